Context: an optimization exercise on an open-source flow, tuned for small area and a short achievable clock period. The choices shown serve that exercise and are no tape-out recipe. At most, simulation tests tie the RTL to the original design; equivalence was not proved. Order is by start time. A run may have started before the one above it ended, and the first run may already hold edits. Not every run is shown, and edits may drop behaviour that the tests do not exercise. Function not checked in runs 2 to 11, 14, 16 to 21 and 24: the RTL went through the layout flow alone. Power figures rest on the tool's default switching activity, not on a simulated workload.

==> design.v <==
module iitb_proc (clk, reset, i_mem_addr, i_mem_data, reg1, reg2, reg3, reg4, reg5, reg6, reg7);
input clk, reset;
output [15:0] i_mem_addr;
input [15:0] i_mem_data;
output [15:0] reg1, reg2, reg3, reg4, reg5, reg6, reg7;
reg         first;               
reg  [15:0] irf, pc_f;           
reg  [4:0]  d_op;                
reg  [2:0]  d_ra, d_rc;
reg  [8:0]  d_imm;               
reg         d_cimm;
reg  [15:0] pc_d;
reg  [4:0]  e_op;                
reg  [2:0]  e_rc;
reg         e_alu, e_compl;
reg  [15:0] out_d1, out_d2, brj;
reg         sig1_q, sig2_q;
reg  [15:0] frm_q;
reg  [15:0] alu_q;               
reg  [6:0]  m_addr;
reg         m_rd, m_wr, m_wb, m_alu;
reg  [2:0]  m_rc;
reg         fc, fz;
reg  [1:0]  wbdis;
reg  [15:0] rd_data;             
reg         w_wb, w_alu;
reg  [2:0]  w_rc;
reg  [15:0] R0;
reg  [15:0] R1, R2, R3, R4, R5, R6, R7;
assign i_mem_addr = R0;
assign reg1 = R1; assign reg2 = R2; assign reg3 = R3; assign reg4 = R4;
assign reg5 = R5; assign reg6 = R6; assign reg7 = R7;
always @(posedge clk or posedge reset)
	if (reset) begin
		first <= 1'b1;
		irf <= 16'd0;
		pc_f <= 16'd0;
	end else begin
		first <= 1'b0;
		irf <= first ? 16'd0 : i_mem_data;
		pc_f <= R0;
	end
wire [3:0] opc = irf[15:12];
wire [2:0] fn = irf[2:0];
wire d_hold = (opc == 4'b0010) && (fn[1:0] == 2'b11);
reg  [4:0] dn_op;
reg  [2:0] dn_ra, dn_rc;
reg        dn_cimm;
always @(*) begin
	dn_op = 5'd0;
	dn_ra = irf[11:9];
	dn_rc = irf[11:9];
	dn_cimm = 1'b0;
	case (opc)
	4'b0000: begin dn_op = 5'd0; dn_rc = irf[8:6]; dn_cimm = 1'b1; end
	4'b0001: begin
		dn_rc = irf[5:3];
		case (fn)
		3'b000: dn_op = 5'd1;
		3'b010: dn_op = 5'd2;
		3'b001: dn_op = 5'd3;
		3'b011: dn_op = 5'd4;
		3'b100: dn_op = 5'd5;
		3'b110: dn_op = 5'd6;
		3'b101: dn_op = 5'd7;
		default: dn_op = 5'd8;
		endcase
	end
	4'b0010: begin
		dn_rc = irf[5:3];
		case (fn)
		3'b000: dn_op = 5'd9;
		3'b010: dn_op = 5'd10;
		3'b001: dn_op = 5'd11;
		3'b100: dn_op = 5'd12;
		3'b110: dn_op = 5'd13;
		default: dn_op = 5'd14;
		endcase
	end
	4'b0011: begin dn_op = 5'd15; dn_ra = irf[8:6]; dn_cimm = 1'b1; end
	4'b0100: begin dn_op = 5'd16; dn_ra = irf[8:6]; dn_cimm = 1'b1; end
	4'b0101: begin dn_op = 5'd17; dn_cimm = 1'b1; end   
	4'b1000: dn_op = 5'd20;
	4'b1001: dn_op = 5'd21;
	4'b1010: dn_op = 5'd22;
	4'b1100: begin dn_op = 5'd23; dn_cimm = 1'b1; end
	4'b1101: dn_op = 5'd24;
	4'b1111: begin dn_op = 5'd25; dn_cimm = 1'b1; end
	default: dn_rc = irf[5:3];
	endcase
end
always @(posedge clk or posedge reset)
	if (reset) begin
		d_op <= 5'd0;
		d_ra <= 3'd0;
		d_rc <= 3'd0;
		d_imm <= 9'd0;
		d_cimm <= 1'b0;
		pc_d <= 16'd0;
	end else begin
		if (!d_hold) begin
			d_op <= dn_op;
			d_ra <= dn_ra;
			d_rc <= dn_rc;
			d_imm <= irf[8:0];
			d_cimm <= dn_cimm;
		end
		pc_d <= pc_f;
	end
wire [4:0]  f = d_op;
wire [2:0]  ra = d_ra, rb = d_imm[8:6];
wire        f_alu = (f != 5'd0) && (f < 5'd15);
wire        f_jump = (f == 5'd23) || (f == 5'd24) || (f == 5'd25);
wire        f_sw = (f == 5'd17);
wire        f_lli = (f == 5'd15);
wire        f_compl = (f == 5'd5) || (f == 5'd6) || (f == 5'd7) || (f == 5'd8) ||
                      (f == 5'd12) || (f == 5'd13) || (f == 5'd14);
wire [15:0] sext6 = {{10{d_imm[5]}}, d_imm[5:0]};
wire [15:0] zext9 = {7'd0, d_imm};
reg [15:0] rA, rB;
always @(*) begin
	case (ra)
	3'd0: rA = R0; 3'd1: rA = R1; 3'd2: rA = R2; 3'd3: rA = R3;
	3'd4: rA = R4; 3'd5: rA = R5; 3'd6: rA = R6; default: rA = R7;
	endcase
	case (rb)
	3'd0: rB = R0; 3'd1: rB = R1; 3'd2: rB = R2; 3'd3: rB = R3;
	3'd4: rB = R4; 3'd5: rB = R5; 3'd6: rB = R6; default: rB = R7;
	endcase
end
wire [15:0] alu_fwd;
wire        f_upd = f_alu && (e_alu || m_alu || w_alu);
wire [2:0]  fw_rc = w_alu ? w_rc : m_alu ? m_rc : e_rc;
wire [15:0] fw_val = w_alu ? rd_data : m_alu ? alu_q : alu_fwd;
wire        sig1 = f_upd ? (fw_rc == ra) : sig1_q;
wire        sig2 = f_upd ? (fw_rc == rb) : sig2_q;
wire [15:0] frm = f_upd ? fw_val : frm_q;
wire [15:0] d1n = sig1 ? frm : f_jump ? pc_d + 16'd2 : rA;
wire [15:0] d2n = sig2 ? frm : f_sw ? rB + sext6 : d_cimm ? (f_lli ? zext9 : sext6) : rB;
wire        bj;
wire [15:0] r0n = first ? 16'd0 :
                  bj ? brj :
                  (f == 5'd23) ? pc_d + {zext9[14:0], 1'b0} :
                  (f == 5'd24) ? rB :
                  (f == 5'd25) ? rA + {zext9[14:0], 1'b0} :
                  R0 + 16'd2;
always @(posedge clk or posedge reset)
	if (reset) begin
		e_op <= 5'd0;
		e_rc <= 3'd0;
		e_alu <= 1'b0;
		e_compl <= 1'b0;
		out_d1 <= 16'd0;
		out_d2 <= 16'd0;
		brj <= 16'd0;
		sig1_q <= 1'b0;
		sig2_q <= 1'b0;
		frm_q <= 16'd0;
		R0 <= 16'd0;
	end else begin
		e_op <= f;
		e_rc <= d_rc;
		e_alu <= f_alu;
		e_compl <= f_compl;
		out_d1 <= d1n;
		out_d2 <= d2n;
		brj <= pc_d + {sext6[14:0], 1'b0};
		sig1_q <= sig1;
		sig2_q <= sig2;
		frm_q <= frm;
		R0 <= r0n;
	end
wire [15:0] wd = rd_data;
always @(posedge clk) begin
	if (reset) R1 <= 16'd1; else if (w_wb && w_rc == 3'd1) R1 <= wd;
	if (reset) R2 <= 16'd2; else if (w_wb && w_rc == 3'd2) R2 <= wd;
	if (reset) R3 <= 16'd3; else if (w_wb && w_rc == 3'd3) R3 <= wd;
	if (reset) R4 <= 16'd4; else if (w_wb && w_rc == 3'd4) R4 <= wd;
	if (reset) R5 <= 16'd5; else if (w_wb && w_rc == 3'd5) R5 <= wd;
	if (reset) R6 <= 16'h8000; else if (w_wb && w_rc == 3'd6) R6 <= wd;
	if (reset) R7 <= 16'h8000; else if (w_wb && w_rc == 3'd7) R7 <= wd;
end
wire [4:0]  x = e_op;
wire [15:0] op1 = out_d1, op2 = out_d2;
wire        x_add = (x < 5'd9);
wire        x_nand = (x > 5'd8) && (x < 5'd15);
wire        x_jump = (x == 5'd23) || (x == 5'd24) || (x == 5'd25);
wire        x_cc = (x == 5'd2) || (x == 5'd6) || (x == 5'd10) || (x == 5'd13);
wire        x_cz = (x == 5'd3) || (x == 5'd7) || (x == 5'd11) || (x == 5'd14);
wire        x_unc = (x == 5'd0) || (x == 5'd1) || (x == 5'd4) || (x == 5'd5) || (x == 5'd8) ||
                    (x == 5'd9) || (x == 5'd12) || (x == 5'd15) || (x == 5'd16) ||
                    (x == 5'd23) || (x == 5'd24);
wire        cin = ((x == 5'd4) || (x == 5'd8)) && fc;
wire [15:0] opb = op2 ^ {16{e_compl}};
wire [16:0] sum = {1'b0, op1} + {1'b0, opb} + {16'd0, e_compl} + {16'd0, cin};
wire [15:0] opr2 = e_compl ? (~op2 + 16'd1) : op2;
wire [15:0] nand_out = ~(op1 & opr2);
assign alu_fwd = x_add ? sum[15:0] : nand_out;
wire [15:0] alu_n = x_add ? sum[15:0] : x_nand ? nand_out :
                    ((x == 5'd15) || (x == 5'd16)) ? op2 : op1;
wire        eq = (op1 == op2);
wire        lt = (op1 < op2);
assign bj = ((x == 5'd20) && eq) || ((x == 5'd21) && lt) || ((x == 5'd22) && (lt || eq));
wire        wb_n = (wbdis == 2'd0) && ((x_cc && fc) || (x_cz && fz) || x_unc);
wire        fc_n = (wbdis == 2'd0) ? (!e_compl && sum[16]) : fc;
wire        fz_n = (wbdis != 2'd0) ? fz :
                   x_add ? (sum[15:0] == 16'd0) :
                   x_nand ? (nand_out == 16'd0) : fz;
always @(posedge clk or posedge reset)
	if (reset) begin
		alu_q <= 16'd0;
		m_addr <= 7'd0;
		m_rd <= 1'b0;
		m_wr <= 1'b0;
		m_wb <= 1'b0;
		m_alu <= 1'b0;
		m_rc <= 3'd0;
		fc <= 1'b0;
		fz <= 1'b0;
		wbdis <= 2'd0;
	end else begin
		alu_q <= alu_n;
		m_addr <= (x == 5'd16) ? sum[6:0] : op2[6:0];
		m_rd <= (x == 5'd16);
		m_wr <= (x == 5'd17);
		m_wb <= wb_n;
		m_alu <= e_alu;
		m_rc <= e_rc;
		fc <= fc_n;
		fz <= fz_n;
		wbdis <= bj ? 2'd3 : x_jump ? 2'd2 : (wbdis != 2'd0) ? wbdis - 2'd1 : 2'd0;
	end
wire [5:0] oi = m_addr[6:1];
wire [5:0] ei = m_addr[6:1] + {5'd0, m_addr[0]};
wire [7:0] wd_e = m_addr[0] ? alu_q[15:8] : alu_q[7:0];
wire [7:0] wd_o = m_addr[0] ? alu_q[7:0] : alu_q[15:8];
localparam [47:0] INIT_E = 48'h33_84_03_02_01_06;    
localparam [47:0] INIT_O = 48'h99_40_20_80_40_00;    
reg [511:0] ebank, obank;
genvar j;
generate for (j = 0; j < 64; j = j + 1) begin : bank
	always @(posedge clk) begin
		if (reset || (m_wr && ei == j))
			ebank[8*j +: 8] <= reset ? ((j < 6) ? INIT_E[8*j +: 8] : 8'd0) : wd_e;
		if (reset || (m_wr && oi == j))
			obank[8*j +: 8] <= reset ? ((j < 6) ? INIT_O[8*j +: 8] : 8'd0) : wd_o;
	end
end endgenerate
wire [7:0] rd_e = ebank[8*ei +: 8];
wire [7:0] rd_o = obank[8*oi +: 8];
wire [15:0] rd_n = m_addr[0] ? {rd_e, rd_o} : {rd_o, rd_e};
always @(posedge clk or posedge reset)
	if (reset) begin
		rd_data <= 16'd0;
		w_wb <= 1'b0;
		w_alu <= 1'b0;
		w_rc <= 3'd0;
	end else begin
		rd_data <= m_rd ? rd_n : alu_q;
		w_wb <= m_wb;
		w_alu <= m_alu;
		w_rc <= m_rc;
	end
endmodule
==> run.sh <==
#!/bin/bash
# synth_recipe.tcl (not shown) runs the flow's synth.tcl, then flattens the netlist and writes it again
# the make line also repeats each setting of config.mk as NAME=value (left out here)
make -C /OpenROAD-flow-scripts/flow DESIGN_CONFIG=/design/flow/config.mk WORK_HOME=/design/flow/orfs CLKGATE_MAP_FILE= SYNTH_SCRIPT=/design/flow/synth_recipe.tcl finish
==> config.mk <==
export PLATFORM = sky130hd
export DESIGN_NAME = iitb_proc
export DESIGN_NICKNAME = iitb_proc
export VERILOG_FILES = /design/flow/design.v
export SDC_FILE = /design/flow/constraint.sdc
export NUM_CORES = 4
export LEC_CHECK = 0
export CAP_MARGIN = 20
export CORE_MARGIN = 2
export CORE_UTILIZATION = 30
export PLACE_DENSITY = 0.4
export SLEW_MARGIN = 20
==> constraint.sdc <==
create_clock -name core_clock -period 10.0 [get_ports {clk}]
set_input_delay 2.0000 -clock core_clock [delete_from_list [all_inputs] [get_ports {clk}]]
set_output_delay 2.0000 -clock core_clock [all_outputs]
set_load 0.01 [all_outputs]
==> flow_summary.yaml, run 1 <==
layout:
  fin_util_pct: 35.2
  multi_input_area_um2: 21200
  syn_to_final_growth_pct: 16.8
  nets: 4490
  final_cells: 7183
  n_fill_cell: 19500
  ff_latch_area_um2: 38400
  final_layout_size_suffix_gt1_share_pct: 18.5
  reg.largest.list: "ebank (512), obank (512)"
cts:
  cts_buffers: 159
  cts.sinks: 1353
  htree_levels: 4
  path_clk_slew_ps: 60
  worstSkewPairLatency_ps: 810
  clk_path_buf_depth: 3
  cts_tree: "yes"
  cts-root-buf: "clkbuf_16"
  ctsHoldBuffers: 0
  cts-resized-gates: 0
  post-cts-setup-buffer-count: 0
flow_run:
  maxCapViolCount: 0
global_routing:
  globalRouteTotalUtil_pct: 19.3
  overflow: 0
  grt_pass1_vias: 37500
  grt_pass1_wl_mm: 287
  antenna_found_initial: 11
  grt_max_degree: 158
die:
  floorplan.die_area_um2: 206000
  boundaryPins: 146
  core_area_um2: 202000
  die_w_um: 454
  start_util_pct: 30.1
  die_y_um: 454
  num_rows: 165
detailed_routing:
  wl_met2_mm: 95.7
  route.top_layer_used: "met4"
  dr.pass1.iters: 5
  vias: 37500
  wl_met1_mm: 91.5
  drtIter0Drc: 3753
  vias_per_cell: 5.22
  wl_met3_mm: 8.73
  antenna_left: 0
  drcViolationCount: 0
  totalWireLength_mm: 201
  wl_per_cell_um: 27.9
synth:
  ys.flop_type: "edfxtp_1"
  synth_top_area_share_pct: 50.6
  synth_fp_nets: 4341
  synth_cells: 4224
  synth_area_leaders: "edfxtp_1, mux4_2, dfrtp_1, dfxtp_1, nand2_1"
  syn_area_um2: 60800
  synth_edf_count: 1024
  synth_cell_types: 87
  avgSynthCellArea_um2: 14.4
  yosys.area.top_type: "edfxtp_1"
  ys_warn_count: 1
  ys_ff_latch: 1353
  ys_top_cells_by_count: "edfxtp_1, nand2_1, mux4_2"
  async_reset_ff_share_pct: 16.0
  ys_seq_area_share_pct: 63.2
  yosysMostFrequentCell: "edfxtp_1"
setup_path:
  path_class: "reg2reg"
  crit_path_max_incr_delay_ps: 790
  slowest_stage: "nand3_1"
  crit_chain: "buf_4, nand3_1, o22ai_1, inv_1, ha_1, nor3_1, a221oi_1, a2111oi_0, o31ai_1, a31oi_1, xnor2_1, a21oi_1, mux2_2"
  worstPathRequired_ps: 10680
  critical_path.endpoint_type: "register"
  cp_top_family: "compound AO/OA/AOI/OAI gates"
  worstPathArrival_ps: 5760
  cp-start-kind: "register"
  path_buf_inv: 2
  critPathMaxFanout: 57
timing:
  fin_crit_sh_pct: 50.8
  slew_violations: 0
  max_slew_margin_pct: 25.0
  tightest_slew_ps: 1120
  hold_viol_final: 0
  fin_crit_ps: 5080
  rsz0062_at_grt: "no"
  fmax_mhz: 197
  skew_ps: 41.8
  setup_tns_ps: 0
  finalSetupViolCount: 0
  timing.hold.ws_ps: 322
pwr:
  finalPower_w: 0.0223
  p_leak_nw: 25.4
  p_per_area_nw_per_um2: 314
  ir_drop_mv: 0.218
place:
  hpwl_mm: 135
  placed_cells: 6881
  port_buffers: 145
  place_congestion: 0.901
min_path:
  hold_class: "reg2reg"
status:
  status: "complete, no violations"
## layout make-up
| class | instances | share of cell area, % |
|---|---|---|
| diodes | 2 | 0.00704 |
| clock buffers | 207 | 6.11 |
| clock inverters | 90 | 1.42 |
| inverters | 73 | 0.396 |
| multi-input cells | 2518 | 29.8 |
| flip-flops and latches | 1353 | 54.1 |
| well taps | 2672 | 4.71 |
| repair buffers | 268 | 3.44 |
## metrics by stage
stage / worst slack (ps) / instance area, um2
after CTS: 4770 / 71000
after global routing: 4650 / 71000
after global placement: 4780 / 65600
final: 4920 / 71000
after floorplan: 2960 / 60800
after detailed placement: 4800 / 65600
## metal layers
layer / vias up / track usage, %
li1: 16500 / -
met1: 19700 / 27.4
met2: 985 / 31.1
met3: 236 / 2.50
met4: 0 / 5.12
met5: - / 0
## kinds of logic (layout without fill, tap and decap cells)
group / after synthesis / after routing / share of synthesized area (%)
other cells: 1 / 3 / 0.00617
fa+ha+maj: 100 / 100 / 2.10
compound gates: 718 / 718 / 7.56
buf+inv: 353 / 638 / 2.38
mux: 481 / 481 / 15.1
xor+xnor: 121 / 121 / 1.74
flops: 1353 / 1353 / 63.2
simple gates: 1097 / 1097 / 7.89
## cell usage in the layout, fill, tap and decap left out, types with 13 or more instances in the layout
| master | netlist | routed |
|---|---|---|
| nand3_1 | 74 | 74 |
| a221oi_1 | 23 | 23 |
| clkbuf_16 | 0 | 160 |
| clkinv_2 | 0 | 34 |
| nor3_1 | 41 | 40 |
| and2_1 | 13 | 13 |
| o21ai_0 | 138 | 135 |
| nor2_4 | 0 | 16 |
| buf_4 | 3 | 119 |
| inv_1 | 73 | 72 |
| xor2_1 | 43 | 41 |
| mux2i_1 | 98 | 98 |
| o31ai_1 | 25 | 20 |
| a21oi_1 | 248 | 248 |
| a21o_1 | 29 | 29 |
| o21a_1 | 15 | 15 |
| or2_2 | 18 | 18 |
| nand2_1 | 561 | 561 |
| o22ai_1 | 31 | 31 |
| mux4_2 | 347 | 347 |
| or3_1 | 15 | 15 |
| clkdlybuf4s50_1 | 0 | 144 |
| nand2b_1 | 20 | 20 |
| nor2b_1 | 42 | 42 |
| edfxtp_1 | 1024 | 1024 |
| clkinv_1 | 0 | 22 |
| dfxtp_1 | 112 | 112 |
| mux2_2 | 36 | 36 |
| clkbuf_1 | 187 | 28 |
| nand4_1 | 13 | 13 |
| o211ai_1 | 19 | 19 |
| ha_1 | 95 | 93 |
| a31oi_1 | 21 | 21 |
| and3_1 | 21 | 21 |
| clkbuf_8 | 0 | 16 |
| dfrtp_1 | 216 | 206 |
| nor2_1 | 236 | 218 |
| xnor2_1 | 78 | 77 |
| a211oi_1 | 47 | 47 |
## final timing paths
kind                                         to  slack [ps]  depth (start not counted)                 start
max in group asynchronous       first$_DFF_PP1_        6170                          5                 reset
hold reg to reg               pc_d[1]$_DFF_PP0_         320                          0     pc_f[1]$_DFF_PP0_
setup reg to reg           out_d2[15]$_DFF_PP0_        4920                         13  d_imm[7]$_DFFE_PP0N_
hold / removal                pc_d[1]$_DFF_PP0_         320                          0     pc_f[1]$_DFF_PP0_
setup / recovery           out_d2[15]$_DFF_PP0_        4920                         13  d_imm[7]$_DFFE_PP0N_
min in group asynchronous  rd_data[3]$_DFF_PP0_        1730                          2                 reset
## report_power, final
| group | internal, W | switching [W] |
|---|---|---|
| Combinational | 0.00338 | 0.00438 |
| Sequential | 0.00771 | 0.000952 |
| Clock | 0.00342 | 0.00247 |
| Total | 0.0145 | 0.00780 |
==> inputs of run 2 (changes only) <==
--- a/design.v
+++ b/design.v
@@ -172,13 +172,13 @@
 	end
 wire [15:0] wd = rd_data;
 always @(posedge clk) begin
-	if (reset) R1 <= 16'd1; else if (w_wb && w_rc == 3'd1) R1 <= wd;
-	if (reset) R2 <= 16'd2; else if (w_wb && w_rc == 3'd2) R2 <= wd;
-	if (reset) R3 <= 16'd3; else if (w_wb && w_rc == 3'd3) R3 <= wd;
-	if (reset) R4 <= 16'd4; else if (w_wb && w_rc == 3'd4) R4 <= wd;
-	if (reset) R5 <= 16'd5; else if (w_wb && w_rc == 3'd5) R5 <= wd;
-	if (reset) R6 <= 16'h8000; else if (w_wb && w_rc == 3'd6) R6 <= wd;
-	if (reset) R7 <= 16'h8000; else if (w_wb && w_rc == 3'd7) R7 <= wd;
+	if (reset || (w_wb && w_rc == 3'd1)) R1 <= reset ? 16'd1 : wd;
+	if (reset || (w_wb && w_rc == 3'd2)) R2 <= reset ? 16'd2 : wd;
+	if (reset || (w_wb && w_rc == 3'd3)) R3 <= reset ? 16'd3 : wd;
+	if (reset || (w_wb && w_rc == 3'd4)) R4 <= reset ? 16'd4 : wd;
+	if (reset || (w_wb && w_rc == 3'd5)) R5 <= reset ? 16'd5 : wd;
+	if (reset || (w_wb && w_rc == 3'd6)) R6 <= reset ? 16'h8000 : wd;
+	if (reset || (w_wb && w_rc == 3'd7)) R7 <= reset ? 16'h8000 : wd;
 end
 wire [4:0]  x = e_op;
 wire [15:0] op1 = out_d1, op2 = out_d2;
@@ -237,17 +237,27 @@
 localparam [47:0] INIT_E = 48'h33_84_03_02_01_06;    
 localparam [47:0] INIT_O = 48'h99_40_20_80_40_00;    
 reg [511:0] ebank, obank;
-genvar j;
+wire [63:0] dec_e = 64'd1 << ei;
+wire [63:0] dec_o = 64'd1 << oi;
+genvar j, b;
 generate for (j = 0; j < 64; j = j + 1) begin : bank
 	always @(posedge clk) begin
-		if (reset || (m_wr && ei == j))
+		if (reset || (m_wr && dec_e[j]))
 			ebank[8*j +: 8] <= reset ? ((j < 6) ? INIT_E[8*j +: 8] : 8'd0) : wd_e;
-		if (reset || (m_wr && oi == j))
+		if (reset || (m_wr && dec_o[j]))
 			obank[8*j +: 8] <= reset ? ((j < 6) ? INIT_O[8*j +: 8] : 8'd0) : wd_o;
 	end
 end endgenerate
-wire [7:0] rd_e = ebank[8*ei +: 8];
-wire [7:0] rd_o = obank[8*oi +: 8];
+wire [7:0] rd_e, rd_o;
+generate for (b = 0; b < 8; b = b + 1) begin : rdbit
+	wire [63:0] ecol, ocol;
+	for (j = 0; j < 64; j = j + 1) begin : col
+		assign ecol[j] = ebank[8*j + b];
+		assign ocol[j] = obank[8*j + b];
+	end
+	assign rd_e[b] = |(ecol & dec_e);
+	assign rd_o[b] = |(ocol & dec_o);
+end endgenerate
 wire [15:0] rd_n = m_addr[0] ? {rd_e, rd_o} : {rd_o, rd_e};
 always @(posedge clk or posedge reset)
 	if (reset) begin
--- a/config.mk
+++ b/config.mk
@@ -7,6 +7,6 @@
 export LEC_CHECK = 0
 export CAP_MARGIN = 20
 export CORE_MARGIN = 2
-export CORE_UTILIZATION = 30
-export PLACE_DENSITY = 0.4
+export CORE_UTILIZATION = 45
+export PLACE_DENSITY = 0.55
 export SLEW_MARGIN = 20
==> run 2 against run 1 <==
  * Still clean
  * Via count up 17%
  * Synthesized area down 1.4%
  * Register-to-register slack worse by 290 ps
  * Setup slack worse by 290 ps
  * Critical path type unchanged
  * Critical endpoint is now rd_data[14]$_DFF_PP0_
==> flow_summary.yaml, run 2 <==
status:
  status: "complete, no violations"
cts:
  htree_levels: 4
  cts-root-buf: "clkbuf_16"
  ctsHoldBuffers: 0
  cts_buffers: 145
  path_clk_slew_ps: 60
  cts.sinks: 1353
  clk_path_buf_depth: 3
  cts-resized-gates: 0
  cts_tree: "yes"
  post-cts-setup-buffer-count: 0
  worstSkewPairLatency_ps: 810
die:
  die_w_um: 369
  boundaryPins: 146
  num_rows: 133
  floorplan.die_area_um2: 136000
  die_y_um: 369
  core_area_um2: 132000
  start_util_pct: 45.5
timing:
  hold_viol_final: 0
  setup_tns_ps: 0
  max_slew_margin_pct: 20.6
  fin_crit_ps: 5370
  finalSetupViolCount: 0
  timing.final.ws_setup_ps: 4630
  fmax_mhz: 186
  fin_crit_sh_pct: 53.7
  skew_ps: 28.4
  slew_violations: 0
  rsz0062_at_grt: "no"
  tightest_slew_ps: 1160
synth:
  synth_cell_types: 103
  synth_edf_count: 1136
  ys_seq_area_share_pct: 66.0
  ys.flop_type: "edfxtp_1"
  ys_warn_count: 1
  syn_area_um2: 60000
  synth_cells: 4587
  synth_fp_nets: 4704
  ys_ff_latch: 1353
  synth_top_area_share_pct: 56.9
  yosys.area.top_type: "edfxtp_1"
  ys_top_cells_by_count: "edfxtp_1, nand2_1, a22oi_1"
  async_reset_ff_share_pct: 16.0
  avgSynthCellArea_um2: 13.1
  yosysMostFrequentCell: "edfxtp_1"
  synth_area_leaders: "edfxtp_1, dfrtp_1, a22oi_1, nand2_1, ha_1"
detailed_routing:
  totalWireLength_mm: 229
  dr.pass1.iters: 6
  vias_per_cell: 6.57
  wl_per_cell_um: 34.2
  drtIter0Drc: 6651
  antenna_left: 0
  vias: 43900
  drcViolationCount: 0
place:
  dpl_worst_slack_ps: 4930
  hpwl_mm: 156
  port_buffers: 145
  place_congestion: 0.950
pwr:
  intPower_w: 0.0130
  pwr-share-clk_pct: 26.8
  p_per_area_nw_per_um2: 299
  ir_drop_mv: 0.189
  p_sw_w: 0.00765
  pwr-share-seq_pct: 43.2
  p_leak_nw: 25.5
  combPwrFrac_pct: 30.0
  switching_share_pct: 37.0
layout:
  final_cell_mix: "edfxtp_1, nand2_1, a22oi_1, nor2_1, dfrtp_1"
  reg.largest.list: "ebank (512), obank (512)"
  n_fill_cell: 11200
  final_layout_size_suffix_gt1_share_pct: 11.2
  syn_to_final_growth_pct: 15.2
  final_common_cell: "edfxtp_1"
  nets: 4926
  fin_util_pct: 52.4
setup_path:
  critPathMaxFanout: 18
  worstPathRequired_ps: 10630
  worstPathArrival_ps: 6000
  path_class: "reg2reg"
  cp-start-kind: "register"
  critical_path.endpoint_type: "register"
global_routing:
  antenna_found_initial: 4
  overflow: 0
  grt_max_degree: 86
  globalRouteTotalUtil_pct: 33.1
  grt_pass1_vias: 41200
  grt_pass1_wl_mm: 318
min_path:
  hold_class: "reg2reg"
flow_run:
  maxCapViolCount: 0
-- run 2: path summary, 6_finish.rpt --
check / start / end / slack (ps) / depth (start not counted)
max: m_addr[1]$_DFF_PP0_ / rd_data[14]$_DFF_PP0_ / 4630 / 11
max in group asynchronous: reset / brj[2]$_DFF_PP0_ / 7150 / 3
min in group asynchronous: reset / alu_q[7]$_DFF_PP0_ / 1500 / 2
min reg2reg: pc_f[2]$_DFF_PP0_ / pc_d[2]$_DFF_PP0_ / 340 / 0
max reg2reg: m_addr[1]$_DFF_PP0_ / rd_data[14]$_DFF_PP0_ / 4630 / 11
min: pc_f[2]$_DFF_PP0_ / pc_d[2]$_DFF_PP0_ / 340 / 0
-- run 2: cell families after synthesis --
family	count (synthesis)	share of synthesized area (%)
and+or+nand+nor	1372	10.9
DFF	1353	66.0
AOI/OAI and AO/OA	1184	14.4
buffers and inverters	334	2.27
muxes	124	2.55
xor gates and xnor gates	119	1.76
adders and majority gates	100	2.13
other	1	0.00625
-- run 2: stage by stage --
step                instance area [um2]  power (W)  cells  hold slack, ps
global placement                  64200     0.0149   6417             331
CTS                               69100     0.0205   6684             347
floorplan                         60000     0.0120   4587             331
detailed placement                64200     0.0150   6417             336
global route                      69100     0.0213   6684             348
finish                            69100     0.0207   6686             340
-- run 2: critical path, cell delays in order, from the launching register on --
cell and delay [ps]:
dfrtp_1 510, ha_1 350, ha_1 830, nor2b_1 320
nand2_1 340, a211oi_1 110, buf_4 230, a2111oi_0 1020
nand3_1 130, or4_1 590, nor3_1 590, o22ai_1 170
-- run 2: routing by layer --
| layer | share of wire [%] | GRT usage, % | vias up |
|---|---|---|---|
| met5 | 0.044 | 0 | - |
| met4 | 5.1 | 15.2 | 4 |
| li1 | - | - | 18400 |
| met2 | 44 | 50.0 | 2933 |
| met3 | 11 | 6.82 | 504 |
| met1 | 40 | 46.1 | 22100 |
-- run 2: cell type report --
class / instances / area [um2] / area share (%)
inverters: 94 / 360 / 0.522
flip-flops and latches: 1353 / 39600 / 57.2
multi-input cells: 2900 / 19400 / 28.0
repair buffers: 315 / 2730 / 3.94
clock buffers: 186 / 3900 / 5.64
well taps: 1755 / 2200 / 3.18
clock inverters: 81 / 1000 / 1.45
diodes: 2 / 5.00 / 0.00724
-- run 2: power groups by stage --
stage	registers, W	logic (W)	clock network, W
2_1_floorplan	0.00855	0.00348	0
3_3_place_gp	0.00898	0.00596	0
3_5_place_dp	0.00900	0.00600	0
4_1_cts	0.00890	0.00602	0.00559
5_1_grt	0.00902	0.00649	0.00580
6_report	0.00893	0.00619	0.00555
==> inputs of run 3 (changes only) <==
--- a/config.mk
+++ b/config.mk
@@ -5,8 +5,10 @@
 export SDC_FILE = /design/flow/constraint.sdc
 export NUM_CORES = 4
 export LEC_CHECK = 0
+export ABC_CLOCK_PERIOD_IN_PS = 3500
 export CAP_MARGIN = 20
 export CORE_MARGIN = 2
 export CORE_UTILIZATION = 45
 export PLACE_DENSITY = 0.55
+export SETUP_SLACK_MARGIN = 5
 export SLEW_MARGIN = 20
==> run 3 against run 2 <==
  * Largest power group unchanged
  * Total power down 0.21%
  * Largest cell class unchanged
  * Critical path type unchanged
  * Sequential cell count unchanged
  * Still clean on timing, DRC and antenna
  * Clock-buffer cell count decreased by 1
  * First-iteration DRC count is 3.9% higher
  * Synthesized area did not move
==> flow_summary.yaml, run 3 <==
setup_path:
  worstPathArrival_ps: 5520
  crit_chain: "ha_1, ha_2, and3_1, a2111o_2, and2_1, nor3_1, o2bb2ai_1, or4_1, or4_1, a221o_1"
  crit_path_max_incr_delay_ps: 730
  reg2reg_to: "rd_data[0]$_DFF_PP0_"
  path_class: "reg2reg"
  slowest_stage: "or4_1"
  r2r_setup_slack_ps: 5160
  crit_path_start: "m_addr[1]$_DFF_PP0_"
  critical_path.endpoint_type: "register"
  cp_common_cell: "or4_1"
  reg2reg_depth: 10
  worstPathRequired_ps: 10680
  cp-start-kind: "register"
  critPathMaxFanout: 17
  r2r-start: "m_addr[1]$_DFF_PP0_"
layout:
  final_layout_size_suffix_gt1_share_pct: 11.2
  ff_latch_area_um2: 39600
  syn_to_final_growth_pct: 15.2
  final_cell_mix: "edfxtp_1, nand2_1, a22oi_1, nor2_1, dfrtp_1"
  final_common_cell: "edfxtp_1"
  final_cells: 6691
  nets: 4935
  n_fill_cell: 11300
  reg.largest.list: "ebank (512), obank (512)"
  multi_input_area_um2: 19400
cts:
  path_clk_slew_ps: 60
  cts.sinks: 1353
  ctsHoldBuffers: 0
  cts_tree: "yes"
  worstSkewPairLatency_ps: 810
  clk_path_buf_depth: 3
  htree_levels: 4
  cts_buffers: 146
  cts-root-buf: "clkbuf_16"
synth:
  yosys.area.top_type: "edfxtp_1"
  ys_ff_latch: 1353
  syn_area_um2: 60000
  synth_cell_types: 103
  ys_warn_count: 1
  avgSynthCellArea_um2: 13.1
  ys_top_cells_by_count: "edfxtp_1, nand2_1, a22oi_1"
  ys_seq_area_share_pct: 66.0
  synth_edf_count: 1136
  synth_cells: 4587
  async_reset_ff_share_pct: 16.0
  ys.flop_type: "edfxtp_1"
  synth_top_area_share_pct: 56.9
  synth_area_leaders: "edfxtp_1, dfrtp_1, a22oi_1, nand2_1, ha_1"
  synth_fp_nets: 4704
  yosysMostFrequentCell: "edfxtp_1"
min_path:
  hp-start: "pc_f[3]$_DFF_PP0_"
  hold_path_depth: 0
  hold_class: "reg2reg"
  whs_endpoint: "pc_d[3]$_DFF_PP0_"
detailed_routing:
  dr.pass1.iters: 7
  vias_per_cell: 6.58
  wl_per_cell_um: 34.5
  totalWireLength_mm: 231
  antenna_left: 0
  vias: 44000
  drcViolationCount: 0
  drtIter0Drc: 6910
die:
  boundaryPins: 146
  num_rows: 133
  die_w_um: 369
  floorplan.die_area_um2: 136000
  start_util_pct: 45.5
  core_area_um2: 132000
  die_y_um: 369
flow_run:
  maxCapViolCount: 0
global_routing:
  overflow: 0
  antenna_found_initial: 8
  globalRouteTotalUtil_pct: 33.5
  grt_max_degree: 119
  grt_pass1_vias: 41100
  grt_pass1_wl_mm: 321
timing:
  slew_violations: 0
  rsz0062_at_grt: "yes"
  fmax_mhz: 206
  fin_crit_sh_pct: 48.4
  setup_tns_ps: 0
  fin_crit_ps: 4840
  max_slew_margin_pct: 19.4
  hold_viol_final: 0
  tightest_slew_ps: 1200
  skew_ps: 33.4
  finalSetupViolCount: 0
pwr:
  p_per_area_nw_per_um2: 299
  p_leak_nw: 25.5
  ir_drop_mv: 0.185
place:
  place_congestion: 0.971
  placed_cells: 6419
  hpwl_mm: 159
  port_buffers: 145
status:
  status: "complete, no violations"
[run 3: cell types whose count changed in the layout (fill, tap and decap cells not counted), moves of 3 or more]
cell       delta
bufinv_16     -6
buf_6         +5
nor2_1        +3
nor2_2        -3
a211oi_1      -4
a211oi_2      +4
clkinv_1      +5
[run 3: cell families (layout without fill, tap and decap cells)]
kind of cell    after synthesis  after routing  share of synthesized area (%)
xor+xnor                    119            119                           1.76
buf+inv                     334            682                           2.27
compound gates             1184           1184                           14.4
fa+ha+maj                   100            100                           2.13
simple gates               1372           1372                           10.9
flops                      1353           1353                           66.0
mux                         124            124                           2.55
other cells                   1              2                        0.00625
[run 3: final cells by class]
type                            count  area share [%]
Sequential cell                  1353            57.3
Multi-Input combinational cell   2900            28.1
Clock buffer                      185            5.64
Timing Repair Buffer              323            4.09
Tap cell                         1755            3.18
Clock inverter                     80            1.22
Inverter                           94           0.522
Antenna cell                        1         0.00362
[run 3: routing by layer]
metal / routed length [um] / share of wire, % / GRT usage, % / vias to the layer above
li1: - / - / - / 18400
met1: 92600 / 40 / 46.6 / 22300
met2: 104000 / 45 / 51.5 / 2797
met3: 23600 / 10 / 6.62 / 522
met4: 10600 / 4.6 / 13.8 / 8
met5: 53 / 0.023 / 0 / -
[run 3: timing repair]
action                                  4_1_cts  5_1_grt
hold endpoints to repair                      0        0
pin swaps                                     0        2
endpoints found under the setup margin        5       13
resized for setup                             3       11
buffers inserted                              0        4
[run 3: through the flow]
step	setup WS (ps)	area, um2	power (W)	hold WS, ps	util [%]
CTS	5070	69000	0.0205	346	52.3
finish	5160	69100	0.0206	339	52.4
global route	4920	69100	0.0213	354	52.4
detailed placement	4930	64200	0.0151	336	48.7
floorplan	5420	60000	0.0120	331	-
global placement	4990	64200	0.0151	332	48.7
[run 3: how the worst max path moves through the flow]
stage / end / slack (ps)
2_1_floorplan: R0[15]$_DFF_PP0_ / 5420
3_3_place_gp: out_d2[14]$_DFF_PP0_ / 4990
3_5_place_dp: rd_data[15]$_DFF_PP0_ / 4930
4_1_cts: rd_data[14]$_DFF_PP0_ / 5070
5_1_grt: out_d2[14]$_DFF_PP0_ / 4920
6_report: rd_data[0]$_DFF_PP0_ / 5160
[run 3: worst max-delay path: cells and delay by family, from the launching register on]
family / cells / cell delay, ps
DFF: 1 / 550
adders and majority gates: 2 / 760
and+or+nand+nor: 5 / 2370
AOI/OAI and AO/OA: 3 / 1040
[run 3: where the power goes]
group | internal, W | leakage [nW] | total, W | switching [W]
clock | 0.00305 | 2.29 | 0.00539 | 0.00235
combinational | 0.00187 | 8.86 | 0.00627 | 0.00441
sequential | 0.00799 | 14.3 | 0.00896 | 0.000967
==> inputs of run 4 (changes only) <==
--- a/design.v
+++ b/design.v
@@ -17,7 +17,8 @@
 reg         sig1_q, sig2_q;
 reg  [15:0] frm_q;
 reg  [15:0] alu_q;               
-reg  [6:0]  m_addr;
+reg  [5:0]  m_ei, m_oi;
+reg         m_a0;
 reg         m_rd, m_wr, m_wb, m_alu;
 reg  [2:0]  m_rc;
 reg         fc, fz;
@@ -34,12 +35,12 @@
 	if (reset) begin
 		first <= 1'b1;
 		irf <= 16'd0;
-		pc_f <= 16'd0;
 	end else begin
 		first <= 1'b0;
 		irf <= first ? 16'd0 : i_mem_data;
-		pc_f <= R0;
-	end
+	end
+always @(posedge clk)
+	pc_f <= R0;
 wire [3:0] opc = irf[15:12];
 wire [2:0] fn = irf[2:0];
 wire d_hold = (opc == 4'b0010) && (fn[1:0] == 2'b11);
@@ -92,21 +93,19 @@
 always @(posedge clk or posedge reset)
 	if (reset) begin
 		d_op <= 5'd0;
-		d_ra <= 3'd0;
 		d_rc <= 3'd0;
-		d_imm <= 9'd0;
-		d_cimm <= 1'b0;
-		pc_d <= 16'd0;
-	end else begin
-		if (!d_hold) begin
-			d_op <= dn_op;
-			d_ra <= dn_ra;
-			d_rc <= dn_rc;
-			d_imm <= irf[8:0];
-			d_cimm <= dn_cimm;
-		end
-		pc_d <= pc_f;
-	end
+	end else if (!d_hold) begin
+		d_op <= dn_op;
+		d_rc <= dn_rc;
+	end
+always @(posedge clk) begin
+	if (!d_hold) begin
+		d_ra <= dn_ra;
+		d_imm <= irf[8:0];
+		d_cimm <= dn_cimm;
+	end
+	pc_d <= pc_f;
+end
 wire [4:0]  f = d_op;
 wire [2:0]  ra = d_ra, rb = d_imm[8:6];
 wire        f_alu = (f != 5'd0) && (f < 5'd15);
@@ -138,9 +137,10 @@
 wire [15:0] d1n = sig1 ? frm : f_jump ? pc_d + 16'd2 : rA;
 wire [15:0] d2n = sig2 ? frm : f_sw ? rB + sext6 : d_cimm ? (f_lli ? zext9 : sext6) : rB;
 wire        bj;
+wire [15:0] pc_off = pc_d + {(f == 5'd23) ? zext9[14:0] : sext6[14:0], 1'b0};
 wire [15:0] r0n = first ? 16'd0 :
                   bj ? brj :
-                  (f == 5'd23) ? pc_d + {zext9[14:0], 1'b0} :
+                  (f == 5'd23) ? pc_off :
                   (f == 5'd24) ? rB :
                   (f == 5'd25) ? rA + {zext9[14:0], 1'b0} :
                   R0 + 16'd2;
@@ -150,26 +150,24 @@
 		e_rc <= 3'd0;
 		e_alu <= 1'b0;
 		e_compl <= 1'b0;
-		out_d1 <= 16'd0;
-		out_d2 <= 16'd0;
-		brj <= 16'd0;
 		sig1_q <= 1'b0;
 		sig2_q <= 1'b0;
-		frm_q <= 16'd0;
 		R0 <= 16'd0;
 	end else begin
 		e_op <= f;
 		e_rc <= d_rc;
 		e_alu <= f_alu;
 		e_compl <= f_compl;
-		out_d1 <= d1n;
-		out_d2 <= d2n;
-		brj <= pc_d + {sext6[14:0], 1'b0};
 		sig1_q <= sig1;
 		sig2_q <= sig2;
-		frm_q <= frm;
 		R0 <= r0n;
 	end
+always @(posedge clk) begin
+	out_d1 <= d1n;
+	out_d2 <= d2n;
+	brj <= pc_off;
+	frm_q <= frm;
+end
 wire [15:0] wd = rd_data;
 always @(posedge clk) begin
 	if (reset || (w_wb && w_rc == 3'd1)) R1 <= reset ? 16'd1 : wd;
@@ -206,34 +204,34 @@
 wire        fz_n = (wbdis != 2'd0) ? fz :
                    x_add ? (sum[15:0] == 16'd0) :
                    x_nand ? (nand_out == 16'd0) : fz;
-always @(posedge clk or posedge reset)
-	if (reset) begin
-		alu_q <= 16'd0;
-		m_addr <= 7'd0;
+wire [6:0]  maddr = (x == 5'd16) ? sum[6:0] : op2[6:0];
+always @(posedge clk or posedge reset)
+	if (reset) begin
 		m_rd <= 1'b0;
 		m_wr <= 1'b0;
 		m_wb <= 1'b0;
 		m_alu <= 1'b0;
-		m_rc <= 3'd0;
-		fc <= 1'b0;
-		fz <= 1'b0;
 		wbdis <= 2'd0;
 	end else begin
-		alu_q <= alu_n;
-		m_addr <= (x == 5'd16) ? sum[6:0] : op2[6:0];
 		m_rd <= (x == 5'd16);
 		m_wr <= (x == 5'd17);
 		m_wb <= wb_n;
 		m_alu <= e_alu;
-		m_rc <= e_rc;
-		fc <= fc_n;
-		fz <= fz_n;
 		wbdis <= bj ? 2'd3 : x_jump ? 2'd2 : (wbdis != 2'd0) ? wbdis - 2'd1 : 2'd0;
 	end
-wire [5:0] oi = m_addr[6:1];
-wire [5:0] ei = m_addr[6:1] + {5'd0, m_addr[0]};
-wire [7:0] wd_e = m_addr[0] ? alu_q[15:8] : alu_q[7:0];
-wire [7:0] wd_o = m_addr[0] ? alu_q[7:0] : alu_q[15:8];
+always @(posedge clk) begin
+	alu_q <= alu_n;
+	m_a0 <= maddr[0];
+	m_oi <= maddr[6:1];
+	m_ei <= maddr[6:1] + {5'd0, maddr[0]};
+	m_rc <= e_rc;
+	fc <= fc_n;
+	fz <= fz_n;
+end
+wire [5:0] oi = m_oi;
+wire [5:0] ei = m_ei;
+wire [7:0] wd_e = m_a0 ? alu_q[15:8] : alu_q[7:0];
+wire [7:0] wd_o = m_a0 ? alu_q[7:0] : alu_q[15:8];
 localparam [47:0] INIT_E = 48'h33_84_03_02_01_06;    
 localparam [47:0] INIT_O = 48'h99_40_20_80_40_00;    
 reg [511:0] ebank, obank;
@@ -258,17 +256,17 @@
 	assign rd_e[b] = |(ecol & dec_e);
 	assign rd_o[b] = |(ocol & dec_o);
 end endgenerate
-wire [15:0] rd_n = m_addr[0] ? {rd_e, rd_o} : {rd_o, rd_e};
-always @(posedge clk or posedge reset)
-	if (reset) begin
-		rd_data <= 16'd0;
+wire [15:0] rd_n = m_a0 ? {rd_e, rd_o} : {rd_o, rd_e};
+always @(posedge clk or posedge reset)
+	if (reset) begin
 		w_wb <= 1'b0;
 		w_alu <= 1'b0;
-		w_rc <= 3'd0;
-	end else begin
-		rd_data <= m_rd ? rd_n : alu_q;
+	end else begin
 		w_wb <= m_wb;
 		w_alu <= m_alu;
-		w_rc <= m_rc;
-	end
+	end
+always @(posedge clk) begin
+	rd_data <= m_rd ? rd_n : alu_q;
+	w_rc <= m_rc;
+end
 endmodule
==> flow/run.sh (new file) <==
#!/bin/bash
# Layout flow: the standard ORFS flow (standard synthesis unchanged), with
# timing repair aimed below the 10 ns period so that the achieved period is short.
set -euo pipefail
cd "$(dirname "$0")/.."
bash standard.sh SETUP_SLACK_MARGIN=6.5 finish > flow_orfs.log 2>&1
==> standard.sh (new file) <==
#!/bin/bash
# synth_recipe.tcl (not shown) runs the flow's synth.tcl, then flattens the netlist and writes it again
# the make line also repeats each setting of config.mk as NAME=value (left out here)
make -C /OpenROAD-flow-scripts/flow DESIGN_CONFIG=/design/flow/config.mk WORK_HOME=/design/flow/orfs CLKGATE_MAP_FILE= SYNTH_SCRIPT=/design/flow/synth_recipe.tcl "${@:-finish}"
--- a/config.mk
+++ b/config.mk
@@ -8,7 +8,6 @@
 export ABC_CLOCK_PERIOD_IN_PS = 3500
 export CAP_MARGIN = 20
 export CORE_MARGIN = 2
-export CORE_UTILIZATION = 45
-export PLACE_DENSITY = 0.55
-export SETUP_SLACK_MARGIN = 5
+export CORE_UTILIZATION = 30
+export PLACE_DENSITY = 0.4
 export SLEW_MARGIN = 20
removed: run.sh
==> run 4 against run 3 <==
  * Setup slack better by 1200 ps
  * Critical path type unchanged
  * Die area is 45% higher
  * Clock skew increased by 20 ps
==> flow_summary.yaml, run 4 <==
place:
  place_area_um2: 63300
  dpl_worst_slack_ps: 4980
  place_congestion: 0.948
  port_buffers: 145
  hpwl_mm: 178
synth:
  synth_top_family_by_area: "compound AO/OA/AOI/OAI gates"
  synthSimpleGateAreaFrac_pct: 11.3
  ys.flop_type: "edfxtp_1"
  synth_area_leaders: "edfxtp_1, a22oi_1, dfxtp_1, nand2_1, dfrtp_1"
  ys_ff_latch: 1359
  synth_edf_count: 1151
  ys_top_cells_by_count: "edfxtp_1, nand2_1, a22oi_1"
  synth_cells: 4432
  ys_warn_count: 1
  synth_fp_nets: 4546
  yosys.area.top_type: "edfxtp_1"
  synth-xor-area-share_pct: 1.64
  synth_cell_types: 98
  yosysMostFrequentCell: "edfxtp_1"
  async_reset_ff_share_pct: 4.49
  synth_mux_area_share_pct: 2.81
  synth_fa_ha_area_share_pct: 2.12
  synth_compound_area_share_pct: 13.0
  syn_area_um2: 58200
  ys_seq_area_share_pct: 67.1
  synth_top_area_share_pct: 59.4
  avgSynthCellArea_um2: 13.1
timing:
  skew_ps: 53.0
  fin_crit_ps: 3650
  timing.hold.ws_ps: 303
  setup_tns_ps: 0
  max_slew_margin_pct: 20.9
  slew_violations: 0
  rsz0062_at_grt: "yes"
  hold_viol_final: 0
  timing.final.ws_setup_ps: 6350
  tightest_slew_ps: 1180
  fmax_mhz: 274
  fin_crit_sh_pct: 36.5
  finalSetupViolCount: 0
cts:
  cts.sinks: 1359
  worstSkewPairLatency_ps: 840
  ctsHoldBuffers: 0
  cts-root-buf: "clkbuf_16"
  clk_path_buf_depth: 3
  htree_levels: 4
  path_clk_slew_ps: 60
  cts_buffers: 156
  cts_tree: "yes"
setup_path:
  worstPathRequired_ps: 10710
  worstPathArrival_ps: 4370
  path_class: "reg2reg"
  critPathMaxFanout: 16
  cp-start-kind: "register"
  critical_path.endpoint_type: "register"
die:
  core_area_um2: 193000
  floorplan.die_area_um2: 197000
  boundaryPins: 146
  num_rows: 161
  die_w_um: 444
  start_util_pct: 30.2
  die_y_um: 444
flow_run:
  maxCapViolCount: 0
global_routing:
  grt_pass1_vias: 40700
  overflow: 0
  grt_pass1_wl_mm: 349
  antenna_found_initial: 6
  grt_max_degree: 87
  globalRouteTotalUtil_pct: 25.5
detailed_routing:
  drcViolationCount: 0
  antenna_left: 0
  totalWireLength_mm: 258
  drtIter0Drc: 5181
  wl_per_cell_um: 34.2
  dr.pass1.iters: 6
  vias: 42400
  vias_per_cell: 5.62
layout:
  final_area_um2: 70900
  final_cell_mix: "edfxtp_1, nand2_1, a22oi_1, buf_4, nor2_1"
  nets: 5014
  fin_util_pct: 36.8
  final_layout_size_suffix_gt1_share_pct: 21.1
  reg.largest.list: "ebank (512), obank (512)"
  syn_to_final_growth_pct: 22.0
  final_common_cell: "edfxtp_1"
pwr:
  p_per_area_nw_per_um2: 301
  ir_drop_mv: 0.162
  p_leak_nw: 26.3
min_path:
  hold_class: "reg2reg"
status:
  status: "complete, no violations"
==> run 4: final cells by class <==
cell class | instances | area (um2)
clock buffers | 214 | 4250
fillers | 18700 | 122000
diodes | 3 | 7.51
repair buffers | 505 | 4170
well taps | 2526 | 3160
inverters | 84 | 353
multi-input cells | 2794 | 19200
clock inverters | 72 | 751
flip-flops and latches | 1359 | 39100
==> run 4: worst max-delay path: stages (launching register included) <==
cell and delay, ps:
dfxtp_1 570, or2_4 380, nor2_1 120, buf_4 210, a22oi_1 460, nand3_1 330
nor3_2 420, nand4_1 370, mux2_2 380, mux2_2 260
==> run 4: kinds of logic (layout without fill, tap and decap cells) <==
group,Yosys count,count (layout)
other,1,4
AO/OA/AOI/OAI,1040,1040
flip-flops,1359,1359
AND/OR/NAND/NOR,1410,1410
buffers and inverters,279,875
adder cells (fa/ha/maj),96,96
multiplexers,138,138
XOR/XNOR,109,109
==> run 4: what timing repair did <==
action / 4_1_cts / 5_1_grt
pin swaps: 32 / 41
hold endpoints to repair: 0 / 0
gates cloned: 8 / 2
setup buffers: 148 / 56
resized for setup: 727 / 110
endpoints found under the setup margin: 970 / 329
==> run 4: final timing paths <==
| kind | from | endpoint | slack [ps] | depth (start not counted) |
|---|---|---|---|---|
| hold reg to reg | pc_f[6]$_DFF_P_ | pc_d[6]$_DFF_P_ | 300 | 0 |
| max in group asynchronous | reset | e_compl$_DFF_PP0_ | 7820 | 3 |
| min in group asynchronous | reset | irf[0]$_DFF_PP0_ | 1270 | 2 |
| setup / recovery | m_ei[3]$_DFF_P_ | rd_data[9]$_DFF_P_ | 6350 | 9 |
| hold / removal | pc_f[6]$_DFF_P_ | pc_d[6]$_DFF_P_ | 300 | 0 |
| setup reg to reg | m_ei[3]$_DFF_P_ | rd_data[9]$_DFF_P_ | 6350 | 9 |
==> run 4: per-layer routing <==
| layer | track usage (%) | part of all wire [%] | vias up |
|---|---|---|---|
| met5 | 0 | 0.0050 | - |
| met4 | 8.07 | 3.3 | 2 |
| met3 | 4.10 | 7.4 | 346 |
| met2 | 38.8 | 45 | 1871 |
| met1 | 37.1 | 45 | 22100 |
| li1 | - | - | 18200 |
==> run 4: per-stage QoR <==
step | cells | power (W)
after CTS | 7496 | 0.0211
after global routing | 7556 | 0.0222
after floorplan | 4432 | 0.0119
after detailed placement | 7054 | 0.0150
final | 7557 | 0.0214
after global placement | 7054 | 0.0151
==> run 4: power breakdown <==
part           internal (W)  switching (W)
Clock               0.00319        0.00247
Sequential          0.00812        0.00121
Combinational       0.00214        0.00421
==> inputs of run 5 (changes only) <==
--- a/design.v
+++ b/design.v
@@ -170,13 +170,13 @@
 end
 wire [15:0] wd = rd_data;
 always @(posedge clk) begin
-	if (reset || (w_wb && w_rc == 3'd1)) R1 <= reset ? 16'd1 : wd;
-	if (reset || (w_wb && w_rc == 3'd2)) R2 <= reset ? 16'd2 : wd;
-	if (reset || (w_wb && w_rc == 3'd3)) R3 <= reset ? 16'd3 : wd;
-	if (reset || (w_wb && w_rc == 3'd4)) R4 <= reset ? 16'd4 : wd;
-	if (reset || (w_wb && w_rc == 3'd5)) R5 <= reset ? 16'd5 : wd;
-	if (reset || (w_wb && w_rc == 3'd6)) R6 <= reset ? 16'h8000 : wd;
-	if (reset || (w_wb && w_rc == 3'd7)) R7 <= reset ? 16'h8000 : wd;
+	if (reset) R1 <= 16'd1; else if (w_wb && w_rc == 3'd1) R1 <= wd;
+	if (reset) R2 <= 16'd2; else if (w_wb && w_rc == 3'd2) R2 <= wd;
+	if (reset) R3 <= 16'd3; else if (w_wb && w_rc == 3'd3) R3 <= wd;
+	if (reset) R4 <= 16'd4; else if (w_wb && w_rc == 3'd4) R4 <= wd;
+	if (reset) R5 <= 16'd5; else if (w_wb && w_rc == 3'd5) R5 <= wd;
+	if (reset) R6 <= 16'h8000; else if (w_wb && w_rc == 3'd6) R6 <= wd;
+	if (reset) R7 <= 16'h8000; else if (w_wb && w_rc == 3'd7) R7 <= wd;
 end
 wire [4:0]  x = e_op;
 wire [15:0] op1 = out_d1, op2 = out_d2;
==> run 5 against run 4 <==
  * Sequential share of layout area shrank 0.99 points
  * Critical path depth grew 4
  * Critical endpoint is now out_d2[15]$_DFF_P_
  * Largest cell class unchanged
  * Still clean on timing, DRC and antenna
  * First-iteration DRC count shrank 2.3%
  * Register-to-register slack lost 80 ps
  * Final area shrank 0.12%
  * Total power shrank 7.4%
==> flow_summary.yaml, run 5 <==
global_routing:
  overflow: 0
  grt_max_degree: 91
  antenna_found_initial: 6
  grt_pass1_wl_mm: 349
  grt_pass1_vias: 41000
  globalRouteTotalUtil_pct: 25.4
detailed_routing:
  vias: 43100
  drtIter0Drc: 5062
  wl_per_cell_um: 33.0
  antenna_left: 0
  totalWireLength_mm: 255
  dr.pass1.iters: 6
  drcViolationCount: 0
  vias_per_cell: 5.58
synth:
  synth_fp_nets: 4818
  ys_seq_area_share_pct: 65.7
  syn_area_um2: 57700
  ys_top_cells_by_count: "edfxtp_1, nand2_1, a22oi_1"
  ys_warn_count: 1
  synth_area_leaders: "edfxtp_1, dfxtp_1, a22oi_1, nand2_1, dfrtp_1"
  ys.flop_type: "edfxtp_1"
  synth_top_area_share_pct: 54.1
  synth_cells: 4704
  yosys.area.top_type: "edfxtp_1"
  async_reset_ff_share_pct: 4.49
  synth_cell_types: 83
  ys_ff_latch: 1359
  avgSynthCellArea_um2: 12.3
  synth_edf_count: 1039
  yosysMostFrequentCell: "edfxtp_1"
timing:
  fin_crit_ps: 3730
  fmax_mhz: 268
  tightest_slew_ps: 1180
  max_slew_margin_pct: 21.0
  fin_crit_sh_pct: 37.3
  rsz0062_at_grt: "yes"
  hold_viol_final: 0
  setup_tns_ps: 0
  slew_violations: 0
  skew_ps: 46.3
  finalSetupViolCount: 0
place:
  hpwl_mm: 173
  place_congestion: 0.933
  port_buffers: 145
layout:
  final_cell_mix: "edfxtp_1, nand2_1, a22oi_1, nor2_1, buf_4"
  syn_to_final_growth_pct: 22.8
  nets: 5202
  final_common_cell: "edfxtp_1"
  n_fill_cell: 18600
  reg.largest.list: "ebank (512), obank (512)"
  final_layout_size_suffix_gt1_share_pct: 21.0
  fin_util_pct: 37.2
die:
  floorplan.die_area_um2: 196000
  die_y_um: 442
  die_w_um: 442
  start_util_pct: 30.3
  num_rows: 160
  core_area_um2: 191000
  boundaryPins: 146
cts:
  worstSkewPairLatency_ps: 830
  htree_levels: 4
  cts-root-buf: "clkbuf_16"
  ctsHoldBuffers: 0
  cts.sinks: 1359
  path_clk_slew_ps: 60
  cts_tree: "yes"
  clk_path_buf_depth: 3
  cts_buffers: 157
setup_path:
  critical_path.endpoint_type: "register"
  critPathMaxFanout: 6
  path_class: "reg2reg"
  worstPathRequired_ps: 10670
  cp-start-kind: "register"
  reg2reg_depth: 13
  worstPathArrival_ps: 4400
min_path:
  hold_class: "reg2reg"
  hold_path_depth: 0
pwr:
  p_leak_nw: 26.0
  ir_drop_mv: 0.164
  p_per_area_nw_per_um2: 279
status:
  status: "complete, no violations"
flow_run:
  maxCapViolCount: 0
run 5: report_power, final:
part	leakage, nW	internal (W)	switching [W]
combinational	9.92	0.00164	0.00354
clock	2.47	0.00323	0.00249
sequential	13.6	0.00783	0.00103
total	26.0	0.0127	0.00706
run 5: cells by family after synthesis:
logic type | synth area share, %
fa+ha+maj | 2.13
flops | 65.7
other cells | 0.00650
mux | 2.85
simple gates | 11.8
xor+xnor | 1.79
buf+inv | 2.01
compound gates | 13.7
run 5: routing by layer:
metal	global-route usage, %	part of all wire [%]	up-vias
met5	0	0	-
met4	7.24	3.0	0
met3	3.66	6.6	318
met1	36.3	45	22200
met2	39.8	46	1957
li1	-	-	18600
run 5: area by class of cell:
class / count / area, um2 / area share [%]
sequential: 1359 / 38300 / 54.1
multi-input combinational: 3046 / 19900 / 28.1
clock buffer: 208 / 4290 / 6.06
timing repair buffer: 458 / 4090 / 5.78
tap: 2511 / 3140 / 4.43
clock inverter: 84 / 790 / 1.11
inverter: 66 / 264 / 0.373
antenna: 1 / 2.50 / 0.00353
run 5: critical path, cell delays in order (launching register included):
cell and delay (ps):
dfrtp_2 450, buf_12 170, xor2_2 180, ha_4 290, ha_4 210, a2111oi_4 310
o21ai_2 130, a221o_1 390, a31o_4 280, o41ai_4 260, mux2i_2 310, o31ai_1 110
a22o_1 220, mux2_4 260
run 5: path summary, 6_finish.rpt:
kind | to | startpoint | slack [ps]
max in group asynchronous | sig2_q$_DFF_PP0_ | reset | 7460
worst min register to register | pc_d[15]$_DFF_P_ | pc_f[15]$_DFF_P_ | 320
worst max-delay path | out_d2[15]$_DFF_P_ | e_compl$_DFF_PP0_ | 6270
worst min-delay path | pc_d[15]$_DFF_P_ | pc_f[15]$_DFF_P_ | 320
worst max register to register | out_d2[15]$_DFF_P_ | e_compl$_DFF_PP0_ | 6270
min in group asynchronous | m_rd$_DFF_PP0_ | reset | 1550
run 5: stage by stage:
stage                     area [um2]  std cells  hold WS (ps)  setup slack, ps  power (W)
after floorplan                58000       4704           310             6270     0.0110
after global placement         62800       7273           310             5360     0.0136
after detailed placement       62800       7275           312             5310     0.0136
after CTS                      70000       7690           317             6200     0.0195
after global routing           70800       7733           317             6110     0.0205
final                          70800       7733           318             6270     0.0198
run 5: repair_timing:
action                     CTS  global route
setup endpoints to repair  598           170
resized for setup          826           110
pin swaps                   44            48
buffers inserted           113            40
cloned                      10             1
==> inputs of run 6 (changes only) <==
--- a/design.v
+++ b/design.v
@@ -170,13 +170,13 @@
 end
 wire [15:0] wd = rd_data;
 always @(posedge clk) begin
-	if (reset) R1 <= 16'd1; else if (w_wb && w_rc == 3'd1) R1 <= wd;
-	if (reset) R2 <= 16'd2; else if (w_wb && w_rc == 3'd2) R2 <= wd;
-	if (reset) R3 <= 16'd3; else if (w_wb && w_rc == 3'd3) R3 <= wd;
-	if (reset) R4 <= 16'd4; else if (w_wb && w_rc == 3'd4) R4 <= wd;
-	if (reset) R5 <= 16'd5; else if (w_wb && w_rc == 3'd5) R5 <= wd;
-	if (reset) R6 <= 16'h8000; else if (w_wb && w_rc == 3'd6) R6 <= wd;
-	if (reset) R7 <= 16'h8000; else if (w_wb && w_rc == 3'd7) R7 <= wd;
+	if (reset || (w_wb && w_rc == 3'd1)) R1 <= reset ? 16'd1 : wd;
+	if (reset || (w_wb && w_rc == 3'd2)) R2 <= reset ? 16'd2 : wd;
+	if (reset || (w_wb && w_rc == 3'd3)) R3 <= reset ? 16'd3 : wd;
+	if (reset || (w_wb && w_rc == 3'd4)) R4 <= reset ? 16'd4 : wd;
+	if (reset || (w_wb && w_rc == 3'd5)) R5 <= reset ? 16'd5 : wd;
+	if (reset || (w_wb && w_rc == 3'd6)) R6 <= reset ? 16'h8000 : wd;
+	if (reset || (w_wb && w_rc == 3'd7)) R7 <= reset ? 16'h8000 : wd;
 end
 wire [4:0]  x = e_op;
 wire [15:0] op1 = out_d1, op2 = out_d2;
--- a/config.mk
+++ b/config.mk
@@ -9,5 +9,7 @@
 export CAP_MARGIN = 20
 export CORE_MARGIN = 2
 export CORE_UTILIZATION = 30
+export CTS_CLUSTER_DIAMETER = 100
+export CTS_CLUSTER_SIZE = 30
 export PLACE_DENSITY = 0.4
 export SLEW_MARGIN = 20
==> run 6 against run 5 <==
  * Total power down 3.1%
  * Sequential share of layout area up 3.0 points
  * Final cell count down 4.6%
  * Global-route usage down 0.12 points
  * Clock skew up 24 ps
  * Core utilization down 1.6 points
  * Via count down 3.4%
  * Largest power group unchanged
==> flow_summary.yaml, run 6 <==
status:
  status: "complete, no violations"
min_path:
  hold_class: "reg2reg"
synth:
  avgSynthCellArea_um2: 13.1
  synth_top_area_share_pct: 59.4
  synth_area_leaders: "edfxtp_1, a22oi_1, dfxtp_1, nand2_1, dfrtp_1"
  yosys.area.top_type: "edfxtp_1"
  ys.flop_type: "edfxtp_1"
  async_reset_ff_share_pct: 4.49
  synth_cell_types: 98
  syn_area_um2: 58200
  synth_fp_nets: 4546
  ys_seq_area_share_pct: 67.1
  ys_warn_count: 1
  ys_ff_latch: 1359
  synth_edf_count: 1151
  ys_top_cells_by_count: "edfxtp_1, nand2_1, a22oi_1"
  yosysMostFrequentCell: "edfxtp_1"
  synth_cells: 4432
detailed_routing:
  vias_per_cell: 5.65
  antenna_left: 0
  dr.pass1.iters: 6
  totalWireLength_mm: 256
  wl_per_cell_um: 34.8
  drtIter0Drc: 5525
  vias: 41700
  drcViolationCount: 0
layout:
  n_fill_cell: 18900
  reg.largest.list: "ebank (512), obank (512)"
  ff_latch_area_um2: 39100
  final_layout_size_suffix_gt1_share_pct: 19.2
  fin_util_pct: 35.6
  syn_to_final_growth_pct: 17.7
  final_cells: 7377
  final_cell_mix: "edfxtp_1, nand2_1, a22oi_1, buf_4, nor2_1"
  multi_input_area_um2: 19400
  nets: 4917
  final_common_cell: "edfxtp_1"
die:
  num_rows: 161
  boundaryPins: 146
  floorplan.die_area_um2: 197000
  die_w_um: 444
  core_area_um2: 193000
  start_util_pct: 30.2
  die_y_um: 444
timing:
  fmax_mhz: 271
  hold_viol_final: 0
  fin_crit_sh_pct: 36.9
  rsz0062_at_grt: "yes"
  finalSetupViolCount: 0
  setup_tns_ps: 0
  skew_ps: 70.2
  slew_violations: 0
  tightest_slew_ps: 1180
  timing.hold.ws_ps: 335
  max_slew_margin_pct: 21.3
  fin_crit_ps: 3690
  timing.final.ws_setup_ps: 6310
cts:
  path_clk_slew_ps: 120
  cts_buffers: 66
  htree_levels: 3
  cts_tree: "yes"
  worstSkewPairLatency_ps: 770
  cts.sinks: 1359
  cts-root-buf: "clkbuf_16"
  clk_path_buf_depth: 3
global_routing:
  globalRouteTotalUtil_pct: 25.2
  overflow: 0
  grt_pass1_vias: 39700
  grt_pass1_wl_mm: 346
  grt_max_degree: 87
  busiest_layer: "met2"
  met3_usage_pct: 2.85
  met1_usage_pct: 37.4
  met2_usage_pct: 38.6
  antenna_found_initial: 4
setup_path:
  path_class: "reg2reg"
  crit_path_start: "e_compl$_DFF_PP0_"
  worstPathRequired_ps: 10560
  path_buf_inv: 1
  r2r-start: "e_compl$_DFF_PP0_"
  cp.depth: 12
  crit_path_end: "fz$_DFFE_PP_"
  reg2reg_depth: 12
  cp-start-kind: "register"
  r2r_setup_slack_ps: 6310
  critical_path.endpoint_type: "register"
  slowest_stage: "dfrtp_2"
  cp_top_family: "compound AO/OA/AOI/OAI gates"
  crit_chain: "buf_12, xor2_1, ha_1, ha_4, a211o_1, a21o_4, a2111oi_4, o21ai_2, a222oi_1, nand4_1, nor4_2, a21o_1"
  worstPathArrival_ps: 4250
  critPathMaxFanout: 20
  reg2reg_to: "fz$_DFFE_PP_"
  crit_path_max_incr_delay_ps: 440
flow_run:
  maxCapViolCount: 0
place:
  dpl_worst_slack_ps: 4980
  placed_cells: 7054
  port_buffers: 145
  hpwl_mm: 178
  place_congestion: 0.948
pwr:
  ir_drop_mv: 0.156
  p_per_area_nw_per_um2: 280
  p_leak_nw: 25.0
==> run 6: cell count changes after synthesis, sizes merged, moves of 47 or more <==
cell    before   now
nor3        71   118
dfxtp      259   147
edfxtp    1039  1151
clkbuf     186   103
a21oi      239    93
nand2      811   605
==> run 6: logic make-up (layout without fill, tap and decap cells) <==
kind of cell / after synthesis / count (layout) / synth area share (%)
multiplexers: 138 / 138 / 2.81
XOR/XNOR: 109 / 109 / 1.64
other: 1 / 6 / 0.00645
adder cells (fa/ha/maj): 96 / 96 / 2.12
AO/OA/AOI/OAI: 1040 / 1040 / 13.0
buffers and inverters: 279 / 693 / 2.00
AND/OR/NAND/NOR: 1410 / 1410 / 11.3
flip-flops: 1359 / 1359 / 67.1
==> run 6: worst reg2reg max path, delay by kind of cell, from the launching register on <==
kind	cells	cell delay, ps
compound gates	6	1640
fa+ha+maj	2	590
buf+inv	1	170
xor+xnor	1	190
simple gates	2	470
flops	1	440
==> run 6: timing repair <==
action / in CTS / in global routing
gates resized for setup: 569 / 151
setup endpoints to repair: 974 / 339
pin swaps: 30 / 63
cloned: 8 / 3
hold buffers: 0 / 0
setup buffers: 144 / 52
==> run 6: how the worst min path moves through the flow <==
stage                     slack (ps)                to        startpoint  depth (start not counted)
after floorplan                  310   pc_d[0]$_DFF_P_   pc_f[0]$_DFF_P_                          0
after CTS                        340  pc_d[13]$_DFF_P_  pc_f[13]$_DFF_P_                          0
after detailed placement         310   pc_d[4]$_DFF_P_   pc_f[4]$_DFF_P_                          0
after global placement           310   pc_d[0]$_DFF_P_   pc_f[0]$_DFF_P_                          0
after global routing             340  pc_d[12]$_DFF_P_  pc_f[12]$_DFF_P_                          0
final                            340   pc_d[7]$_DFF_P_   pc_f[7]$_DFF_P_                          0
==> run 6: metal layers <==
layer	vias up	wire [um]
li1	17800	-
met1	21800	117000
met2	1736	115000
met3	283	16000
met4	0	8450
met5	-	0
==> run 6: layout make-up <==
| type | instances | share of cell area, % |
|---|---|---|
| Clock buffer | 77 | 2.53 |
| Antenna cell | 5 | 0.0183 |
| Inverter | 84 | 0.512 |
| Multi-Input combinational cell | 2794 | 28.4 |
| Clock inverter | 34 | 0.724 |
| Tap cell | 2526 | 4.62 |
| Timing Repair Buffer | 497 | 6.15 |
| Sequential cell | 1359 | 57.1 |
| Timing Repair inverter | 1 | 0.0164 |
==> run 6: power breakdown <==
group	internal, W	leakage (nW)	switching, W
Combinational	0.00216	10.2	0.00426
Clock	0.00136	1.07	0.00208
Sequential	0.00810	13.7	0.00121
Total	0.0116	25.0	0.00754
==> run 6: per-stage QoR <==
step | instance area [um2] | total power [W]
after floorplan | 58400 | 0.0119
after global placement | 63300 | 0.0151
after detailed placement | 63300 | 0.0150
after CTS | 67300 | 0.0188
after global routing | 68500 | 0.0199
final | 68500 | 0.0192
==> inputs of run 7 (changes only) <==
--- a/design.v
+++ b/design.v
@@ -19,7 +19,8 @@
 reg  [15:0] alu_q;               
 reg  [5:0]  m_ei, m_oi;
 reg         m_a0;
-reg         m_rd, m_wr, m_wb, m_alu;
+reg         m_wr, m_wb, m_alu;
+reg         m_selo, m_sele, m_sela;    
 reg  [2:0]  m_rc;
 reg         fc, fz;
 reg  [1:0]  wbdis;
@@ -130,12 +131,15 @@
 wire [15:0] alu_fwd;
 wire        f_upd = f_alu && (e_alu || m_alu || w_alu);
 wire [2:0]  fw_rc = w_alu ? w_rc : m_alu ? m_rc : e_rc;
-wire [15:0] fw_val = w_alu ? rd_data : m_alu ? alu_q : alu_fwd;
 wire        sig1 = f_upd ? (fw_rc == ra) : sig1_q;
 wire        sig2 = f_upd ? (fw_rc == rb) : sig2_q;
-wire [15:0] frm = f_upd ? fw_val : frm_q;
-wire [15:0] d1n = sig1 ? frm : f_jump ? pc_d + 16'd2 : rA;
-wire [15:0] d2n = sig2 ? frm : f_sw ? rB + sext6 : d_cimm ? (f_lli ? zext9 : sext6) : rB;
+wire        fw_e = f_upd && !w_alu && !m_alu;
+wire [15:0] frm_early = !f_upd ? frm_q : w_alu ? rd_data : alu_q;
+wire [15:0] frm = fw_e ? alu_fwd : frm_early;
+wire [15:0] d1_early = sig1 ? frm_early : f_jump ? pc_d + 16'd2 : rA;
+wire [15:0] d2_early = sig2 ? frm_early : f_sw ? rB + sext6 : d_cimm ? (f_lli ? zext9 : sext6) : rB;
+wire [15:0] d1n = (fw_e && sig1) ? alu_fwd : d1_early;
+wire [15:0] d2n = (fw_e && sig2) ? alu_fwd : d2_early;
 wire        bj;
 wire [15:0] pc_off = pc_d + {(f == 5'd23) ? zext9[14:0] : sext6[14:0], 1'b0};
 wire [15:0] r0n = first ? 16'd0 :
@@ -170,13 +174,13 @@
 end
 wire [15:0] wd = rd_data;
 always @(posedge clk) begin
-	if (reset || (w_wb && w_rc == 3'd1)) R1 <= reset ? 16'd1 : wd;
-	if (reset || (w_wb && w_rc == 3'd2)) R2 <= reset ? 16'd2 : wd;
-	if (reset || (w_wb && w_rc == 3'd3)) R3 <= reset ? 16'd3 : wd;
-	if (reset || (w_wb && w_rc == 3'd4)) R4 <= reset ? 16'd4 : wd;
-	if (reset || (w_wb && w_rc == 3'd5)) R5 <= reset ? 16'd5 : wd;
-	if (reset || (w_wb && w_rc == 3'd6)) R6 <= reset ? 16'h8000 : wd;
-	if (reset || (w_wb && w_rc == 3'd7)) R7 <= reset ? 16'h8000 : wd;
+	if (reset) R1 <= 16'd1; else if (w_wb && w_rc == 3'd1) R1 <= wd;
+	if (reset) R2 <= 16'd2; else if (w_wb && w_rc == 3'd2) R2 <= wd;
+	if (reset) R3 <= 16'd3; else if (w_wb && w_rc == 3'd3) R3 <= wd;
+	if (reset) R4 <= 16'd4; else if (w_wb && w_rc == 3'd4) R4 <= wd;
+	if (reset) R5 <= 16'd5; else if (w_wb && w_rc == 3'd5) R5 <= wd;
+	if (reset) R6 <= 16'h8000; else if (w_wb && w_rc == 3'd6) R6 <= wd;
+	if (reset) R7 <= 16'h8000; else if (w_wb && w_rc == 3'd7) R7 <= wd;
 end
 wire [4:0]  x = e_op;
 wire [15:0] op1 = out_d1, op2 = out_d2;
@@ -190,7 +194,7 @@
                     (x == 5'd23) || (x == 5'd24);
 wire        cin = ((x == 5'd4) || (x == 5'd8)) && fc;
 wire [15:0] opb = op2 ^ {16{e_compl}};
-wire [16:0] sum = {1'b0, op1} + {1'b0, opb} + {16'd0, e_compl} + {16'd0, cin};
+wire [16:0] sum = {1'b0, op1} + {1'b0, opb} + {15'd0, e_compl & cin, e_compl ^ cin};
 wire [15:0] opr2 = e_compl ? (~op2 + 16'd1) : op2;
 wire [15:0] nand_out = ~(op1 & opr2);
 assign alu_fwd = x_add ? sum[15:0] : nand_out;
@@ -207,13 +211,11 @@
 wire [6:0]  maddr = (x == 5'd16) ? sum[6:0] : op2[6:0];
 always @(posedge clk or posedge reset)
 	if (reset) begin
-		m_rd <= 1'b0;
 		m_wr <= 1'b0;
 		m_wb <= 1'b0;
 		m_alu <= 1'b0;
 		wbdis <= 2'd0;
 	end else begin
-		m_rd <= (x == 5'd16);
 		m_wr <= (x == 5'd17);
 		m_wb <= wb_n;
 		m_alu <= e_alu;
@@ -221,6 +223,9 @@
 	end
 always @(posedge clk) begin
 	alu_q <= alu_n;
+	m_sele <= (x == 5'd16) && !maddr[0];
+	m_selo <= (x == 5'd16) && maddr[0];
+	m_sela <= (x != 5'd16);
 	m_a0 <= maddr[0];
 	m_oi <= maddr[6:1];
 	m_ei <= maddr[6:1] + {5'd0, maddr[0]};
@@ -256,7 +261,8 @@
 	assign rd_e[b] = |(ecol & dec_e);
 	assign rd_o[b] = |(ocol & dec_o);
 end endgenerate
-wire [15:0] rd_n = m_a0 ? {rd_e, rd_o} : {rd_o, rd_e};
+wire [15:0] rd_n = ({rd_o, rd_e} & {16{m_sele}}) | ({rd_e, rd_o} & {16{m_selo}}) |
+                   (alu_q & {16{m_sela}});
 always @(posedge clk or posedge reset)
 	if (reset) begin
 		w_wb <= 1'b0;
@@ -266,7 +272,7 @@
 		w_alu <= m_alu;
 	end
 always @(posedge clk) begin
-	rd_data <= m_rd ? rd_n : alu_q;
+	rd_data <= rd_n;
 	w_rc <= m_rc;
 end
 endmodule
--- a/config.mk
+++ b/config.mk
@@ -9,7 +9,5 @@
 export CAP_MARGIN = 20
 export CORE_MARGIN = 2
 export CORE_UTILIZATION = 30
-export CTS_CLUSTER_DIAMETER = 100
-export CTS_CLUSTER_SIZE = 30
 export PLACE_DENSITY = 0.4
 export SLEW_MARGIN = 20
==> run 7 against run 6 <==
  * Synthesized area decreased by 0.36%
  * Clock-buffer cell count grew 136
  * Critical path depth grew 6
  * Core utilization increased by 1.3 points
  * Clock power increased by 65%
  * Synthesized cell count is 7.2% higher
  * Final area rose by 3.5%
  * Critical endpoint is now R0[15]$_DFF_PP0_
  * Largest cell class unchanged
  * Largest power group unchanged
==> flow_summary.yaml, run 7 <==
status:
  status: "complete, no violations"
synth:
  synth_fp_nets: 4867
  synth_top_area_share_pct: 53.8
  ys_warn_count: 1
  ys_ff_latch: 1361
  ys_seq_area_share_pct: 65.5
  syn_area_um2: 58000
  avgSynthCellArea_um2: 12.2
  ys.flop_type: "edfxtp_1"
  synth_cells: 4753
  ys_top_cells_by_count: "edfxtp_1, nand2_1, a22oi_1"
  yosys.area.top_type: "edfxtp_1"
  synth_cell_types: 90
  synth_edf_count: 1039
  async_reset_ff_share_pct: 4.41
  yosysMostFrequentCell: "edfxtp_1"
  synth_area_leaders: "edfxtp_1, dfxtp_1, a22oi_1, nand2_1, dfrtp_1"
cts:
  cts-root-buf: "clkbuf_16"
  cts_tree: "yes"
  worstSkewPairLatency_ps: 800
  cts_buffers: 157
  path_clk_slew_ps: 60
  cts.sinks: 1361
  htree_levels: 4
  clk_path_buf_depth: 3
pwr:
  p_per_area_nw_per_um2: 282
  p_leak_nw: 25.6
  finalPower_w: 0.0200
  ir_drop_mv: 0.187
global_routing:
  globalRouteTotalUtil_pct: 25.7
  grt_max_degree: 100
  overflow: 0
  antenna_found_initial: 2
  grt_pass1_vias: 41900
  grt_pass1_wl_mm: 355
timing:
  timing.final.ws_setup_ps: 6070
  fmax_mhz: 255
  finalSetupViolCount: 0
  max_slew_margin_pct: 22.7
  hold_viol_final: 0
  tightest_slew_ps: 1150
  setup_tns_ps: 0
  rsz0062_at_grt: "yes"
  fin_crit_ps: 3930
  fin_crit_sh_pct: 39.3
  skew_ps: 38.6
  slew_violations: 0
setup_path:
  crit_chain: "buf_12, nor2b_4, a22oi_2, nor2_1, a311o_1, o21ai_1, a21oi_2, ha_2, inv_2, fa_2, nand2b_4, a21oi_4, o31a_1, o21ai_2, nor4b_2, xor2_1, a211o_1, a311oi_1"
  critPathMaxFanout: 6
  slowest_stage: "edfxtp_1"
  worstPathArrival_ps: 4610
  critical_path.endpoint_type: "register"
  crit_path_max_incr_delay_ps: 440
  cp-start-kind: "register"
  path_class: "reg2reg"
  worstPathRequired_ps: 10690
detailed_routing:
  wl_per_cell_um: 33.6
  totalWireLength_mm: 260
  dr.pass1.iters: 8
  vias_per_cell: 5.67
  drtIter0Drc: 5444
  vias: 43900
  antenna_left: 0
  drcViolationCount: 0
layout:
  final_common_cell: "edfxtp_1"
  reg.largest.list: "ebank (512), obank (512)"
  fin_util_pct: 36.9
  n_fill_cell: 18800
  syn_to_final_growth_pct: 22.3
  final_cell_mix: "edfxtp_1, nand2_1, a22oi_1, nor2_1, buf_4"
  nets: 5206
  final_layout_size_suffix_gt1_share_pct: 19.2
die:
  start_util_pct: 30.2
  die_y_um: 444
  die_w_um: 444
  floorplan.die_area_um2: 197000
  core_area_um2: 192000
  num_rows: 161
  boundaryPins: 146
place:
  dpl_worst_slack_ps: 5400
  place_congestion: 0.924
  hpwl_mm: 178
  port_buffers: 145
flow_run:
  maxCapViolCount: 0
min_path:
  hold_class: "reg2reg"
-- run 7: changes by cell type after synthesis, sizes merged, moves of 29 or more --
cell and delta:
a21oi +108, buf -37, clkbuf +79, dfxtp +115
edfxtp -112, nand2 +259, nor2b -33, nor3 -54
o211ai +29, o21ai +42
-- run 7: final timing paths --
check / startpoint / end / slack [ps] / depth (start not counted)
max in group asynchronous: reset / R0[13]$_DFF_PP0_ / 7610 / 3
hold / removal: pc_f[3]$_DFF_P_ / pc_d[3]$_DFF_P_ / 320 / 0
hold reg to reg: pc_f[3]$_DFF_P_ / pc_d[3]$_DFF_P_ / 320 / 0
min in group asynchronous: reset / m_wr$_DFF_PP0_ / 1380 / 2
setup reg to reg: d_ra[1]$_DFFE_PN_ / R0[15]$_DFF_PP0_ / 6070 / 18
setup / recovery: d_ra[1]$_DFFE_PN_ / R0[15]$_DFF_PP0_ / 6070 / 18
-- run 7: layout make-up --
type / instances / area (um2) / area share, %
flip-flops and latches: 1361 / 38200 / 53.9
multi-input cells: 3087 / 20400 / 28.8
clock buffers: 213 / 4180 / 5.90
repair buffers: 417 / 3850 / 5.43
well taps: 2526 / 3160 / 4.46
clock inverters: 74 / 792 / 1.12
inverters: 68 / 268 / 0.378
diodes: 5 / 12.5 / 0.0177
-- run 7: where the power goes --
part           switching, W  internal (W)  leakage, nW
Sequential          0.00103       0.00783         13.6
Clock               0.00246       0.00319         2.38
Combinational       0.00372       0.00177         9.65
Total               0.00721        0.0128         25.6
-- run 7: repair_timing --
item / 4_1_cts / 5_1_grt
endpoints found under the setup margin: 429 / 87
cloned: 7 / 1
buffers inserted: 70 / 30
pin swaps: 79 / 59
hold endpoints to repair: 0 / 0
resized for setup: 704 / 156
hold buffers: 0 / 0
-- run 7: cell families after synthesis --
family	synth area share [%]
compound gates	14.4
xor+xnor	1.74
fa+ha+maj	2.15
buf+inv	2.10
flops	65.5
mux	2.12
other cells	0.00647
simple gates	12.0
-- run 7: routing by layer --
layer	up-vias	global-route usage [%]	part of all wire [%]
met5	-	0	0
met4	0	8.82	3.8
met3	381	3.49	6.5
met2	2114	41.9	47
met1	22600	35.1	43
li1	18800	-	-
-- run 7: worst max-delay path, delay by kind of cell (launching register included) --
kind                       cells  cell delay, ps
AOI/OAI and AO/OA              9            1680
adders and majority gates      2             610
buffers and inverters          2             220
xor gates and xnor gates       1             110
and+or+nand+nor                4             750
DFF                            1             440
-- run 7: metrics by stage --
stage               cell area (um2)  hold slack (ps)  cells
floorplan                     58200              310   4753
global placement              63200              311   7351
finish                        70900              324   7751
detailed placement            63200              312   7351
CTS                           69900              325   7715
global route                  70900              327   7746
==> inputs of run 8 (changes only) <==
==> design.v: back to that of run 5 <==
--- a/config.mk
+++ b/config.mk
@@ -9,5 +9,7 @@
 export CAP_MARGIN = 20
 export CORE_MARGIN = 2
 export CORE_UTILIZATION = 30
+export CTS_CLUSTER_DIAMETER = 80
+export CTS_CLUSTER_SIZE = 20
 export PLACE_DENSITY = 0.4
 export SLEW_MARGIN = 20
==> run 8 against run 7 <==
  * Still clean on timing, DRC and antenna
  * Sequential cell count is 2 lower
  * Non-clock buffer count grew 18
  * Core utilization decreased by 0.78 points
  * Hold slack got worse by 11 ps
  * Total power fell by 9.1%
  * Via count shrank 3.1%
  * Setup slack improved by 200 ps
  * First-iteration DRC count fell by 1.8%
  * Final cell count fell by 2.1%
  * Largest power group unchanged
==> flow_summary.yaml, run 8 <==
setup_path:
  slowest_stage: "dfrtp_2"
  worstPathRequired_ps: 10680
  crit_path_max_incr_delay_ps: 470
  critPathMaxFanout: 6
  cp_common_cell: "ha_4"
  cp_top_family: "compound AO/OA/AOI/OAI gates"
  crit_chain: "buf_12, xor2_2, ha_4, ha_4, a2111oi_4, o21ai_2, a221o_1, a31o_4, o41ai_4, mux2i_2, o31ai_1, a22o_1, mux2_4"
  critical_path.endpoint_type: "register"
  worstPathArrival_ps: 4410
  path_class: "reg2reg"
  path_buf_inv: 1
  cp-start-kind: "register"
layout:
  final_layout_size_suffix_gt1_share_pct: 19.2
  final_common_cell: "edfxtp_1"
  syn_to_final_growth_pct: 19.3
  fin_util_pct: 36.1
  final_area_um2: 68800
  final_cell_mix: "edfxtp_1, nand2_1, a22oi_1, nor2_1, buf_4"
  nets: 5120
  reg.largest.list: "ebank (512), obank (512)"
synth:
  ys_top_cells_by_count: "edfxtp_1, nand2_1, a22oi_1"
  synth_edf_count: 1039
  synth_cells: 4704
  synth_fp_nets: 4818
  synth_area_leaders: "edfxtp_1, dfxtp_1, a22oi_1, nand2_1, dfrtp_1"
  synth_top_area_share_pct: 54.1
  ys_warn_count: 1
  yosys.area.top_type: "edfxtp_1"
  yosysMostFrequentCell: "edfxtp_1"
  ys_ff_latch: 1359
  syn_area_um2: 57700
  ys_seq_area_share_pct: 65.7
  async_reset_ff_share_pct: 4.49
  ys.flop_type: "edfxtp_1"
  synth_cell_types: 83
  avgSynthCellArea_um2: 12.3
timing:
  skew_ps: 43.3
  slew_violations: 0
  finalSetupViolCount: 0
  tightest_slew_ps: 1190
  fin_crit_ps: 3720
  hold_viol_final: 0
  setup_tns_ps: 0
  max_slew_margin_pct: 20.2
  timing.final.ws_setup_ps: 6280
  fmax_mhz: 268
  fin_crit_sh_pct: 37.2
  rsz0062_at_grt: "yes"
cts:
  path_clk_slew_ps: 70
  clk_path_buf_depth: 3
  cts_buffers: 98
  cts-root-buf: "clkbuf_16"
  cts_tree: "yes"
  ctsHoldBuffers: 0
  htree_levels: 3
  worstSkewPairLatency_ps: 800
  cts.sinks: 1359
status:
  status: "complete, no violations"
global_routing:
  globalRouteTotalUtil_pct: 25.2
  grt_pass1_vias: 40400
  overflow: 0
  grt_pass1_wl_mm: 347
  antenna_found_initial: 5
  grt_max_degree: 91
die:
  floorplan.die_area_um2: 196000
  boundaryPins: 146
  core_area_um2: 191000
  num_rows: 160
  die_y_um: 442
  start_util_pct: 30.3
  die_w_um: 442
pwr:
  ir_drop_mv: 0.166
  switching_share_pct: 37.5
  p_sw_w: 0.00682
  pwr-share-clk_pct: 23.4
  combPwrFrac_pct: 27.9
  intPower_w: 0.0114
  pwr-share-seq_pct: 48.7
  p_leak_nw: 25.0
  p_per_area_nw_per_um2: 264
place:
  port_buffers: 145
  dpl_worst_slack_ps: 5310
  hpwl_mm: 173
  place_area_um2: 62800
  place_congestion: 0.933
detailed_routing:
  vias: 42600
  wl_per_cell_um: 33.4
  antenna_left: 0
  drtIter0Drc: 5347
  dr.pass1.iters: 5
  drcViolationCount: 0
  vias_per_cell: 5.61
  totalWireLength_mm: 253
min_path:
  hold_class: "reg2reg"
flow_run:
  maxCapViolCount: 0
run 8: cell types whose count changed after synthesis, moves of 12 or more:
cell      change
a211oi_1     +18
a21oi_1      +39
buf_2        -16
mux2_2       +14
mux2i_1      +12
nand2_1      -53
nand4_1      +15
nor2_1       +41
o211ai_1     -33
o21ai_0      -38
o221ai_1     -21
run 8: repair_timing:
| action | 4_1_cts | 5_1_grt |
|---|---|---|
| setup endpoints to repair | 597 | 160 |
| gates resized for setup | 766 | 105 |
| buffers inserted | 106 | 26 |
| gates cloned | 9 | 1 |
| pin swaps | 44 | 51 |
run 8: cells by family (layout without fill, tap and decap cells):
kind of cell / Yosys count / after routing / share of synthesized area (%)
flip-flops: 1359 / 1359 / 65.7
buffers and inverters: 299 / 671 / 2.01
AO/OA/AOI/OAI: 1151 / 1151 / 13.7
XOR/XNOR: 118 / 118 / 1.79
AND/OR/NAND/NOR: 1546 / 1546 / 11.8
multiplexers: 134 / 134 / 2.85
adder cells (fa/ha/maj): 96 / 96 / 2.13
other: 1 / 4 / 0.00650
run 8: metrics by stage:
step | hold WS [ps] | instances | total power [W]
after detailed placement | 312 | 7275 | 0.0136
after global placement | 310 | 7273 | 0.0136
after floorplan | 310 | 4704 | 0.0110
after global routing | 318 | 7587 | 0.0189
after CTS | 312 | 7560 | 0.0180
final | 314 | 7590 | 0.0182
run 8: per-layer routing:
layer	track usage (%)	share of wire (%)
met1	36.4	45
met2	39.4	46
met3	3.21	6.5
met4	7.33	3.2
met5	0	0
run 8: area by class of cell:
type,count,area [um2]
fill,18700,122000
sequential,1359,38300
multi-input combinational,3046,19900
timing repair buffer,435,3930
tap,2511,3140
clock buffer,113,2550
clock inverter,57,688
inverter,66,264
antenna,3,7.51
run 8: path summary, 6_finish.rpt:
path                              startpoint                  end  slack (ps)  cells past startpoint
setup / recovery           e_compl$_DFF_PP0_   out_d2[15]$_DFF_P_        6280                     13
hold / removal              pc_f[13]$_DFF_P_     pc_d[13]$_DFF_P_         310                      0
setup reg to reg           e_compl$_DFF_PP0_   out_d2[15]$_DFF_P_        6280                     13
hold reg to reg             pc_f[13]$_DFF_P_     pc_d[13]$_DFF_P_         310                      0
max in group asynchronous              reset  d_op[4]$_DFFE_PP0N_        7400                      3
min in group asynchronous              reset       m_rd$_DFF_PP0_        1540                      2
run 8: power groups by stage:
| stage | combinational, W | sequential (W) | clock [W] |
|---|---|---|---|
| 5_1_grt | 0.00540 | 0.00894 | 0.00453 |
| 3_3_place_gp | 0.00464 | 0.00899 | 0 |
| 2_1_floorplan | 0.00273 | 0.00824 | 0 |
| 3_5_place_dp | 0.00460 | 0.00895 | 0 |
| 4_1_cts | 0.00488 | 0.00882 | 0.00435 |
| 6_report | 0.00508 | 0.00885 | 0.00426 |
==> inputs of run 9 (changes only) <==
--- a/design.v
+++ b/design.v
@@ -19,7 +19,8 @@
 reg  [15:0] alu_q;               
 reg  [5:0]  m_ei, m_oi;
 reg         m_a0;
-reg         m_rd, m_wr, m_wb, m_alu;
+reg         m_wr, m_wb, m_alu;
+reg         m_selo, m_sele, m_sela;    
 reg  [2:0]  m_rc;
 reg         fc, fz;
 reg  [1:0]  wbdis;
@@ -130,12 +131,15 @@
 wire [15:0] alu_fwd;
 wire        f_upd = f_alu && (e_alu || m_alu || w_alu);
 wire [2:0]  fw_rc = w_alu ? w_rc : m_alu ? m_rc : e_rc;
-wire [15:0] fw_val = w_alu ? rd_data : m_alu ? alu_q : alu_fwd;
 wire        sig1 = f_upd ? (fw_rc == ra) : sig1_q;
 wire        sig2 = f_upd ? (fw_rc == rb) : sig2_q;
-wire [15:0] frm = f_upd ? fw_val : frm_q;
-wire [15:0] d1n = sig1 ? frm : f_jump ? pc_d + 16'd2 : rA;
-wire [15:0] d2n = sig2 ? frm : f_sw ? rB + sext6 : d_cimm ? (f_lli ? zext9 : sext6) : rB;
+wire        fw_e = f_upd && !w_alu && !m_alu;
+wire [15:0] frm_early = !f_upd ? frm_q : w_alu ? rd_data : alu_q;
+wire [15:0] frm = fw_e ? alu_fwd : frm_early;
+wire [15:0] d1_early = sig1 ? frm_early : f_jump ? pc_d + 16'd2 : rA;
+wire [15:0] d2_early = sig2 ? frm_early : f_sw ? rB + sext6 : d_cimm ? (f_lli ? zext9 : sext6) : rB;
+wire [15:0] d1n = (fw_e && sig1) ? alu_fwd : d1_early;
+wire [15:0] d2n = (fw_e && sig2) ? alu_fwd : d2_early;
 wire        bj;
 wire [15:0] pc_off = pc_d + {(f == 5'd23) ? zext9[14:0] : sext6[14:0], 1'b0};
 wire [15:0] r0n = first ? 16'd0 :
@@ -190,7 +194,12 @@
                     (x == 5'd23) || (x == 5'd24);
 wire        cin = ((x == 5'd4) || (x == 5'd8)) && fc;
 wire [15:0] opb = op2 ^ {16{e_compl}};
-wire [16:0] sum = {1'b0, op1} + {1'b0, opb} + {16'd0, e_compl} + {16'd0, cin};
+wire [15:0] cs_r = {14'd0, e_compl & cin, e_compl ^ cin};
+wire [15:0] cs_s = op1 ^ opb ^ cs_r;
+wire [16:0] cs_c = {(op1 & opb) | (op1 & cs_r) | (opb & cs_r), 1'b0};
+wire [16:0] sum = {1'b0, cs_s} + cs_c;
+wire [15:0] cs_p = cs_s ^ cs_c[15:0];
+wire        sum_zero = (cs_p == {cs_s[14:0] | cs_c[14:0], 1'b0});
 wire [15:0] opr2 = e_compl ? (~op2 + 16'd1) : op2;
 wire [15:0] nand_out = ~(op1 & opr2);
 assign alu_fwd = x_add ? sum[15:0] : nand_out;
@@ -201,19 +210,18 @@
 assign bj = ((x == 5'd20) && eq) || ((x == 5'd21) && lt) || ((x == 5'd22) && (lt || eq));
 wire        wb_n = (wbdis == 2'd0) && ((x_cc && fc) || (x_cz && fz) || x_unc);
 wire        fc_n = (wbdis == 2'd0) ? (!e_compl && sum[16]) : fc;
+wire        nand_zero = (op1 == 16'hffff) && (e_compl ? (op2 == 16'd1) : (op2 == 16'hffff));
 wire        fz_n = (wbdis != 2'd0) ? fz :
-                   x_add ? (sum[15:0] == 16'd0) :
-                   x_nand ? (nand_out == 16'd0) : fz;
+                   x_add ? sum_zero :
+                   x_nand ? nand_zero : fz;
 wire [6:0]  maddr = (x == 5'd16) ? sum[6:0] : op2[6:0];
 always @(posedge clk or posedge reset)
 	if (reset) begin
-		m_rd <= 1'b0;
 		m_wr <= 1'b0;
 		m_wb <= 1'b0;
 		m_alu <= 1'b0;
 		wbdis <= 2'd0;
 	end else begin
-		m_rd <= (x == 5'd16);
 		m_wr <= (x == 5'd17);
 		m_wb <= wb_n;
 		m_alu <= e_alu;
@@ -221,6 +229,9 @@
 	end
 always @(posedge clk) begin
 	alu_q <= alu_n;
+	m_sele <= (x == 5'd16) && !maddr[0];
+	m_selo <= (x == 5'd16) && maddr[0];
+	m_sela <= (x != 5'd16);
 	m_a0 <= maddr[0];
 	m_oi <= maddr[6:1];
 	m_ei <= maddr[6:1] + {5'd0, maddr[0]};
@@ -256,7 +267,8 @@
 	assign rd_e[b] = |(ecol & dec_e);
 	assign rd_o[b] = |(ocol & dec_o);
 end endgenerate
-wire [15:0] rd_n = m_a0 ? {rd_e, rd_o} : {rd_o, rd_e};
+wire [15:0] rd_n = ({rd_o, rd_e} & {16{m_sele}}) | ({rd_e, rd_o} & {16{m_selo}}) |
+                   (alu_q & {16{m_sela}});
 always @(posedge clk or posedge reset)
 	if (reset) begin
 		w_wb <= 1'b0;
@@ -266,7 +278,7 @@
 		w_alu <= m_alu;
 	end
 always @(posedge clk) begin
-	rd_data <= m_rd ? rd_n : alu_q;
+	rd_data <= rd_n;
 	w_rc <= m_rc;
 end
 endmodule
==> run 9 against run 8 <==
  * Still clean
  * Critical path type unchanged
  * Total power up 3.1%
  * Sequential share of layout area decreased by 0.80 points
  * Largest power group unchanged
  * Critical endpoint is now out_d1[15]$_DFF_P_
  * Non-clock buffer count is 22 higher
==> flow_summary.yaml, run 9 <==
status:
  status: "complete, no violations"
die:
  start_util_pct: 30.1
  die_y_um: 443
  die_w_um: 443
  core_area_um2: 192000
  boundaryPins: 146
  num_rows: 161
  floorplan.die_area_um2: 197000
setup_path:
  path_class: "reg2reg"
  path_buf_inv: 0
  crit_path_max_incr_delay_ps: 420
  r2r-start: "e_op[4]$_DFF_PP0_"
  cp_top_family: "compound AO/OA/AOI/OAI gates"
  worstPathRequired_ps: 10610
  critical_path.endpoint_type: "register"
  cp-start-kind: "register"
  reg2reg_to: "out_d1[15]$_DFF_P_"
  worstPathArrival_ps: 4450
  r2r_setup_slack_ps: 6160
  crit_chain: "nand2b_4, nor4_4, ha_4, fa_2, ha_4, fa_2, a211oi_2, nor2_2, o41ai_2, o21ai_2, a21o_1, a21oi_2, xor2_2, o2bb2ai_4, o221ai_2"
  slowest_stage: "dfrtp_2"
  critPathMaxFanout: 3
  reg2reg_depth: 15
detailed_routing:
  vias: 43100
  drcViolationCount: 0
  wl_per_cell_um: 35.0
  dr.pass1.iters: 6
  vias_per_cell: 5.72
  totalWireLength_mm: 264
  antenna_left: 0
  drtIter0Drc: 5367
layout:
  nets: 5065
  n_fill_cell: 18700
  final_common_cell: "edfxtp_1"
  fin_util_pct: 36.3
  multi_input_area_um2: 20300
  final_layout_size_suffix_gt1_share_pct: 19.2
  syn_to_final_growth_pct: 20.5
  ff_latch_area_um2: 38300
  reg.largest.list: "ebank (512), obank (512)"
  final_cell_mix: "edfxtp_1, nand2_1, buf_4, nor2_1, a22oi_1"
  final_area_um2: 69800
synth:
  synth_cells: 4615
  ys_warn_count: 1
  ys_seq_area_share_pct: 65.5
  synth_edf_count: 1039
  ys_ff_latch: 1361
  synth_cell_types: 82
  avgSynthCellArea_um2: 12.5
  synth_fp_nets: 4744
  yosysMostFrequentCell: "edfxtp_1"
  ys_top_cells_by_count: "edfxtp_1, nand2_1, dfxtp_1"
  yosys.area.top_type: "edfxtp_1"
  synth_top_area_share_pct: 53.9
  async_reset_ff_share_pct: 4.41
  synth_area_leaders: "edfxtp_1, dfxtp_1, nand2_1, a22o_1, a22oi_1"
  syn_area_um2: 57900
  ys.flop_type: "edfxtp_1"
pwr:
  pwr-share-clk_pct: 23.8
  intPower_w: 0.0116
  ir_drop_mv: 0.145
  switching_share_pct: 37.9
  p_sw_w: 0.00711
  p_leak_nw: 25.0
  p_per_area_nw_per_um2: 269
  pwr-share-seq_pct: 47.8
  combPwrFrac_pct: 28.4
timing:
  fmax_mhz: 261
  hold_viol_final: 0
  fin_crit_sh_pct: 38.4
  skew_ps: 53.2
  tightest_slew_ps: 1180
  timing.final.ws_setup_ps: 6160
  rsz0062_at_grt: "yes"
  setup_tns_ps: 0
  fin_crit_ps: 3840
  max_slew_margin_pct: 20.9
  slew_violations: 0
  finalSetupViolCount: 0
min_path:
  whs_endpoint: "pc_d[11]$_DFF_P_"
  hp-start: "pc_f[11]$_DFF_P_"
  hold_class: "reg2reg"
  hold_path_depth: 0
place:
  place_area_um2: 63100
  dpl_worst_slack_ps: 5150
  port_buffers: 145
  place_congestion: 0.985
  hpwl_mm: 182
flow_run:
  maxCapViolCount: 0
cts:
  cts_buffers: 99
  ctsHoldBuffers: 0
  cts_tree: "yes"
  worstSkewPairLatency_ps: 790
  cts.sinks: 1361
  path_clk_slew_ps: 90
  cts-root-buf: "clkbuf_16"
  clk_path_buf_depth: 3
  htree_levels: 3
global_routing:
  antenna_found_initial: 12
  overflow: 0
  grt_pass1_vias: 40800
  grt_pass1_wl_mm: 356
  globalRouteTotalUtil_pct: 25.9
  grt_max_degree: 85
==> run 9: cell types whose count changed after synthesis, moves of 23 or more <==
cell and change:
a21oi_1 -29, nand3_1 +23, nor2_1 -69, nand2_1 -96, a221oi_1 +158, clkbuf_1 -25
a22oi_1 -315, a22o_1 +162
==> run 9: kinds of logic (layout without fill, tap and decap cells) <==
group,count (synthesis),in the layout,share of synthesized area (%)
adders and majority gates,113,113,2.51
AOI/OAI and AO/OA,1152,1152,14.4
other,1,3,0.00648
muxes,111,111,2.31
DFF,1361,1361,65.5
xor gates and xnor gates,135,135,2.04
and+or+nand+nor,1427,1427,11.0
buffers and inverters,315,714,2.21
==> run 9: final cells by class <==
cell class              count  area share [%]
flip-flops and latches   1361            54.9
clock inverters            58            1.17
repair buffers            457            6.04
well taps                2526            4.53
clock buffers             121            3.76
diodes                      2         0.00717
inverters                  78           0.441
multi-input cells        2939            29.2
==> run 9: worst max-delay path by stage <==
stage,start,end,slack [ps],depth (start not counted)
6_report,e_op[4]$_DFF_PP0_,out_d1[15]$_DFF_P_,6160,15
5_1_grt,d_imm[6]$_DFFE_PN_,out_d2[15]$_DFF_P_,6000,17
4_1_cts,e_op[4]$_DFF_PP0_,out_d1[15]$_DFF_P_,6170,15
3_5_place_dp,d_imm[7]$_DFFE_PN_,out_d2[15]$_DFF_P_,5150,13
3_3_place_gp,d_imm[7]$_DFFE_PN_,out_d2[15]$_DFF_P_,5240,13
2_1_floorplan,e_op[2]$_DFF_PP0_,out_d1[15]$_DFF_P_,6310,16
==> run 9: power by group through the flow <==
stage	clock network, W	registers (W)	logic [W]
3_5_place_dp	0	0.00903	0.00464
5_1_grt	0.00472	0.00903	0.00562
6_report	0.00446	0.00896	0.00532
4_1_cts	0.00453	0.00892	0.00490
3_3_place_gp	0	0.00907	0.00466
2_1_floorplan	0	0.00823	0.00272
==> run 9: through the flow <==
| stage | hold WS [ps] | cells | total power (W) |
|---|---|---|---|
| 4_1_cts | 329 | 7466 | 0.0183 |
| 6_report | 322 | 7542 | 0.0187 |
| 3_3_place_gp | 311 | 7221 | 0.0137 |
| 2_1_floorplan | 310 | 4615 | 0.0110 |
| 3_5_place_dp | 312 | 7221 | 0.0137 |
| 5_1_grt | 335 | 7542 | 0.0194 |
==> run 9: per-layer routing <==
layer / global-route usage, % / share of wire, %
met2: 40.8 / 45
met4: 8.71 / 3.9
met3: 4.20 / 7.2
met1: 36.2 / 44
met5: 0 / 0.019
==> run 9: timing repair <==
action / CTS / global route
endpoints found under the hold margin: 0 / 0
pin swaps: 53 / 97
setup buffers: 59 / 71
resized for setup: 626 / 182
cloned: 7 / 3
setup endpoints to repair: 729 / 74
==> run 9: worst reg2reg max path: stages, from the launching register on <==
cell,delay [ps]
dfrtp_2,420
nand2b_4,150
nor4_4,260
ha_4,250
fa_2,390
ha_4,190
fa_2,410
a211oi_2,240
nor2_2,80
o41ai_2,290
o21ai_2,100
a21o_1,180
a21oi_2,160
xor2_2,280
o2bb2ai_4,180
o221ai_2,110
==> inputs of run 10 (changes only) <==
==> flow/run.sh (replaced) <==
#!/bin/bash
# Layout flow: the standard ORFS flow (standard synthesis unchanged), with
# timing repair aimed below the 10 ns period so that the achieved period is short,
# and clock tree synthesis without dummy loads.
set -euo pipefail
cd "$(dirname "$0")/.."
bash standard.sh SETUP_SLACK_MARGIN=6.5 \
  "CTS_ARGS=-sink_clustering_enable -repair_clock_nets -sink_clustering_size 20 -sink_clustering_max_diameter 80 -dont_use_dummy_load" \
  finish > flow_orfs.log 2>&1
==> run 10 against run 9 <==
  * Still clean on timing, DRC and antenna
  * Core utilization down 0.80 points
  * Non-clock buffer count fell by 29
  * Clock-buffer cell count is 22 lower
  * Sequential power is essentially flat
  * Maximum frequency decreased by 0.62%
  * Sequential share of layout area up 1.2 points
  * Critical endpoint is now out_d2[15]$_DFF_P_
  * Highest routed layer unchanged
==> flow_summary.yaml, run 10 <==
synth:
  ys_warn_count: 1
  ys_ff_latch: 1361
  synth_cell_types: 82
  synth_area_leaders: "edfxtp_1, dfxtp_1, nand2_1, a22o_1, a22oi_1"
  avgSynthCellArea_um2: 12.5
  yosys.area.top_type: "edfxtp_1"
  synth_top_area_share_pct: 53.9
  synth_edf_count: 1039
  async_reset_ff_share_pct: 4.41
  yosysMostFrequentCell: "edfxtp_1"
  ys_top_cells_by_count: "edfxtp_1, nand2_1, dfxtp_1"
  ys.flop_type: "edfxtp_1"
  syn_area_um2: 57900
  ys_seq_area_share_pct: 65.5
  synth_cells: 4615
  synth_fp_nets: 4744
place:
  port_buffers: 145
  placed_cells: 7221
  place_congestion: 0.985
  dpl_worst_slack_ps: 5150
  hpwl_mm: 182
layout:
  multi_input_area_um2: 20200
  final_cells: 7436
  final_layout_size_suffix_gt1_share_pct: 16.5
  n_fill_cell: 18800
  final_cell_mix: "edfxtp_1, nand2_1, buf_4, nor2_1, a22oi_1"
  fin_util_pct: 35.5
  nets: 5036
  syn_to_final_growth_pct: 17.8
  final_common_cell: "edfxtp_1"
  ff_latch_area_um2: 38200
  reg.largest.list: "ebank (512), obank (512)"
setup_path:
  crit_chain: "buf_12, buf_6, buf_4, mux2i_2, nor3_2, o22a_2, ha_4, a211o_1, a2111oi_4, o31ai_2, o211ai_1, o21ai_2, a2111oi_4, a41oi_2, o211ai_1, o2bb2ai_1"
  worstPathRequired_ps: 10650
  slowest_stage: "edfxtp_1"
  cp_top_family: "compound AO/OA/AOI/OAI gates"
  worstPathArrival_ps: 4520
  cp-start-kind: "register"
  path_buf_inv: 3
  reg2reg_to: "out_d2[15]$_DFF_P_"
  reg2reg_depth: 16
  crit_path_max_incr_delay_ps: 450
  critical_path.endpoint_type: "register"
  r2r_setup_slack_ps: 6140
  path_class: "reg2reg"
  r2r-start: "d_imm[6]$_DFFE_PN_"
  critPathMaxFanout: 7
die:
  die_w_um: 443
  die_y_um: 443
  floorplan.die_area_um2: 197000
  core_area_um2: 192000
  num_rows: 161
  start_util_pct: 30.1
  boundaryPins: 146
cts:
  path_clk_slew_ps: 80
  htree_levels: 3
  cts.sinks: 1361
  clk_path_buf_depth: 3
  worstSkewPairLatency_ps: 780
  cts_buffers: 99
  cts-root-buf: "clkbuf_16"
  cts_tree: "yes"
global_routing:
  grt_max_degree: 85
  met2_usage_pct: 40.8
  globalRouteTotalUtil_pct: 25.9
  grt_pass1_wl_mm: 355
  grt_pass1_vias: 40500
  met1_usage_pct: 36.4
  busiest_layer: "met2"
  met3_usage_pct: 3.92
  overflow: 0
  antenna_found_initial: 19
pwr:
  p_leak_nw: 24.6
  finalPower_w: 0.0180
  p_per_area_nw_per_um2: 263
  ir_drop_mv: 0.145
detailed_routing:
  wl_per_cell_um: 35.4
  vias_per_cell: 5.74
  totalWireLength_mm: 263
  drtIter0Drc: 5341
  antenna_left: 0
  drcViolationCount: 0
  vias: 42700
  dr.pass1.iters: 6
timing:
  tightest_slew_ps: 1170
  timing.final.ws_setup_ps: 6140
  max_slew_margin_pct: 21.6
  setup_tns_ps: 0
  slew_violations: 0
  hold_viol_final: 0
  fmax_mhz: 259
  fin_crit_sh_pct: 38.6
  fin_crit_ps: 3860
  finalSetupViolCount: 0
  rsz0062_at_grt: "yes"
  skew_ps: 93.4
min_path:
  hold_path_depth: 0
  whs_endpoint: "pc_d[11]$_DFF_P_"
  hp-start: "pc_f[11]$_DFF_P_"
  hold_class: "reg2reg"
flow_run:
  maxCapViolCount: 0
status:
  status: "complete, no violations"
run 10: cell count changes in the layout (fill, tap and decap cells not counted), moves of 8 or more:
cell	before	now
buf_4	271	246
clkbuf_1	17	0
clkdlybuf4s15_1	66	16
clkdlybuf4s15_2	28	3
clkinv_4	8	0
dfxtp_1	143	152
dfxtp_2	52	61
dfxtp_4	67	49
dlygate4sd2_1	27	106
run 10: final cells by class:
type,instances,share of cell area [%]
diodes,5,0.0183
repair buffers,428,5.62
flip-flops and latches,1361,56.0
well taps,2526,4.63
inverters,78,0.451
multi-input cells,2939,29.6
clock buffers,99,3.63
run 10: how the worst max path moves through the flow:
| stage | depth (start not counted) | start | endpoint | slack (ps) |
|---|---|---|---|---|
| after floorplan | 16 | e_op[2]$_DFF_PP0_ | out_d1[15]$_DFF_P_ | 6310 |
| after global placement | 13 | d_imm[7]$_DFFE_PN_ | out_d2[15]$_DFF_P_ | 5240 |
| after detailed placement | 13 | d_imm[7]$_DFFE_PN_ | out_d2[15]$_DFF_P_ | 5150 |
| after CTS | 15 | d_imm[6]$_DFFE_PN_ | out_d2[15]$_DFF_P_ | 6170 |
| after global routing | 16 | d_imm[6]$_DFFE_PN_ | out_d2[15]$_DFF_P_ | 5980 |
| final | 16 | d_imm[6]$_DFFE_PN_ | out_d2[15]$_DFF_P_ | 6140 |
run 10: what timing repair did:
item	in CTS	in global routing
gates resized for setup	475	164
pin swaps	31	73
hold buffers	0	0
cloned	8	2
endpoints found under the setup margin	730	72
setup buffers	54	47
run 10: through the flow:
stage          area, um2  hold slack [ps]
2_1_floorplan      58200              310
3_3_place_gp       63100              311
3_5_place_dp       63100              312
4_1_cts            67000              322
5_1_grt            68200              333
6_report           68200              316
run 10: kinds of logic after synthesis:
| kind of cell | after synthesis | synth area share [%] |
|---|---|---|
| adders and majority gates | 113 | 2.51 |
| and+or+nand+nor | 1427 | 11.0 |
| xor gates and xnor gates | 135 | 2.04 |
| DFF | 1361 | 65.5 |
| other | 1 | 0.00648 |
| buffers and inverters | 315 | 2.21 |
| muxes | 111 | 2.31 |
| AOI/OAI and AO/OA | 1152 | 14.4 |
run 10: where the power goes:
| part | internal, W | leakage (nW) | switching, W |
|---|---|---|---|
| clock network | 0.00174 | 1.22 | 0.00197 |
| registers | 0.00780 | 13.6 | 0.00117 |
| logic | 0.00168 | 9.83 | 0.00362 |
run 10: per-layer routing:
metal  wire [um]  vias to the layer above
met5          17                        -
met2      119000                     1977
met3       18900                      346
met1      115000                    22100
li1            -                    18200
met4        9520                        4
==> inputs of run 11 (changes only) <==
--- a/design.v
+++ b/design.v
@@ -13,7 +13,8 @@
 reg  [4:0]  e_op;                
 reg  [2:0]  e_rc;
 reg         e_alu, e_compl;
-reg  [15:0] out_d1, out_d2, brj;
+reg  [15:0] out_d1, out_d2, brj;    
+reg         e_t0, e_t1;              
 reg         sig1_q, sig2_q;
 reg  [15:0] frm_q;
 reg  [15:0] alu_q;               
@@ -138,12 +139,13 @@
 wire [15:0] frm = fw_e ? alu_fwd : frm_early;
 wire [15:0] d1_early = sig1 ? frm_early : f_jump ? pc_d + 16'd2 : rA;
 wire [15:0] d2_early = sig2 ? frm_early : f_sw ? rB + sext6 : d_cimm ? (f_lli ? zext9 : sext6) : rB;
+wire [15:0] alu_fwd_x;                
 wire [15:0] d1n = (fw_e && sig1) ? alu_fwd : d1_early;
-wire [15:0] d2n = (fw_e && sig2) ? alu_fwd : d2_early;
+wire [15:0] d2n_x = (fw_e && sig2) ? alu_fwd_x : (d2_early ^ {16{f_compl}});
 wire        bj;
 wire [15:0] pc_off = pc_d + {(f == 5'd23) ? zext9[14:0] : sext6[14:0], 1'b0};
-wire [15:0] r0n = first ? 16'd0 :
-                  bj ? brj :
+wire [15:0] r0n = bj ? brj :          
+                  first ? 16'd0 :
                   (f == 5'd23) ? pc_off :
                   (f == 5'd24) ? rB :
                   (f == 5'd25) ? rA + {zext9[14:0], 1'b0} :
@@ -168,7 +170,9 @@
 	end
 always @(posedge clk) begin
 	out_d1 <= d1n;
-	out_d2 <= d2n;
+	out_d2 <= d2n_x;
+	e_t1 <= (f == 5'd8) && fc_n;
+	e_t0 <= f_compl ^ (((f == 5'd4) || (f == 5'd8)) && fc_n);
 	brj <= pc_off;
 	frm_q <= frm;
 end
@@ -183,7 +187,7 @@
 	if (reset) R7 <= 16'h8000; else if (w_wb && w_rc == 3'd7) R7 <= wd;
 end
 wire [4:0]  x = e_op;
-wire [15:0] op1 = out_d1, op2 = out_d2;
+wire [15:0] op1 = out_d1, opb = out_d2;
 wire        x_add = (x < 5'd9);
 wire        x_nand = (x > 5'd8) && (x < 5'd15);
 wire        x_jump = (x == 5'd23) || (x == 5'd24) || (x == 5'd25);
@@ -192,29 +196,29 @@
 wire        x_unc = (x == 5'd0) || (x == 5'd1) || (x == 5'd4) || (x == 5'd5) || (x == 5'd8) ||
                     (x == 5'd9) || (x == 5'd12) || (x == 5'd15) || (x == 5'd16) ||
                     (x == 5'd23) || (x == 5'd24);
-wire        cin = ((x == 5'd4) || (x == 5'd8)) && fc;
-wire [15:0] opb = op2 ^ {16{e_compl}};
-wire [15:0] cs_r = {14'd0, e_compl & cin, e_compl ^ cin};
+wire        fc_n;
+wire [15:0] cs_r = {14'd0, e_t1, e_t0};
 wire [15:0] cs_s = op1 ^ opb ^ cs_r;
 wire [16:0] cs_c = {(op1 & opb) | (op1 & cs_r) | (opb & cs_r), 1'b0};
 wire [16:0] sum = {1'b0, cs_s} + cs_c;
 wire [15:0] cs_p = cs_s ^ cs_c[15:0];
 wire        sum_zero = (cs_p == {cs_s[14:0] | cs_c[14:0], 1'b0});
-wire [15:0] opr2 = e_compl ? (~op2 + 16'd1) : op2;
+wire [15:0] opr2 = opb + {15'd0, e_compl};    
 wire [15:0] nand_out = ~(op1 & opr2);
 assign alu_fwd = x_add ? sum[15:0] : nand_out;
+assign alu_fwd_x = x_add ? (sum[15:0] ^ {16{f_compl}}) : (nand_out ^ {16{f_compl}});
 wire [15:0] alu_n = x_add ? sum[15:0] : x_nand ? nand_out :
-                    ((x == 5'd15) || (x == 5'd16)) ? op2 : op1;
-wire        eq = (op1 == op2);
-wire        lt = (op1 < op2);
+                    ((x == 5'd15) || (x == 5'd16)) ? opb : op1;
+wire        eq = (op1 == opb);
+wire        lt = (op1 < opb);
 assign bj = ((x == 5'd20) && eq) || ((x == 5'd21) && lt) || ((x == 5'd22) && (lt || eq));
 wire        wb_n = (wbdis == 2'd0) && ((x_cc && fc) || (x_cz && fz) || x_unc);
-wire        fc_n = (wbdis == 2'd0) ? (!e_compl && sum[16]) : fc;
-wire        nand_zero = (op1 == 16'hffff) && (e_compl ? (op2 == 16'd1) : (op2 == 16'hffff));
+assign      fc_n = (wbdis == 2'd0) ? (!e_compl && sum[16]) : fc;
+wire        nand_zero = (op1 == 16'hffff) && (e_compl ? (opb == 16'hfffe) : (opb == 16'hffff));
 wire        fz_n = (wbdis != 2'd0) ? fz :
                    x_add ? sum_zero :
                    x_nand ? nand_zero : fz;
-wire [6:0]  maddr = (x == 5'd16) ? sum[6:0] : op2[6:0];
+wire [6:0]  maddr = (x == 5'd16) ? sum[6:0] : opb[6:0];
 always @(posedge clk or posedge reset)
 	if (reset) begin
 		m_wr <= 1'b0;
==> flow/run.sh (replaced) <==
#!/bin/bash
# Layout flow: the standard ORFS flow (standard synthesis unchanged), with
# timing repair aimed below the 10 ns period so that the achieved period is short.
set -euo pipefail
cd "$(dirname "$0")/.."
bash standard.sh SETUP_SLACK_MARGIN=6.5 finish > flow_orfs.log 2>&1
==> run 11 against run 10 <==
  * Clock skew down 31 ps
  * First-iteration DRC count down 8.0%
  * Non-clock buffer count up 9
  * Hold slack better by 12 ps
  * Die area up 0.98%
  * Synthesized cell count up 0.26%
  * Routed wire length down 0.39%
  * Combinational power up 5.1%
  * Sequential share of layout area down 0.90 points
  * Critical path type unchanged
  * Critical endpoint is now out_d2[12]$_DFF_P_
  * Largest power group unchanged
==> flow_summary.yaml, run 11 <==
status:
  status: "complete, no violations"
pwr:
  finalPower_w: 0.0189
  ir_drop_mv: 0.213
  p_per_area_nw_per_um2: 271
  p_leak_nw: 24.9
setup_path:
  r2r-start: "d_imm[7]$_DFFE_PN_"
  crit_chain: "buf_4, buf_16, nor2_1, mux4_2, nor2_4, ha_4, inv_2, fa_2, nor2b_2, o2111ai_2, and4b_1, o31a_1, buf_4, o21bai_1, a21oi_1, xnor2_1, o211ai_1, xnor2_1"
  crit_path_start: "d_imm[7]$_DFFE_PN_"
  critPathMaxFanout: 13
  worstPathRequired_ps: 10630
  cp-start-kind: "register"
  slowest_stage: "mux4_2"
  path_class: "reg2reg"
  crit_path_max_incr_delay_ps: 530
  worstPathArrival_ps: 4550
  critical_path.endpoint_type: "register"
layout:
  n_fill_cell: 18800
  final_common_cell: "edfxtp_1"
  ff_latch_area_um2: 38400
  final_layout_size_suffix_gt1_share_pct: 20.2
  nets: 5074
  multi_input_area_um2: 20400
  final_cell_mix: "edfxtp_1, nand2_1, nor2_1, buf_4, a22oi_1"
  syn_to_final_growth_pct: 19.0
  final_area_um2: 69600
  reg.largest.list: "ebank (512), obank (512)"
  fin_util_pct: 35.8
die:
  floorplan.die_area_um2: 198000
  num_rows: 162
  core_area_um2: 194000
  die_y_um: 446
  boundaryPins: 146
  die_w_um: 446
  start_util_pct: 30.1
timing:
  max_slew_margin_pct: 16.6
  rsz0062_at_grt: "yes"
  fin_crit_sh_pct: 39.2
  fin_crit_ps: 3920
  timing.final.ws_setup_ps: 6080
  setup_tns_ps: 0
  fmax_mhz: 255
  hold_viol_final: 0
  slew_violations: 0
  finalSetupViolCount: 0
  skew_ps: 62.6
  tightest_slew_ps: 1250
synth:
  yosysMostFrequentCell: "edfxtp_1"
  synth_area_leaders: "edfxtp_1, dfxtp_1, nand2_1, a22oi_1, dfrtp_1"
  ys_warn_count: 1
  synth_cell_types: 108
  syn_area_um2: 58500
  ys.flop_type: "edfxtp_1"
  yosys.area.top_type: "edfxtp_1"
  synth_top_area_share_pct: 53.3
  synth_edf_count: 1038
  ys_top_cells_by_count: "edfxtp_1, nand2_1, nor2_1"
  avgSynthCellArea_um2: 12.6
  ys_seq_area_share_pct: 64.9
  synth_cells: 4627
  async_reset_ff_share_pct: 4.40
  ys_ff_latch: 1363
  synth_fp_nets: 4755
detailed_routing:
  wl_per_cell_um: 34.6
  drtIter0Drc: 4915
  drcViolationCount: 0
  totalWireLength_mm: 262
  dr.pass1.iters: 8
  vias_per_cell: 5.70
  vias: 43100
  antenna_left: 0
min_path:
  hold_class: "reg2reg"
  hp-start: "m_rc[2]$_DFF_P_"
global_routing:
  antenna_found_initial: 10
  grt_max_degree: 105
  globalRouteTotalUtil_pct: 25.7
  grt_pass1_wl_mm: 356
  grt_pass1_vias: 41300
  overflow: 0
cts:
  clk_path_buf_depth: 3
  cts_buffers: 95
  cts_tree: "yes"
  worstSkewPairLatency_ps: 800
  cts.sinks: 1363
  path_clk_slew_ps: 90
  htree_levels: 3
  cts-root-buf: "clkbuf_16"
place:
  place_congestion: 0.959
  port_buffers: 145
  hpwl_mm: 179
  dpl_worst_slack_ps: 5050
  place_area_um2: 63600
flow_run:
  maxCapViolCount: 0
==> run 11: cell types whose count changed in the layout (fill, tap and decap cells not counted), moves of 23 or more <==
cell,delta
clkbuf_1,+24
nand2_1,-59
buf_2,+29
clkdlybuf4s15_2,+54
dlygate4sd2_1,-95
dfxtp_4,+43
a22oi_1,+44
nor3_1,-27
dfxtp_2,-32
nor2_1,+23
==> run 11: power breakdown <==
part	internal, W	switching [W]	total [W]
Combinational	0.00171	0.00386	0.00557
Sequential	0.00793	0.00110	0.00903
Clock	0.00200	0.00226	0.00426
==> run 11: logic make-up after synthesis <==
| kind of cell | synth area share, % |
|---|---|
| xor gates and xnor gates | 1.90 |
| AOI/OAI and AO/OA | 14.2 |
| DFF | 64.9 |
| and+or+nand+nor | 11.4 |
| other | 0.00641 |
| muxes | 2.81 |
| buffers and inverters | 2.28 |
| adders and majority gates | 2.43 |
==> run 11: what timing repair did <==
action,CTS,global route
gates cloned,10,2
setup buffers,89,28
pin swaps,42,75
hold buffers,0,0
endpoints found under the setup margin,616,76
gates resized for setup,735,117
==> run 11: metrics by stage <==
| stage | hold slack, ps | std cells |
|---|---|---|
| after detailed placement | 312 | 7261 |
| after floorplan | 310 | 4627 |
| after global routing | 326 | 7567 |
| after global placement | 310 | 7260 |
| after CTS | 328 | 7534 |
| final | 328 | 7570 |
==> run 11: critical path: cells and delay by family, from the launching register on <==
| kind | cells | cell delay (ps) |
|---|---|---|
| AOI/OAI and AO/OA | 5 | 900 |
| buffers and inverters | 4 | 560 |
| DFF | 1 | 370 |
| and+or+nand+nor | 4 | 580 |
| xor gates and xnor gates | 2 | 240 |
| adders and majority gates | 2 | 530 |
| muxes | 1 | 530 |
==> run 11: layout make-up <==
cell class              count  area share [%]
multi-input cells        2955            29.3
clock buffers             124            3.69
inverters                  94           0.528
flip-flops and latches   1363            55.1
diodes                      5          0.0180
well taps                2542            4.57
clock inverters            50           0.937
repair buffers            437            5.77
==> run 11: final timing paths <==
check                                      to  slack [ps]  cells after the start
max in group asynchronous      m_wr$_DFF_PP0_        7060                      3
min                           w_rc[2]$_DFF_P_         330                      0
max reg2reg                out_d2[12]$_DFF_P_        6080                     18
min reg2reg                   w_rc[2]$_DFF_P_         330                      0
max                        out_d2[12]$_DFF_P_        6080                     18
min in group asynchronous      w_wb$_DFF_PP0_        2160                      3
==> run 11: layer usage <==
| layer | part of all wire (%) | vias to the layer above | global-route usage (%) |
|---|---|---|---|
| li1 | - | 18400 | - |
| met1 | 44 | 22400 | 36.1 |
| met2 | 45 | 1935 | 40.4 |
| met3 | 6.9 | 368 | 4.17 |
| met4 | 3.8 | 4 | 8.64 |
| met5 | 0.0080 | - | 0 |
==> inputs of run 12 (changes only) <==
--- a/design.v
+++ b/design.v
@@ -10,6 +10,8 @@
 reg  [8:0]  d_imm;               
 reg         d_cimm;
 reg  [15:0] pc_d;
+reg  [15:0] rA_q, rB_q;
+reg         ra_is0, rb_is0;
 reg  [4:0]  e_op;                
 reg  [2:0]  e_rc;
 reg         e_alu, e_compl;
@@ -100,7 +102,24 @@
 		d_op <= dn_op;
 		d_rc <= dn_rc;
 	end
-always @(posedge clk) begin
+wire [2:0] ra_n = d_hold ? d_ra : dn_ra;
+wire [2:0] rb_n = d_hold ? d_imm[8:6] : irf[8:6];
+reg  [15:0] rnA, rnB;
+always @(*) begin
+	case (ra_n)
+	3'd1: rnA = R1; 3'd2: rnA = R2; 3'd3: rnA = R3; 3'd4: rnA = R4;
+	3'd5: rnA = R5; 3'd6: rnA = R6; default: rnA = R7;
+	endcase
+	case (rb_n)
+	3'd1: rnB = R1; 3'd2: rnB = R2; 3'd3: rnB = R3; 3'd4: rnB = R4;
+	3'd5: rnB = R5; 3'd6: rnB = R6; default: rnB = R7;
+	endcase
+end
+always @(posedge clk) begin
+	rA_q <= (w_wb && w_rc == ra_n) ? rd_data : rnA;
+	rB_q <= (w_wb && w_rc == rb_n) ? rd_data : rnB;
+	ra_is0 <= (ra_n == 3'd0);
+	rb_is0 <= (rb_n == 3'd0);
 	if (!d_hold) begin
 		d_ra <= dn_ra;
 		d_imm <= irf[8:0];
@@ -118,17 +137,8 @@
                       (f == 5'd12) || (f == 5'd13) || (f == 5'd14);
 wire [15:0] sext6 = {{10{d_imm[5]}}, d_imm[5:0]};
 wire [15:0] zext9 = {7'd0, d_imm};
-reg [15:0] rA, rB;
-always @(*) begin
-	case (ra)
-	3'd0: rA = R0; 3'd1: rA = R1; 3'd2: rA = R2; 3'd3: rA = R3;
-	3'd4: rA = R4; 3'd5: rA = R5; 3'd6: rA = R6; default: rA = R7;
-	endcase
-	case (rb)
-	3'd0: rB = R0; 3'd1: rB = R1; 3'd2: rB = R2; 3'd3: rB = R3;
-	3'd4: rB = R4; 3'd5: rB = R5; 3'd6: rB = R6; default: rB = R7;
-	endcase
-end
+wire [15:0] rA = ra_is0 ? R0 : rA_q;
+wire [15:0] rB = rb_is0 ? R0 : rB_q;
 wire [15:0] alu_fwd;
 wire        f_upd = f_alu && (e_alu || m_alu || w_alu);
 wire [2:0]  fw_rc = w_alu ? w_rc : m_alu ? m_rc : e_rc;
==> flow/run.sh (replaced) <==
#!/bin/bash
# Layout flow: the standard ORFS flow (standard synthesis unchanged), with
# timing repair aimed below the 10 ns period so that the achieved period is short,
# and clock tree synthesis without dummy loads.
set -euo pipefail
cd "$(dirname "$0")/.."
bash standard.sh SETUP_SLACK_MARGIN=6.5 \
  "CTS_ARGS=-sink_clustering_enable -repair_clock_nets -sink_clustering_size 20 -sink_clustering_max_diameter 80 -dont_use_dummy_load" \
  finish > flow_orfs.log 2>&1
==> run 12 against run 11 <==
  * Still clean
  * Clock skew rose by 16 ps
  * Synthesized area increased by 1.3%
  * Synthesized cell count grew 5.5%
  * Maximum frequency grew 11%
  * Final area shrank 2.6%
  * Global-route usage hardly changed
  * Final cell count increased by 1.8%
  * Clock-buffer cell count shrank 23
  * Combinational power is about 10% lower
  * Critical endpoint is now rd_data[5]$_DFF_P_
  * Largest cell class unchanged
  * Largest power group unchanged
  * Highest routed layer unchanged
==> flow_summary.yaml, run 12 <==
setup_path:
  path_class: "reg2reg"
  critPathMaxFanout: 15
  crit_chain: "nand2_1, nor3_1, buf_4, a22o_1, a221oi_1, nand4_1, nor3_1, nand2_1, a22oi_1, nand2_1"
  reg2reg_depth: 10
  worstPathArrival_ps: 4150
  crit_path_start: "m_ei[2]$_DFF_P_"
  cp-start-kind: "register"
  crit_path_max_incr_delay_ps: 570
  critical_path.endpoint_type: "register"
  r2r_setup_slack_ps: 6470
  worstPathRequired_ps: 10620
  crit_path_end: "rd_data[5]$_DFF_P_"
  path_buf_inv: 1
  cp_common_cell: "nand2_1"
  cp.depth: 10
  reg2reg_to: "rd_data[5]$_DFF_P_"
  r2r-start: "m_ei[2]$_DFF_P_"
  slowest_stage: "a221oi_1"
  cp_top_family: "simple AND/OR/NAND/NOR gates"
die:
  die_w_um: 448
  die_y_um: 448
  boundaryPins: 146
  core_area_um2: 197000
  floorplan.die_area_um2: 201000
  start_util_pct: 30.1
  num_rows: 163
timing:
  fin_crit_sh_pct: 35.3
  finalSetupViolCount: 0
  setup_tns_ps: 0
  tightest_slew_ps: 1210
  timing.final.ws_setup_ps: 6470
  hold_viol_final: 0
  slew_violations: 0
  rsz0062_at_grt: "yes"
  fin_crit_ps: 3530
  fmax_mhz: 283
  skew_ps: 78.8
  max_slew_margin_pct: 18.8
pwr:
  p_leak_nw: 24.6
  ir_drop_mv: 0.217
  finalPower_w: 0.0181
  p_per_area_nw_per_um2: 266
cts:
  cts_tree: "yes"
  path_clk_slew_ps: 80
  cts-root-buf: "clkbuf_16"
  clk_path_buf_depth: 3
  ctsHoldBuffers: 0
  htree_levels: 3
  cts.sinks: 1397
  worstSkewPairLatency_ps: 810
  cts_buffers: 101
detailed_routing:
  drtIter0Drc: 5711
  totalWireLength_mm: 264
  vias: 43200
  dr.pass1.iters: 6
  drcViolationCount: 0
  vias_per_cell: 5.60
  antenna_left: 0
  wl_per_cell_um: 34.2
status:
  status: "complete, no violations"
place:
  port_buffers: 145
  place_congestion: 1.00
  hpwl_mm: 186
  placed_cells: 7574
  place_area_um2: 64400
  dpl_worst_slack_ps: 5260
layout:
  final_cells: 7710
  reg.largest.list: "ebank (512), obank (512)"
  final_layout_size_suffix_gt1_share_pct: 12.7
  final_cell_mix: "edfxtp_1, nand2_1, a22oi_1, a21oi_1, nor2_1"
  final_area_um2: 67800
  nets: 5193
  final_common_cell: "edfxtp_1"
  syn_to_final_growth_pct: 14.5
synth:
  async_reset_ff_share_pct: 4.29
  syn_area_um2: 59300
  yosysMostFrequentCell: "edfxtp_1"
  synth_cell_types: 93
  ys_seq_area_share_pct: 65.2
  synth_cells: 4880
  synth_top_area_share_pct: 52.5
  ys_ff_latch: 1397
  avgSynthCellArea_um2: 12.1
  synth_area_leaders: "edfxtp_1, dfxtp_1, nand2_1, a22oi_1, dfrtp_1"
  yosys.area.top_type: "edfxtp_1"
  ys_warn_count: 1
  synth_edf_count: 1035
  synth_fp_nets: 5003
  ys.flop_type: "edfxtp_1"
  ys_top_cells_by_count: "edfxtp_1, nand2_1, a22oi_1"
global_routing:
  overflow: 0
  grt_pass1_vias: 40900
  grt_pass1_wl_mm: 357
  globalRouteTotalUtil_pct: 25.7
  grt_max_degree: 96
  antenna_found_initial: 11
min_path:
  hold_class: "reg2reg"
flow_run:
  maxCapViolCount: 0
[run 12: area by class of cell]
type | count | area (um2)
Fill cell | 19300 | 129000
Sequential cell | 1397 | 38800
Multi-Input combinational cell | 3146 | 19900
Tap cell | 2640 | 3300
Timing Repair Buffer | 329 | 2810
Clock buffer | 101 | 2530
Inverter | 95 | 387
Antenna cell | 2 | 5.00
[run 12: metrics by stage]
stage / hold WS [ps] / utilization (%)
after global routing: 303 / 34.5
after global placement: 310 / 32.7
final: 300 / 34.5
after floorplan: 310 / -
after detailed placement: 312 / 32.7
after CTS: 298 / 34.3
[run 12: where the power goes]
group | leakage [nW] | total (W) | internal (W) | switching [W]
sequential | 13.8 | 0.00930 | 0.00804 | 0.00126
combinational | 9.52 | 0.00500 | 0.00140 | 0.00359
clock | 1.24 | 0.00377 | 0.00177 | 0.00199
[run 12: how the worst min path moves through the flow]
| stage | slack [ps] | to | depth (start not counted) | start |
|---|---|---|---|---|
| 6_report | 300 | pc_d[9]$_DFF_P_ | 0 | pc_f[9]$_DFF_P_ |
| 3_5_place_dp | 310 | pc_d[10]$_DFF_P_ | 0 | pc_f[10]$_DFF_P_ |
| 3_3_place_gp | 310 | pc_d[1]$_DFF_P_ | 0 | pc_f[1]$_DFF_P_ |
| 4_1_cts | 300 | pc_d[9]$_DFF_P_ | 0 | pc_f[9]$_DFF_P_ |
| 5_1_grt | 300 | pc_d[9]$_DFF_P_ | 0 | pc_f[9]$_DFF_P_ |
| 2_1_floorplan | 310 | pc_d[0]$_DFF_P_ | 0 | pc_f[0]$_DFF_P_ |
[run 12: cell families (layout without fill, tap and decap cells)]
group	Yosys count	count (layout)	synth area share, %
AOI/OAI and AO/OA	1196	1197	14.1
muxes	127	127	2.32
adders and majority gates	105	105	2.29
buffers and inverters	338	525	2.35
and+or+nand+nor	1570	1570	11.5
xor gates and xnor gates	146	146	2.16
other	1	3	0.00633
DFF	1397	1397	65.2
[run 12: worst reg2reg max path, delay by kind of cell, from the launching register on]
family / cells / cell delay (ps)
simple gates: 6 / 1530
compound gates: 3 / 1220
buf+inv: 1 / 220
flops: 1 / 450
[run 12: timing repair]
action	CTS	global route
setup endpoints to repair	551	75
pin swaps	8	12
setup buffers	26	5
gates resized for setup	391	54
gates cloned	1	0
[run 12: layer usage]
layer  track usage (%)  wire [um]  vias up
met5                 0         19        -
met4              8.30       9640        4
met3              3.86      18300      325
met2              40.9     122000     1979
met1              36.0     114000    22200
li1                  -          -    18700
==> inputs of run 13 (changes only) <==
==> flow/run.sh (replaced) <==
#!/bin/bash
# Layout flow: the standard ORFS flow (standard synthesis unchanged), with
# timing repair aimed below the 10 ns period so that the achieved period is short,
# clock tree synthesis without dummy loads, and plain buffers on the ports.
set -euo pipefail
cd "$(dirname "$0")/.."
bash standard.sh SETUP_SLACK_MARGIN=6.5 \
  "CTS_ARGS=-sink_clustering_enable -repair_clock_nets -sink_clustering_size 20 -sink_clustering_max_diameter 80 -dont_use_dummy_load" \
  "BUFFER_PORTS_ARGS=-buffer_cell sky130_fd_sc_hd__buf_2" \
  finish > flow_orfs.log 2>&1
==> run 13 against run 12 <==
  * First-iteration DRC count up 0.72%
  * Global-route usage up 0.10 points
  * Final area down 1.3%
  * Total power up 0.57%
  * Sequential power up 2%
  * Clock-buffer cell count down 2
  * Routed wire length up 0.59%
  * Die area unchanged
  * Largest power group unchanged
==> flow_summary.yaml, run 13 <==
die:
  boundaryPins: 146
  core_area_um2: 197000
  floorplan.die_area_um2: 201000
  start_util_pct: 30.1
  num_rows: 163
  die_w_um: 448
  die_y_um: 448
setup_path:
  crit_path_max_incr_delay_ps: 490
  cp.depth: 8
  critical_path.endpoint_type: "register"
  reg2reg_depth: 8
  slowest_stage: "dfxtp_1"
  critPathMaxFanout: 9
  worstPathRequired_ps: 10630
  cp-start-kind: "register"
  worstPathArrival_ps: 4210
  path_buf_inv: 0
  cp_top_family: "simple AND/OR/NAND/NOR gates"
  crit_chain: "nand3b_1, nor2_1, a22oi_1, nand4_1, nor3_1, nand4_1, a22oi_1, nand2_1"
  path_class: "reg2reg"
synth:
  synth_fp_nets: 5003
  yosys.area.top_type: "edfxtp_1"
  ys_top_cells_by_count: "edfxtp_1, nand2_1, a22oi_1"
  synth_cells: 4880
  ys_ff_latch: 1397
  synth_top_area_share_pct: 52.5
  synth_edf_count: 1035
  ys_warn_count: 1
  synth_cell_types: 93
  avgSynthCellArea_um2: 12.1
  async_reset_ff_share_pct: 4.29
  ys_seq_area_share_pct: 65.2
  syn_area_um2: 59300
  ys.flop_type: "edfxtp_1"
  yosysMostFrequentCell: "edfxtp_1"
  synth_area_leaders: "edfxtp_1, dfxtp_1, nand2_1, a22oi_1, dfrtp_1"
cts:
  cts-root-buf: "clkbuf_16"
  cts_buffers: 99
  cts.sinks: 1397
  path_clk_slew_ps: 80
  clk_path_buf_depth: 3
  htree_levels: 3
  ctsHoldBuffers: 0
  cts_tree: "yes"
  worstSkewPairLatency_ps: 790
timing:
  fmax_mhz: 280
  max_slew_margin_pct: 16.6
  rsz0062_at_grt: "yes"
  finalSetupViolCount: 0
  setup_tns_ps: 0
  fin_crit_sh_pct: 35.7
  skew_ps: 114
  hold_viol_final: 0
  tightest_slew_ps: 1250
  slew_violations: 0
  timing.final.ws_setup_ps: 6430
  fin_crit_ps: 3570
detailed_routing:
  wl_per_cell_um: 34.4
  dr.pass1.iters: 6
  vias_per_cell: 5.66
  totalWireLength_mm: 265
  drtIter0Drc: 5752
  vias: 43600
  antenna_left: 0
  drcViolationCount: 0
min_path:
  hold_path_depth: 0
  hold_class: "reg2reg"
global_routing:
  globalRouteTotalUtil_pct: 25.8
  grt_pass1_vias: 41000
  overflow: 0
  grt_max_degree: 109
  antenna_found_initial: 5
  grt_pass1_wl_mm: 359
place:
  place_congestion: 1.01
  hpwl_mm: 189
  dpl_worst_slack_ps: 5160
  port_buffers: 145
layout:
  n_fill_cell: 19500
  final_layout_size_suffix_gt1_share_pct: 13.4
  syn_to_final_growth_pct: 13.0
  reg.largest.list: "ebank (512), obank (512)"
  final_cell_mix: "edfxtp_1, nand2_1, a22oi_1, dfxtp_1, a21oi_1"
  nets: 5184
  final_common_cell: "edfxtp_1"
status:
  status: "complete, no violations"
pwr:
  p_leak_nw: 24.4
  ir_drop_mv: 0.182
  p_per_area_nw_per_um2: 271
  finalPower_w: 0.0182
flow_run:
  maxCapViolCount: 0
[run 13: metrics by stage]
stage | util (%) | area [um2] | cells | hold slack (ps)
final | 34.0 | 66900 | 7701 | 315
after global routing | 34.0 | 66900 | 7699 | 320
after CTS | 33.8 | 66600 | 7679 | 316
after detailed placement | 32.3 | 63600 | 7565 | 313
after global placement | 32.3 | 63600 | 7565 | 310
after floorplan | - | 59400 | 4880 | 310
[run 13: kinds of logic after synthesis]
kind of cell,after synthesis,synth area share (%)
mux,127,2.32
simple gates,1570,11.5
compound gates,1196,14.1
fa+ha+maj,105,2.29
buf+inv,338,2.35
flops,1397,65.2
other cells,1,0.00633
xor+xnor,146,2.16
[run 13: layout make-up]
cell class	count	area [um2]	share of cell area, %
Timing Repair Buffer	323	2170	3.24
Antenna cell	2	5.00	0.00748
Inverter	95	388	0.580
Sequential cell	1397	38700	57.8
Multi-Input combinational cell	3145	19900	29.7
Tap cell	2640	3300	4.94
Clock buffer	99	2480	3.70
[run 13: what timing repair did]
| action | CTS | global route |
|---|---|---|
| gates cloned | 0 | 0 |
| pin swaps | 7 | 14 |
| setup buffers | 15 | 18 |
| gates resized for setup | 103 | 51 |
| endpoints found under the hold margin | 0 | 0 |
| setup endpoints to repair | 415 | 73 |
[run 13: path summary, 6_finish.rpt]
path | startpoint | slack (ps) | endpoint
min in group asynchronous | reset | 2110 | w_wb$_DFF_PP0_
hold reg to reg | pc_f[8]$_DFF_P_ | 320 | pc_d[8]$_DFF_P_
hold / removal | pc_f[8]$_DFF_P_ | 320 | pc_d[8]$_DFF_P_
setup / recovery | m_oi[5]$_DFF_P_ | 6430 | rd_data[14]$_DFF_P_
setup reg to reg | m_oi[5]$_DFF_P_ | 6430 | rd_data[14]$_DFF_P_
max in group asynchronous | reset | 7190 | R0[12]$_DFF_PP0_
[run 13: metal layers]
layer / vias up / track usage (%) / routed length (um)
li1: 18700 / - / -
met1: 22500 / 36.2 / 115000
met2: 2019 / 40.2 / 120000
met3: 379 / 3.89 / 19300
met4: 2 / 9.84 / 10900
met5: - / 0 / 19
[run 13: where the power goes]
part / internal (W) / switching [W] / total [W] / leakage, nW
Clock: 0.00174 / 0.00200 / 0.00374 / 1.22
Combinational: 0.00142 / 0.00355 / 0.00497 / 9.31
Sequential: 0.00805 / 0.00140 / 0.00946 / 13.8
Total: 0.0112 / 0.00696 / 0.0182 / 24.4
==> inputs of run 14 (changes only) <==
--- a/design.v
+++ b/design.v
@@ -20,7 +20,7 @@
 reg         sig1_q, sig2_q;
 reg  [15:0] frm_q;
 reg  [15:0] alu_q;               
-reg  [5:0]  m_ei, m_oi;
+reg  [7:0]  m_ehi, m_elo, m_ohi, m_olo;    
 reg         m_a0;
 reg         m_wr, m_wb, m_alu;
 reg         m_selo, m_sele, m_sela;    
@@ -187,15 +187,24 @@
 	frm_q <= frm;
 end
 wire [15:0] wd = rd_data;
-always @(posedge clk) begin
-	if (reset) R1 <= 16'd1; else if (w_wb && w_rc == 3'd1) R1 <= wd;
-	if (reset) R2 <= 16'd2; else if (w_wb && w_rc == 3'd2) R2 <= wd;
-	if (reset) R3 <= 16'd3; else if (w_wb && w_rc == 3'd3) R3 <= wd;
-	if (reset) R4 <= 16'd4; else if (w_wb && w_rc == 3'd4) R4 <= wd;
-	if (reset) R5 <= 16'd5; else if (w_wb && w_rc == 3'd5) R5 <= wd;
-	if (reset) R6 <= 16'h8000; else if (w_wb && w_rc == 3'd6) R6 <= wd;
-	if (reset) R7 <= 16'h8000; else if (w_wb && w_rc == 3'd7) R7 <= wd;
-end
+always @(posedge clk or posedge reset)
+	if (reset) begin
+		R1 <= 16'd1;
+		R2 <= 16'd2;
+		R3 <= 16'd3;
+		R4 <= 16'd4;
+		R5 <= 16'd5;
+		R6 <= 16'h8000;
+		R7 <= 16'h8000;
+	end else if (w_wb) begin
+		if (w_rc == 3'd1) R1 <= wd;
+		if (w_rc == 3'd2) R2 <= wd;
+		if (w_rc == 3'd3) R3 <= wd;
+		if (w_rc == 3'd4) R4 <= wd;
+		if (w_rc == 3'd5) R5 <= wd;
+		if (w_rc == 3'd6) R6 <= wd;
+		if (w_rc == 3'd7) R7 <= wd;
+	end
 wire [4:0]  x = e_op;
 wire [15:0] op1 = out_d1, opb = out_d2;
 wire        x_add = (x < 5'd9);
@@ -247,39 +256,44 @@
 	m_selo <= (x == 5'd16) && maddr[0];
 	m_sela <= (x != 5'd16);
 	m_a0 <= maddr[0];
-	m_oi <= maddr[6:1];
-	m_ei <= maddr[6:1] + {5'd0, maddr[0]};
+	m_ohi <= 8'd1 << maddr[6:4];
+	m_olo <= 8'd1 << maddr[3:1];
+	m_ehi <= 8'd1 << (maddr[6:4] + {2'd0, maddr[0] && (maddr[3:1] == 3'd7)});
+	m_elo <= 8'd1 << (maddr[3:1] + {2'd0, maddr[0]});
 	m_rc <= e_rc;
 	fc <= fc_n;
 	fz <= fz_n;
 end
-wire [5:0] oi = m_oi;
-wire [5:0] ei = m_ei;
 wire [7:0] wd_e = m_a0 ? alu_q[15:8] : alu_q[7:0];
 wire [7:0] wd_o = m_a0 ? alu_q[7:0] : alu_q[15:8];
 localparam [47:0] INIT_E = 48'h33_84_03_02_01_06;    
 localparam [47:0] INIT_O = 48'h99_40_20_80_40_00;    
 reg [511:0] ebank, obank;
-wire [63:0] dec_e = 64'd1 << ei;
-wire [63:0] dec_o = 64'd1 << oi;
-genvar j, b;
+reg rst_q;
+always @(posedge clk) rst_q <= reset;
+genvar j, b, g;
 generate for (j = 0; j < 64; j = j + 1) begin : bank
 	always @(posedge clk) begin
-		if (reset || (m_wr && dec_e[j]))
-			ebank[8*j +: 8] <= reset ? ((j < 6) ? INIT_E[8*j +: 8] : 8'd0) : wd_e;
-		if (reset || (m_wr && dec_o[j]))
-			obank[8*j +: 8] <= reset ? ((j < 6) ? INIT_O[8*j +: 8] : 8'd0) : wd_o;
+		if (rst_q || (m_wr && m_ehi[j / 8] && m_elo[j % 8]))
+			ebank[8*j +: 8] <= rst_q ? ((j < 6) ? INIT_E[8*j +: 8] : 8'd0) : wd_e;
+		if (rst_q || (m_wr && m_ohi[j / 8] && m_olo[j % 8]))
+			obank[8*j +: 8] <= rst_q ? ((j < 6) ? INIT_O[8*j +: 8] : 8'd0) : wd_o;
 	end
 end endgenerate
 wire [7:0] rd_e, rd_o;
 generate for (b = 0; b < 8; b = b + 1) begin : rdbit
-	wire [63:0] ecol, ocol;
-	for (j = 0; j < 64; j = j + 1) begin : col
-		assign ecol[j] = ebank[8*j + b];
-		assign ocol[j] = obank[8*j + b];
+	wire [7:0] eg, og;
+	for (g = 0; g < 8; g = g + 1) begin : grp
+		wire [7:0] ecol, ocol;
+		for (j = 0; j < 8; j = j + 1) begin : col
+			assign ecol[j] = ebank[8*(8*g + j) + b];
+			assign ocol[j] = obank[8*(8*g + j) + b];
+		end
+		assign eg[g] = |(ecol & m_elo);
+		assign og[g] = |(ocol & m_olo);
 	end
-	assign rd_e[b] = |(ecol & dec_e);
-	assign rd_o[b] = |(ocol & dec_o);
+	assign rd_e[b] = |(eg & m_ehi);
+	assign rd_o[b] = |(og & m_ohi);
 end endgenerate
 wire [15:0] rd_n = ({rd_o, rd_e} & {16{m_sele}}) | ({rd_e, rd_o} & {16{m_selo}}) |
                    (alu_q & {16{m_sela}});
==> run 14 against run 13 <==
  * Still clean
  * Routed wire length is 23% lower
  * Maximum frequency is 2.6% higher
  * Global-route usage down 6.3 points
  * Synthesized area grew 1.5%
  * Synthesized cell count is 7.4% lower
  * Setup slack improved by 91 ps
  * Non-clock buffer count shrank 63
  * Critical endpoint is now reg3[1]
  * Largest cell class unchanged
  * Largest power group unchanged
  * Highest routed layer is now met4
==> flow_summary.yaml, run 14 <==
status:
  status: "complete, no violations"
detailed_routing:
  vias: 38900
  drtIter0Drc: 3455
  totalWireLength_mm: 205
  drcViolationCount: 0
  vias_per_cell: 5.39
  dr.pass1.iters: 6
  wl_per_cell_um: 28.4
  antenna_left: 0
timing:
  timing.final.ws_setup_ps: 6520
  skew_ps: 68.6
  setup_tns_ps: 0
  rsz0062_at_grt: "yes"
  finalSetupViolCount: 0
  tightest_slew_ps: 1080
  hold_viol_final: 0
  slew_violations: 0
  fin_crit_sh_pct: 34.8
  max_slew_margin_pct: 28.0
  fmax_mhz: 287
  fin_crit_ps: 3480
min_path:
  hold_path_depth: 0
  whs_endpoint: "pc_d[0]$_DFF_P_"
  hp-start: "pc_f[0]$_DFF_P_"
  hold_class: "reg2reg"
synth:
  synth_fp_nets: 4642
  async_reset_ff_share_pct: 12.1
  yosys.area.top_type: "edfxtp_1"
  synth_area_leaders: "edfxtp_1, a22oi_1, dfxtp_1, dfrtp_1, mux2_2"
  synth_edf_count: 1035
  synth_top_area_share_pct: 51.7
  synth_cell_types: 91
  synth_cells: 4517
  yosysMostFrequentCell: "edfxtp_1"
  syn_area_um2: 60200
  ys_seq_area_share_pct: 65.9
  ys.flop_type: "edfxtp_1"
  ys_ff_latch: 1418
  ys_top_cells_by_count: "edfxtp_1, a22oi_1, nand2_1"
  ys_warn_count: 1
  avgSynthCellArea_um2: 13.3
global_routing:
  antenna_found_initial: 7
  grt_pass1_vias: 38300
  overflow: 0
  grt_max_degree: 79
  grt_pass1_wl_mm: 293
  globalRouteTotalUtil_pct: 19.6
setup_path:
  reg2reg_depth: 11
  r2r_setup_slack_ps: 6560
  path_class: "reg2out"
  crit_chain: "buf_6"
  worstPathRequired_ps: 8000
  crit_path_max_incr_delay_ps: 620
  cp_top_family: "flip-flops"
  cp-start-kind: "register"
  critical_path.endpoint_type: "output port"
  reg2reg_to: "e_t1$_DFF_P_"
  critPathMaxFanout: 2
  slowest_stage: "dfstp_2"
  path_buf_inv: 1
  worstPathArrival_ps: 1480
  r2r-start: "out_d2[1]$_DFF_P_"
layout:
  reg.largest.list: "ebank (512), obank (512)"
  final_cell_mix: "edfxtp_1, a22oi_1, nand2_1, dfxtp_1, nor2_1"
  syn_to_final_growth_pct: 11.6
  ff_latch_area_um2: 39800
  final_layout_size_suffix_gt1_share_pct: 16.0
  final_common_cell: "edfxtp_1"
  n_fill_cell: 19700
  nets: 4677
  multi_input_area_um2: 19500
flow_run:
  maxCapViolCount: 0
pwr:
  intPower_w: 0.0123
  pwr-share-clk_pct: 18.8
  p_sw_w: 0.00757
  combPwrFrac_pct: 30.8
  p_per_area_nw_per_um2: 296
  pwr-share-seq_pct: 50.4
  ir_drop_mv: 0.149
  switching_share_pct: 38.0
  p_leak_nw: 24.4
die:
  core_area_um2: 199000
  die_y_um: 452
  num_rows: 164
  start_util_pct: 30.2
  die_w_um: 452
  floorplan.die_area_um2: 204000
  boundaryPins: 146
cts:
  clk_path_buf_depth: 3
  htree_levels: 3
  cts_buffers: 101
  worstSkewPairLatency_ps: 750
  cts.sinks: 1418
  path_clk_slew_ps: 80
  cts-root-buf: "clkbuf_16"
  cts_tree: "yes"
place:
  place_congestion: 0.851
  port_buffers: 145
  hpwl_mm: 130
  dpl_worst_slack_ps: 5740
## run 14: per-stage QoR
stage | instance area [um2] | cells | utilization, % | total power (W) | hold slack [ps]
after floorplan | 60200 | 4517 | - | 0.0129 | 310
after global routing | 67100 | 7207 | 33.6 | 0.0209 | 329
final | 67100 | 7212 | 33.7 | 0.0199 | 321
after CTS | 66900 | 7196 | 33.5 | 0.0200 | 323
after global placement | 63700 | 7057 | 31.9 | 0.0160 | 310
after detailed placement | 63700 | 7057 | 31.9 | 0.0160 | 312
## run 14: repair_timing
item,in CTS,in global routing
setup endpoints to repair,125,66
resized for setup,109,47
pin swaps,12,10
hold buffers,0,0
cloned,3,0
buffers inserted,35,10
## run 14: worst register-to-register path: stages, from the launching register on
cell	delay, ps
dfxtp_4	390
fa_2	460
ha_2	200
a211o_1	350
a2111oi_4	410
nor3_2	110
o41ai_2	230
buf_4	170
a21oi_2	80
xnor2_2	190
or4_4	460
a2111oi_4	290
## run 14: cell families (layout without fill, tap and decap cells)
kind of cell    count (synthesis)  count (layout)  share of synthesized area (%)
flops                        1418            1418                           65.9
compound gates               1313            1313                           15.4
simple gates                  882             884                           7.25
buf+inv                       415             445                           2.73
mux                           239             240                           4.36
xor+xnor                      141             141                           2.05
fa+ha+maj                     108             108                           2.32
other cells                     1               7                        0.00623
## run 14: metal layers
layer,up-vias,track usage (%),routed length (um)
met5,-,0,0
met4,0,4.82,4870
met3,205,2.62,9560
met2,980,30.7,93100
met1,20200,28.4,97000
li1,17500,-,-
## run 14: area by class of cell
class	count	area share, %
Antenna cell	6	0.0224
Clock buffer	101	3.77
Inverter	84	0.490
Multi-Input combinational cell	2687	29.0
Sequential cell	1418	59.3
Tap cell	2656	4.95
Timing Repair Buffer	260	2.51
## run 14: power groups by stage
| stage | Combinational (W) | Sequential, W | Clock, W |
|---|---|---|---|
| 2_1_floorplan | 0.00374 | 0.00911 | 0 |
| 3_3_place_gp | 0.00588 | 0.0101 | 0 |
| 3_5_place_dp | 0.00587 | 0.0101 | 0 |
| 4_1_cts | 0.00612 | 0.0100 | 0.00387 |
| 5_1_grt | 0.00667 | 0.0102 | 0.00405 |
| 6_report | 0.00613 | 0.0100 | 0.00375 |
## run 14: worst max-delay path by stage
stage / from / endpoint / slack [ps] / depth (start not counted)
2_1_floorplan: reset / R0[0]$_DFFE_PP0P_ / 5810 / 1
3_3_place_gp: irf[15]$_DFF_PP0_ / rA_q[10]$_DFF_P_ / 5680 / 11
3_5_place_dp: irf[15]$_DFF_PP0_ / rA_q[7]$_DFF_P_ / 5740 / 10
4_1_cts: R6[15]$_DFFE_PP1P_ / reg6[15] / 6460 / 1
5_1_grt: rb_is0$_DFF_P_ / out_d2[14]$_DFF_P_ / 6390 / 11
6_report: R3[1]$_DFFE_PP1P_ / reg3[1] / 6520 / 1
==> inputs of run 15 (changes only) <==
--- a/design.v
+++ b/design.v
@@ -187,24 +187,15 @@
 	frm_q <= frm;
 end
 wire [15:0] wd = rd_data;
-always @(posedge clk or posedge reset)
-	if (reset) begin
-		R1 <= 16'd1;
-		R2 <= 16'd2;
-		R3 <= 16'd3;
-		R4 <= 16'd4;
-		R5 <= 16'd5;
-		R6 <= 16'h8000;
-		R7 <= 16'h8000;
-	end else if (w_wb) begin
-		if (w_rc == 3'd1) R1 <= wd;
-		if (w_rc == 3'd2) R2 <= wd;
-		if (w_rc == 3'd3) R3 <= wd;
-		if (w_rc == 3'd4) R4 <= wd;
-		if (w_rc == 3'd5) R5 <= wd;
-		if (w_rc == 3'd6) R6 <= wd;
-		if (w_rc == 3'd7) R7 <= wd;
-	end
+always @(posedge clk) begin
+	if (reset) R1 <= 16'd1; else if (w_wb && w_rc == 3'd1) R1 <= wd;
+	if (reset) R2 <= 16'd2; else if (w_wb && w_rc == 3'd2) R2 <= wd;
+	if (reset) R3 <= 16'd3; else if (w_wb && w_rc == 3'd3) R3 <= wd;
+	if (reset) R4 <= 16'd4; else if (w_wb && w_rc == 3'd4) R4 <= wd;
+	if (reset) R5 <= 16'd5; else if (w_wb && w_rc == 3'd5) R5 <= wd;
+	if (reset) R6 <= 16'h8000; else if (w_wb && w_rc == 3'd6) R6 <= wd;
+	if (reset) R7 <= 16'h8000; else if (w_wb && w_rc == 3'd7) R7 <= wd;
+end
 wire [4:0]  x = e_op;
 wire [15:0] op1 = out_d1, opb = out_d2;
 wire        x_add = (x < 5'd9);
@@ -269,15 +260,13 @@
 localparam [47:0] INIT_E = 48'h33_84_03_02_01_06;    
 localparam [47:0] INIT_O = 48'h99_40_20_80_40_00;    
 reg [511:0] ebank, obank;
-reg rst_q;
-always @(posedge clk) rst_q <= reset;
 genvar j, b, g;
 generate for (j = 0; j < 64; j = j + 1) begin : bank
 	always @(posedge clk) begin
-		if (rst_q || (m_wr && m_ehi[j / 8] && m_elo[j % 8]))
-			ebank[8*j +: 8] <= rst_q ? ((j < 6) ? INIT_E[8*j +: 8] : 8'd0) : wd_e;
-		if (rst_q || (m_wr && m_ohi[j / 8] && m_olo[j % 8]))
-			obank[8*j +: 8] <= rst_q ? ((j < 6) ? INIT_O[8*j +: 8] : 8'd0) : wd_o;
+		if (reset || (m_wr && m_ehi[j / 8] && m_elo[j % 8]))
+			ebank[8*j +: 8] <= reset ? ((j < 6) ? INIT_E[8*j +: 8] : 8'd0) : wd_e;
+		if (reset || (m_wr && m_ohi[j / 8] && m_olo[j % 8]))
+			obank[8*j +: 8] <= reset ? ((j < 6) ? INIT_O[8*j +: 8] : 8'd0) : wd_o;
 	end
 end endgenerate
 wire [7:0] rd_e, rd_o;
==> run 15 against run 14 <==
  * Clock power is 2% lower
  * Synthesized area fell by 0.26%
  * Clock-buffer cell count decreased by 5
  * Largest cell class unchanged
  * Sequential power down 5%
  * Still clean on timing, DRC and antenna
  * Final area fell by 1.6%
  * Non-clock buffer count down 42
  * Total power shrank 7.6%
  * Global-route usage grew 0.82 points
==> flow_summary.yaml, run 15 <==
setup_path:
  crit_chain: "fa_1, ha_1, inv_1, fa_1, xnor2_1, mux2i_4, nor3_1, and2_1, ha_1, ha_1, xnor2_1, nor2_1"
  crit_path_max_incr_delay_ps: 540
  path_class: "reg2reg"
  worstPathRequired_ps: 10630
  critical_path.endpoint_type: "register"
  cp_common_cell: "ha_1"
  worstPathArrival_ps: 4070
  cp_top_family: "adder cells"
  slowest_stage: "fa_1"
  critPathMaxFanout: 9
  path_buf_inv: 1
  cp-start-kind: "register"
synth:
  synth_edf_count: 1035
  synth_fp_nets: 4996
  avgSynthCellArea_um2: 12.3
  synth_area_leaders: "edfxtp_1, dfxtp_1, a22oi_1, nand2_1, dfrtp_1"
  async_reset_ff_share_pct: 4.23
  synth_cells: 4871
  syn_area_um2: 60000
  ys_seq_area_share_pct: 65.1
  ys_ff_latch: 1417
  synth_top_area_share_pct: 51.8
  yosysMostFrequentCell: "edfxtp_1"
  ys.flop_type: "edfxtp_1"
  synth_cell_types: 102
  ys_warn_count: 1
  ys_top_cells_by_count: "edfxtp_1, nand2_1, a22oi_1"
  yosys.area.top_type: "edfxtp_1"
timing:
  max_slew_margin_pct: 21.6
  timing.final.ws_setup_ps: 6560
  setup_tns_ps: 0
  skew_ps: 115
  slew_violations: 0
  rsz0062_at_grt: "yes"
  finalSetupViolCount: 0
  fmax_mhz: 291
  tightest_slew_ps: 1170
  hold_viol_final: 0
  fin_crit_sh_pct: 34.4
  fin_crit_ps: 3440
detailed_routing:
  vias: 40300
  drcViolationCount: 0
  totalWireLength_mm: 213
  dr.pass1.iters: 5
  vias_per_cell: 5.37
  wl_per_cell_um: 28.4
  drtIter0Drc: 3843
  antenna_left: 0
place:
  dpl_worst_slack_ps: 5460
  port_buffers: 145
  placed_cells: 7383
  hpwl_mm: 139
  place_congestion: 0.864
  place_area_um2: 63300
cts:
  cts_tree: "yes"
  path_clk_slew_ps: 90
  cts-root-buf: "clkbuf_16"
  worstSkewPairLatency_ps: 780
  cts.sinks: 1417
  ctsHoldBuffers: 0
  cts_buffers: 96
  htree_levels: 3
  clk_path_buf_depth: 3
global_routing:
  grt_pass1_vias: 40000
  grt_max_degree: 109
  antenna_found_initial: 7
  overflow: 0
  globalRouteTotalUtil_pct: 20.4
  grt_pass1_wl_mm: 303
die:
  num_rows: 164
  boundaryPins: 146
  start_util_pct: 30.1
  floorplan.die_area_um2: 204000
  die_w_um: 451
  die_y_um: 451
  core_area_um2: 199000
layout:
  reg.largest.list: "ebank (512), obank (512)"
  final_cells: 7497
  final_common_cell: "edfxtp_1"
  n_fill_cell: 19800
  final_area_um2: 66100
  syn_to_final_growth_pct: 10.1
  final_cell_mix: "edfxtp_1, nand2_1, a22oi_1, dfxtp_1, a21oi_1"
  nets: 4962
  final_layout_size_suffix_gt1_share_pct: 10.8
pwr:
  p_leak_nw: 23.2
  p_per_area_nw_per_um2: 278
  ir_drop_mv: 0.141
status:
  status: "complete, no violations"
min_path:
  hold_class: "reg2reg"
flow_run:
  maxCapViolCount: 0
[run 15: final timing paths]
check | from | depth (start not counted) | to | slack, ps
worst max register to register | out_d1[1]$_DFF_P_ | 12 | m_ehi[6]$_SDFF_PN0_ | 6560
max in group asynchronous | reset | 3 | m_alu$_DFF_PP0_ | 7180
worst min register to register | pc_f[6]$_DFF_P_ | 0 | pc_d[6]$_DFF_P_ | 310
min in group asynchronous | reset | 3 | R0[4]$_DFF_PP0_ | 2330
worst max-delay path | out_d1[1]$_DFF_P_ | 12 | m_ehi[6]$_SDFF_PN0_ | 6560
worst min-delay path | pc_f[6]$_DFF_P_ | 0 | pc_d[6]$_DFF_P_ | 310
[run 15: cell type report]
class                           count  area [um2]  area share (%)
Antenna cell                        6        15.0          0.0227
Tap cell                         2656        3320            5.03
Multi-Input combinational cell   3026       19500            29.6
Timing Repair Buffer              218        1320            2.00
Sequential cell                  1417       39100            59.3
Clock buffer                       96        2400            3.64
Inverter                           78         313           0.474
[run 15: worst register-to-register path: stages (launching register included)]
cell     delay (ps)
dfxtp_1         370
fa_1            540
ha_1            210
inv_1            80
fa_1            460
xnor2_1         190
mux2i_4         320
nor3_1          100
and2_1          200
ha_1            190
ha_1            230
xnor2_1         370
nor2_1           90
[run 15: report_power, final]
part / switching [W] / total (W) / internal, W
combinational: 0.00369 / 0.00527 / 0.00158
sequential: 0.00128 / 0.00946 / 0.00818
clock: 0.00197 / 0.00366 / 0.00169
total: 0.00694 / 0.0184 / 0.0115
[run 15: metal layers]
| layer | vias up | routed length, um | track usage [%] | part of all wire (%) |
|---|---|---|---|---|
| met4 | 0 | 5960 | 5.89 | 2.8 |
| met3 | 208 | 10600 | 2.72 | 5.0 |
| li1 | 18300 | - | - | - |
| met5 | - | 0 | 0 | 0 |
| met1 | 20600 | 94700 | 27.9 | 44 |
| met2 | 1194 | 102000 | 33.5 | 48 |
[run 15: logic make-up (layout without fill, tap and decap cells)]
logic type / Yosys count / in the layout / share of synthesized area [%]
buffers and inverters: 428 / 392 / 2.88
adders and majority gates: 108 / 108 / 2.32
DFF: 1417 / 1417 / 65.1
xor gates and xnor gates: 137 / 137 / 2.01
muxes: 149 / 149 / 2.73
AOI/OAI and AO/OA: 1265 / 1265 / 14.6
and+or+nand+nor: 1366 / 1366 / 10.4
other: 1 / 7 / 0.00625
[run 15: what timing repair did]
action / CTS / global route
setup endpoints to repair: 422 / 60
pin swaps: 2 / 2
setup buffers: 4 / 8
gates resized for setup: 52 / 26
[run 15: through the flow]
step                      utilization (%)  hold WS, ps  total power (W)
final                                33.2          307           0.0184
after global routing                 33.1          306           0.0193
after CTS                            33.1          304           0.0186
after detailed placement             31.8          312           0.0149
after global placement               31.8          310           0.0149
after floorplan                         -          310           0.0120
==> inputs of run 16 (changes only) <==
--- a/design.v
+++ b/design.v
@@ -5,6 +5,7 @@
 output [15:0] reg1, reg2, reg3, reg4, reg5, reg6, reg7;
 reg         first;               
 reg  [15:0] irf, pc_f;           
+reg         irf_hold, irf_rab;   
 reg  [4:0]  d_op;                
 reg  [2:0]  d_ra, d_rc;
 reg  [8:0]  d_imm;               
@@ -39,15 +40,19 @@
 	if (reset) begin
 		first <= 1'b1;
 		irf <= 16'd0;
+		irf_hold <= 1'b0;
+		irf_rab <= 1'b0;
 	end else begin
 		first <= 1'b0;
 		irf <= first ? 16'd0 : i_mem_data;
+		irf_hold <= !first && (i_mem_data[15:12] == 4'b0010) && (i_mem_data[1:0] == 2'b11);
+		irf_rab <= !first && ((i_mem_data[15:12] == 4'b0011) || (i_mem_data[15:12] == 4'b0100));
 	end
 always @(posedge clk)
 	pc_f <= R0;
 wire [3:0] opc = irf[15:12];
 wire [2:0] fn = irf[2:0];
-wire d_hold = (opc == 4'b0010) && (fn[1:0] == 2'b11);
+wire d_hold = irf_hold;
 reg  [4:0] dn_op;
 reg  [2:0] dn_ra, dn_rc;
 reg        dn_cimm;
@@ -102,7 +107,7 @@
 		d_op <= dn_op;
 		d_rc <= dn_rc;
 	end
-wire [2:0] ra_n = d_hold ? d_ra : dn_ra;
+wire [2:0] ra_n = d_hold ? d_ra : irf_rab ? irf[8:6] : irf[11:9];
 wire [2:0] rb_n = d_hold ? d_imm[8:6] : irf[8:6];
 reg  [15:0] rnA, rnB;
 always @(*) begin
@@ -187,15 +192,24 @@
 	frm_q <= frm;
 end
 wire [15:0] wd = rd_data;
-always @(posedge clk) begin
-	if (reset) R1 <= 16'd1; else if (w_wb && w_rc == 3'd1) R1 <= wd;
-	if (reset) R2 <= 16'd2; else if (w_wb && w_rc == 3'd2) R2 <= wd;
-	if (reset) R3 <= 16'd3; else if (w_wb && w_rc == 3'd3) R3 <= wd;
-	if (reset) R4 <= 16'd4; else if (w_wb && w_rc == 3'd4) R4 <= wd;
-	if (reset) R5 <= 16'd5; else if (w_wb && w_rc == 3'd5) R5 <= wd;
-	if (reset) R6 <= 16'h8000; else if (w_wb && w_rc == 3'd6) R6 <= wd;
-	if (reset) R7 <= 16'h8000; else if (w_wb && w_rc == 3'd7) R7 <= wd;
-end
+always @(posedge clk or posedge reset)
+	if (reset) begin
+		R1 <= 16'd1;
+		R2 <= 16'd2;
+		R3 <= 16'd3;
+		R4 <= 16'd4;
+		R5 <= 16'd5;
+		R6 <= 16'h8000;
+		R7 <= 16'h8000;
+	end else if (w_wb) begin
+		if (w_rc == 3'd1) R1 <= wd;
+		if (w_rc == 3'd2) R2 <= wd;
+		if (w_rc == 3'd3) R3 <= wd;
+		if (w_rc == 3'd4) R4 <= wd;
+		if (w_rc == 3'd5) R5 <= wd;
+		if (w_rc == 3'd6) R6 <= wd;
+		if (w_rc == 3'd7) R7 <= wd;
+	end
 wire [4:0]  x = e_op;
 wire [15:0] op1 = out_d1, opb = out_d2;
 wire        x_add = (x < 5'd9);
@@ -228,7 +242,9 @@
 wire        fz_n = (wbdis != 2'd0) ? fz :
                    x_add ? sum_zero :
                    x_nand ? nand_zero : fz;
-wire [6:0]  maddr = (x == 5'd16) ? sum[6:0] : opb[6:0];
+wire [6:0]  maddr = (x == 5'd16) ? op1[6:0] + opb[6:0] : opb[6:0];
+wire [7:0]  ohi_n = 8'd1 << maddr[6:4];
+wire [7:0]  olo_n = 8'd1 << maddr[3:1];
 always @(posedge clk or posedge reset)
 	if (reset) begin
 		m_wr <= 1'b0;
@@ -247,10 +263,10 @@
 	m_selo <= (x == 5'd16) && maddr[0];
 	m_sela <= (x != 5'd16);
 	m_a0 <= maddr[0];
-	m_ohi <= 8'd1 << maddr[6:4];
-	m_olo <= 8'd1 << maddr[3:1];
-	m_ehi <= 8'd1 << (maddr[6:4] + {2'd0, maddr[0] && (maddr[3:1] == 3'd7)});
-	m_elo <= 8'd1 << (maddr[3:1] + {2'd0, maddr[0]});
+	m_ohi <= ohi_n;
+	m_olo <= olo_n;
+	m_ehi <= (maddr[0] && olo_n[7]) ? {ohi_n[6:0], ohi_n[7]} : ohi_n;
+	m_elo <= maddr[0] ? {olo_n[6:0], olo_n[7]} : olo_n;
 	m_rc <= e_rc;
 	fc <= fc_n;
 	fz <= fz_n;
@@ -260,13 +276,15 @@
 localparam [47:0] INIT_E = 48'h33_84_03_02_01_06;    
 localparam [47:0] INIT_O = 48'h99_40_20_80_40_00;    
 reg [511:0] ebank, obank;
+reg rst_q;
+always @(posedge clk) rst_q <= reset;
 genvar j, b, g;
 generate for (j = 0; j < 64; j = j + 1) begin : bank
 	always @(posedge clk) begin
-		if (reset || (m_wr && m_ehi[j / 8] && m_elo[j % 8]))
-			ebank[8*j +: 8] <= reset ? ((j < 6) ? INIT_E[8*j +: 8] : 8'd0) : wd_e;
-		if (reset || (m_wr && m_ohi[j / 8] && m_olo[j % 8]))
-			obank[8*j +: 8] <= reset ? ((j < 6) ? INIT_O[8*j +: 8] : 8'd0) : wd_o;
+		if (rst_q || (m_wr && m_ehi[j / 8] && m_elo[j % 8]))
+			ebank[8*j +: 8] <= rst_q ? ((j < 6) ? INIT_E[8*j +: 8] : 8'd0) : wd_e;
+		if (rst_q || (m_wr && m_ohi[j / 8] && m_olo[j % 8]))
+			obank[8*j +: 8] <= rst_q ? ((j < 6) ? INIT_O[8*j +: 8] : 8'd0) : wd_o;
 	end
 end endgenerate
 wire [7:0] rd_e, rd_o;
==> run 16 against run 15 <==
  * Still clean on timing, DRC and antenna
  * First-iteration DRC count down 8.2%
  * Sequential share of layout area rose by 0.31 points
  * Critical path depth shrank 11
  * Sequential power rose by 7%
  * Maximum frequency down 1.5%
  * Clock-buffer cell count stayed put
  * Clock power hardly changed
  * Largest cell class unchanged
==> flow_summary.yaml, run 16 <==
global_routing:
  grt_pass1_wl_mm: 295
  overflow: 0
  globalRouteTotalUtil_pct: 19.7
  grt_pass1_vias: 38100
  grt_max_degree: 73
  antenna_found_initial: 14
synth:
  avgSynthCellArea_um2: 13.1
  ys_warn_count: 1
  synth_cell_types: 97
  ys_seq_area_share_pct: 65.7
  yosysMostFrequentCell: "edfxtp_1"
  ys_top_cells_by_count: "edfxtp_1, a22oi_1, nand2_1"
  synth_area_leaders: "edfxtp_1, a22oi_1, dfxtp_1, dfrtp_1, nand2_1"
  synth_edf_count: 1038
  ys.flop_type: "edfxtp_1"
  syn_area_um2: 60500
  synth_fp_nets: 4758
  async_reset_ff_share_pct: 12.3
  yosys.area.top_type: "edfxtp_1"
  ys_ff_latch: 1420
  synth_top_area_share_pct: 51.6
  synth_cells: 4631
place:
  port_buffers: 145
  place_congestion: 0.848
  place_area_um2: 64100
  hpwl_mm: 133
  placed_cells: 7173
cts:
  cts.sinks: 1420
  path_clk_slew_ps: 70
  cts-root-buf: "clkbuf_16"
  htree_levels: 3
  cts_tree: "yes"
  ctsHoldBuffers: 0
  cts_buffers: 96
  clk_path_buf_depth: 3
  worstSkewPairLatency_ps: 770
setup_path:
  worstPathRequired_ps: 8000
  path_buf_inv: 1
  cp-start-kind: "register"
  critical_path.endpoint_type: "output port"
  cp_top_family: "flip-flops"
  path_class: "reg2out"
  crit_chain: "buf_6"
  slowest_stage: "dfstp_2"
  crit_path_max_incr_delay_ps: 590
  critPathMaxFanout: 4
  worstPathArrival_ps: 1490
timing:
  skew_ps: 112
  finalSetupViolCount: 0
  max_slew_margin_pct: 28.0
  setup_tns_ps: 0
  hold_viol_final: 0
  fin_crit_sh_pct: 34.9
  rsz0062_at_grt: "yes"
  slew_violations: 0
  tightest_slew_ps: 1070
  fmax_mhz: 287
  fin_crit_ps: 3490
pwr:
  pwr-share-seq_pct: 50.0
  combPwrFrac_pct: 31.7
  p_per_area_nw_per_um2: 301
  p_leak_nw: 24.4
  intPower_w: 0.0122
  switching_share_pct: 39.3
  p_sw_w: 0.00790
  ir_drop_mv: 0.180
  pwr-share-clk_pct: 18.3
layout:
  n_fill_cell: 19600
  final_cell_mix: "edfxtp_1, a22oi_1, nand2_1, a21oi_1, dfxtp_1"
  multi_input_area_um2: 19400
  final_common_cell: "edfxtp_1"
  final_layout_size_suffix_gt1_share_pct: 12.9
  nets: 4761
  ff_latch_area_um2: 39800
  reg.largest.list: "ebank (512), obank (512)"
  final_area_um2: 66800
  syn_to_final_growth_pct: 10.6
  final_cells: 7297
  fin_util_pct: 33.4
die:
  die_y_um: 453
  start_util_pct: 30.2
  boundaryPins: 146
  die_w_um: 453
  floorplan.die_area_um2: 205000
  core_area_um2: 200000
  num_rows: 164
min_path:
  hold_class: "reg2reg"
detailed_routing:
  dr.pass1.iters: 5
  totalWireLength_mm: 207
  antenna_left: 0
  drcViolationCount: 0
  wl_per_cell_um: 28.4
  drtIter0Drc: 3528
  vias: 39500
  vias_per_cell: 5.41
status:
  status: "complete, no violations"
flow_run:
  maxCapViolCount: 0
## run 16: cells by family after synthesis
kind of cell / after synthesis / synth area share, %
multiplexers: 191 / 3.47
AND/OR/NAND/NOR: 936 / 7.57
flip-flops: 1420 / 65.7
adder cells (fa/ha/maj): 109 / 2.38
other: 1 / 0.00620
buffers and inverters: 442 / 2.82
XOR/XNOR: 139 / 2.01
AO/OA/AOI/OAI: 1393 / 16.1
## run 16: timing repair
action | in CTS | in global routing
resized for setup | 40 | 25
setup buffers | 18 | 1
endpoints found under the setup margin | 53 | 24
endpoints found under the hold margin | 0 | 0
pin swaps | 0 | 5
## run 16: stage by stage
step	worst slack (ps)	power (W)	hold slack [ps]
4_1_cts	6430	0.0203	329
5_1_grt	6430	0.0211	334
3_3_place_gp	6090	0.0165	310
2_1_floorplan	5780	0.0131	310
3_5_place_dp	6080	0.0165	312
6_report	6510	0.0201	326
## run 16: per-layer routing
metal | GRT usage [%] | share of wire [%]
met1 | 29.3 | 48
met2 | 29.3 | 44
met3 | 3.74 | 6.0
met4 | 4.97 | 2.2
met5 | 0 | 0.013
## run 16: final timing paths
| check | start | endpoint | slack, ps | cells after the start |
|---|---|---|---|---|
| max | R6[15]$_DFFE_PP1P_ | reg6[15] | 6510 | 1 |
| min | pc_f[14]$_DFF_P_ | pc_d[14]$_DFF_P_ | 330 | 0 |
| max reg2reg | out_d2[2]$_DFF_P_ | e_t0$_DFF_P_ | 6520 | 12 |
| min reg2reg | pc_f[14]$_DFF_P_ | pc_d[14]$_DFF_P_ | 330 | 0 |
| max in group asynchronous | reset | m_alu$_DFF_PP0_ | 6970 | 3 |
| min in group asynchronous | reset | R3[11]$_DFFE_PP0P_ | 1440 | 2 |
## run 16: power groups by stage
| stage | combinational (W) | clock, W | sequential (W) |
|---|---|---|---|
| final | 0.00638 | 0.00367 | 0.0101 |
| after detailed placement | 0.00629 | 0 | 0.0102 |
| after floorplan | 0.00390 | 0 | 0.00918 |
| after global placement | 0.00631 | 0 | 0.0102 |
| after CTS | 0.00641 | 0.00379 | 0.0101 |
| after global routing | 0.00692 | 0.00396 | 0.0102 |
## run 16: layout make-up
class | instances | share of cell area, %
tap | 2656 | 4.97
inverter | 104 | 0.597
sequential | 1420 | 59.6
timing repair buffer | 243 | 2.25
antenna | 9 | 0.0337
multi-input combinational | 2769 | 29.0
clock buffer | 96 | 3.59
==> inputs of run 17 (changes only) <==
--- a/design.v
+++ b/design.v
@@ -192,24 +192,15 @@
 	frm_q <= frm;
 end
 wire [15:0] wd = rd_data;
-always @(posedge clk or posedge reset)
-	if (reset) begin
-		R1 <= 16'd1;
-		R2 <= 16'd2;
-		R3 <= 16'd3;
-		R4 <= 16'd4;
-		R5 <= 16'd5;
-		R6 <= 16'h8000;
-		R7 <= 16'h8000;
-	end else if (w_wb) begin
-		if (w_rc == 3'd1) R1 <= wd;
-		if (w_rc == 3'd2) R2 <= wd;
-		if (w_rc == 3'd3) R3 <= wd;
-		if (w_rc == 3'd4) R4 <= wd;
-		if (w_rc == 3'd5) R5 <= wd;
-		if (w_rc == 3'd6) R6 <= wd;
-		if (w_rc == 3'd7) R7 <= wd;
-	end
+always @(posedge clk) begin
+	if (reset) R1 <= 16'd1; else if (w_wb && w_rc == 3'd1) R1 <= wd;
+	if (reset) R2 <= 16'd2; else if (w_wb && w_rc == 3'd2) R2 <= wd;
+	if (reset) R3 <= 16'd3; else if (w_wb && w_rc == 3'd3) R3 <= wd;
+	if (reset) R4 <= 16'd4; else if (w_wb && w_rc == 3'd4) R4 <= wd;
+	if (reset) R5 <= 16'd5; else if (w_wb && w_rc == 3'd5) R5 <= wd;
+	if (reset) R6 <= 16'h8000; else if (w_wb && w_rc == 3'd6) R6 <= wd;
+	if (reset) R7 <= 16'h8000; else if (w_wb && w_rc == 3'd7) R7 <= wd;
+end
 wire [4:0]  x = e_op;
 wire [15:0] op1 = out_d1, opb = out_d2;
 wire        x_add = (x < 5'd9);
==> run 17 against run 16 <==
  * Still clean on timing, DRC and antenna
  * Clock skew shrank 1.9 ps
  * Routed wire length decreased by 1.5%
  * Final area fell by 0.51%
  * Clock power is 2% higher
  * Sequential share of layout area decreased by 0.55 points
  * Critical path depth did not move
  * Sequential power decreased by 6%
  * Sequential cell count did not move
  * Critical path type unchanged
==> flow_summary.yaml, run 17 <==
synth:
  ys_top_cells_by_count: "edfxtp_1, a22oi_1, nand2_1"
  avgSynthCellArea_um2: 12.5
  synth_fp_nets: 4928
  synth_cells: 4801
  ys.flop_type: "edfxtp_1"
  async_reset_ff_share_pct: 4.37
  synth_compound_area_share_pct: 16.7
  synth_edf_count: 1038
  ys_seq_area_share_pct: 65.1
  synthSimpleGateAreaFrac_pct: 8.57
  synth_area_leaders: "edfxtp_1, dfxtp_1, a22oi_1, nand2_1, a21oi_1"
  synth_mux_area_share_pct: 2.21
  synth_top_family_by_area: "compound AO/OA/AOI/OAI gates"
  synth-xor-area-share_pct: 2.10
  yosys.area.top_type: "edfxtp_1"
  synth_top_area_share_pct: 51.9
  yosysMostFrequentCell: "edfxtp_1"
  synth_cell_types: 94
  synth_fa_ha_area_share_pct: 2.39
  ys_ff_latch: 1420
  ys_warn_count: 1
  syn_area_um2: 60100
timing:
  fin_crit_sh_pct: 34.5
  max_slew_margin_pct: 22.6
  setup_tns_ps: 0
  tightest_slew_ps: 1160
  rsz0062_at_grt: "yes"
  skew_ps: 110
  slew_violations: 0
  fin_crit_ps: 3450
  hold_viol_final: 0
  timing.final.ws_setup_ps: 6550
  fmax_mhz: 290
  finalSetupViolCount: 0
  timing.hold.ws_ps: 301
global_routing:
  grt_pass1_vias: 39500
  grt_max_degree: 76
  globalRouteTotalUtil_pct: 19.5
  grt_pass1_wl_mm: 294
  antenna_found_initial: 6
  overflow: 0
layout:
  reg.largest.list: "ebank (512), obank (512)"
  syn_to_final_growth_pct: 10.6
  final_layout_size_suffix_gt1_share_pct: 11.5
  fin_util_pct: 33.3
  final_cell_mix: "edfxtp_1, a22oi_1, nand2_1, a21oi_1, dfxtp_1"
  nets: 4907
  n_fill_cell: 19700
  final_common_cell: "edfxtp_1"
place:
  dpl_worst_slack_ps: 6010
  place_congestion: 0.832
  port_buffers: 145
  hpwl_mm: 129
cts:
  cts_tree: "yes"
  worstSkewPairLatency_ps: 750
  htree_levels: 3
  clk_path_buf_depth: 3
  ctsHoldBuffers: 0
  cts-root-buf: "clkbuf_16"
  cts.sinks: 1420
  path_clk_slew_ps: 80
  cts_buffers: 100
setup_path:
  r2r_setup_slack_ps: 6590
  path_buf_inv: 1
  cp_top_family: "flip-flops"
  crit_chain: "buf_2"
  worstPathArrival_ps: 1450
  worstPathRequired_ps: 8000
  critical_path.endpoint_type: "output port"
  slowest_stage: "dfxtp_1"
  critPathMaxFanout: 4
  cp-start-kind: "register"
  path_class: "reg2out"
  crit_path_max_incr_delay_ps: 500
die:
  start_util_pct: 30.1
  die_w_um: 452
  boundaryPins: 146
  floorplan.die_area_um2: 204000
  num_rows: 164
  die_y_um: 452
  core_area_um2: 199000
detailed_routing:
  dr.pass1.iters: 6
  vias: 39900
  wl_per_cell_um: 27.4
  totalWireLength_mm: 204
  vias_per_cell: 5.36
  drtIter0Drc: 3471
  antenna_left: 0
  drcViolationCount: 0
min_path:
  hold_class: "reg2reg"
pwr:
  ir_drop_mv: 0.130
  p_leak_nw: 23.7
  p_per_area_nw_per_um2: 282
status:
  status: "complete, no violations"
flow_run:
  maxCapViolCount: 0
==> run 17: power breakdown <==
part           switching, W  leakage, nW  internal (W)  total [W]
Combinational       0.00374         8.49       0.00175    0.00549
Sequential          0.00133         14.0       0.00818    0.00951
Clock               0.00198         1.23       0.00176    0.00374
Total               0.00706         23.7        0.0117     0.0187
==> run 17: logic make-up after synthesis <==
| family | after synthesis |
|---|---|
| flip-flops | 1420 |
| AND/OR/NAND/NOR | 1107 |
| other | 1 |
| adder cells (fa/ha/maj) | 109 |
| AO/OA/AOI/OAI | 1450 |
| multiplexers | 122 |
| buffers and inverters | 448 |
| XOR/XNOR | 144 |
==> run 17: worst paths after layout <==
check,cells past startpoint,end,start
worst min register to register,0,pc_d[0]$_DFF_P_,pc_f[0]$_DFF_P_
max in group asynchronous,3,wbdis[0]$_DFF_PP0_,reset
worst max-delay path,1,reg5[11],R5[11]$_SDFFE_PP0P_
min in group asynchronous,3,w_wb$_DFF_PP0_,reset
worst max register to register,13,out_d1[13]$_DFF_P_,out_d1[1]$_DFF_P_
worst min-delay path,0,pc_d[0]$_DFF_P_,pc_f[0]$_DFF_P_
==> run 17: area by class of cell <==
| type | count | area, um2 | area share [%] |
|---|---|---|---|
| sequential | 1420 | 39200 | 59.0 |
| inverter | 93 | 350 | 0.527 |
| clock buffer | 100 | 2500 | 3.76 |
| tap | 2656 | 3320 | 5.00 |
| antenna | 8 | 20.0 | 0.0301 |
| multi-input combinational | 2933 | 19700 | 29.6 |
| timing repair buffer | 232 | 1390 | 2.09 |
==> run 17: through the flow <==
stage / cells / instance area [um2] / total power [W]
floorplan: 4801 / 60100 / 0.0123
global placement: 7318 / 63600 / 0.0150
detailed placement: 7319 / 63600 / 0.0151
CTS: 7421 / 66200 / 0.0189
global route: 7435 / 66500 / 0.0197
finish: 7442 / 66500 / 0.0187
==> run 17: routing by layer <==
metal | up-vias | global-route usage, % | wire, um | share of wire, %
met3 | 202 | 3.40 | 11900 | 5.8
li1 | 18200 | - | - | -
met5 | - | 0 | 13 | 0.0064
met4 | 2 | 4.38 | 3670 | 1.8
met2 | 1131 | 31.2 | 94700 | 46
met1 | 20300 | 27.5 | 93700 | 46
==> run 17: repair_timing <==
action                     CTS  global route
resized for setup           45            33
buffers inserted             2            13
setup endpoints to repair   40            23
pin swaps                    5            12
==> inputs of run 18 (changes only) <==
--- a/design.v
+++ b/design.v
@@ -6,6 +6,7 @@
 reg         first;               
 reg  [15:0] irf, pc_f;           
 reg         irf_hold, irf_rab;   
+reg  [2:0]  ra_sel, rb_sel;      
 reg  [4:0]  d_op;                
 reg  [2:0]  d_ra, d_rc;
 reg  [8:0]  d_imm;               
@@ -36,17 +37,26 @@
 assign i_mem_addr = R0;
 assign reg1 = R1; assign reg2 = R2; assign reg3 = R3; assign reg4 = R4;
 assign reg5 = R5; assign reg6 = R6; assign reg7 = R7;
+wire [15:0] nx_irf = first ? 16'd0 : i_mem_data;
+wire        nx_hold = (nx_irf[15:12] == 4'b0010) && (nx_irf[1:0] == 2'b11);
+wire        nx_rab = (nx_irf[15:12] == 4'b0011) || (nx_irf[15:12] == 4'b0100);
 always @(posedge clk or posedge reset)
 	if (reset) begin
 		first <= 1'b1;
 		irf <= 16'd0;
 		irf_hold <= 1'b0;
 		irf_rab <= 1'b0;
+		ra_sel <= 3'd0;
+		rb_sel <= 3'd0;
 	end else begin
+		if (!nx_hold) begin
+			ra_sel <= nx_rab ? nx_irf[8:6] : nx_irf[11:9];
+			rb_sel <= nx_irf[8:6];
+		end
 		first <= 1'b0;
 		irf <= first ? 16'd0 : i_mem_data;
-		irf_hold <= !first && (i_mem_data[15:12] == 4'b0010) && (i_mem_data[1:0] == 2'b11);
-		irf_rab <= !first && ((i_mem_data[15:12] == 4'b0011) || (i_mem_data[15:12] == 4'b0100));
+		irf_hold <= nx_hold;
+		irf_rab <= nx_rab;
 	end
 always @(posedge clk)
 	pc_f <= R0;
@@ -107,8 +117,8 @@
 		d_op <= dn_op;
 		d_rc <= dn_rc;
 	end
-wire [2:0] ra_n = d_hold ? d_ra : irf_rab ? irf[8:6] : irf[11:9];
-wire [2:0] rb_n = d_hold ? d_imm[8:6] : irf[8:6];
+wire [2:0] ra_n = ra_sel;    
+wire [2:0] rb_n = rb_sel;    
 reg  [15:0] rnA, rnB;
 always @(*) begin
 	case (ra_n)
==> run 18 against run 17 <==
  * Clock skew is 19 ps higher
  * Core utilization rose by 0.067 points
  * Largest cell class unchanged
  * Sequential power is essentially flat
  * Still clean on timing, DRC and antenna
  * Highest routed layer unchanged
  * Maximum frequency shrank 0.10%
  * Largest power group unchanged
==> flow_summary.yaml, run 18 <==
synth:
  synth_cell_types: 87
  avgSynthCellArea_um2: 12.8
  ys_warn_count: 1
  ys_ff_latch: 1425
  synth_compound_area_share_pct: 15.5
  syn_area_um2: 60400
  synth_edf_count: 1038
  synth_top_area_share_pct: 51.6
  yosys.area.top_type: "edfxtp_1"
  ys.flop_type: "edfxtp_1"
  yosysMostFrequentCell: "edfxtp_1"
  synth_cells: 4726
  synth_fp_nets: 4853
  synth-xor-area-share_pct: 2.06
  synth_mux_area_share_pct: 3.86
  async_reset_ff_share_pct: 4.70
  synthSimpleGateAreaFrac_pct: 8.37
  ys_seq_area_share_pct: 65.0
  synth_fa_ha_area_share_pct: 2.38
  synth_area_leaders: "edfxtp_1, dfxtp_1, a22oi_1, dfrtp_1, nand2_1"
  ys_top_cells_by_count: "edfxtp_1, a22oi_1, nand2_1"
  synth_top_family_by_area: "compound AO/OA/AOI/OAI gates"
timing:
  tightest_slew_ps: 1150
  timing.final.ws_setup_ps: 6550
  max_slew_margin_pct: 23.4
  finalSetupViolCount: 0
  hold_viol_final: 0
  fin_crit_ps: 3450
  skew_ps: 129
  rsz0062_at_grt: "yes"
  fmax_mhz: 290
  slew_violations: 0
  fin_crit_sh_pct: 34.5
  setup_tns_ps: 0
place:
  dpl_worst_slack_ps: 5780
  place_congestion: 0.845
  port_buffers: 145
  hpwl_mm: 133
  placed_cells: 7259
layout:
  final_cell_mix: "edfxtp_1, a22oi_1, nand2_1, dfxtp_1, a21oi_1"
  syn_to_final_growth_pct: 10.6
  n_fill_cell: 19700
  multi_input_area_um2: 19800
  final_layout_size_suffix_gt1_share_pct: 12.1
  nets: 4853
  final_cells: 7385
  final_common_cell: "edfxtp_1"
  reg.largest.list: "ebank (512), obank (512)"
  ff_latch_area_um2: 39400
detailed_routing:
  vias_per_cell: 5.37
  dr.pass1.iters: 5
  antenna_left: 0
  drtIter0Drc: 3006
  totalWireLength_mm: 207
  drcViolationCount: 0
  wl_per_cell_um: 28.0
  vias: 39700
die:
  floorplan.die_area_um2: 205000
  boundaryPins: 146
  die_y_um: 453
  die_w_um: 453
  start_util_pct: 30.2
  core_area_um2: 200000
  num_rows: 164
pwr:
  ir_drop_mv: 0.136
  p_leak_nw: 23.8
  p_per_area_nw_per_um2: 277
flow_run:
  maxCapViolCount: 0
setup_path:
  critical_path.endpoint_type: "register"
  path_class: "reg2reg"
  worstPathRequired_ps: 10630
  worstPathArrival_ps: 4080
  crit_path_max_incr_delay_ps: 400
  r2r-start: "out_d2[3]$_DFF_P_"
  crit_path_start: "out_d2[3]$_DFF_P_"
  slowest_stage: "dfxtp_4"
  critPathMaxFanout: 7
  cp_top_family: "compound AO/OA/AOI/OAI gates"
  path_buf_inv: 3
  cp-start-kind: "register"
  crit_chain: "inv_1, ha_2, inv_1, ha_1, o211ai_1, o211ai_1, a31oi_2, o21ai_2, a31oi_4, xor2_2, o41ai_2, buf_4, or4_1, o211a_1"
global_routing:
  grt_pass1_wl_mm: 297
  grt_max_degree: 85
  grt_pass1_vias: 39300
  overflow: 0
  antenna_found_initial: 5
  globalRouteTotalUtil_pct: 19.8
min_path:
  hold_class: "reg2reg"
  hp-start: "pc_f[2]$_DFF_P_"
cts:
  cts_tree: "yes"
  ctsHoldBuffers: 0
  cts-root-buf: "clkbuf_16"
  cts.sinks: 1425
  htree_levels: 3
  cts_buffers: 97
  worstSkewPairLatency_ps: 770
  path_clk_slew_ps: 90
  clk_path_buf_depth: 3
status:
  status: "complete, no violations"
run 18: per-stage QoR:
| step | total power, W | area (um2) | hold slack [ps] | util, % |
|---|---|---|---|---|
| 3_3_place_gp | 0.0148 | 63800 | 310 | 31.9 |
| 2_1_floorplan | 0.0121 | 60400 | 310 | - |
| 5_1_grt | 0.0194 | 66800 | 311 | 33.4 |
| 6_report | 0.0185 | 66800 | 309 | 33.4 |
| 4_1_cts | 0.0186 | 66500 | 293 | 33.3 |
| 3_5_place_dp | 0.0148 | 63900 | 312 | 32.0 |
run 18: metal layers:
layer	share of wire, %	global-route usage (%)
met5	0.013	0
met4	2.3	4.77
met3	5.5	3.35
met2	46	31.5
met1	46	27.9
run 18: cell type report:
type,instances,area share [%]
antenna,5,0.0187
clock buffer,97,3.64
inverter,88,0.499
multi-input combinational,2870,29.6
sequential,1425,59.0
tap,2656,4.98
timing repair buffer,244,2.24
run 18: power breakdown:
group / internal, W / total (W) / switching (W)
clock: 0.00171 / 0.00370 / 0.00199
combinational: 0.00168 / 0.00529 / 0.00361
sequential: 0.00819 / 0.00949 / 0.00130
total: 0.0116 / 0.0185 / 0.00690
run 18: worst paths after layout:
check / endpoint / slack (ps) / cells past startpoint
min in group asynchronous: e_op[1]$_DFF_PP0_ / 1420 / 2
max reg2reg: e_t0$_DFF_P_ / 6550 / 14
min: pc_d[2]$_DFF_P_ / 310 / 0
min reg2reg: pc_d[2]$_DFF_P_ / 310 / 0
max in group asynchronous: rb_sel[0]$_DFFE_PP0N_ / 7440 / 3
max: e_t0$_DFF_P_ / 6550 / 14
run 18: logic make-up (layout without fill, tap and decap cells):
| group | Yosys count | after routing |
|---|---|---|
| adder cells (fa/ha/maj) | 109 | 109 |
| XOR/XNOR | 141 | 141 |
| AND/OR/NAND/NOR | 1069 | 1069 |
| other | 1 | 6 |
| flip-flops | 1425 | 1425 |
| AO/OA/AOI/OAI | 1352 | 1352 |
| multiplexers | 197 | 198 |
| buffers and inverters | 432 | 429 |
run 18: what timing repair did:
action | CTS | global route
pin swaps | 7 | 11
gates cloned | 1 | 0
setup endpoints to repair | 49 | 27
setup buffers | 6 | 17
resized for setup | 53 | 37
==> inputs of run 19 (changes only) <==
--- a/design.v
+++ b/design.v
@@ -6,7 +6,6 @@
 reg         first;               
 reg  [15:0] irf, pc_f;           
 reg         irf_hold, irf_rab;   
-reg  [2:0]  ra_sel, rb_sel;      
 reg  [4:0]  d_op;                
 reg  [2:0]  d_ra, d_rc;
 reg  [8:0]  d_imm;               
@@ -37,26 +36,17 @@
 assign i_mem_addr = R0;
 assign reg1 = R1; assign reg2 = R2; assign reg3 = R3; assign reg4 = R4;
 assign reg5 = R5; assign reg6 = R6; assign reg7 = R7;
-wire [15:0] nx_irf = first ? 16'd0 : i_mem_data;
-wire        nx_hold = (nx_irf[15:12] == 4'b0010) && (nx_irf[1:0] == 2'b11);
-wire        nx_rab = (nx_irf[15:12] == 4'b0011) || (nx_irf[15:12] == 4'b0100);
 always @(posedge clk or posedge reset)
 	if (reset) begin
 		first <= 1'b1;
 		irf <= 16'd0;
 		irf_hold <= 1'b0;
 		irf_rab <= 1'b0;
-		ra_sel <= 3'd0;
-		rb_sel <= 3'd0;
 	end else begin
-		if (!nx_hold) begin
-			ra_sel <= nx_rab ? nx_irf[8:6] : nx_irf[11:9];
-			rb_sel <= nx_irf[8:6];
-		end
 		first <= 1'b0;
 		irf <= first ? 16'd0 : i_mem_data;
-		irf_hold <= nx_hold;
-		irf_rab <= nx_rab;
+		irf_hold <= !first && (i_mem_data[15:12] == 4'b0010) && (i_mem_data[1:0] == 2'b11);
+		irf_rab <= !first && ((i_mem_data[15:12] == 4'b0011) || (i_mem_data[15:12] == 4'b0100));
 	end
 always @(posedge clk)
 	pc_f <= R0;
@@ -117,8 +107,8 @@
 		d_op <= dn_op;
 		d_rc <= dn_rc;
 	end
-wire [2:0] ra_n = ra_sel;    
-wire [2:0] rb_n = rb_sel;    
+wire [2:0] ra_n = d_hold ? d_ra : irf_rab ? irf[8:6] : irf[11:9];
+wire [2:0] rb_n = d_hold ? d_imm[8:6] : irf[8:6];
 reg  [15:0] rnA, rnB;
 always @(*) begin
 	case (ra_n)
--- a/flow/run.sh
+++ b/flow/run.sh
@@ -4,7 +4,7 @@
 # clock tree synthesis without dummy loads, and plain buffers on the ports.
 set -euo pipefail
 cd "$(dirname "$0")/.."
-bash standard.sh SETUP_SLACK_MARGIN=6.5 \
+bash standard.sh SETUP_SLACK_MARGIN=6.9 \
   "CTS_ARGS=-sink_clustering_enable -repair_clock_nets -sink_clustering_size 20 -sink_clustering_max_diameter 80 -dont_use_dummy_load" \
   "BUFFER_PORTS_ARGS=-buffer_cell sky130_fd_sc_hd__buf_2" \
   finish > flow_orfs.log 2>&1
==> run 19 against run 18 <==
  * Combinational power is 12% higher
  * Sequential share of layout area decreased by 2.3 points
  * Sequential power is essentially flat
  * Still clean on timing, DRC and antenna
  * Largest power group unchanged
  * Setup slack improved by 150 ps
  * Core utilization grew 1.5 points
==> flow_summary.yaml, run 19 <==
setup_path:
  worstPathArrival_ps: 1310
  critPathMaxFanout: 2
  path_class: "reg2out"
  critical_path.endpoint_type: "output port"
  crit_chain: "buf_6"
  crit_path_max_incr_delay_ps: 450
  worstPathRequired_ps: 8000
  cp-start-kind: "register"
  cp_top_family: "flip-flops"
  path_buf_inv: 1
  slowest_stage: "dfrtp_2"
place:
  place_congestion: 0.828
  dpl_worst_slack_ps: 6260
  port_buffers: 145
  hpwl_mm: 128
  placed_cells: 7317
synth:
  ys.flop_type: "edfxtp_1"
  yosys.area.top_type: "edfxtp_1"
  synth_fp_nets: 4928
  synth_top_area_share_pct: 51.9
  ys_warn_count: 1
  synth_edf_count: 1038
  synth_cell_types: 94
  async_reset_ff_share_pct: 4.37
  ys_ff_latch: 1420
  ys_top_cells_by_count: "edfxtp_1, a22oi_1, nand2_1"
  ys_seq_area_share_pct: 65.1
  synth_cells: 4801
  syn_area_um2: 60100
  avgSynthCellArea_um2: 12.5
  synth_area_leaders: "edfxtp_1, dfxtp_1, a22oi_1, nand2_1, a21oi_1"
  yosysMostFrequentCell: "edfxtp_1"
global_routing:
  grt_pass1_wl_mm: 297
  met1_usage_pct: 28.1
  busiest_layer: "met2"
  grt_pass1_vias: 40000
  grt_max_degree: 72
  globalRouteTotalUtil_pct: 19.7
  met2_usage_pct: 31.3
  overflow: 0
  met3_usage_pct: 3.00
  antenna_found_initial: 3
die:
  start_util_pct: 30.1
  die_y_um: 452
  floorplan.die_area_um2: 204000
  core_area_um2: 199000
  num_rows: 164
  boundaryPins: 146
  die_w_um: 452
timing:
  tightest_slew_ps: 1190
  skew_ps: 111
  hold_viol_final: 0
  rsz0062_at_grt: "yes"
  fmax_mhz: 302
  timing.final.ws_setup_ps: 6690
  max_slew_margin_pct: 20.4
  finalSetupViolCount: 0
  slew_violations: 0
  fin_crit_sh_pct: 33.1
  setup_tns_ps: 0
  fin_crit_ps: 3310
  timing.hold.ws_ps: 324
cts:
  cts.sinks: 1420
  cts_tree: "yes"
  cts-root-buf: "clkbuf_16"
  cts_buffers: 100
  worstSkewPairLatency_ps: 770
  clk_path_buf_depth: 3
  path_clk_slew_ps: 60
  htree_levels: 3
detailed_routing:
  wl_per_cell_um: 27.1
  dr.pass1.iters: 6
  totalWireLength_mm: 206
  vias_per_cell: 5.35
  vias: 40800
  antenna_left: 0
  drtIter0Drc: 3259
  drcViolationCount: 0
flow_run:
  maxCapViolCount: 0
layout:
  nets: 5094
  final_layout_size_suffix_gt1_share_pct: 18.7
  final_common_cell: "edfxtp_1"
  final_cells: 7625
  final_cell_mix: "edfxtp_1, a22oi_1, nand2_1, a21oi_1, buf_4"
  syn_to_final_growth_pct: 16.0
  reg.largest.list: "ebank (512), obank (512)"
  n_fill_cell: 19600
pwr:
  p_leak_nw: 25.0
  finalPower_w: 0.0192
  ir_drop_mv: 0.156
  p_per_area_nw_per_um2: 275
min_path:
  hold_class: "reg2reg"
status:
  status: "complete, no violations"
-- run 19: kinds of logic after synthesis --
kind of cell,count (synthesis),synth area share (%)
AO/OA/AOI/OAI,1450,16.7
flip-flops,1420,65.1
AND/OR/NAND/NOR,1107,8.57
buffers and inverters,448,2.92
XOR/XNOR,144,2.10
multiplexers,122,2.21
adder cells (fa/ha/maj),109,2.39
other,1,0.00624
-- run 19: through the flow --
stage               util (%)  area [um2]
global route            35.0       69700
detailed placement      31.9       63600
floorplan                  -       60200
finish                  35.0       69700
global placement        31.9       63600
CTS                     34.6       68900
-- run 19: cell type report --
type | count | area, um2 | area share [%]
flip-flops and latches | 1420 | 39600 | 56.7
multi-input cells | 2933 | 20200 | 29.0
repair buffers | 419 | 3730 | 5.35
well taps | 2656 | 3320 | 4.77
clock buffers | 100 | 2500 | 3.59
inverters | 93 | 354 | 0.508
diodes | 4 | 10.0 | 0.0144
-- run 19: path summary, 6_finish.rpt --
check / start / to / slack [ps] / cells past startpoint
min: pc_f[2]$_DFF_P_ / pc_d[2]$_DFF_P_ / 320 / 0
max reg2reg: R0[0]$_DFFE_PP0P_ / out_d2[10]$_DFF_P_ / 6780 / 14
max in group asynchronous: reset / R0[3]$_DFF_PP0_ / 7740 / 2
min reg2reg: pc_f[2]$_DFF_P_ / pc_d[2]$_DFF_P_ / 320 / 0
max: R0[0]$_DFFE_PP0P_ / i_mem_addr[0] / 6690 / 1
min in group asynchronous: reset / w_alu$_DFF_PP0_ / 1540 / 2
-- run 19: layer usage --
| layer | vias to the layer above | wire [um] |
|---|---|---|
| met5 | - | 13 |
| met4 | 2 | 4010 |
| met3 | 215 | 10600 |
| met2 | 1105 | 95200 |
| met1 | 20900 | 96600 |
| li1 | 18500 | - |
-- run 19: repair_timing --
action	CTS	global route
cloned	0	2
buffers inserted	160	42
setup endpoints to repair	932	177
hold buffers	0	0
endpoints found under the hold margin	0	0
resized for setup	456	82
pin swaps	35	60
-- run 19: power by group --
part	total, W	internal (W)	switching, W	leakage, nW
Clock	0.00375	0.00176	0.00199	1.23
Sequential	0.00952	0.00819	0.00133	14.1
Combinational	0.00591	0.00203	0.00388	9.67
Total	0.0192	0.0120	0.00720	25.0
==> inputs of run 20 (changes only) <==
--- a/design.v
+++ b/design.v
@@ -6,6 +6,7 @@
 reg         first;               
 reg  [15:0] irf, pc_f;           
 reg         irf_hold, irf_rab;   
+reg  [2:0]  ra_sel, rb_sel;      
 reg  [4:0]  d_op;                
 reg  [2:0]  d_ra, d_rc;
 reg  [8:0]  d_imm;               
@@ -36,17 +37,26 @@
 assign i_mem_addr = R0;
 assign reg1 = R1; assign reg2 = R2; assign reg3 = R3; assign reg4 = R4;
 assign reg5 = R5; assign reg6 = R6; assign reg7 = R7;
+wire [15:0] nx_irf = first ? 16'd0 : i_mem_data;
+wire        nx_hold = (nx_irf[15:12] == 4'b0010) && (nx_irf[1:0] == 2'b11);
+wire        nx_rab = (nx_irf[15:12] == 4'b0011) || (nx_irf[15:12] == 4'b0100);
 always @(posedge clk or posedge reset)
 	if (reset) begin
 		first <= 1'b1;
 		irf <= 16'd0;
 		irf_hold <= 1'b0;
 		irf_rab <= 1'b0;
+		ra_sel <= 3'd0;
+		rb_sel <= 3'd0;
 	end else begin
+		if (!nx_hold) begin
+			ra_sel <= nx_rab ? nx_irf[8:6] : nx_irf[11:9];
+			rb_sel <= nx_irf[8:6];
+		end
 		first <= 1'b0;
 		irf <= first ? 16'd0 : i_mem_data;
-		irf_hold <= !first && (i_mem_data[15:12] == 4'b0010) && (i_mem_data[1:0] == 2'b11);
-		irf_rab <= !first && ((i_mem_data[15:12] == 4'b0011) || (i_mem_data[15:12] == 4'b0100));
+		irf_hold <= nx_hold;
+		irf_rab <= nx_rab;
 	end
 always @(posedge clk)
 	pc_f <= R0;
@@ -107,8 +117,8 @@
 		d_op <= dn_op;
 		d_rc <= dn_rc;
 	end
-wire [2:0] ra_n = d_hold ? d_ra : irf_rab ? irf[8:6] : irf[11:9];
-wire [2:0] rb_n = d_hold ? d_imm[8:6] : irf[8:6];
+wire [2:0] ra_n = ra_sel;    
+wire [2:0] rb_n = rb_sel;    
 reg  [15:0] rnA, rnB;
 always @(*) begin
 	case (ra_n)
==> run 20 against run 19 <==
  * Final cell count shrank 1.0%
  * Non-clock buffer count shrank 18
  * Clock skew shrank 7.5 ps
  * Sequential power decreased by 0.4%
  * Critical path depth is the same
  * Register-to-register slack better by 80 ps
  * Clock power increased by 3%
  * Still clean on timing, DRC and antenna
  * Clock-buffer cell count up 5
  * Combinational power is 4.7% lower
  * First-iteration DRC count down 0.25%
  * Critical endpoint is now i_mem_addr[7]
  * Synthesized area up 0.41%
==> flow_summary.yaml, run 20 <==
global_routing:
  grt_pass1_vias: 39700
  grt_pass1_wl_mm: 301
  overflow: 0
  globalRouteTotalUtil_pct: 20.1
  antenna_found_initial: 12
  grt_max_degree: 79
layout:
  ff_latch_area_um2: 39700
  nets: 5018
  syn_to_final_growth_pct: 15.7
  n_fill_cell: 19600
  final_common_cell: "edfxtp_1"
  final_cell_mix: "edfxtp_1, a22oi_1, nand2_1, buf_4, a21oi_1"
  final_layout_size_suffix_gt1_share_pct: 18.9
  reg.largest.list: "ebank (512), obank (512)"
  final_cells: 7549
  multi_input_area_um2: 20300
setup_path:
  worstPathRequired_ps: 8000
  worstPathArrival_ps: 1360
  crit_path_max_incr_delay_ps: 470
  path_buf_inv: 1
  cp-start-kind: "register"
  reg2reg_to: "out_d2[15]$_DFF_P_"
  critical_path.endpoint_type: "output port"
  r2r_setup_slack_ps: 6860
  path_class: "reg2out"
  cp_top_family: "flip-flops"
  crit_chain: "buf_6"
  reg2reg_depth: 13
  slowest_stage: "dfrtp_2"
  r2r-start: "e_t1$_DFF_P_"
  critPathMaxFanout: 2
timing:
  tightest_slew_ps: 1160
  fmax_mhz: 297
  max_slew_margin_pct: 22.6
  skew_ps: 104
  hold_viol_final: 0
  setup_tns_ps: 0
  fin_crit_sh_pct: 33.6
  slew_violations: 0
  rsz0062_at_grt: "yes"
  finalSetupViolCount: 0
  fin_crit_ps: 3360
cts:
  clk_path_buf_depth: 3
  cts_tree: "yes"
  htree_levels: 3
  cts-root-buf: "clkbuf_16"
  cts_buffers: 105
  cts.sinks: 1425
  path_clk_slew_ps: 80
  worstSkewPairLatency_ps: 770
pwr:
  switching_share_pct: 37.1
  pwr-share-clk_pct: 20.4
  combPwrFrac_pct: 29.7
  p_per_area_nw_per_um2: 272
  pwr-share-seq_pct: 50.0
  p_leak_nw: 25.0
  ir_drop_mv: 0.163
  p_sw_w: 0.00703
  intPower_w: 0.0119
detailed_routing:
  wl_per_cell_um: 28.0
  antenna_left: 0
  drtIter0Drc: 3251
  dr.pass1.iters: 7
  totalWireLength_mm: 211
  vias: 40400
  vias_per_cell: 5.35
  drcViolationCount: 0
place:
  placed_cells: 7251
  place_congestion: 0.829
  port_buffers: 145
  hpwl_mm: 132
synth:
  avgSynthCellArea_um2: 12.8
  synth_cells: 4726
  async_reset_ff_share_pct: 4.70
  ys.flop_type: "edfxtp_1"
  ys_ff_latch: 1425
  synth_area_leaders: "edfxtp_1, dfxtp_1, a22oi_1, dfrtp_1, nand2_1"
  syn_area_um2: 60400
  synth_top_area_share_pct: 51.6
  synth_cell_types: 87
  synth_fp_nets: 4853
  ys_seq_area_share_pct: 65.0
  ys_warn_count: 1
  ys_top_cells_by_count: "edfxtp_1, a22oi_1, nand2_1"
  yosysMostFrequentCell: "edfxtp_1"
  yosys.area.top_type: "edfxtp_1"
  synth_edf_count: 1038
status:
  status: "complete, no violations"
min_path:
  hold_path_depth: 0
  whs_endpoint: "pc_d[12]$_DFF_P_"
  hp-start: "pc_f[12]$_DFF_P_"
  hold_class: "reg2reg"
flow_run:
  maxCapViolCount: 0
die:
  boundaryPins: 146
  start_util_pct: 30.2
  floorplan.die_area_um2: 205000
  die_w_um: 453
  num_rows: 164
  core_area_um2: 200000
  die_y_um: 453
==> run 20: cell types whose count changed after synthesis, moves of 9 or more <==
cell | previous run | this run
mux2_2 | 49 | 58
o211ai_1 | 27 | 36
mux2i_1 | 67 | 113
o21ai_0 | 99 | 113
nor2_1 | 185 | 209
a211oi_1 | 58 | 23
a22oi_1 | 583 | 594
mux4_2 | 0 | 21
buf_2 | 25 | 11
a31oi_1 | 22 | 34
a21oi_1 | 336 | 237
nor2b_1 | 28 | 40
nand2_1 | 520 | 437
==> run 20: power groups by stage <==
stage | Combinational [W] | Clock (W) | Sequential, W
2_1_floorplan | 0.00347 | 0 | 0.00867
3_3_place_gp | 0.00519 | 0 | 0.00961
3_5_place_dp | 0.00520 | 0 | 0.00963
4_1_cts | 0.00553 | 0.00397 | 0.00948
5_1_grt | 0.00610 | 0.00415 | 0.00963
6_report | 0.00563 | 0.00386 | 0.00948
==> run 20: how the worst max path moves through the flow <==
stage	from	to	slack, ps	cells after the start
final	R0[7]$_DFF_PP0_	i_mem_addr[7]	6640	1
after global placement	out_d2[2]$_DFF_P_	e_t1$_DFF_P_	6160	12
after floorplan	rb_is0$_DFF_P_	out_d2[14]$_DFF_P_	6910	14
after CTS	R0[7]$_DFF_PP0_	i_mem_addr[7]	6570	1
after global routing	R0[7]$_DFF_PP0_	i_mem_addr[7]	6600	1
after detailed placement	out_d2[2]$_DFF_P_	e_t1$_DFF_P_	6130	12
==> run 20: logic make-up (layout without fill, tap and decap cells) <==
group,count (synthesis),count (layout),share of synthesized area [%]
AO/OA/AOI/OAI,1352,1352,15.5
XOR/XNOR,141,141,2.06
adder cells (fa/ha/maj),109,109,2.38
buffers and inverters,432,594,2.78
flip-flops,1425,1425,65.0
multiplexers,197,198,3.86
other,1,5,0.00621
AND/OR/NAND/NOR,1069,1069,8.37
==> run 20: layout make-up <==
class	count	share of cell area (%)
flip-flops and latches	1425	56.8
inverters	88	0.480
multi-input cells	2870	29.1
repair buffers	401	5.07
diodes	4	0.0143
clock buffers	105	3.76
well taps	2656	4.76
==> run 20: per-stage QoR <==
step / cell area, um2 / worst slack, ps / power, W / util [%] / hold slack (ps)
after global placement: 63800 / 6160 / 0.0148 / 31.9 / 310
after global routing: 69800 / 6600 / 0.0199 / 34.9 / 333
after detailed placement: 63900 / 6130 / 0.0148 / 32.0 / 312
final: 69800 / 6640 / 0.0190 / 34.9 / 325
after floorplan: 60500 / 6910 / 0.0121 / - / 310
after CTS: 69100 / 6570 / 0.0190 / 34.6 / 327
==> run 20: repair_timing <==
| action | 4_1_cts | 5_1_grt |
|---|---|---|
| setup buffers | 152 | 35 |
| resized for setup | 463 | 90 |
| setup endpoints to repair | 1103 | 178 |
| gates cloned | 1 | 0 |
| hold buffers | 0 | 0 |
| pin swaps | 32 | 30 |
==> run 20: layer usage <==
metal  GRT usage (%)  up-vias  share of wire [%]  routed length (um)
li1                -    18300                  -                   -
met1            28.0    20800                 46               96200
met2            32.2     1029                 47               98400
met4            5.29        0                2.5                5300
met5               0        -                  0                   0
met3            3.35      209                5.3               11200
==> inputs of run 21 (changes only) <==
--- a/design.v
+++ b/design.v
@@ -6,7 +6,6 @@
 reg         first;               
 reg  [15:0] irf, pc_f;           
 reg         irf_hold, irf_rab;   
-reg  [2:0]  ra_sel, rb_sel;      
 reg  [4:0]  d_op;                
 reg  [2:0]  d_ra, d_rc;
 reg  [8:0]  d_imm;               
@@ -37,26 +36,17 @@
 assign i_mem_addr = R0;
 assign reg1 = R1; assign reg2 = R2; assign reg3 = R3; assign reg4 = R4;
 assign reg5 = R5; assign reg6 = R6; assign reg7 = R7;
-wire [15:0] nx_irf = first ? 16'd0 : i_mem_data;
-wire        nx_hold = (nx_irf[15:12] == 4'b0010) && (nx_irf[1:0] == 2'b11);
-wire        nx_rab = (nx_irf[15:12] == 4'b0011) || (nx_irf[15:12] == 4'b0100);
 always @(posedge clk or posedge reset)
 	if (reset) begin
 		first <= 1'b1;
 		irf <= 16'd0;
 		irf_hold <= 1'b0;
 		irf_rab <= 1'b0;
-		ra_sel <= 3'd0;
-		rb_sel <= 3'd0;
 	end else begin
-		if (!nx_hold) begin
-			ra_sel <= nx_rab ? nx_irf[8:6] : nx_irf[11:9];
-			rb_sel <= nx_irf[8:6];
-		end
 		first <= 1'b0;
 		irf <= first ? 16'd0 : i_mem_data;
-		irf_hold <= nx_hold;
-		irf_rab <= nx_rab;
+		irf_hold <= !first && (i_mem_data[15:12] == 4'b0010) && (i_mem_data[1:0] == 2'b11);
+		irf_rab <= !first && ((i_mem_data[15:12] == 4'b0011) || (i_mem_data[15:12] == 4'b0100));
 	end
 always @(posedge clk)
 	pc_f <= R0;
@@ -117,8 +107,8 @@
 		d_op <= dn_op;
 		d_rc <= dn_rc;
 	end
-wire [2:0] ra_n = ra_sel;    
-wire [2:0] rb_n = rb_sel;    
+wire [2:0] ra_n = d_hold ? d_ra : irf_rab ? irf[8:6] : irf[11:9];
+wire [2:0] rb_n = d_hold ? d_imm[8:6] : irf[8:6];
 reg  [15:0] rnA, rnB;
 always @(*) begin
 	case (ra_n)
--- a/flow/run.sh
+++ b/flow/run.sh
@@ -4,7 +4,7 @@
 # clock tree synthesis without dummy loads, and plain buffers on the ports.
 set -euo pipefail
 cd "$(dirname "$0")/.."
-bash standard.sh SETUP_SLACK_MARGIN=6.9 \
+bash standard.sh SETUP_SLACK_MARGIN=6.7 \
   "CTS_ARGS=-sink_clustering_enable -repair_clock_nets -sink_clustering_size 20 -sink_clustering_max_diameter 80 -dont_use_dummy_load" \
   "BUFFER_PORTS_ARGS=-buffer_cell sky130_fd_sc_hd__buf_2" \
   finish > flow_orfs.log 2>&1
==> run 21 against run 20 <==
  * Core utilization is 0.98 points lower
  * First-iteration DRC count is 14% higher
  * Setup slack better by 26 ps
  * Clock-buffer cell count is 9 lower
  * Synthesized cell count is 1.6% higher
  * Sequential power hardly changed
  * Sequential cell count is 5 lower
  * Routed wire length is 2.4% lower
  * Critical path type unchanged
  * Largest cell class unchanged
==> flow_summary.yaml, run 21 <==
status:
  status: "complete, no violations"
synth:
  ys_ff_latch: 1420
  avgSynthCellArea_um2: 12.5
  synth-xor-area-share_pct: 2.10
  yosys.area.top_type: "edfxtp_1"
  synth_fp_nets: 4928
  synth_edf_count: 1038
  synth_compound_area_share_pct: 16.7
  synth_mux_area_share_pct: 2.21
  synth_top_area_share_pct: 51.9
  ys_warn_count: 1
  yosysMostFrequentCell: "edfxtp_1"
  synth_cells: 4801
  synth_area_leaders: "edfxtp_1, dfxtp_1, a22oi_1, nand2_1, a21oi_1"
  ys_seq_area_share_pct: 65.1
  synth_fa_ha_area_share_pct: 2.39
  ys.flop_type: "edfxtp_1"
  synthSimpleGateAreaFrac_pct: 8.57
  syn_area_um2: 60100
  async_reset_ff_share_pct: 4.37
  synth_cell_types: 94
  ys_top_cells_by_count: "edfxtp_1, a22oi_1, nand2_1"
  synth_top_family_by_area: "compound AO/OA/AOI/OAI gates"
detailed_routing:
  drcViolationCount: 0
  vias_per_cell: 5.39
  drtIter0Drc: 3719
  dr.pass1.iters: 6
  vias: 40400
  wl_per_cell_um: 27.5
  totalWireLength_mm: 206
  antenna_left: 0
cts:
  clk_path_buf_depth: 3
  cts-root-buf: "clkbuf_16"
  cts.sinks: 1420
  worstSkewPairLatency_ps: 780
  ctsHoldBuffers: 0
  cts_buffers: 96
  htree_levels: 3
  cts_tree: "yes"
  path_clk_slew_ps: 70
timing:
  finalSetupViolCount: 0
  fin_crit_ps: 3340
  skew_ps: 151
  hold_viol_final: 0
  fin_crit_sh_pct: 33.4
  fmax_mhz: 300
  tightest_slew_ps: 1110
  setup_tns_ps: 0
  slew_violations: 0
  max_slew_margin_pct: 25.5
  rsz0062_at_grt: "yes"
layout:
  nets: 4981
  reg.largest.list: "ebank (512), obank (512)"
  final_common_cell: "edfxtp_1"
  n_antenna_cell: 0
  final_layout_size_suffix_gt1_share_pct: 15.8
  fin_util_pct: 34.0
  final_area_um2: 67700
  final_cell_mix: "edfxtp_1, a22oi_1, nand2_1, a21oi_1, buf_4"
  n_fill_cell: 19700
  syn_to_final_growth_pct: 12.7
pwr:
  p_per_area_nw_per_um2: 278
  pwr-share-clk_pct: 19.6
  switching_share_pct: 37.8
  combPwrFrac_pct: 30.2
  intPower_w: 0.0117
  p_leak_nw: 24.2
  p_sw_w: 0.00712
  ir_drop_mv: 0.171
  finalPower_w: 0.0188
  pwr-share-seq_pct: 50.2
setup_path:
  path_buf_inv: 1
  cp_top_family: "flip-flops"
  cp-start-kind: "register"
  worstPathRequired_ps: 8000
  worstPathArrival_ps: 1340
  path_class: "reg2out"
  critPathMaxFanout: 4
  slowest_stage: "dfrtp_2"
  crit_chain: "buf_6"
  critical_path.endpoint_type: "output port"
  crit_path_max_incr_delay_ps: 460
global_routing:
  grt_pass1_wl_mm: 297
  antenna_found_initial: 3
  grt_pass1_vias: 39600
  globalRouteTotalUtil_pct: 19.7
  overflow: 0
  grt_max_degree: 78
die:
  floorplan.die_area_um2: 204000
  start_util_pct: 30.1
  num_rows: 164
  core_area_um2: 199000
  boundaryPins: 146
  die_w_um: 452
  die_y_um: 452
place:
  hpwl_mm: 130
  place_congestion: 0.846
  place_area_um2: 63600
  port_buffers: 145
min_path:
  hold_class: "reg2reg"
flow_run:
  maxCapViolCount: 0
-- run 21: cell count changes after synthesis, moves of 14 or more --
cell / delta
a211oi_1: +35
nor2_1: -24
nand2_1: +83
a21oi_1: +99
mux2i_1: -46
mux4_2: -21
buf_2: +14
o21ai_0: -14
-- run 21: layout make-up --
cell class	instances	area, um2	share of cell area (%)
clock buffer	96	2400	3.55
sequential	1420	39500	58.4
timing repair buffer	310	2300	3.40
multi-input combinational	2933	19800	29.3
inverter	93	350	0.517
tap	2656	3320	4.91
-- run 21: final timing paths --
check / from / depth (start not counted) / end / slack (ps)
max in group asynchronous: reset / 3 / e_op[0]$_DFF_PP0_ / 7380
worst min-delay path: pc_f[7]$_DFF_P_ / 0 / pc_d[7]$_DFF_P_ / 330
worst max-delay path: R0[0]$_DFFE_PP0P_ / 1 / i_mem_addr[0] / 6660
worst min register to register: pc_f[7]$_DFF_P_ / 0 / pc_d[7]$_DFF_P_ / 330
min in group asynchronous: reset / 3 / e_rc[2]$_DFF_PP0_ / 1930
worst max register to register: out_d1[1]$_DFF_P_ / 13 / out_d1[13]$_DFF_P_ / 6690
-- run 21: per-layer routing --
layer,up-vias,wire length [um],GRT usage [%],share of wire (%)
li1,18300,-,-,-
met1,20900,96700,28.1,47
met2,1064,95400,31.5,46
met3,189,10100,2.78,4.9
met4,0,3960,4.34,1.9
met5,-,0,0,0
-- run 21: cell families (layout without fill, tap and decap cells) --
group                      after synthesis  after routing
AOI/OAI and AO/OA                     1450           1450
xor gates and xnor gates               144            144
adders and majority gates              109            109
buffers and inverters                  448            499
DFF                                   1420           1420
muxes                                  122            122
other                                    1              1
and+or+nand+nor                       1107           1107
-- run 21: stage by stage --
step	setup slack [ps]	std cells	hold slack (ps)
after floorplan	6700	4801	310
after global placement	6260	7320	310
after detailed placement	6230	7321	313
after CTS	6620	7489	329
after global routing	6570	7508	329
final	6660	7508	326
-- run 21: repair_timing --
action                                 CTS  global route
gates resized for setup                305            48
pin swaps                               22            30
setup buffers                           72            18
setup endpoints to repair              202            55
cloned                                   0             1
endpoints found under the hold margin    0             0
-- run 21: power by group through the flow --
stage                     combinational (W)  sequential, W  clock (W)
after floorplan                     0.00364        0.00867          0
after global placement              0.00547        0.00960          0
after detailed placement            0.00545        0.00962          0
after CTS                           0.00564        0.00947    0.00380
after global routing                0.00618        0.00962    0.00397
final                               0.00569        0.00947    0.00369
==> inputs of run 22 (changes only) <==
--- a/design.v
+++ b/design.v
@@ -159,8 +159,8 @@
 wire [15:0] d2n_x = (fw_e && sig2) ? alu_fwd_x : (d2_early ^ {16{f_compl}});
 wire        bj;
 wire [15:0] pc_off = pc_d + {(f == 5'd23) ? zext9[14:0] : sext6[14:0], 1'b0};
-wire [15:0] r0n = bj ? brj :          
-                  first ? 16'd0 :
+wire [15:0] r0n = bj ? brj :
+                  (first || reset) ? 16'd0 :
                   (f == 5'd23) ? pc_off :
                   (f == 5'd24) ? rB :
                   (f == 5'd25) ? rA + {zext9[14:0], 1'b0} :
@@ -173,7 +173,6 @@
 		e_compl <= 1'b0;
 		sig1_q <= 1'b0;
 		sig2_q <= 1'b0;
-		R0 <= 16'd0;
 	end else begin
 		e_op <= f;
 		e_rc <= d_rc;
@@ -181,9 +180,9 @@
 		e_compl <= f_compl;
 		sig1_q <= sig1;
 		sig2_q <= sig2;
-		R0 <= r0n;
 	end
 always @(posedge clk) begin
+	R0 <= r0n;
 	out_d1 <= d1n;
 	out_d2 <= d2n_x;
 	e_t1 <= (f == 5'd8) && fc_n;
==> run 22 against run 21 <==
  * Still clean on timing, DRC and antenna
  * Combinational power shrank 4.2%
  * Global-route usage grew 0.82 points
  * Clock power is essentially flat
  * Maximum frequency shrank 0.58%
  * Routed wire length grew 4.0%
  * Synthesized area grew 0.15%
  * Total power shrank 1.4%
  * Sequential cell count is the same
  * Non-clock buffer count grew 44
  * Highest routed layer is now met5
==> flow_summary.yaml, run 22 <==
synth:
  yosys.area.top_type: "edfxtp_1"
  ys.flop_type: "edfxtp_1"
  syn_area_um2: 60200
  avgSynthCellArea_um2: 12.4
  ys_warn_count: 1
  ys_top_cells_by_count: "edfxtp_1, a22oi_1, nand2_1"
  ys_seq_area_share_pct: 64.9
  synth_edf_count: 1039
  synth_area_leaders: "edfxtp_1, dfxtp_1, a22oi_1, nand2_1, a21oi_1"
  synth_top_area_share_pct: 51.8
  async_reset_ff_share_pct: 3.24
  synth_cells: 4841
  synth_fp_nets: 4968
  ys_ff_latch: 1420
  synth_cell_types: 92
  yosysMostFrequentCell: "edfxtp_1"
pwr:
  p_leak_nw: 24.6
  p_per_area_nw_per_um2: 271
  ir_drop_mv: 0.155
setup_path:
  critPathMaxFanout: 3
  critical_path.endpoint_type: "register"
  path_class: "reg2reg"
  worstPathRequired_ps: 10610
  cp-start-kind: "register"
  worstPathArrival_ps: 3970
timing:
  skew_ps: 101
  fin_crit_ps: 3350
  fmax_mhz: 298
  timing.hold.ws_ps: 328
  fin_crit_sh_pct: 33.5
  hold_viol_final: 0
  slew_violations: 0
  tightest_slew_ps: 1140
  setup_tns_ps: 0
  finalSetupViolCount: 0
  timing.final.ws_setup_ps: 6650
  rsz0062_at_grt: "yes"
  max_slew_margin_pct: 23.8
global_routing:
  met3_usage_pct: 2.99
  grt_max_degree: 92
  antenna_found_initial: 4
  grt_pass1_vias: 40800
  met1_usage_pct: 29.9
  busiest_layer: "met2"
  overflow: 0
  globalRouteTotalUtil_pct: 20.5
  met2_usage_pct: 32.0
  grt_pass1_wl_mm: 308
cts:
  cts-root-buf: "clkbuf_16"
  path_clk_slew_ps: 70
  worstSkewPairLatency_ps: 750
  cts_tree: "yes"
  ctsHoldBuffers: 0
  htree_levels: 3
  cts.sinks: 1420
  cts_buffers: 99
  clk_path_buf_depth: 3
flow_run:
  maxCapViolCount: 0
die:
  boundaryPins: 146
  core_area_um2: 200000
  die_y_um: 452
  floorplan.die_area_um2: 204000
  start_util_pct: 30.2
  die_w_um: 452
  num_rows: 164
detailed_routing:
  vias_per_cell: 5.44
  wl_per_cell_um: 28.2
  drcViolationCount: 0
  vias: 41400
  totalWireLength_mm: 214
  antenna_left: 0
  drtIter0Drc: 3840
  dr.pass1.iters: 6
layout:
  final_common_cell: "edfxtp_1"
  final_layout_size_suffix_gt1_share_pct: 15.9
  final_cells: 7598
  syn_to_final_growth_pct: 13.9
  final_cell_mix: "edfxtp_1, a22oi_1, nand2_1, a21oi_1, buf_4"
  reg.largest.list: "ebank (512), obank (512)"
  nets: 5069
place:
  port_buffers: 145
  placed_cells: 7358
  place_congestion: 0.881
  hpwl_mm: 136
  dpl_worst_slack_ps: 5820
min_path:
  hold_class: "reg2reg"
status:
  status: "complete, no violations"
## run 22: cell types whose count changed in the layout (fill, tap and decap cells not counted), sizes merged, moves of 15 or more
cell	change
o211ai	-19
dfrtp	-16
mux2i	+22
buf	+44
dfxtp	+15
a221oi	+19
nand2	-33
a211oi	-20
a21oi	-27
nor2	+40
## run 22: worst max-delay path: stages, from the launching register on
cell      delay, ps
dfxtp_4         360
fa_2            600
ha_4            170
inv_2            40
fa_2            370
nor2b_4         170
o31ai_4          70
a21oi_1         330
a311oi_1        180
xnor2_1         230
mux2i_2         330
o21ai_0         160
a21o_1          220
## run 22: repair_timing
item	4_1_cts	5_1_grt
setup endpoints to repair	269	130
pin swaps	11	13
resized for setup	380	60
buffers inserted	125	13
## run 22: through the flow
step | total power (W) | instance area [um2] | util [%]
6_report | 0.0186 | 68600 | 34.3
2_1_floorplan | 0.0121 | 60200 | -
5_1_grt | 0.0195 | 68600 | 34.3
3_3_place_gp | 0.0148 | 63700 | 31.9
4_1_cts | 0.0187 | 68200 | 34.2
3_5_place_dp | 0.0148 | 63700 | 31.9
## run 22: power by group
group,internal [W],leakage (nW),switching [W]
sequential,0.00813,14.0,0.00127
combinational,0.00175,9.34,0.00370
clock,0.00174,1.22,0.00198
total,0.0116,24.6,0.00696
## run 22: cell families (layout without fill, tap and decap cells)
| logic type | Yosys count | in the layout | synth area share (%) |
|---|---|---|---|
| compound gates | 1422 | 1422 | 16.3 |
| flops | 1420 | 1420 | 64.9 |
| simple gates | 1167 | 1167 | 9.10 |
| buf+inv | 445 | 544 | 2.87 |
| mux | 142 | 142 | 2.50 |
| xor+xnor | 135 | 135 | 1.96 |
| fa+ha+maj | 109 | 109 | 2.39 |
| other cells | 1 | 3 | 0.00623 |
## run 22: layout make-up
class                      count  area (um2)
tap                         2656        3320
sequential                  1420       39600
multi-input combinational   2976       20000
fill                       19600      131000
antenna                        2        5.00
inverter                      91         345
clock buffer                  99        2480
timing repair buffer         354        2870
## run 22: metal layers
layer	up-vias	wire length, um	part of all wire [%]
met2	1145	97300	45
met1	21300	101000	47
li1	18600	-	-
met3	230	11200	5.2
met5	-	42	0.020
met4	8	4910	2.3
## run 22: final timing paths
| kind | from | to | slack [ps] | cells after the start |
|---|---|---|---|---|
| min in group asynchronous | reset | sig1_q$_DFF_PP0_ | 1470 | 2 |
| setup reg to reg | out_d2[1]$_DFF_P_ | out_d1[11]$_DFF_P_ | 6650 | 12 |
| setup / recovery | out_d2[1]$_DFF_P_ | out_d1[11]$_DFF_P_ | 6650 | 12 |
| hold reg to reg | pc_f[13]$_DFF_P_ | pc_d[13]$_DFF_P_ | 330 | 0 |
| max in group asynchronous | reset | first$_DFF_PP1_ | 7650 | 3 |
| hold / removal | pc_f[13]$_DFF_P_ | pc_d[13]$_DFF_P_ | 330 | 0 |
==> inputs of run 23 (changes only) <==
--- a/config.mk
+++ b/config.mk
@@ -8,8 +8,8 @@
 export ABC_CLOCK_PERIOD_IN_PS = 3500
 export CAP_MARGIN = 20
 export CORE_MARGIN = 2
-export CORE_UTILIZATION = 30
+export CORE_UTILIZATION = 40
 export CTS_CLUSTER_DIAMETER = 80
 export CTS_CLUSTER_SIZE = 20
-export PLACE_DENSITY = 0.4
+export PLACE_DENSITY = 0.5
 export SLEW_MARGIN = 20
==> run 23 against run 22 <==
  * Still clean
  * Clock power fell by 5%
  * First-iteration DRC count fell by 15%
  * Global-route usage rose by 4.4 points
  * Final area fell by 2.9%
  * Combinational power fell by 2%
  * Sequential share of layout area rose by 1.7 points
  * Hold slack got worse by 5.4 ps
  * Critical path type unchanged
  * Critical endpoint is now out_d1[13]$_DFF_P_
  * Largest cell class unchanged
  * Largest power group unchanged
==> flow_summary.yaml, run 23 <==
synth:
  syn_area_um2: 60200
  ys_top_cells_by_count: "edfxtp_1, a22oi_1, nand2_1"
  yosysMostFrequentCell: "edfxtp_1"
  synth_area_leaders: "edfxtp_1, dfxtp_1, a22oi_1, nand2_1, a21oi_1"
  synth_cells: 4841
  async_reset_ff_share_pct: 3.24
  ys_ff_latch: 1420
  synth_fp_nets: 4968
  synth_top_area_share_pct: 51.8
  synth_edf_count: 1039
  ys_seq_area_share_pct: 64.9
  yosys.area.top_type: "edfxtp_1"
  synth_cell_types: 92
  avgSynthCellArea_um2: 12.4
  ys_warn_count: 1
  ys.flop_type: "edfxtp_1"
min_path:
  hold_path_depth: 0
  hold_class: "reg2reg"
  whs_endpoint: "pc_d[15]$_DFF_P_"
  hp-start: "pc_f[15]$_DFF_P_"
timing:
  skew_ps: 118
  hold_viol_final: 0
  slew_violations: 0
  setup_tns_ps: 0
  fin_crit_ps: 3320
  timing.final.ws_setup_ps: 6680
  timing.hold.ws_ps: 323
  finalSetupViolCount: 0
  fmax_mhz: 301
  max_slew_margin_pct: 18.8
  fin_crit_sh_pct: 33.2
  tightest_slew_ps: 1220
  rsz0062_at_grt: "yes"
detailed_routing:
  drcViolationCount: 0
  vias_per_cell: 5.94
  dr.pass1.iters: 6
  totalWireLength_mm: 194
  vias: 41000
  antenna_left: 0
  wl_per_cell_um: 28.2
  drtIter0Drc: 3275
cts:
  ctsHoldBuffers: 0
  cts_buffers: 92
  htree_levels: 3
  path_clk_slew_ps: 80
  cts-root-buf: "clkbuf_16"
  clk_path_buf_depth: 3
  cts_tree: "yes"
  worstSkewPairLatency_ps: 750
  cts.sinks: 1420
setup_path:
  cp_top_family: "adder cells"
  worstPathArrival_ps: 3850
  critical_path.endpoint_type: "register"
  worstPathRequired_ps: 10530
  crit_path_max_incr_delay_ps: 560
  path_buf_inv: 1
  reg2reg_to: "out_d1[13]$_DFF_P_"
  slowest_stage: "fa_1"
  critPathMaxFanout: 2
  r2r-start: "e_t1$_DFF_P_"
  cp-start-kind: "register"
  reg2reg_depth: 12
  path_class: "reg2reg"
  crit_chain: "fa_1, ha_2, inv_2, fa_2, nor2b_4, o31ai_4, a2111o_1, a31oi_2, xor2_2, a21oi_2, o221ai_2, mux2_4"
  r2r_setup_slack_ps: 6680
status:
  status: "complete, no violations"
die:
  core_area_um2: 150000
  die_w_um: 392
  start_util_pct: 40.2
  num_rows: 142
  floorplan.die_area_um2: 154000
  die_y_um: 392
  boundaryPins: 146
layout:
  reg.largest.list: "ebank (512), obank (512)"
  final_cell_mix: "edfxtp_1, a22oi_1, nand2_1, a21oi_1, nor2_1"
  fin_util_pct: 44.5
  nets: 5003
  final_common_cell: "edfxtp_1"
  final_cells: 6893
  final_layout_size_suffix_gt1_share_pct: 14.6
  syn_to_final_growth_pct: 10.5
global_routing:
  grt_pass1_wl_mm: 281
  grt_max_degree: 85
  overflow: 0
  globalRouteTotalUtil_pct: 24.8
  antenna_found_initial: 3
  grt_pass1_vias: 39800
place:
  dpl_worst_slack_ps: 6120
  placed_cells: 6717
  hpwl_mm: 123
  port_buffers: 145
  place_congestion: 0.907
flow_run:
  maxCapViolCount: 0
pwr:
  p_leak_nw: 24.1
  p_per_area_nw_per_um2: 274
  ir_drop_mv: 0.147
-- run 23: cell counts after synthesis --
No cell type changed its count.
-- run 23: how the worst max path moves through the flow --
stage                         end  slack [ps]  cells after the start      startpoint
2_1_floorplan      R0[15]$_DFF_P_        6590                     13  ra_is0$_DFF_P_
3_3_place_gp       R0[15]$_DFF_P_        6160                     11  ra_is0$_DFF_P_
3_5_place_dp   out_d2[14]$_DFF_P_        6120                     11  rb_is0$_DFF_P_
4_1_cts            i_mem_addr[15]        6590                      1  R0[15]$_DFF_P_
5_1_grt        out_d1[13]$_DFF_P_        6600                     12    e_t1$_DFF_P_
6_report       out_d1[13]$_DFF_P_        6680                     12    e_t1$_DFF_P_
-- run 23: final cells by class --
type,instances,area (um2)
Tap cell,2016,2520
Timing Repair Buffer,295,1940
Inverter,91,348
Multi-Input combinational cell,2976,19900
Antenna cell,3,7.51
Sequential cell,1420,39600
Clock buffer,92,2300
Fill cell,13800,83000
-- run 23: timing repair --
item                                    in CTS  in global routing
gates cloned                                 0                  0
endpoints found under the setup margin     178                 47
buffers inserted                            65                 16
resized for setup                          270                 59
pin swaps                                    8                  8
-- run 23: stage by stage --
step,total power (W),area (um2)
2_1_floorplan,0.0121,60200
3_3_place_gp,0.0146,62800
3_5_place_dp,0.0146,62800
4_1_cts,0.0182,66200
5_1_grt,0.0190,66500
6_report,0.0182,66600
-- run 23: cells by family after synthesis --
group           Yosys count  synth area share, %
compound gates         1422                 16.3
flops                  1420                 64.9
simple gates           1167                 9.10
buf+inv                 445                 2.87
mux                     142                 2.50
xor+xnor                135                 1.96
fa+ha+maj               109                 2.39
other cells               1              0.00623
-- run 23: per-layer routing --
metal | global-route usage [%] | routed length (um) | vias to the layer above
met2 | 40.7 | 92200 | 1264
met3 | 2.65 | 8840 | 305
met1 | 33.8 | 84700 | 20900
met5 | 0 | 0 | -
met4 | 10.0 | 8670 | 0
li1 | - | - | 18500
-- run 23: power by group --
group	switching [W]	total [W]	leakage (nW)	internal, W
Sequential	0.00123	0.00935	14.0	0.00813
Clock	0.00191	0.00354	1.13	0.00162
Combinational	0.00362	0.00532	8.95	0.00170
==> inputs of run 24 (changes only) <==
--- a/design.v
+++ b/design.v
@@ -159,8 +159,8 @@
 wire [15:0] d2n_x = (fw_e && sig2) ? alu_fwd_x : (d2_early ^ {16{f_compl}});
 wire        bj;
 wire [15:0] pc_off = pc_d + {(f == 5'd23) ? zext9[14:0] : sext6[14:0], 1'b0};
-wire [15:0] r0n = bj ? brj :
-                  (first || reset) ? 16'd0 :
+wire [15:0] r0n = bj ? brj :          
+                  first ? 16'd0 :
                   (f == 5'd23) ? pc_off :
                   (f == 5'd24) ? rB :
                   (f == 5'd25) ? rA + {zext9[14:0], 1'b0} :
@@ -173,6 +173,7 @@
 		e_compl <= 1'b0;
 		sig1_q <= 1'b0;
 		sig2_q <= 1'b0;
+		R0 <= 16'd0;
 	end else begin
 		e_op <= f;
 		e_rc <= d_rc;
@@ -180,9 +181,9 @@
 		e_compl <= f_compl;
 		sig1_q <= sig1;
 		sig2_q <= sig2;
+		R0 <= r0n;
 	end
 always @(posedge clk) begin
-	R0 <= r0n;
 	out_d1 <= d1n;
 	out_d2 <= d2n_x;
 	e_t1 <= (f == 5'd8) && fc_n;
==> run 24 against run 23 <==
  * Setup slack got worse by 1.0 ps
  * Register-to-register slack about the same
  * Sequential cell count unchanged
  * Sequential power increased by 2%
  * Core utilization decreased by 0.21 points
  * Critical endpoint unchanged
  * Highest routed layer unchanged
==> flow_summary.yaml, run 24 <==
synth:
  synth_cells: 4801
  async_reset_ff_share_pct: 4.37
  synth_cell_types: 94
  ys.flop_type: "edfxtp_1"
  yosys.area.top_type: "edfxtp_1"
  ys_seq_area_share_pct: 65.1
  synth_area_leaders: "edfxtp_1, dfxtp_1, a22oi_1, nand2_1, a21oi_1"
  synth_edf_count: 1038
  ys_ff_latch: 1420
  synth_fp_nets: 4928
  synth_top_area_share_pct: 51.9
  avgSynthCellArea_um2: 12.5
  syn_area_um2: 60100
  yosysMostFrequentCell: "edfxtp_1"
  ys_warn_count: 1
  ys_top_cells_by_count: "edfxtp_1, a22oi_1, nand2_1"
pwr:
  p_leak_nw: 23.9
  intPower_w: 0.0115
  p_per_area_nw_per_um2: 279
  ir_drop_mv: 0.171
  pwr-share-seq_pct: 51.5
  switching_share_pct: 37.5
  p_sw_w: 0.00694
  combPwrFrac_pct: 29.8
  finalPower_w: 0.0185
  pwr-share-clk_pct: 18.7
global_routing:
  overflow: 0
  globalRouteTotalUtil_pct: 24.5
  grt_pass1_wl_mm: 277
  antenna_found_initial: 1
  grt_max_degree: 91
  grt_pass1_vias: 38700
layout:
  final_common_cell: "edfxtp_1"
  final_cell_mix: "edfxtp_1, a22oi_1, nand2_1, a21oi_1, dfxtp_1"
  syn_to_final_growth_pct: 10.2
  final_area_um2: 66200
  final_layout_size_suffix_gt1_share_pct: 14.9
  nets: 4937
  reg.largest.list: "ebank (512), obank (512)"
  final_cells: 6825
timing:
  skew_ps: 104
  max_slew_margin_pct: 25.1
  setup_tns_ps: 0
  fin_crit_sh_pct: 33.2
  timing.hold.ws_ps: 298
  slew_violations: 0
  fmax_mhz: 301
  tightest_slew_ps: 1120
  rsz0062_at_grt: "yes"
  finalSetupViolCount: 0
  hold_viol_final: 0
  fin_crit_ps: 3320
detailed_routing:
  antenna_left: 0
  vias_per_cell: 5.93
  drtIter0Drc: 3932
  dr.pass1.iters: 6
  vias: 40500
  drcViolationCount: 0
  totalWireLength_mm: 192
  wl_per_cell_um: 28.1
place:
  port_buffers: 145
  place_congestion: 0.926
  place_area_um2: 62700
  placed_cells: 6674
  hpwl_mm: 122
die:
  start_util_pct: 40.2
  floorplan.die_area_um2: 153000
  core_area_um2: 150000
  boundaryPins: 146
  die_y_um: 392
  num_rows: 142
  die_w_um: 392
cts:
  htree_levels: 3
  worstSkewPairLatency_ps: 750
  cts.sinks: 1420
  path_clk_slew_ps: 80
  cts_tree: "yes"
  cts-root-buf: "clkbuf_16"
  clk_path_buf_depth: 3
  cts_buffers: 89
setup_path:
  worstPathRequired_ps: 10560
  cp-start-kind: "register"
  path_class: "reg2reg"
  worstPathArrival_ps: 3890
  critPathMaxFanout: 3
  critical_path.endpoint_type: "register"
min_path:
  hold_class: "reg2reg"
status:
  status: "complete, no violations"
flow_run:
  maxCapViolCount: 0
==> run 24: changes by cell type in the layout (fill, tap and decap cells not counted), sizes merged, moves of 11 or more <==
cell	previous run	this run
a21oi	312	339
dfrtp	45	61
nor3	44	32
o211ai	17	36
xor2	43	54
buf	295	272
a211oi	38	58
nor2	226	186
nand2	488	521
dfxtp	335	320
a221oi	34	15
mux2i	92	70
==> run 24: layout make-up <==
cell class | count | area, um2
fillers | 13900 | 83400
flip-flops and latches | 1420 | 39500
multi-input cells | 2933 | 19800
well taps | 2016 | 2520
clock buffers | 89 | 2230
repair buffers | 273 | 1850
inverters | 93 | 355
diodes | 1 | 2.50
==> run 24: kinds of logic (layout without fill, tap and decap cells) <==
kind of cell | count (synthesis) | in the layout | synth area share (%)
xor+xnor | 144 | 144 | 2.10
mux | 122 | 122 | 2.21
fa+ha+maj | 109 | 109 | 2.39
compound gates | 1450 | 1450 | 16.7
buf+inv | 448 | 455 | 2.92
other cells | 1 | 2 | 0.00624
simple gates | 1107 | 1107 | 8.57
flops | 1420 | 1420 | 65.1
==> run 24: per-stage QoR <==
| step | util (%) | setup WS [ps] |
|---|---|---|
| 2_1_floorplan | - | 6700 |
| 3_3_place_gp | 41.9 | 6070 |
| 3_5_place_dp | 41.9 | 6090 |
| 4_1_cts | 44.0 | 6590 |
| 5_1_grt | 44.3 | 6560 |
| 6_report | 44.3 | 6680 |
==> run 24: repair_timing <==
action                                  in CTS  in global routing
gates cloned                                 0                  1
setup buffers                               45                 13
resized for setup                          229                 66
endpoints found under the hold margin        0                  0
pin swaps                                   10                 22
hold buffers                                 0                  0
endpoints found under the setup margin     178                 58
==> run 24: path summary, 6_finish.rpt <==
| path | startpoint | end | slack (ps) | cells past startpoint |
|---|---|---|---|---|
| max | out_d1[1]$_DFF_P_ | out_d1[13]$_DFF_P_ | 6680 | 13 |
| min | pc_f[8]$_DFF_P_ | pc_d[8]$_DFF_P_ | 300 | 0 |
| max reg2reg | out_d1[1]$_DFF_P_ | out_d1[13]$_DFF_P_ | 6680 | 13 |
| min reg2reg | pc_f[8]$_DFF_P_ | pc_d[8]$_DFF_P_ | 300 | 0 |
| max in group asynchronous | reset | d_op[3]$_DFFE_PP0N_ | 7450 | 3 |
| min in group asynchronous | reset | irf[8]$_DFF_PP0_ | 1580 | 2 |
==> run 24: critical path: stages, from the launching register on <==
cell	delay, ps
dfxtp_4	350
fa_1	560
ha_2	190
inv_1	60
fa_2	390
nand2b_4	160
a21o_4	230
a211oi_2	200
a211o_1	200
a21oi_2	100
xnor2_2	180
a21oi_2	230
o221ai_2	120
mux2_4	270
==> run 24: power groups by stage <==
stage	combinational [W]	clock (W)	sequential, W
after global placement	0.00529	0	0.00961
after detailed placement	0.00529	0	0.00964
after floorplan	0.00364	0	0.00867
after CTS	0.00543	0.00354	0.00950
after global routing	0.00593	0.00373	0.00965
final	0.00551	0.00346	0.00951
==> run 24: layer usage <==
metal / wire length, um / track usage (%) / up-vias
li1: - / - / 18200
met1: 85400 / 35.0 / 20600
met2: 89200 / 39.1 / 1401
met3: 11700 / 3.18 / 251
met4: 5650 / 7.08 / 0
met5: 0 / 0 / -
==> inputs of run 25 (changes only) <==
--- a/design.v
+++ b/design.v
@@ -159,8 +159,8 @@
 wire [15:0] d2n_x = (fw_e && sig2) ? alu_fwd_x : (d2_early ^ {16{f_compl}});
 wire        bj;
 wire [15:0] pc_off = pc_d + {(f == 5'd23) ? zext9[14:0] : sext6[14:0], 1'b0};
-wire [15:0] r0n = bj ? brj :          
-                  first ? 16'd0 :
+wire [15:0] r0n = bj ? brj :
+                  (first || reset) ? 16'd0 :
                   (f == 5'd23) ? pc_off :
                   (f == 5'd24) ? rB :
                   (f == 5'd25) ? rA + {zext9[14:0], 1'b0} :
@@ -173,7 +173,6 @@
 		e_compl <= 1'b0;
 		sig1_q <= 1'b0;
 		sig2_q <= 1'b0;
-		R0 <= 16'd0;
 	end else begin
 		e_op <= f;
 		e_rc <= d_rc;
@@ -181,9 +180,9 @@
 		e_compl <= f_compl;
 		sig1_q <= sig1;
 		sig2_q <= sig2;
-		R0 <= r0n;
 	end
 always @(posedge clk) begin
+	R0 <= r0n;
 	out_d1 <= d1n;
 	out_d2 <= d2n_x;
 	e_t1 <= (f == 5'd8) && fc_n;
--- a/config.mk
+++ b/config.mk
@@ -8,8 +8,8 @@
 export ABC_CLOCK_PERIOD_IN_PS = 3500
 export CAP_MARGIN = 20
 export CORE_MARGIN = 2
-export CORE_UTILIZATION = 40
+export CORE_UTILIZATION = 52
 export CTS_CLUSTER_DIAMETER = 80
 export CTS_CLUSTER_SIZE = 20
-export PLACE_DENSITY = 0.5
+export PLACE_DENSITY = 0.62
 export SLEW_MARGIN = 20
==> run 25 against run 24 <==
  * Still clean on timing, DRC and antenna
  * Sequential power fell by 3.6%
  * Total power decreased by 3.3%
  * Sequential share of layout area up 0.73 points
  * Non-clock buffer count shrank 29
  * Final cell count is 7.3% lower
  * Largest power group unchanged
==> flow_summary.yaml, run 25 <==
status:
  status: "complete, no violations"
setup_path:
  crit_chain: "buf_6, buf_6"
  cp_common_cell: "buf_6"
  cp_top_family: "flip-flops"
  worstPathArrival_ps: 1320
  reg2reg_depth: 11
  worstPathRequired_ps: 8000
  r2r_setup_slack_ps: 6710
  critical_path.endpoint_type: "output port"
  crit_path_max_incr_delay_ps: 400
  cp-start-kind: "register"
  slowest_stage: "edfxtp_1"
  path_class: "reg2out"
  critPathMaxFanout: 2
  reg2reg_to: "e_t0$_DFF_P_"
  path_buf_inv: 2
  r2r-start: "out_d2[1]$_DFF_P_"
synth:
  synth_top_area_share_pct: 51.8
  synth_fp_nets: 4968
  synth_cells: 4841
  yosys.area.top_type: "edfxtp_1"
  ys_top_cells_by_count: "edfxtp_1, a22oi_1, nand2_1"
  synth_area_leaders: "edfxtp_1, dfxtp_1, a22oi_1, nand2_1, a21oi_1"
  synth_cell_types: 92
  syn_area_um2: 60200
  ys_seq_area_share_pct: 64.9
  ys_ff_latch: 1420
  ys_warn_count: 1
  ys.flop_type: "edfxtp_1"
  async_reset_ff_share_pct: 3.24
  avgSynthCellArea_um2: 12.4
  synth_edf_count: 1039
  yosysMostFrequentCell: "edfxtp_1"
min_path:
  whs_endpoint: "pc_d[2]$_DFF_P_"
  hold_class: "reg2reg"
  hold_path_depth: 0
  hp-start: "pc_f[2]$_DFF_P_"
timing:
  max_slew_margin_pct: 22.4
  timing.final.ws_setup_ps: 6680
  setup_tns_ps: 0
  fin_crit_sh_pct: 33.2
  rsz0062_at_grt: "yes"
  hold_viol_final: 0
  slew_violations: 0
  fin_crit_ps: 3320
  skew_ps: 78.5
  finalSetupViolCount: 0
  tightest_slew_ps: 1160
  fmax_mhz: 301
  timing.hold.ws_ps: 323
die:
  die_y_um: 344
  start_util_pct: 52.5
  boundaryPins: 146
  core_area_um2: 115000
  die_w_um: 344
  floorplan.die_area_um2: 119000
  num_rows: 124
place:
  dpl_worst_slack_ps: 6120
  port_buffers: 145
  hpwl_mm: 113
  placed_cells: 6218
  place_congestion: 0.909
layout:
  nets: 4943
  final_common_cell: "edfxtp_1"
  final_cell_mix: "edfxtp_1, a22oi_1, nand2_1, a21oi_1, nor2_1"
  final_layout_size_suffix_gt1_share_pct: 13.3
  n_antenna_cell: 0
  reg.largest.list: "ebank (512), obank (512)"
  syn_to_final_growth_pct: 8.11
  final_cells: 6326
detailed_routing:
  wl_per_cell_um: 28.0
  vias_per_cell: 6.49
  totalWireLength_mm: 177
  dr.pass1.iters: 8
  drtIter0Drc: 4379
  drcViolationCount: 0
  antenna_left: 0
  vias: 41100
cts:
  cts_buffers: 83
  cts-root-buf: "clkbuf_16"
  clk_path_buf_depth: 3
  worstSkewPairLatency_ps: 700
  htree_levels: 3
  cts_tree: "yes"
  path_clk_slew_ps: 70
  ctsHoldBuffers: 0
  cts.sinks: 1420
global_routing:
  grt_pass1_wl_mm: 260
  overflow: 0
  grt_pass1_vias: 39200
  globalRouteTotalUtil_pct: 29.5
  grt_max_degree: 91
  antenna_found_initial: 4
pwr:
  ir_drop_mv: 0.177
  p_leak_nw: 23.7
  p_per_area_nw_per_um2: 275
flow_run:
  maxCapViolCount: 0
## run 25: cells by family (layout without fill, tap and decap cells)
logic type | count (synthesis) | in the layout | synth area share [%]
other | 1 | 1 | 0.00623
multiplexers | 142 | 142 | 2.50
adder cells (fa/ha/maj) | 109 | 109 | 2.39
flip-flops | 1420 | 1420 | 64.9
AO/OA/AOI/OAI | 1422 | 1422 | 16.3
buffers and inverters | 445 | 418 | 2.87
AND/OR/NAND/NOR | 1167 | 1167 | 9.10
XOR/XNOR | 135 | 135 | 1.96
## run 25: where the power goes
group	switching (W)	total, W	internal (W)
clock	0.00182	0.00329	0.00147
sequential	0.00103	0.00917	0.00813
combinational	0.00368	0.00541	0.00173
total	0.00653	0.0179	0.0113
## run 25: through the flow
stage / total power, W / cell area [um2] / util (%)
finish: 0.0179 / 65100 / 56.8
global route: 0.0186 / 65100 / 56.8
CTS: 0.0177 / 64700 / 56.4
detailed placement: 0.0144 / 62200 / 54.3
global placement: 0.0144 / 62200 / 54.3
floorplan: 0.0121 / 60200 / -
## run 25: worst max-delay path by stage
stage / cells past startpoint / start / end / slack, ps
finish: 2 / R0[0]$_DFFE_PP_ / i_mem_addr[0] / 6680
detailed placement: 11 / out_d2[2]$_DFF_P_ / e_t0$_DFF_P_ / 6120
CTS: 11 / out_d2[2]$_DFF_P_ / e_t0$_DFF_P_ / 6630
global route: 12 / R0[0]$_DFFE_PP_ / out_d2[14]$_DFF_P_ / 6610
floorplan: 13 / ra_is0$_DFF_P_ / R0[15]$_DFF_P_ / 6590
global placement: 11 / out_d2[2]$_DFF_P_ / e_t0$_DFF_P_ / 6150
## run 25: layout make-up
cell class / instances / area, um2
Fill cell: 9460 / 49600
Sequential cell: 1420 / 39300
Multi-Input combinational cell: 2976 / 19900
Clock buffer: 83 / 2080
Tap cell: 1512 / 1890
Timing Repair Buffer: 244 / 1540
Inverter: 91 / 345
## run 25: per-layer routing
metal	track usage [%]	share of wire [%]	vias up
met5	0	0.025	-
met1	41.1	42	20500
met4	13.3	5.2	6
li1	-	-	18400
met3	3.40	6.9	351
met2	46.8	46	1866
## run 25: repair_timing
item,4_1_cts,5_1_grt
pin swaps,7,14
resized for setup,126,93
setup endpoints to repair,126,61
buffers inserted,11,12
==> inputs of run 26 (changes only) <==
--- a/flow/run.sh
+++ b/flow/run.sh
@@ -4,7 +4,7 @@
 # clock tree synthesis without dummy loads, and plain buffers on the ports.
 set -euo pipefail
 cd "$(dirname "$0")/.."
-bash standard.sh SETUP_SLACK_MARGIN=6.7 \
+bash standard.sh SETUP_SLACK_MARGIN=6.9 \
   "CTS_ARGS=-sink_clustering_enable -repair_clock_nets -sink_clustering_size 20 -sink_clustering_max_diameter 80 -dont_use_dummy_load" \
   "BUFFER_PORTS_ARGS=-buffer_cell sky130_fd_sc_hd__buf_2" \
   finish > flow_orfs.log 2>&1
--- a/config.mk
+++ b/config.mk
@@ -8,8 +8,8 @@
 export ABC_CLOCK_PERIOD_IN_PS = 3500
 export CAP_MARGIN = 20
 export CORE_MARGIN = 2
-export CORE_UTILIZATION = 52
+export CORE_UTILIZATION = 45
 export CTS_CLUSTER_DIAMETER = 80
 export CTS_CLUSTER_SIZE = 20
-export PLACE_DENSITY = 0.62
+export PLACE_DENSITY = 0.55
 export SLEW_MARGIN = 20
==> run 26 against run 25 <==
  * Routed wire length up 7.2%
  * Final cell count increased by 6.6%
  * Non-clock buffer count is 156 higher
  * Hold slack worse by 1.3 ps
  * Maximum frequency down 1.8%
  * Register-to-register slack better by 40 ps
==> flow_summary.yaml, run 26 <==
layout:
  syn_to_final_growth_pct: 12.7
  reg.largest.list: "ebank (512), obank (512)"
  final_common_cell: "edfxtp_1"
  n_fill_cell: 11600
  final_cell_mix: "edfxtp_1, a22oi_1, nand2_1, a21oi_1, buf_4"
  nets: 5103
  final_layout_size_suffix_gt1_share_pct: 17.1
  ff_latch_area_um2: 39500
  multi_input_area_um2: 20100
setup_path:
  path_class: "reg2out"
  critPathMaxFanout: 3
  crit_path_max_incr_delay_ps: 510
  crit_chain: "buf_2"
  slowest_stage: "edfxtp_1"
  critical_path.endpoint_type: "output port"
  cp_top_family: "flip-flops"
  r2r-start: "out_d2[1]$_DFF_P_"
  worstPathArrival_ps: 1380
  cp-start-kind: "register"
  worstPathRequired_ps: 8000
  crit_path_start: "R0[0]$_DFFE_PP_"
  path_buf_inv: 1
cts:
  htree_levels: 3
  cts_buffers: 87
  cts_tree: "yes"
  path_clk_slew_ps: 90
  clk_path_buf_depth: 3
  cts-root-buf: "clkbuf_16"
  cts.sinks: 1420
  worstSkewPairLatency_ps: 710
timing:
  timing.final.ws_setup_ps: 6620
  max_slew_margin_pct: 27.1
  setup_tns_ps: 0
  finalSetupViolCount: 0
  hold_viol_final: 0
  fin_crit_ps: 3380
  fmax_mhz: 296
  fin_crit_sh_pct: 33.8
  tightest_slew_ps: 1090
  skew_ps: 64.8
  rsz0062_at_grt: "yes"
  slew_violations: 0
die:
  floorplan.die_area_um2: 137000
  boundaryPins: 146
  die_w_um: 370
  core_area_um2: 133000
  die_y_um: 370
  start_util_pct: 45.2
  num_rows: 134
global_routing:
  grt_pass1_wl_mm: 275
  grt_max_degree: 84
  antenna_found_initial: 5
  grt_pass1_vias: 39300
  globalRouteTotalUtil_pct: 27.1
  overflow: 0
synth:
  syn_area_um2: 60200
  ys_top_cells_by_count: "edfxtp_1, a22oi_1, nand2_1"
  ys_warn_count: 1
  ys_ff_latch: 1420
  synth_edf_count: 1039
  ys.flop_type: "edfxtp_1"
  async_reset_ff_share_pct: 3.24
  ys_seq_area_share_pct: 64.9
  synth_top_area_share_pct: 51.8
  yosysMostFrequentCell: "edfxtp_1"
  synth_cell_types: 92
  synth_area_leaders: "edfxtp_1, dfxtp_1, a22oi_1, nand2_1, a21oi_1"
  yosys.area.top_type: "edfxtp_1"
  synth_fp_nets: 4968
  synth_cells: 4841
  avgSynthCellArea_um2: 12.4
pwr:
  ir_drop_mv: 0.191
  switching_share_pct: 36.7
  pwr-share-clk_pct: 18.7
  intPower_w: 0.0115
  p_leak_nw: 24.8
  p_per_area_nw_per_um2: 268
  pwr-share-seq_pct: 51.5
  combPwrFrac_pct: 29.8
  p_sw_w: 0.00666
place:
  dpl_worst_slack_ps: 6190
  hpwl_mm: 119
  place_congestion: 0.935
  port_buffers: 145
min_path:
  hp-start: "pc_f[2]$_DFF_P_"
  hold_class: "reg2reg"
detailed_routing:
  drcViolationCount: 0
  vias_per_cell: 6.22
  drtIter0Drc: 4990
  wl_per_cell_um: 28.2
  antenna_left: 0
  dr.pass1.iters: 6
  vias: 42000
  totalWireLength_mm: 190
status:
  status: "complete, no violations"
flow_run:
  maxCapViolCount: 0
==> run 26: metal layers <==
metal | global-route usage, % | vias to the layer above | wire (um)
met1 | 40.8 | 21100 | 85200
met3 | 4.83 | 312 | 15600
met5 | 0 | - | 23
met2 | 40.4 | 1833 | 84100
li1 | - | 18700 | -
met4 | 7.01 | 4 | 5200
==> run 26: cells by family after synthesis <==
logic type / synth area share [%]
muxes: 2.50
buffers and inverters: 2.87
xor gates and xnor gates: 1.96
adders and majority gates: 2.39
other: 0.00623
and+or+nand+nor: 9.10
AOI/OAI and AO/OA: 16.3
DFF: 64.9
==> run 26: worst paths after layout <==
path / slack, ps / endpoint / depth (start not counted)
worst max-delay path: 6620 / i_mem_addr[0] / 1
worst min-delay path: 320 / pc_d[2]$_DFF_P_ / 0
worst max register to register: 6750 / out_d1[13]$_DFF_P_ / 13
worst min register to register: 320 / pc_d[2]$_DFF_P_ / 0
max in group asynchronous: 7640 / d_op[3]$_DFFE_PP0N_ / 3
min in group asynchronous: 1780 / irf[8]$_DFF_PP0_ / 3
==> run 26: area by class of cell <==
type                       instances  area share [%]
inverter                          91           0.513
tap                             1768            3.26
timing repair buffer             400            5.15
antenna                            4          0.0147
sequential                      1420            58.2
multi-input combinational       2976            29.6
clock buffer                      87            3.21
==> run 26: timing repair <==
action / 4_1_cts / 5_1_grt
endpoints found under the hold margin: 0 / 0
hold buffers: 0 / 0
endpoints found under the setup margin: 261 / 209
resized for setup: 442 / 68
gates cloned: 0 / 1
buffers inserted: 150 / 36
pin swaps: 18 / 39
==> run 26: power by group through the flow <==
stage | registers (W) | logic, W | clock network, W
after floorplan | 0.00861 | 0.00348 | 0
after global placement | 0.00943 | 0.00501 | 0
after detailed placement | 0.00947 | 0.00502 | 0
after CTS | 0.00932 | 0.00530 | 0.00346
after global routing | 0.00948 | 0.00582 | 0.00365
final | 0.00935 | 0.00541 | 0.00340
==> run 26: per-stage QoR <==
step | instances | util (%) | hold WS, ps | power (W) | cell area [um2]
6_report | 6746 | 51.0 | 321 | 0.0182 | 67900
4_1_cts | 6705 | 50.6 | 327 | 0.0181 | 67300
2_1_floorplan | 4841 | - | 310 | 0.0121 | 60300
3_3_place_gp | 6468 | 47.0 | 310 | 0.0144 | 62600
3_5_place_dp | 6468 | 47.0 | 312 | 0.0145 | 62600
5_1_grt | 6742 | 51.0 | 330 | 0.0189 | 67900
==> inputs of run 27 (changes only) <==
--- a/flow/run.sh
+++ b/flow/run.sh
@@ -4,7 +4,7 @@
 # clock tree synthesis without dummy loads, and plain buffers on the ports.
 set -euo pipefail
 cd "$(dirname "$0")/.."
-bash standard.sh SETUP_SLACK_MARGIN=6.9 \
+bash standard.sh SETUP_SLACK_MARGIN=6.7 \
   "CTS_ARGS=-sink_clustering_enable -repair_clock_nets -sink_clustering_size 20 -sink_clustering_max_diameter 80 -dont_use_dummy_load" \
   "BUFFER_PORTS_ARGS=-buffer_cell sky130_fd_sc_hd__buf_2" \
   finish > flow_orfs.log 2>&1
==> run 27 against run 26 <==
  * Still clean on timing, DRC and antenna
  * Total power decreased by 1.5%
  * Routed wire length is 2.4% lower
  * Die area unchanged
  * Sequential cell count is the same
  * Critical path depth rose by 1
  * Core utilization fell by 1.8 points
  * First-iteration DRC count is 8.5% lower
  * Register-to-register slack got worse by 40 ps
  * Clock skew increased by 2.1 ps
  * Hold slack lost 17 ps
  * Non-clock buffer count down 159
  * Maximum frequency increased by 0.47%
==> flow_summary.yaml, run 27 <==
status:
  status: "complete, no violations"
synth:
  synth_area_leaders: "edfxtp_1, dfxtp_1, a22oi_1, nand2_1, a21oi_1"
  syn_area_um2: 60200
  synth_fp_nets: 4968
  avgSynthCellArea_um2: 12.4
  synth_cell_types: 92
  synth_edf_count: 1039
  async_reset_ff_share_pct: 3.24
  ys.flop_type: "edfxtp_1"
  ys_top_cells_by_count: "edfxtp_1, a22oi_1, nand2_1"
  ys_ff_latch: 1420
  ys_seq_area_share_pct: 64.9
  synth_top_area_share_pct: 51.8
  synth_cells: 4841
  yosysMostFrequentCell: "edfxtp_1"
  yosys.area.top_type: "edfxtp_1"
  ys_warn_count: 1
setup_path:
  cp_top_family: "flip-flops"
  cp-start-kind: "register"
  slowest_stage: "edfxtp_1"
  path_class: "reg2out"
  crit_chain: "buf_6, buf_6"
  r2r-start: "out_d2[1]$_DFF_P_"
  reg2reg_depth: 13
  crit_path_max_incr_delay_ps: 420
  worstPathRequired_ps: 8000
  critPathMaxFanout: 3
  r2r_setup_slack_ps: 6710
  reg2reg_to: "out_d1[13]$_DFF_P_"
  critical_path.endpoint_type: "output port"
  cp.depth: 2
  path_buf_inv: 2
  worstPathArrival_ps: 1360
  cp_common_cell: "buf_6"
detailed_routing:
  totalWireLength_mm: 186
  wl_per_cell_um: 28.2
  drcViolationCount: 0
  vias: 40900
  dr.pass1.iters: 6
  antenna_left: 0
  drtIter0Drc: 4564
  vias_per_cell: 6.22
cts:
  htree_levels: 3
  worstSkewPairLatency_ps: 710
  path_clk_slew_ps: 80
  cts_tree: "yes"
  cts_buffers: 84
  clk_path_buf_depth: 3
  ctsHoldBuffers: 0
  cts.sinks: 1420
  cts-root-buf: "clkbuf_16"
die:
  boundaryPins: 146
  die_y_um: 370
  num_rows: 134
  die_w_um: 370
  core_area_um2: 133000
  start_util_pct: 45.2
  floorplan.die_area_um2: 137000
timing:
  setup_tns_ps: 0
  fin_crit_sh_pct: 33.6
  skew_ps: 66.9
  max_slew_margin_pct: 19.7
  slew_violations: 0
  hold_viol_final: 0
  fin_crit_ps: 3360
  rsz0062_at_grt: "yes"
  finalSetupViolCount: 0
  timing.hold.ws_ps: 305
  fmax_mhz: 297
  tightest_slew_ps: 1200
  timing.final.ws_setup_ps: 6640
min_path:
  hold_path_depth: 0
  whs_endpoint: "w_rc[1]$_DFF_P_"
  hp-start: "m_rc[1]$_DFF_P_"
  hold_class: "reg2reg"
global_routing:
  antenna_found_initial: 1
  grt_pass1_wl_mm: 271
  overflow: 0
  grt_pass1_vias: 39000
  globalRouteTotalUtil_pct: 26.7
  grt_max_degree: 84
layout:
  nets: 4941
  reg.largest.list: "ebank (512), obank (512)"
  final_cells: 6582
  final_cell_mix: "edfxtp_1, a22oi_1, nand2_1, a21oi_1, nor2_1"
  final_layout_size_suffix_gt1_share_pct: 13.3
  syn_to_final_growth_pct: 8.74
  final_area_um2: 65500
  final_common_cell: "edfxtp_1"
  n_fill_cell: 11800
flow_run:
  maxCapViolCount: 0
place:
  dpl_worst_slack_ps: 6010
  place_area_um2: 62500
  placed_cells: 6469
  port_buffers: 145
  hpwl_mm: 118
  place_congestion: 0.927
pwr:
  p_per_area_nw_per_um2: 273
  p_leak_nw: 23.7
  ir_drop_mv: 0.175
run 27: cell types whose count changed in the layout (fill, tap and decap cells not counted), sizes merged:
cell | previous run | this run
buf | 399 | 241
clkinv | 2 | 0
diode | 4 | 2
inv | 89 | 91
clkbuf | 88 | 84
run 27: cell type report:
cell class	count	area [um2]	area share, %
multi-input cells	2976	19800	30.3
inverters	91	347	0.529
flip-flops and latches	1420	39400	60.2
well taps	1768	2210	3.38
repair buffers	241	1530	2.34
diodes	2	5.00	0.00764
clock buffers	84	2100	3.21
run 27: layer usage:
metal	up-vias	GRT usage, %	routed length [um]
li1	18400	-	-
met5	-	0	0
met1	20700	37.6	80300
met4	0	10.7	7730
met2	1613	42.2	86300
met3	287	3.00	11200
run 27: kinds of logic (layout without fill, tap and decap cells):
family,after synthesis,after routing,share of synthesized area (%)
AO/OA/AOI/OAI,1422,1422,16.3
flip-flops,1420,1420,64.9
AND/OR/NAND/NOR,1167,1167,9.10
buffers and inverters,445,416,2.87
multiplexers,142,142,2.50
XOR/XNOR,135,135,1.96
adder cells (fa/ha/maj),109,109,2.39
other,1,3,0.00623
run 27: report_power, final:
part | total (W) | switching (W) | internal (W)
clock | 0.00334 | 0.00185 | 0.00149
sequential | 0.00933 | 0.00119 | 0.00813
combinational | 0.00521 | 0.00352 | 0.00169
run 27: timing repair:
item	4_1_cts	5_1_grt
buffers inserted	20	7
resized for setup	210	49
pin swaps	9	5
endpoints found under the setup margin	167	43
run 27: worst reg2reg max path: stages, from the launching register on:
cell and delay [ps]:
dfxtp_4 370, fa_2 610, ha_4 160, inv_2 40, fa_2 380, nor2b_4 150, o31ai_2 80, a2111o_1 420
a31oi_2 180, xor2_1 100, buf_4 160, a21oi_2 130, o221ai_2 120, mux2_4 300
run 27: metrics by stage:
stage                     util, %  power, W
after floorplan                 -    0.0121
after global routing         49.2    0.0187
after detailed placement     47.0    0.0145
after global placement       47.0    0.0144
after CTS                    49.0    0.0179
final                        49.2    0.0179
run 27: worst max-delay path by stage:
stage / endpoint / slack, ps / from
floorplan: R0[15]$_DFF_P_ / 6590 / ra_is0$_DFF_P_
global placement: e_t0$_DFF_P_ / 6050 / out_d2[2]$_DFF_P_
detailed placement: e_t0$_DFF_P_ / 6010 / out_d2[2]$_DFF_P_
CTS: i_mem_addr[0] / 6590 / R0[0]$_DFFE_PP_
global route: out_d1[13]$_DFF_P_ / 6560 / out_d2[1]$_DFF_P_
finish: i_mem_addr[0] / 6640 / R0[0]$_DFFE_PP_
==> inputs of run 28 (changes only) <==
--- a/flow/run.sh
+++ b/flow/run.sh
@@ -5,6 +5,6 @@
 set -euo pipefail
 cd "$(dirname "$0")/.."
 bash standard.sh SETUP_SLACK_MARGIN=6.7 \
-  "CTS_ARGS=-sink_clustering_enable -repair_clock_nets -sink_clustering_size 20 -sink_clustering_max_diameter 80 -dont_use_dummy_load" \
+  "CTS_ARGS=-sink_clustering_enable -repair_clock_nets -sink_clustering_size 24 -sink_clustering_max_diameter 70 -dont_use_dummy_load" \
   "BUFFER_PORTS_ARGS=-buffer_cell sky130_fd_sc_hd__buf_2" \
   finish > flow_orfs.log 2>&1
==> run 28 against run 27 <==
  * Sequential power about the same
  * Non-clock buffer count rose by 11
  * Synthesized cell count unchanged
  * Global-route usage about the same
  * Highest routed layer unchanged
  * Combinational power about the same
  * Hold slack better by 20 ps
  * Sequential share of layout area is 0.22 points lower
==> flow_summary.yaml, run 28 <==
die:
  start_util_pct: 45.2
  core_area_um2: 133000
  floorplan.die_area_um2: 137000
  die_y_um: 370
  num_rows: 134
  die_w_um: 370
  boundaryPins: 146
pwr:
  p_per_area_nw_per_um2: 274
  intPower_w: 0.0114
  p_sw_w: 0.00659
  combPwrFrac_pct: 29.1
  switching_share_pct: 36.7
  pwr-share-clk_pct: 19.0
  p_leak_nw: 23.9
  pwr-share-seq_pct: 51.9
  ir_drop_mv: 0.189
cts:
  cts.sinks: 1420
  ctsHoldBuffers: 0
  clk_path_buf_depth: 3
  path_clk_slew_ps: 60
  htree_levels: 3
  cts_tree: "yes"
  cts_buffers: 88
  worstSkewPairLatency_ps: 730
  cts-root-buf: "clkbuf_16"
timing:
  rsz0062_at_grt: "yes"
  timing.hold.ws_ps: 324
  fin_crit_ps: 3390
  hold_viol_final: 0
  skew_ps: 72.8
  finalSetupViolCount: 0
  fmax_mhz: 295
  max_slew_margin_pct: 20.6
  fin_crit_sh_pct: 33.9
  setup_tns_ps: 0
  tightest_slew_ps: 1190
  slew_violations: 0
synth:
  ys_warn_count: 1
  synth_compound_area_share_pct: 16.3
  synth_cell_types: 92
  synth_top_area_share_pct: 51.8
  ys_seq_area_share_pct: 64.9
  avgSynthCellArea_um2: 12.4
  yosys.area.top_type: "edfxtp_1"
  ys_top_cells_by_count: "edfxtp_1, a22oi_1, nand2_1"
  synth_mux_area_share_pct: 2.50
  synth_top_family_by_area: "compound AO/OA/AOI/OAI gates"
  ys_ff_latch: 1420
  async_reset_ff_share_pct: 3.24
  synth_cells: 4841
  synthSimpleGateAreaFrac_pct: 9.10
  synth_edf_count: 1039
  syn_area_um2: 60200
  synth_area_leaders: "edfxtp_1, dfxtp_1, a22oi_1, nand2_1, a21oi_1"
  ys.flop_type: "edfxtp_1"
  synth_fp_nets: 4968
  yosysMostFrequentCell: "edfxtp_1"
  synth_fa_ha_area_share_pct: 2.39
  synth-xor-area-share_pct: 1.96
place:
  port_buffers: 145
  hpwl_mm: 118
  place_congestion: 0.927
detailed_routing:
  vias_per_cell: 6.24
  drcViolationCount: 0
  antenna_left: 0
  totalWireLength_mm: 186
  vias: 41200
  wl_per_cell_um: 28.2
  drtIter0Drc: 4656
  dr.pass1.iters: 8
setup_path:
  path_class: "reg2out"
  critPathMaxFanout: 2
  worstPathArrival_ps: 1390
  critical_path.endpoint_type: "output port"
  worstPathRequired_ps: 8000
  cp-start-kind: "register"
layout:
  final_layout_size_suffix_gt1_share_pct: 13.6
  final_common_cell: "edfxtp_1"
  nets: 4956
  reg.largest.list: "ebank (512), obank (512)"
  fin_util_pct: 49.3
  syn_to_final_growth_pct: 9.09
  final_cell_mix: "edfxtp_1, a22oi_1, nand2_1, a21oi_1, nor2_1"
global_routing:
  grt_pass1_wl_mm: 271
  overflow: 0
  globalRouteTotalUtil_pct: 26.7
  grt_max_degree: 84
  grt_pass1_vias: 39100
  antenna_found_initial: 2
status:
  status: "complete, no violations"
flow_run:
  maxCapViolCount: 0
min_path:
  hold_class: "reg2reg"
## run 28: cell counts after synthesis
No cell type changed its count.
## run 28: repair_timing
action / in CTS / in global routing
endpoints found under the setup margin: 179 / 46
setup buffers: 33 / 5
gates cloned: 0 / 0
pin swaps: 9 / 9
gates resized for setup: 199 / 60
## run 28: power groups by stage
stage	sequential, W	clock (W)	combinational, W
3_5_place_dp	0.00945	0	0.00505
3_3_place_gp	0.00941	0	0.00502
5_1_grt	0.00945	0.00368	0.00564
4_1_cts	0.00931	0.00348	0.00518
6_report	0.00933	0.00342	0.00523
2_1_floorplan	0.00862	0	0.00347
## run 28: metrics by stage
stage | cells | instance area [um2] | power [W] | setup slack, ps
floorplan | 4841 | 60200 | 0.0121 | 6590
global placement | 6468 | 62500 | 0.0144 | 6050
detailed placement | 6469 | 62500 | 0.0145 | 6010
CTS | 6590 | 65400 | 0.0180 | 6580
global route | 6595 | 65700 | 0.0188 | 6550
finish | 6597 | 65700 | 0.0180 | 6610
## run 28: worst paths after layout
| kind | from | endpoint | slack (ps) | cells after the start |
|---|---|---|---|---|
| min in group asynchronous | reset | w_wb$_DFF_PP0_ | 1570 | 2 |
| max | R0[0]$_DFFE_PP_ | i_mem_addr[0] | 6610 | 2 |
| max in group asynchronous | reset | m_wr$_DFF_PP0_ | 7830 | 2 |
| max reg2reg | out_d1[1]$_DFF_P_ | out_d1[13]$_DFF_P_ | 6700 | 13 |
| min | pc_f[3]$_DFF_P_ | pc_d[3]$_DFF_P_ | 320 | 0 |
| min reg2reg | pc_f[3]$_DFF_P_ | pc_d[3]$_DFF_P_ | 320 | 0 |
## run 28: worst max-delay path: stages, from the launching register on
cell,delay (ps)
edfxtp_1,420
buf_6,150
buf_6,110
## run 28: final cells by class
class	instances	area, um2
clock buffers	88	2200
inverters	91	349
multi-input cells	2976	19900
well taps	1768	2210
fillers	11800	67400
flip-flops and latches	1420	39400
diodes	2	5.00
repair buffers	252	1610
## run 28: logic make-up after synthesis
family / count (synthesis)
buf+inv: 445
mux: 142
flops: 1420
compound gates: 1422
other cells: 1
simple gates: 1167
fa+ha+maj: 109
xor+xnor: 135
## run 28: layer usage
| metal | share of wire (%) | global-route usage [%] | wire (um) |
|---|---|---|---|
| met3 | 5.8 | 3.15 | 10700 |
| met2 | 47 | 42.6 | 86900 |
| met4 | 4.1 | 9.94 | 7700 |
| met1 | 43 | 37.6 | 81000 |
| met5 | 0 | 0 | 0 |
==> inputs of run 29 (changes only) <==
--- a/design.v
+++ b/design.v
@@ -145,6 +145,7 @@
 wire [15:0] rA = ra_is0 ? R0 : rA_q;
 wire [15:0] rB = rb_is0 ? R0 : rB_q;
 wire [15:0] alu_fwd;
+wire        x_add_e = (e_op < 5'd9);
 wire        f_upd = f_alu && (e_alu || m_alu || w_alu);
 wire [2:0]  fw_rc = w_alu ? w_rc : m_alu ? m_rc : e_rc;
 wire        sig1 = f_upd ? (fw_rc == ra) : sig1_q;
@@ -155,8 +156,13 @@
 wire [15:0] d1_early = sig1 ? frm_early : f_jump ? pc_d + 16'd2 : rA;
 wire [15:0] d2_early = sig2 ? frm_early : f_sw ? rB + sext6 : d_cimm ? (f_lli ? zext9 : sext6) : rB;
 wire [15:0] alu_fwd_x;                
-wire [15:0] d1n = (fw_e && sig1) ? alu_fwd : d1_early;
-wire [15:0] d2n_x = (fw_e && sig2) ? alu_fwd_x : (d2_early ^ {16{f_compl}});
+wire [15:0] sum_fwd, nand_fwd;
+wire        s1_sum = fw_e && sig1 && x_add_e, s1_nand = fw_e && sig1 && !x_add_e;
+wire        s2_sum = fw_e && sig2 && x_add_e, s2_nand = fw_e && sig2 && !x_add_e;
+wire [15:0] d1n = ({16{s1_sum}} & sum_fwd) | ({16{s1_nand}} & nand_fwd) |
+                  ({16{!(fw_e && sig1)}} & d1_early);
+wire [15:0] d2n_x = ({16{s2_sum}} & (sum_fwd ^ {16{f_compl}})) | ({16{s2_nand}} & (nand_fwd ^ {16{f_compl}})) |
+                    ({16{!(fw_e && sig2)}} & (d2_early ^ {16{f_compl}}));
 wire        bj;
 wire [15:0] pc_off = pc_d + {(f == 5'd23) ? zext9[14:0] : sext6[14:0], 1'b0};
 wire [15:0] r0n = bj ? brj :
@@ -220,6 +226,8 @@
 wire [15:0] opr2 = opb + {15'd0, e_compl};    
 wire [15:0] nand_out = ~(op1 & opr2);
 assign alu_fwd = x_add ? sum[15:0] : nand_out;
+assign sum_fwd = sum[15:0];
+assign nand_fwd = nand_out;
 assign alu_fwd_x = x_add ? (sum[15:0] ^ {16{f_compl}}) : (nand_out ^ {16{f_compl}});
 wire [15:0] alu_n = x_add ? sum[15:0] : x_nand ? nand_out :
                     ((x == 5'd15) || (x == 5'd16)) ? opb : op1;
--- a/flow/run.sh
+++ b/flow/run.sh
@@ -5,6 +5,6 @@
 set -euo pipefail
 cd "$(dirname "$0")/.."
 bash standard.sh SETUP_SLACK_MARGIN=6.7 \
-  "CTS_ARGS=-sink_clustering_enable -repair_clock_nets -sink_clustering_size 24 -sink_clustering_max_diameter 70 -dont_use_dummy_load" \
+  "CTS_ARGS=-sink_clustering_enable -repair_clock_nets -sink_clustering_size 20 -sink_clustering_max_diameter 80 -dont_use_dummy_load" \
   "BUFFER_PORTS_ARGS=-buffer_cell sky130_fd_sc_hd__buf_2" \
   finish > flow_orfs.log 2>&1
==> run 29 against run 28 <==
  * Hold slack gained 6.7 ps
  * Via count shrank 1.7%
  * Synthesized area shrank 0.29%
  * Critical endpoint is now e_t0$_DFF_P_
  * Critical path type is now reg2reg
  * Clock skew grew 15 ps
  * Non-clock buffer count shrank 10
  * Clock power shrank 1%
  * Sequential power is essentially flat
  * First-iteration DRC count shrank 9.8%
  * Core utilization shrank 0.19 points
  * Routed wire length shrank 1.3%
  * Setup slack gained 120 ps
==> flow_summary.yaml, run 29 <==
synth:
  yosys.area.top_type: "edfxtp_1"
  synth_fp_nets: 4952
  syn_area_um2: 60000
  ys_seq_area_share_pct: 65.1
  async_reset_ff_share_pct: 3.24
  synth_top_area_share_pct: 52.0
  ys_top_cells_by_count: "edfxtp_1, a22oi_1, nand2_1"
  synth_cells: 4825
  ys_ff_latch: 1420
  ys_warn_count: 1
  ys.flop_type: "edfxtp_1"
  avgSynthCellArea_um2: 12.4
  synth_edf_count: 1039
  yosysMostFrequentCell: "edfxtp_1"
  synth_cell_types: 90
  synth_area_leaders: "edfxtp_1, dfxtp_1, a22oi_1, nand2_1, a21oi_1"
setup_path:
  worstPathArrival_ps: 3880
  r2r_setup_slack_ps: 6730
  reg2reg_depth: 12
  r2r-start: "out_d2[1]$_DFF_P_"
  crit_path_start: "out_d2[1]$_DFF_P_"
  critical_path.endpoint_type: "register"
  reg2reg_to: "e_t0$_DFF_P_"
  path_class: "reg2reg"
  critPathMaxFanout: 11
  worstPathRequired_ps: 10610
  cp-start-kind: "register"
layout:
  ff_latch_area_um2: 39400
  n_fill_cell: 11700
  multi_input_area_um2: 19700
  syn_to_final_growth_pct: 8.85
  final_cell_mix: "edfxtp_1, a22oi_1, nand2_1, a21oi_1, dfxtp_1"
  final_area_um2: 65300
  final_common_cell: "edfxtp_1"
  final_layout_size_suffix_gt1_share_pct: 12.7
  reg.largest.list: "ebank (512), obank (512)"
  nets: 4937
timing:
  max_slew_margin_pct: 23.6
  skew_ps: 88.2
  rsz0062_at_grt: "yes"
  finalSetupViolCount: 0
  fmax_mhz: 306
  tightest_slew_ps: 1110
  slew_violations: 0
  fin_crit_sh_pct: 32.7
  fin_crit_ps: 3270
  timing.final.ws_setup_ps: 6730
  setup_tns_ps: 0
  hold_viol_final: 0
die:
  core_area_um2: 133000
  start_util_pct: 45.1
  floorplan.die_area_um2: 136000
  die_y_um: 369
  boundaryPins: 146
  die_w_um: 369
  num_rows: 134
detailed_routing:
  wl_per_cell_um: 28.0
  drcViolationCount: 0
  route.top_layer_used: "met5"
  dr.pass1.iters: 6
  wl_met3_mm: 14.2
  vias_per_cell: 6.15
  drtIter0Drc: 4199
  wl_met2_mm: 83.4
  wl_met1_mm: 81.4
  vias: 40500
  totalWireLength_mm: 184
  antenna_left: 0
place:
  place_area_um2: 62400
  port_buffers: 145
  place_congestion: 0.918
  hpwl_mm: 116
  dpl_worst_slack_ps: 5970
global_routing:
  grt_max_degree: 76
  grt_pass1_wl_mm: 268
  antenna_found_initial: 2
  globalRouteTotalUtil_pct: 26.4
  grt_pass1_vias: 38400
  overflow: 0
cts:
  worstSkewPairLatency_ps: 730
  cts_tree: "yes"
  clk_path_buf_depth: 3
  cts_buffers: 86
  cts.sinks: 1420
  cts-root-buf: "clkbuf_16"
  path_clk_slew_ps: 90
  htree_levels: 3
pwr:
  finalPower_w: 0.0181
  p_leak_nw: 23.8
  ir_drop_mv: 0.154
  p_per_area_nw_per_um2: 277
status:
  status: "complete, no violations"
min_path:
  whs_endpoint: "pc_d[8]$_DFF_P_"
  hold_path_depth: 0
  hp-start: "pc_f[8]$_DFF_P_"
  hold_class: "reg2reg"
flow_run:
  maxCapViolCount: 0
[run 29: cell count changes after synthesis, sizes merged, moves of 10 or more]
cell | before | now
nor3 | 44 | 33
o211ai | 17 | 33
mux2 | 50 | 39
nand4 | 160 | 148
nand2 | 488 | 510
nor2 | 226 | 202
inv | 89 | 104
a21oi | 312 | 322
[run 29: worst max-delay path, stage by stage (launching register included)]
cell and delay [ps]:
dfxtp_4 430, fa_2 490, ha_4 180, buf_4 130, a211oi_2 270, o21ai_2 160, o2111ai_1 230, o211ai_1 140
a31oi_2 270, xor2_1 270, o41a_1 240, a21oi_1 90, a311oi_1 230
[run 29: logic make-up (layout without fill, tap and decap cells)]
| family | count (synthesis) | after routing | share of synthesized area, % |
|---|---|---|---|
| muxes | 138 | 138 | 2.39 |
| adders and majority gates | 109 | 109 | 2.40 |
| AOI/OAI and AO/OA | 1426 | 1428 | 16.3 |
| and+or+nand+nor | 1139 | 1139 | 8.90 |
| buffers and inverters | 453 | 434 | 2.93 |
| DFF | 1420 | 1420 | 65.1 |
| xor gates and xnor gates | 139 | 139 | 2.03 |
| other | 1 | 2 | 0.00625 |
[run 29: power by group]
group | internal [W] | leakage, nW | switching [W]
Sequential | 0.00813 | 14.0 | 0.00123
Clock | 0.00153 | 1.06 | 0.00186
Combinational | 0.00171 | 8.71 | 0.00364
Total | 0.0114 | 23.8 | 0.00672
[run 29: worst max-delay path by stage]
| stage | endpoint | slack (ps) | depth (start not counted) |
|---|---|---|---|
| after floorplan | out_d2[15]$_DFF_P_ | 6720 | 13 |
| after global placement | R0[10]$_DFF_P_ | 6020 | 6 |
| after detailed placement | R0[0]$_DFFE_PP_ | 5970 | 5 |
| after CTS | out_d2[15]$_DFF_P_ | 6690 | 13 |
| after global routing | e_t0$_DFF_P_ | 6620 | 13 |
| final | e_t0$_DFF_P_ | 6730 | 12 |
[run 29: what timing repair did]
item | 4_1_cts | 5_1_grt
hold buffers | 0 | 0
gates cloned | 1 | 1
setup endpoints to repair | 158 | 272
resized for setup | 164 | 69
buffers inserted | 16 | 16
pin swaps | 6 | 20
[run 29: layout make-up]
type                    count  share of cell area [%]
well taps                1768                    3.39
multi-input cells        2954                    30.1
clock buffers              86                    3.29
repair buffers            242                    2.36
flip-flops and latches   1420                    60.2
diodes                      1                 0.00383
inverters                 106                   0.617
[run 29: routing by layer]
| layer | global-route usage, % | vias up |
|---|---|---|
| met5 | 0 | - |
| met4 | 7.36 | 2 |
| met3 | 4.80 | 227 |
| met2 | 40.9 | 1582 |
| met1 | 38.1 | 20400 |
| li1 | - | 18200 |
[run 29: stage by stage]
| stage | hold WS, ps | instances | utilization (%) |
|---|---|---|---|
| after floorplan | 310 | 4825 | - |
| after global placement | 310 | 6454 | 46.9 |
| after detailed placement | 312 | 6455 | 46.9 |
| after CTS | 331 | 6558 | 48.9 |
| after global routing | 338 | 6576 | 49.1 |
| final | 331 | 6577 | 49.1 |

==> port drivers added, routing unchanged <==
The flow's constraints put no driver on any port. The routed layouts listed below were extracted and timed again, unchanged, in two steps.
Step 1: set_driving_cell puts a clkbuf_16 on clk and a buf_2 on each other input, an assumption about the parent block.
Step 2 times the ports against the registers' clock, not the clock port: input delays grow and output delays shrink by t, the midpoint of the rising clock arrivals with the driver on.
Three values: ideal ports, drivers, drivers and shift; two values: the first two.
run | shift t [ns] | setup slack, ns | worst setup path at the end | worst register clock-pin slew, ns | cell pins on the clock port's net
run 1 | 0.879 | 4.925 / 4.925 / 4.925 | register to register | 0.07 / 0.07 | 1
run 2 | 0.873 | 4.631 / 4.631 / 4.631 | register to register | 0.07 / 0.07 | 1
run 3 | 0.869 | 5.156 / 5.156 / 5.156 | register to register | 0.07 / 0.07 | 1
run 4 | 0.901 | 6.348 / 6.345 / 5.731 | input to register | 0.07 / 0.07 | 1
run 5 | 0.889 | 6.270 / 6.270 / 5.730 | input to register | 0.07 / 0.07 | 1
run 6 | 0.824 | 6.309 / 6.309 / 5.877 | input to register | 0.12 / 0.12 | 1
run 7 | 0.872 | 6.072 / 6.072 / 5.698 | input to register | 0.07 / 0.07 | 1
run 8 | 0.859 | 6.276 / 6.276 / 5.737 | input to register | 0.09 / 0.09 | 1
run 9 | 0.867 | 6.161 / 6.161 / 5.709 | input to register | 0.09 / 0.09 | 1
run 10 | 0.837 | 6.137 / 6.137 / 5.720 | input to register | 0.09 / 0.09 | 1
run 11 | 0.857 | 6.085 / 6.085 / 5.771 | input to register | 0.10 / 0.10 | 1
run 12 | 0.828 | 6.469 / 6.466 / 5.831 | input to register | 0.09 / 0.09 | 1
run 13 | 0.811 | 6.427 / 6.427 / 5.825 | input to register | 0.09 / 0.09 | 1
run 14 | 0.796 | 6.518 / 6.433 / 6.318 | input, reset recovery | 0.09 / 0.09 | 1
run 15 | 0.807 | 6.562 / 6.490 / 5.814 | input to register | 0.09 / 0.09 | 1
run 16 | 0.803 | 6.510 / 6.423 / 6.228 | input, reset recovery | 0.09 / 0.09 | 1
run 17 | 0.784 | 6.552 / 6.465 / 6.461 | input to register | 0.09 / 0.09 | 1
run 18 | 0.797 | 6.548 / 6.474 / 6.407 | input to register | 0.09 / 0.09 | 1
run 19 | 0.794 | 6.694 / 6.613 / 6.379 | input to register | 0.09 / 0.09 | 1
run 20 | 0.811 | 6.639 / 6.547 / 6.362 | input to register | 0.08 / 0.08 | 1
run 21 | 0.797 | 6.665 / 6.574 / 6.425 | input to register | 0.09 / 0.09 | 1
run 22 | 0.782 | 6.645 / 6.595 / 6.431 | input to register | 0.09 / 0.09 | 1
run 23 | 0.772 | 6.676 / 6.630 / 6.374 | input to register | 0.09 / 0.09 | 1
run 24 | 0.762 | 6.675 / 6.655 / 6.392 | input to register | 0.09 / 0.09 | 1
run 25 | 0.734 | 6.682 / 6.606 / 6.427 | input to register | 0.09 / 0.09 | 1
run 26 | 0.758 | 6.622 / 6.543 / 6.481 | input to register | 0.09 / 0.09 | 1
run 27 | 0.760 | 6.637 / 6.557 / 6.403 | input to register | 0.09 / 0.09 | 1
run 28 | 0.768 | 6.607 / 6.531 / 6.375 | input to register | 0.10 / 0.10 | 1
run 29 | 0.768 | 6.728 / 6.661 / 6.081 | input to register | 0.09 / 0.09 | 1
After both steps setup and hold are still met in every run listed. For run 15, which loses most, drivers alone change the setup slack by -0.072 ns; drivers and shift together by -0.748 ns. Setup slack includes reset recovery checks.
